This design comes from an exercise in tuning for small area on the open sky130 flow, not from production work.
The RTL was checked by simulation tests, not by an equivalence proof against the original design.
Runs are listed by start time; runs that overlapped did not see each other's results, and the first one shown may already differ from the original design.
Some runs may be left out. An edit can pass the tests and still lose a function that they never use.
The flow treats the clock pin as an ideal source, which a real chip does not have.
Power and IR drop assume default switching activity.

## flow/design.v

```verilog
module lcd_controller (	
	idata,irs,istart,odone,iclk,irst_n,
	lcd_data,lcd_rw,lcd_en,lcd_rs	);
input	[7:0]	idata;
input	irs,istart;
input	iclk,irst_n;
output reg odone;
output [7:0] lcd_data;
output reg lcd_en;
output lcd_rw;
output lcd_rs;
reg [4:0]	cont;
reg	[1:0]	state;
reg	prestart,mstart;
assign	lcd_data	=	idata; 
assign	lcd_rw		=	1'b0;
assign	lcd_rs		=	irs;
always@(posedge iclk or negedge irst_n)
begin
	if(!irst_n)
	begin
		odone<=0;	lcd_en<=0;
		prestart<=0;	mstart<=0;
		cont<=0;	state<=0;
	end
	else
	begin
		prestart<=	istart;
		if({prestart,istart}==2'b01)
		begin
			mstart	<=	1'b1;
			odone	<=	1'b0;
		end
		if(mstart)
		begin
			case(state)
			0:	state	<=	1;	 
			1:	begin
					lcd_en	<=	1'b1;
					state		<=	2;
				end
			2:	begin					
					if(cont<25)
					cont	<=	cont+1;
					else
					state		<=	3;
				end
			3:	begin
					lcd_en	<=	1'b0;
					mstart	<=	1'b0;
					odone	<=	1'b1;
					cont	<=	0;
					state		<=	0;
				end
			endcase
		end
	end
end
endmodule
module HW21(btn,CLK,rst_n,sw,
	lcd_on,lcd_data,lcd_rs,lcd_rw,lcd_en);
input  CLK;
input  rst_n;
input [3:0] btn;
input [3:0]sw;
output [7:0] lcd_data;
output lcd_on,lcd_rs,lcd_rw,lcd_en;
reg	[5+2:0]	lut_index;
reg	[8:0]	lut_data;
reg	[5:0]	mlcd_st;
reg	[17:0]	mdly;
reg			mlcd_start;
reg	[7:0]	mlcd_data;
reg			mlcd_rs;
wire		mlcd_done;
wire		rst;
reg [7:0]	string_data[15:0][1:0];
reg [1:0]	string_state;
reg [9:0] tim;
reg [3:0] a,b;
reg [30:0] q;
reg flag;
wire tick;
integer i;
assign rst = rst_n & btn[0] & btn[1] & btn[2] & btn[3];
localparam	
	lcd_intial	=	0,
	lcd_line1	=	5,
	lcd_ch_line	=	lcd_line1+16,
	lcd_line2	=	lcd_line1+16+1,
	lut_size	=	lcd_line1+32+1;
assign lcd_on=1'b1;
always@(posedge CLK or negedge rst)
begin
	if(!rst)
	begin
		lut_index	<=	0;
		mlcd_st		<=	0;
		mdly		<=	0;
		mlcd_start	<=	0;
		mlcd_data	<=	0;
		mlcd_rs		<=	0;
	end
	else
	begin
		if(lut_index<lut_size)
		begin
			case(mlcd_st)
			0:	begin
					mlcd_data	<=	lut_data[7:0];
					mlcd_rs		<=	lut_data[8];
					mlcd_start	<=	1;
					mlcd_st		<=	1;
				end
			1:	begin
					if(mlcd_done)
					begin
						mlcd_start	<=	0;
						mlcd_st		<=	2;					
					end
				end
			2:	begin
					if(mdly<18'h00ffe)
					mdly	<=	mdly+1;
					else
					begin
						mdly	<=	0;
						mlcd_st	<=	3;
					end
				end
			3:	begin
					lut_index	<=	lut_index+1;
					mlcd_st	<=	0;
				end
			endcase
		end
	end
end
always @*
begin
	case(lut_index)
	lcd_intial+0:	lut_data	=	9'h038;
	lcd_intial+1:	lut_data	=	9'h00c;
	lcd_intial+2:	lut_data	=	9'h001;
	lcd_intial+3:	lut_data	=	9'h006;
	lcd_intial+4:	lut_data	=	9'h080;
	lcd_line1+0:	lut_data	=	{1'b1,string_data[0] [0]};	 
	lcd_line1+1:	lut_data	=	{1'b1,string_data[1] [0]};
	lcd_line1+2:	lut_data	=	{1'b1,string_data[2] [0]};
	lcd_line1+3:	lut_data	=	{1'b1,string_data[3] [0]};
	lcd_line1+4:	lut_data	=	{1'b1,string_data[4] [0]};
	lcd_line1+5:	lut_data	=	{1'b1,string_data[5] [0]};
	lcd_line1+6:	lut_data	=	{1'b1,string_data[6] [0]};
	lcd_line1+7:	lut_data	=	{1'b1,string_data[7] [0]};
	lcd_line1+8:	lut_data	=	{1'b1,string_data[8] [0]};
	lcd_line1+9:	lut_data	=	{1'b1,string_data[9] [0]};
	lcd_line1+10:	lut_data	=	{1'b1,string_data[10][0]};
	lcd_line1+11:	lut_data	=	{1'b1,string_data[11][0]};
	lcd_line1+12:	lut_data	=	{1'b1,string_data[12][0]};
	lcd_line1+13:	lut_data	=	{1'b1,string_data[13][0]};
	lcd_line1+14:	lut_data	=	{1'b1,string_data[14][0]};
	lcd_line1+15:	lut_data	=	{1'b1,string_data[15][0]};
	lcd_ch_line:	lut_data	=	9'h0c0;
	lcd_line2+0:	lut_data	=	{1'b1,string_data[0] [1]};	 
	lcd_line2+1:	lut_data	=	{1'b1,string_data[1] [1]};	
	lcd_line2+2:	lut_data	=	{1'b1,string_data[2] [1]};
	lcd_line2+3:	lut_data	=	{1'b1,string_data[3] [1]};
	lcd_line2+4:	lut_data	=	{1'b1,string_data[4] [1]};
	lcd_line2+5:	lut_data	=	{1'b1,string_data[5] [1]};
	lcd_line2+6:	lut_data	=	{1'b1,string_data[6] [1]};
	lcd_line2+7:	lut_data	=	{1'b1,string_data[7] [1]};
	lcd_line2+8:	lut_data	=	{1'b1,string_data[8] [1]};
	lcd_line2+9:	lut_data	=	{1'b1,string_data[9] [1]};
	lcd_line2+10:	lut_data	=	{1'b1,string_data[10][1]};
	lcd_line2+11:	lut_data	=	{1'b1,string_data[11][1]};
	lcd_line2+12:	lut_data	=	{1'b1,string_data[12][1]};
	lcd_line2+13:	lut_data	=	{1'b1,string_data[13][1]};
	lcd_line2+14:	lut_data	=	{1'b1,string_data[14][1]};
	lcd_line2+15:	lut_data	=	{1'b1,string_data[15][1]};
	default:		lut_data	=	9'h120;
	endcase
end
always @(posedge CLK)
begin
	a <= tim % 10;
	b <= tim	/ 10 % 10;
	string_data[0][0]	<=	"C";
	string_data[1][0]	<=	"L";
	string_data[2][0]	<=	"K";
	string_data[3][0]	<=	" ";
	string_data[4][0]	<=	"S";
	string_data[5][0]	<=	"E";
	string_data[6][0]	<=	"T";
	string_data[7][0]	<=	":";
	string_data[8][0]	<=	"0"+b;
	string_data[9][0]	<=	"0"+a;
	string_data[10][0]	<=	" ";
	string_data[11][0]	<=	" ";
	string_data[12][0]	<=	" ";
	string_data[13][0]	<=	" ";
	string_data[14][0]	<=	" ";
	string_data[15][0]	<=	" ";
	for(i=0;i<16;i=i+1)
		string_data[i][1]	<=	8'h20;
end
always @(posedge CLK or negedge rst_n)
begin
	if(!rst_n)
		q <= 0;
	else
		q <= q + 1;
end
assign tick = (q[14:0] == 15'h3fff);
always @(posedge CLK or negedge rst_n)
begin
	if(!rst_n) begin tim <= 0; flag <= 0; end
	else if(tick) begin
	if(!btn[3])tim <= 0;
	else if(!(btn[0] || flag))begin tim <= tim + 1;flag <= 1; end
	else if(!(btn[1] || flag))begin tim <= tim - 1;flag <= 1; end
	else if(btn == 4'b1111)flag<= 0;
	end
end
lcd_controller 		u0	(	 
							.idata(mlcd_data),
							.irs(mlcd_rs),
							.istart(mlcd_start),
							.odone(mlcd_done),
							.iclk(CLK),
							.irst_n(rst),
							.lcd_data(lcd_data),
							.lcd_rw(lcd_rw),
							.lcd_en(lcd_en),
							.lcd_rs(lcd_rs)	);
endmodule
```

## flow/run.sh

```bash
#!/bin/bash
# synth_recipe.tcl (not shown) runs the flow's synth.tcl, then flattens the netlist and writes it again
# the make line also repeats each setting of config.mk as NAME=value (left out here)
make -C /OpenROAD-flow-scripts/flow DESIGN_CONFIG=/design/flow/config.mk WORK_HOME=/design/flow/orfs CLKGATE_MAP_FILE= SYNTH_SCRIPT=/design/flow/synth_recipe.tcl finish
```

## flow/config.mk

```make
export PLATFORM = sky130hd
export DESIGN_NAME = HW21
export DESIGN_NICKNAME = HW21
export VERILOG_FILES = /design/flow/design.v
export SDC_FILE = /design/flow/constraint.sdc
export NUM_CORES = 4
export LEC_CHECK = 0
export CAP_MARGIN = 20
export CORE_MARGIN = 2
export CORE_UTILIZATION = 40
export SLEW_MARGIN = 20
```

## flow/constraint.sdc

```tcl
create_clock -name core_clock -period 10.0 [get_ports {CLK}]
set_input_delay 2.0000 -clock core_clock [delete_from_list [all_inputs] [get_ports {CLK}]]
set_output_delay 2.0000 -clock core_clock [all_outputs]
set_load 0.01 [all_outputs]
```

==> impl_metrics.toml, run 1 <==
[die]
die_x_um = 130
io_pins = 22
core_area_um2 = 15300
fp-row-count = 45
dieArea_um2 = 16800
initial_core_util = 0.412
dieHeight_um = 130

[synth]
ys_seq_area_frac = 0.348
netlist_instances = 721
synth_cell_type_count = 96
post_synth_instance_area_um2 = 6300
post_synth_edffs = 0
postSynthAreaPerCell_um2 = 8.74
postSynth.topFlopCell = "dfrtp_1"
asyncSetResetFlopFracSynth = 0.824
ys_seq_elements = 91
yosysWarnings = 3

[worst_hold_path]
worstHoldStart = "a[2]$_DFF_P_"
timing.hold.worst_endpoint = "string_data[13][2]$_DFF_P_"
min_path_type = "reg2reg"
worst_hold_path.num_cells = 0

[sta]
final-hold-violation-count = 0
transition_time_at_the_pin_with_the_least_slew_margin_ps = 824
post-route-min-period_ps = 7560
timing.setup.tns_ps = 0
rsz0062_at_grt = "false"
final_min_period_over_clock_period = 0.756
finClkSkew_ps = 13.2
max_slew_margin = 0.448
setup_viol_count_final = 0
fmax_ghz = 0.132
final_slew_viol_count = 0

[setup_path]
timing.reg2reg.worst_path_depth = 27
critical_path.reg2reg.endpoint = "b[2]$_DFF_P_"
setup.worst_path.start_class = "flop"
worst-r2r-setup-slack_ps = 2440
cp_data_required_time_ps = 10240
crit_path_max_fanout = 20
type_of_the_worst_setup_path = "reg2reg"
worstSetupEndpointType = "flop"
crit-reg2reg-launch = "tim[8]$_DFFE_PN0P_"
worst_ep_arrival_time_ps = 7810

[placement]
numPortBuffers = 15
gpl.final_weighted_congestion = 0.884
hpwl_um = 9690
placed_cells = 913

[clock_tree]
clock_pin_slew_worst_setup_and_hold_paths_ps = 70
postCtsSetupRepairBufs = 0
clock_sinks = 91
tritoncts.num_buffers = 9
clock_insertion_delay_worst_skew_ps = 340
cts_repair_resize_count = 0
root_buffer = "clkbuf_16"
cts_tree = "done"
ctsLongestPathBuffers = 2
clock_tree.htree_level_count = 3
cts_hold_buffers = 0

[finish]
most-common-layout-cells = "nor2_1, dfrtp_1, nand2_1"
filler_cell_count = 1473
post-route-util = 0.450
drive_above_1_share = 0.0905
layout_commonest_cell = "nor2_1"
final_cell_count_no_fill = 929
finish.net_count = 753
register_area_um2 = 2200
num_antenna_cells = 0
multi_input_gate_area_um2 = 3810
synthToLayoutAreaGrowth_pct = 9.39

[global_route]
grt_antenna_before_repair = 0
grt.overflow.total = 0
grt_start_max_net_pins = 50
groute.usage.overall = 0.168
first_global_vias = 4969
grt_pass1_wl_um = 23500

[route]
dr.first_iter.drc_count = 404
drc = 0
final_antenna_net_count = 0
wl_um = 13300
dr.pass1.iters = 5
routedWlPerCell_um = 14.3
vias_per_std_cell = 5.60
dr_total_vias = 5200

[run]
cap_viol_max_count = 0

[run_status]
status = "finished clean"
## worst max-delay path, stage by stage (launching register included)
cell and delay [ps]:
dfrtp_1 740, nor2_1 130, inv_1 80, ha_1 260
nor2b_1 590, a211oi_1 200, a21oi_1 450, nor4_1 160
o31ai_4 290, nand4_1 480, or4_1 870, a31oi_1 240
o2bb2ai_1 160, nand3_2 140, nor3_4 310, nor2_1 70
nor2_1 90, a21oi_1 50, ha_1 260, o41a_2 530
nor2_1 180, a31oi_4 160, nand2b_4 180, a21o_1 180
ha_1 300, nand2_1 60, o21ai_0 90, a221oi_2 220
## synth_stat cells (all sizes together) (9+ instances only)
cell,instances,area [um2]
nand4,9,56.3
xor2,17,149
a21oi,42,214
and3,11,68.8
clkbuf,20,75.1
dfrtp,75,1880
nor3,19,111
nand3,21,128
a31oi,12,90.1
buf,16,103
nor4,9,56.3
o21ai,45,225
nand2,69,262
inv,34,128
nand2b,10,70.1
ha,29,363
nor2,77,289
xnor2,28,245
dfxtp,16,320
## state kept, by name (all words and copies together), names as in the netlist
name         count
mlcd_rs          1
mlcd_start       1
lut_index        8
u0.cont          5
mdly            18
u0.state         2
u0.lcd_en        1
b                4
u0.odone         1
mlcd_st          2
tim             10
a                4
flag             1
mlcd_data        8
u0.mstart        1
u0.prestart      1
q               15
string_data      8
## final cells by class
type,count,share of cell area
inverters,34,0.0185
well taps,211,0.0383
clock buffers,10,0.0347
clock inverters,6,0.0136
flip-flops and latches,91,0.319
repair buffers,17,0.0239
multi-input cells,560,0.552
## logic make-up (layout without fill, tap and decap cells)
family	after synthesis	after routing	share of synthesized area
simple gates	259	259	0.206
compound gates	208	208	0.242
flops	91	91	0.348
buf+inv	70	67	0.0484
xor+xnor	45	45	0.0625
fa+ha+maj	33	33	0.0657
mux	13	13	0.0260
other cells	2	2	0.00119
## metrics by stage
stage	setup WS (ps)	instance area [um2]	hold slack, ps
6_report	2440	6900	326
3_5_place_dp	2530	6560	312
5_1_grt	1730	6900	331
4_1_cts	2430	6900	326
3_3_place_gp	2590	6560	313
2_1_floorplan	4070	6300	310
## worst max path at each step
stage,from,end,slack (ps),cells past startpoint
2_1_floorplan,tim[8]$_DFFE_PN0P_,b[2]$_DFF_P_,4070,31
3_3_place_gp,tim[8]$_DFFE_PN0P_,b[2]$_DFF_P_,2590,27
3_5_place_dp,tim[8]$_DFFE_PN0P_,b[2]$_DFF_P_,2530,27
4_1_cts,tim[8]$_DFFE_PN0P_,b[2]$_DFF_P_,2430,27
5_1_grt,tim[8]$_DFFE_PN0P_,b[2]$_DFF_P_,1730,30
6_report,tim[8]$_DFFE_PN0P_,b[2]$_DFF_P_,2440,27
## routing by layer
metal  global-route usage  vias up  wire (um)
met5                    0        -          0
met4               0.0601        0        252
met3               0.0277       20        423
met2                0.278      105       6270
met1                0.224     2469       6320
li1                     -     2606          -
Power of run 1 is not shown: the default activity estimate is doubtful for this run.
==> run 2: changes to the inputs <==
==> flow/design.v (replaced) <==
module lcd_controller(iclk, irst_n, tens, units, lcd_data, lcd_rs, lcd_en);
input iclk, irst_n;
input [3:0] tens, units;
output [7:0] lcd_data;
output lcd_rs, lcd_en;
reg [12:0] c;
reg [5:0] k;
reg [8:0] rom;
wire first = (k == 6'd25);
wire done  = (k == 6'd63);
wire wrap  = c[12] & c[0] & (~first | (&c[4:1]));
always @(posedge iclk or negedge irst_n)
	if (!irst_n) begin
		c <= 13'd4097;
		k <= 6'd24;
	end else begin
		c <= wrap ? 13'd0 : c + 13'd1;
		if (wrap & ~done) k <= k + 6'd1;
	end
always @*
	case (k)
	6'd24: rom = 9'h000;
	6'd25: rom = 9'h038;
	6'd26: rom = 9'h00c;
	6'd27: rom = 9'h001;
	6'd28: rom = 9'h006;
	6'd29: rom = 9'h080;
	6'd30: rom = 9'h143;
	6'd31: rom = 9'h14c;
	6'd32: rom = 9'h14b;
	6'd33: rom = 9'h120;
	6'd34: rom = 9'h153;
	6'd35: rom = 9'h145;
	6'd36: rom = 9'h154;
	6'd37: rom = 9'h13a;
	6'd38: rom = {5'h13, tens};
	6'd39: rom = {5'h13, units};
	6'd40: rom = 9'h120;
	6'd41: rom = 9'h120;
	6'd42: rom = 9'h120;
	6'd43: rom = 9'h120;
	6'd44: rom = 9'h120;
	6'd45: rom = 9'h120;
	6'd46: rom = 9'h0c0;
	6'd47: rom = 9'h120;
	6'd48: rom = 9'h120;
	6'd49: rom = 9'h120;
	6'd50: rom = 9'h120;
	6'd51: rom = 9'h120;
	6'd52: rom = 9'h120;
	6'd53: rom = 9'h120;
	6'd54: rom = 9'h120;
	6'd55: rom = 9'h120;
	6'd56: rom = 9'h120;
	6'd57: rom = 9'h120;
	6'd58: rom = 9'h120;
	6'd59: rom = 9'h120;
	6'd60: rom = 9'h120;
	6'd61: rom = 9'h120;
	6'd62: rom = 9'h120;
	6'd63: rom = 9'h120;
	default: rom = 9'h120;
	endcase
assign lcd_en = ~done & ~|c[12:5] & (c[4:0] >= 5'd3) & (c[4:0] <= 5'd29);
assign lcd_data = rom[7:0];
assign lcd_rs = rom[8];
endmodule
module HW21(btn,CLK,rst_n,sw,
	lcd_on,lcd_data,lcd_rs,lcd_rw,lcd_en);
input  CLK;
input  rst_n;
input [3:0] btn;
input [3:0]sw;
output [7:0] lcd_data;
output lcd_on,lcd_rs,lcd_rw,lcd_en;
wire rst = rst_n & btn[0] & btn[1] & btn[2] & btn[3];
assign lcd_on = 1'b1;
assign lcd_rw = 1'b0;
reg [14:0] q;
wire qz = ~|q[13:0];
wire tick = qz & ~q[14];
always @(posedge CLK or negedge rst_n)
	if (!rst_n) q <= 15'h0102;
	else        q <= {q[13:0], q[14] ^ q[13] ^ qz};
reg [3:0] u, t, h;
reg flag;
wire top  = h[3] & h[1] & t[1] & u[1] & u[0];    
wire zero = ~|{u, t, h};                         
wire u9 = u[3] & u[0];
wire t9 = t[3] & t[0];
wire u0 = ~|u;
wire t0 = ~|t;
always @(posedge CLK or negedge rst_n)
begin
	if (!rst_n) begin
		u <= 0; t <= 0; h <= 0; flag <= 0;
	end else if (tick) begin
		if (!btn[3]) begin
			u <= 0; t <= 0; h <= 0;
		end else if (!(btn[0] || flag)) begin
			flag <= 1;
			if (top) begin
				u <= 0; t <= 0; h <= 0;
			end else if (!u9) u <= u + 1;
			else begin
				u <= 0;
				if (!t9) t <= t + 1;
				else begin t <= 0; h <= h + 1; end
			end
		end else if (!(btn[1] || flag)) begin
			flag <= 1;
			if (zero) begin
				u <= 3; t <= 2; h <= 10;
			end else if (!u0) u <= u - 1;
			else begin
				u <= 9;
				if (!t0) t <= t - 1;
				else begin t <= 9; h <= h - 1; end
			end
		end else if (btn == 4'b1111) flag <= 0;
	end
end
lcd_controller u0_lcd (
	.iclk(CLK), .irst_n(rst), .tens(t), .units(u),
	.lcd_data(lcd_data), .lcd_rs(lcd_rs), .lcd_en(lcd_en));
endmodule
==> impl_metrics.toml, run 2 <==
[run_status]
status = "finished clean"

[global_route]
grtUsageMet1 = 0.239
grt_pass1_wl_um = 10400
grt_start_max_net_pins = 30
first_global_vias = 2186
grt-busiest-layer = "met2"
groute.usage.overall = 0.164
grt_antenna_before_repair = 0
global_route.usage.met2 = 0.246
gr-usage-met3 = 0.0314
grt.overflow.total = 0

[synth]
postSynth.topFlopCell = "dfrtp_1"
post-synth-top-count-cell = "dfrtp_1"
post_synth_instance_area_um2 = 2910
synth_cell_type_count = 65
netlist_instances = 321
postSynthAreaPerCell_um2 = 9.07
ys_seq_elements = 47
synth_top_cell_area_share = 0.352
post_synth_edffs = 0
asyncSetResetFlopFracSynth = 1.00
synthTopCellsByCount = "dfrtp_1, nor2_1, nand2_1"
yosysWarnings = 2
synth_area_leaders = "dfrtp_1, ha_1, dfstp_2"
ys_seq_area_frac = 0.406
synth_largest_area_cell = "dfrtp_1"

[power]
leakage_power_nw = 1.29
ir_worst_vdd_mv = 0.0770
powerDensity_nw_per_um2 = 116

[placement]
gpl.final_weighted_congestion = 0.808
detailed_place.area_um2 = 3110
hpwl_um = 4160
dp_worst_setup_slack_ps = 5440
numPortBuffers = 15

[route]
vias_per_std_cell = 5.52
dr_total_vias = 2353
final_antenna_net_count = 0
drc = 0
dr.pass1.iters = 4
wl_um = 5890
dr.first_iter.drc_count = 157
routedWlPerCell_um = 13.8

[clock_tree]
ctsLongestPathBuffers = 2
root_buffer = "clkbuf_8"
clock_insertion_delay_worst_skew_ps = 300
cts_hold_buffers = 0
cts_repair_resize_count = 0
tritoncts.num_buffers = 5
cts_tree = "done"
postCtsSetupRepairBufs = 0
clock_sinks = 47
clock_pin_slew_worst_setup_and_hold_paths_ps = 90
clock_tree.htree_level_count = 2

[finish]
register_area_um2 = 1180
layout_commonest_cell = "dfrtp_1"
finish.net_count = 350
synthToLayoutAreaGrowth_pct = 10.0
registers.top_by_ff_count = "q"
multi_input_gate_area_um2 = 1580
drive_above_1_share = 0.0917
filler_cell_count = 720
number_of_flip_flops_in_the_largest_register = 15
largestRegisters = "q x15, u0_lcd.c x13, u0_lcd.k x6"
fin_area_um2 = 3200
num_antenna_cells = 0
most-common-layout-cells = "dfrtp_1, nor2_1, nand2_1"

[setup_path]
cp_data_required_time_ps = 8000
type_of_the_worst_setup_path = "reg2out"
worst_ep_arrival_time_ps = 2900
setup.worst_path.start_class = "flop"
crit_path_max_fanout = 13
worstSetupEndpointType = "primary output"

[die]
io_pins = 22
dieArea_um2 = 7980
core_area_um2 = 7140
fp-row-count = 31
initial_core_util = 0.408
die_x_um = 89.3
dieHeight_um = 89.3

[worst_hold_path]
min_path_type = "reg2reg"

[sta]
timing.setup.tns_ps = 0
post-route-min-period_ps = 4900
final_slew_viol_count = 0
max_slew_margin = 0.441
rsz0062_at_grt = "false"
finClkSkew_ps = 9.30
final.setup.worst_slack_ps = 5100
setup_viol_count_final = 0
transition_time_at_the_pin_with_the_least_slew_margin_ps = 835
final_min_period_over_clock_period = 0.490
fin_worst_hold_slack_ps = 383
final-hold-violation-count = 0
fmax_ghz = 0.204

[run]
cap_viol_max_count = 0
## run 2: area by class of cell
cell class,count,area share
clock buffer,6,0.0258
clock inverter,2,0.00508
inverter,14,0.0164
multi-input combinational,241,0.493
sequential,47,0.369
tap,99,0.0387
timing repair buffer,17,0.0515
## run 2: final timing paths
kind,slack (ps),startpoint,depth (start not counted),end
min in group asynchronous,2070,rst_n,2,q[11]$_DFF_PN0_
max in group asynchronous,7060,rst_n,5,u0_lcd.c[12]$_DFF_PN1_
worst min register to register,380,q[12]$_DFF_PN0_,0,q[13]$_DFF_PN0_
worst min-delay path,380,q[12]$_DFF_PN0_,0,q[13]$_DFF_PN0_
worst max-delay path,5100,u0_lcd.k[0]$_DFFE_PN0P_,8,lcd_data[5]
worst max register to register,7540,u0_lcd.k[2]$_DFFE_PN0P_,5,u0_lcd.k[5]$_DFFE_PN0P_
## run 2: worst max-delay path, stage by stage (launching register included)
cell and delay, ps:
dfrtp_1 460, inv_1 120, ha_1 360, or3_1 410
a21oi_1 150, a21oi_1 50, or3_1 320, o21ai_0 170
clkdlybuf4s50_1 550
## run 2: metal layers
layer	share of wire	vias up
met5	0	-
met4	0.013	0
met3	0.035	6
met2	0.45	34
met1	0.50	1150
li1	-	1163
## run 2: stage by stage
stage	total power [mW]	util	instances
after floorplan	0.240	-	321
after global placement	0.253	0.435	418
after detailed placement	0.253	0.435	418
after CTS	0.378	0.449	426
after global routing	0.393	0.449	426
final	0.372	0.449	426
## run 2: report_power, final
part	total [mW]	internal (mW)	switching [mW]
registers	0.204	0.194	0.00950
logic	0.0459	0.0200	0.0259
clock network	0.123	0.0565	0.0661
## run 2: cell families after synthesis
| logic type | Yosys count | synth area share |
|---|---|---|
| buffers and inverters | 33 | 0.0511 |
| AND/OR/NAND/NOR | 123 | 0.231 |
| other | 2 | 0.00258 |
| XOR/XNOR | 16 | 0.0481 |
| flip-flops | 47 | 0.406 |
| adder cells (fa/ha/maj) | 14 | 0.0601 |
| multiplexers | 2 | 0.00730 |
| AO/OA/AOI/OAI | 84 | 0.193 |
==> run 3: changes to the inputs <==
==> flow/flow/run.sh (new file) <==
#!/bin/bash
# Own layout flow: the standard synthesis, then its combinational logic mapped
# again by ABC for area (registers untouched: same instances, names and cells),
# then the standard ORFS flow from floorplan on, with buf_1 port buffers and a
# clock tree without dummy loads.  Each tool's output goes to a log_*.txt here.
set -euo pipefail
W=$(pwd)
F=$W/flow
PLAT=${FLOW_PLATFORM:-sky130hd}
LIB=$FLOW_HOME/platforms/$PLAT/lib/sky130_fd_sc_hd__tt_025C_1v80.lib
R=$W/orfs/results/$PLAT/HW21/base
YOSYS=${YOSYS_EXE:-$(command -v yosys || echo $FLOW_HOME/../tools/install/yosys/bin/yosys)}

# 1. standard synthesis
bash standard.sh synth > $W/log_1_synth.txt 2>&1
cp $R/1_2_yosys.v $W/std_1_2_yosys.v

# 2. area remapping of the combinational cells
DU=""
for c in $(grep -o 'sky130_fd_sc_hd__\(lpflow_[a-z0-9_]*\|probec\?_p_8\)' $LIB | sort -u); do DU="$DU -dont_use $c"; done
cat > $W/resyn.ys <<YS
read_liberty -ignore_miss_func $LIB
read_verilog $W/std_1_2_yosys.v
hierarchy -top $FLOW_TOP
setattr -mod -set blackbox 1 sky130_fd_sc_hd__df*
flatten
delete t:\$scopeinfo
opt_clean
stat -liberty $LIB
abc -liberty $LIB $DU -script $F/area.abc
opt_clean -purge
read_liberty -lib -overwrite -ignore_miss_func $LIB
hilomap -singleton -hicell sky130_fd_sc_hd__conb_1 HI -locell sky130_fd_sc_hd__conb_1 LO
splitnets
opt_clean -purge
insbuf -buf sky130_fd_sc_hd__buf_1 A X
check -assert
stat -liberty $LIB
select $FLOW_TOP
write_verilog -selected -noattr -noexpr -nohex -nodec $W/resyn.v
YS
$YOSYS -s $W/resyn.ys > $W/log_2_resyn.txt 2>&1
cp $W/resyn.v $R/1_2_yosys.v
bash standard.sh do-1_synth > $W/log_3_synth_odb.txt 2>&1

# 3. the rest of the standard flow
export BUFFER_PORTS_ARGS="-buffer_cell sky130_fd_sc_hd__buf_1"
export CTS_ARGS="-sink_clustering_enable -repair_clock_nets -dont_use_dummy_load"
bash standard.sh finish > $W/log_4_finish.txt 2>&1
==> flow/flow/area.abc (new file) <==
strash
&get -n
&st
&dch -f
&nf -R 1000
&put
strash
&get -n
&st
&dch -f
&nf -R 1000
&put
==> flow/standard.sh (new file) <==
#!/bin/bash
# synth_recipe.tcl (not shown) runs the flow's synth.tcl, then flattens the netlist and writes it again
# the make line also repeats each setting of config.mk as NAME=value (left out here)
make -C /OpenROAD-flow-scripts/flow DESIGN_CONFIG=/design/flow/config.mk WORK_HOME=/design/flow/orfs CLKGATE_MAP_FILE= SYNTH_SCRIPT=/design/flow/synth_recipe.tcl "${@:-finish}"
removed: flow/run.sh
==> impl_metrics.toml, run 3 <==
[run_status]
status = "finished clean"

[setup_path]
crit-reg2reg-launch = "q[3]$_DFF_PN0_"
critical_path.reg2reg.endpoint = "h[3]$_DFFE_PN0P_"
endpoint = "lcd_data[6]"
crit_path_max_fanout = 6
setup.worst_path.start_class = "flop"
cp_data_required_time_ps = 8000
worstSetupEndpointType = "primary output"
type_of_the_worst_setup_path = "reg2out"
worst_ep_arrival_time_ps = 2070
worstSetupStartpoint = "u0_lcd.k[4]$_DFFE_PN1P_"
worst-r2r-setup-slack_ps = 7180
timing.reg2reg.worst_path_depth = 8

[finish]
layout_commonest_cell = "dfrtp_1"
final_cell_count_no_fill = 358
filler_cell_count = 561
fin_area_um2 = 2590
registers.top_by_ff_count = "q"
most-common-layout-cells = "dfrtp_1, nand2_1, nor2_1"
num_antenna_cells = 0
register_area_um2 = 1180
drive_above_1_share = 0.0455
multi_input_gate_area_um2 = 1170
largestRegisters = "q x15, u0_lcd.c x13, u0_lcd.k x6"
synthToLayoutAreaGrowth_pct = 9.74
finish.net_count = 298
number_of_flip_flops_in_the_largest_register = 15

[sta]
fmax_ghz = 0.246
rsz0062_at_grt = "false"
post-route-min-period_ps = 4070
fin_worst_hold_slack_ps = 379
final_slew_viol_count = 0
transition_time_at_the_pin_with_the_least_slew_margin_ps = 650
timing.setup.tns_ps = 0
max_slew_margin = 0.563
finClkSkew_ps = 17.4
setup_viol_count_final = 0
final-hold-violation-count = 0
final_min_period_over_clock_period = 0.407

[clock_tree]
ctsLongestPathBuffers = 2
tritoncts.num_buffers = 5
cts_repair_resize_count = 0
clock_insertion_delay_worst_skew_ps = 290
clock_pin_slew_worst_setup_and_hold_paths_ps = 80
clock_tree.htree_level_count = 2
clock_sinks = 47
root_buffer = "clkbuf_8"
cts_tree = "done"
postCtsSetupRepairBufs = 0
cts_hold_buffers = 0

[placement]
gpl.final_weighted_congestion = 0.811
detailed_place.area_um2 = 2520
numPortBuffers = 15
placed_cells = 353
hpwl_um = 3680

[route]
dr.pass1.iters = 4
dr_total_vias = 2048
final_antenna_net_count = 0
routedWlPerCell_um = 14.3
wl_um = 5120
drc = 0
dr.first_iter.drc_count = 98
vias_per_std_cell = 5.72

[run]
cap_viol_max_count = 0

[synth]
yosysWarnings = 2
post_synth_instance_area_um2 = 2360
postSynthAreaPerCell_um2 = 8.95
netlist_instances = 264

[global_route]
grt.overflow.total = 0
grt_pass1_wl_um = 9030
grt_antenna_before_repair = 0
gr-usage-met3 = 0.0344
grt-busiest-layer = "met2"
global_route.usage.met2 = 0.291
grtUsageMet1 = 0.237
groute.usage.overall = 0.177
grt_start_max_net_pins = 30
first_global_vias = 1963

[worst_hold_path]
min_path_type = "reg2reg"

[power]
powerDensity_nw_per_um2 = 126
ir_worst_vdd_mv = 0.0846
leakage_power_nw = 1.07
power_frac_seq = 0.612
power.clock.fraction = 0.313
switching_share = 0.244
comb_power_share = 0.075
switching_power_mw = 0.0798
power.internal_mw = 0.247

[die]
initial_core_util = 0.421
die_x_um = 80.9
dieHeight_um = 80.9
fp-row-count = 27
core_area_um2 = 5610
io_pins = 22
dieArea_um2 = 6540
-- run 3: cell count changes in the layout (fill, tap and decap cells not counted), sizes merged, moves of 4 or more --
cell and change:
xnor2 -7, inv -14, nand3 -5, nand4 -7
buf +15, a21oi +9, nor3 +6, ha -14
a31oi +5, clkdlybuf4s50 -15, o21ai -5, or3 -4
nand2 +10, and2 +4
-- run 3: layout make-up --
class,instances,share of cell area
Sequential cell,47,0.456
Tap cell,72,0.0347
Inverter,3,0.00434
Multi-Input combinational cell,214,0.451
Clock buffer,5,0.0265
Timing Repair Buffer,17,0.0275
-- run 3: how the worst min path moves through the flow --
stage                          startpoint         endpoint  slack (ps)  depth (start not counted)
after floorplan            q[3]$_DFF_PN0_   q[4]$_DFF_PN0_         350                          0
after global placement     q[0]$_DFF_PN0_   q[1]$_DFF_PN1_         360                          0
after detailed placement  q[11]$_DFF_PN0_  q[12]$_DFF_PN0_         360                          0
after CTS                 q[10]$_DFF_PN0_  q[11]$_DFF_PN0_         380                          0
after global routing       q[0]$_DFF_PN0_   q[1]$_DFF_PN1_         390                          0
final                      q[0]$_DFF_PN0_   q[1]$_DFF_PN1_         380                          0
-- run 3: worst max-delay path: stages, from the launching register on --
cell and delay [ps]:
dfstp_2 580, nand2_1 90, nor2_1 210, and2_0 220
nand2_1 120, nand2_1 80, o21ai_0 130, o311ai_0 140
buf_1 190
-- run 3: layer usage --
metal / up-vias / part of all wire
li1: 1036 / -
met1: 970 / 0.51
met2: 35 / 0.44
met3: 7 / 0.034
met4: 0 / 0.010
met5: - / 0
-- run 3: per-stage QoR --
step / total power [mW] / setup slack, ps / utilization
after global routing: 0.345 / 5690 / 0.463
after floorplan: 0.219 / 6520 / -
after detailed placement: 0.228 / 5720 / 0.450
after CTS: 0.332 / 5910 / 0.463
after global placement: 0.228 / 5740 / 0.450
final: 0.327 / 5930 / 0.463
-- run 3: power by group through the flow --
stage / clock network [mW] / registers [mW] / logic (mW)
3_3_place_gp: 0 / 0.204 / 0.0241
3_5_place_dp: 0 / 0.204 / 0.0245
2_1_floorplan: 0 / 0.202 / 0.0170
6_report: 0.103 / 0.200 / 0.0244
5_1_grt: 0.116 / 0.201 / 0.0283
4_1_cts: 0.108 / 0.200 / 0.0246
==> run 4: changes to the inputs <==
--- a/flow/design.v
+++ b/flow/design.v
@@ -85,40 +85,40 @@
 reg [3:0] u, t, h;
 reg flag;
+wire E  = tick & btn[3];
+wire S  = E & ~flag & ~(btn[0] & btn[1]);    
+wire dn = btn[0];                             
 wire top  = h[3] & h[1] & t[1] & u[1] & u[0];    
-wire zero = ~|{u, t, h};                         
-wire u9 = u[3] & u[0];
-wire t9 = t[3] & t[0];
-wire u0 = ~|u;
-wire t0 = ~|t;
+wire uz = ~(u[3] | u[2] | u[1] | u[0]);
+wire tz = ~(t[3] | t[2] | t[1] | t[0]);
+wire hz = ~(h[3] | h[2] | h[1] | h[0]);
+wire zero = uz & tz & hz;                        
+function [3:0] tog(input [3:0] v, input d);
+  tog = d ? {~v[0] & ~v[1] & ~v[2],
+             ~v[0] & ~v[1] & (v[2] | v[3]),
+             ~v[0] & (v[3] | v[2] | v[1]),
+             1'b1}
+          : {v[0] & (v[3] | v[2] & v[1]),
+             v[1] & v[0],
+             v[0] & ~v[3],
+             1'b1};
+endfunction
+wire cu = dn ? uz : (u[3] & u[0]);      
+wire ct = cu & (dn ? tz : (t[3] & t[0]));
+wire [3:0] hT = {h[2:0] ^ {3{dn}}, 1'b1};
+wire [3:0] htog = {&hT[3:0], &hT[2:0], &hT[1:0], 1'b1};
+wire clr  = tick & ~btn[3] | S & ~dn & top;    
+wire setw = S & dn & zero;                     
+wire [3:0] un = u ^ ({4{S}} & tog(u, dn));
+wire [3:0] tn = t ^ ({4{S & cu}} & tog(t, dn));
+wire [3:0] hn = h ^ ({4{S & ct}} & htog);
 always @(posedge CLK or negedge rst_n)
-begin
 	if (!rst_n) begin
 		u <= 0; t <= 0; h <= 0; flag <= 0;
-	end else if (tick) begin
-		if (!btn[3]) begin
-			u <= 0; t <= 0; h <= 0;
-		end else if (!(btn[0] || flag)) begin
-			flag <= 1;
-			if (top) begin
-				u <= 0; t <= 0; h <= 0;
-			end else if (!u9) u <= u + 1;
-			else begin
-				u <= 0;
-				if (!t9) t <= t + 1;
-				else begin t <= 0; h <= h + 1; end
-			end
-		end else if (!(btn[1] || flag)) begin
-			flag <= 1;
-			if (zero) begin
-				u <= 3; t <= 2; h <= 10;
-			end else if (!u0) u <= u - 1;
-			else begin
-				u <= 9;
-				if (!t0) t <= t - 1;
-				else begin t <= 9; h <= h - 1; end
-			end
-		end else if (btn == 4'b1111) flag <= 0;
+	end else begin
+		u <= clr ? 4'd0 : setw ? 4'd3  : un;
+		t <= clr ? 4'd0 : setw ? 4'd2  : tn;
+		h <= clr ? 4'd0 : setw ? 4'd10 : hn;
+		if (E) flag <= ~(btn[0] & btn[1] & (btn[2] | ~flag));
 	end
-end
 lcd_controller u0_lcd (
 	.iclk(CLK), .irst_n(rst), .tens(t), .units(u),
--- a/flow/flow/run.sh
+++ b/flow/flow/run.sh
@@ -46,4 +46,4 @@
 # 3. the rest of the standard flow
 export BUFFER_PORTS_ARGS="-buffer_cell sky130_fd_sc_hd__buf_1"
-export CTS_ARGS="-sink_clustering_enable -repair_clock_nets -dont_use_dummy_load"
+export CTS_ARGS="-sink_clustering_enable -sink_clustering_size 50 -sink_clustering_max_diameter 1000 -repair_clock_nets -dont_use_dummy_load"
 bash standard.sh finish > $W/log_4_finish.txt 2>&1
==> impl_metrics.toml, run 4 <==
[run_status]
status = "finished clean"

[finish]
finish.net_count = 287
multi_input_gate_area_um2 = 1080
registers.top_by_ff_count = "q"
synthToLayoutAreaGrowth_pct = 10.1
post-route-util = 0.456
number_of_flip_flops_in_the_largest_register = 15
most-common-layout-cells = "dfrtp_1, nand2_1, nor2_1"
drive_above_1_share = 0.0473
num_antenna_cells = 0
register_area_um2 = 1180
layout_commonest_cell = "dfrtp_1"
largestRegisters = "q x15, u0_lcd.c x13, u0_lcd.k x6"
filler_cell_count = 556

[sta]
post-route-min-period_ps = 4240
setup_viol_count_final = 0
max_slew_margin = 0.395
fmax_ghz = 0.236
rsz0062_at_grt = "false"
final_slew_viol_count = 0
finClkSkew_ps = 23.9
final-hold-violation-count = 0
final.setup.worst_slack_ps = 5760
timing.setup.tns_ps = 0
transition_time_at_the_pin_with_the_least_slew_margin_ps = 901
final_min_period_over_clock_period = 0.424

[global_route]
grt_start_max_net_pins = 30
grtUsageMet1 = 0.221
gr-usage-met3 = 0.0317
grt_pass1_wl_um = 7980
groute.usage.overall = 0.160
grt_antenna_before_repair = 0
grt.overflow.total = 0
global_route.usage.met2 = 0.249
grt-busiest-layer = "met2"
first_global_vias = 1769

[route]
routedWlPerCell_um = 12.8
dr.first_iter.drc_count = 112
dr.pass1.iters = 4
drc = 0
wl_um = 4440
vias_per_std_cell = 5.35
dr_total_vias = 1856
final_antenna_net_count = 0

[setup_path]
type_of_the_worst_setup_path = "reg2out"
setup.worst_path.start_class = "flop"
worst_ep_arrival_time_ps = 2240
worstSetupStartpoint = "u0_lcd.k[4]$_DFFE_PN1P_"
crit_path_max_fanout = 6
worstSetupEndpointType = "primary output"
cp_data_required_time_ps = 8000
crit-reg2reg-launch = "q[0]$_DFF_PN0_"

[clock_tree]
cts_repair_resize_count = 0
clock_sinks = 47
postCtsSetupRepairBufs = 0
clock_insertion_delay_worst_skew_ps = 300
tritoncts.num_buffers = 5
clock_pin_slew_worst_setup_and_hold_paths_ps = 90
ctsLongestPathBuffers = 2
clock_tree.htree_level_count = 2
root_buffer = "clkbuf_8"
cts_tree = "done"
cts_hold_buffers = 0

[die]
core_area_um2 = 5510
die_x_um = 79.6
io_pins = 22
dieArea_um2 = 6330
dieHeight_um = 79.6
initial_core_util = 0.415
fp-row-count = 27

[run]
cap_viol_max_count = 0

[power]
leakage_power_nw = 1.05
powerDensity_nw_per_um2 = 122
ir_worst_vdd_mv = 0.0589
report.power.total_mw = 0.307

[placement]
numPortBuffers = 15
hpwl_um = 3180
gpl.final_weighted_congestion = 0.876
dp_worst_setup_slack_ps = 5460

[synth]
yosysWarnings = 2
post_synth_instance_area_um2 = 2280
postSynthAreaPerCell_um2 = 9.03
netlist_instances = 253

[worst_hold_path]
worstHoldStart = "q[3]$_DFF_PN0_"
min_path_type = "reg2reg"
run 4: layout make-up:
class,count,area share
clock buffers,5,0.0274
inverters,4,0.00597
multi-input cells,202,0.432
flip-flops and latches,47,0.471
well taps,72,0.0358
repair buffers,17,0.0284
run 4: final timing paths:
| kind | cells past startpoint | slack (ps) | endpoint |
|---|---|---|---|
| setup reg to reg | 9 | 6500 | h[1]$_DFF_PN0_ |
| max in group asynchronous | 5 | 7430 | u0_lcd.c[0]$_DFF_PN1_ |
| hold reg to reg | 0 | 390 | q[4]$_DFF_PN0_ |
| min in group asynchronous | 2 | 1680 | q[11]$_DFF_PN0_ |
| hold / removal | 0 | 390 | q[4]$_DFF_PN0_ |
| setup / recovery | 8 | 5760 | lcd_data[5] |
run 4: critical path, stage by stage (launching register included):
cell and delay (ps):
dfstp_2 580, nand2_1 70, or2_0 270, or4_1 550, nand3b_1 100, nor4_1 60
o21ai_0 90, nand2_1 90, buf_1 130
run 4: stage by stage:
stage	std cells	hold WS (ps)	cell area, um2
after floorplan	253	347	2280
after global placement	342	360	2440
after detailed placement	342	365	2440
after CTS	347	387	2510
after global routing	347	393	2510
final	347	386	2510
run 4: layer usage:
metal | wire (um) | up-vias
li1 | - | 938
met1 | 2230 | 889
met2 | 2060 | 27
met3 | 123 | 2
met4 | 34 | 0
met5 | 0 | -
run 4: power by group:
part           switching [mW]  total (mW)  internal, mW
logic                 0.00844      0.0123       0.00383
clock network          0.0570       0.102        0.0452
registers             0.00158       0.193         0.191
==> run 5: changes to the inputs <==
--- a/flow/design.v
+++ b/flow/design.v
@@ -3,18 +3,23 @@
 input [3:0] tens, units;
 output [7:0] lcd_data;
-output lcd_rs, lcd_en;
-reg [12:0] c;
+output lcd_rs;
+output reg lcd_en;
+reg [12:0] s;
 reg [5:0] k;
 reg [8:0] rom;
 wire first = (k == 6'd25);
 wire done  = (k == 6'd63);
-wire wrap  = c[12] & c[0] & (~first | (&c[4:1]));
+wire last  = (s[11:0] == 12'h5ca);
+wire flip  = last & s[12] | first & (s == 13'h0ca7);
+wire fb    = s[4] ^ s[5] ^ s[6] ^ s[12] ^ flip;
 always @(posedge iclk or negedge irst_n)
 	if (!irst_n) begin
-		c <= 13'd4097;
+		s <= 13'h05ca;
 		k <= 6'd24;
+		lcd_en <= 1'b0;
 	end else begin
-		c <= wrap ? 13'd0 : c + 13'd1;
-		if (wrap & ~done) k <= k + 6'd1;
+		s <= {s[11:0], fb};
+		if (last & ~done) k <= k + 6'd1;
+		lcd_en <= (lcd_en | (s == 13'h0e56) & ~done) & ~(s == 13'h0efe);
 	end
 always @*
@@ -62,5 +67,4 @@
 	default: rom = 9'h120;
 	endcase
-assign lcd_en = ~done & ~|c[12:5] & (c[4:0] >= 5'd3) & (c[4:0] <= 5'd29);
 assign lcd_data = rom[7:0];
 assign lcd_rs = rom[8];
--- a/flow/flow/run.sh
+++ b/flow/flow/run.sh
@@ -2,6 +2,6 @@
 # Own layout flow: the standard synthesis, then its combinational logic mapped
 # again by ABC for area (registers untouched: same instances, names and cells),
-# then the standard ORFS flow from floorplan on, with buf_1 port buffers and a
-# clock tree without dummy loads.  Each tool's output goes to a log_*.txt here.
+# then the standard ORFS flow with buf_1 port buffers and, in place of its
+# CTS step, a single clock buffer driving every register (flow/cts.tcl).  Each tool's output goes to a log_*.txt here.
 set -euo pipefail
 W=$(pwd)
@@ -44,6 +44,12 @@
 bash standard.sh do-1_synth > $W/log_3_synth_odb.txt 2>&1
 
-# 3. the rest of the standard flow
+# 3. placement, standard
 export BUFFER_PORTS_ARGS="-buffer_cell sky130_fd_sc_hd__buf_1"
-export CTS_ARGS="-sink_clustering_enable -sink_clustering_size 50 -sink_clustering_max_diameter 1000 -repair_clock_nets -dont_use_dummy_load"
-bash standard.sh finish > $W/log_4_finish.txt 2>&1
+bash standard.sh place > $W/log_4_place.txt 2>&1
+
+# 4. clock tree: one buffer (flow/cts.tcl) in place of the standard CTS
+RESULTS=$R LIB=$LIB PLAT=$PLAT CLKBUF=${CLKBUF:-sky130_fd_sc_hd__clkbuf_8} NCLK=${NCLK:-3} \
+  openroad -no_init -exit $F/cts.tcl > $W/log_5_cts.txt 2>&1
+
+# 5. routing and the rest of the standard flow
+bash standard.sh finish > $W/log_6_finish.txt 2>&1
==> flow/flow/cts.tcl (new file) <==
# Clock tree: the registers are split into NCLK groups of neighbours
# (k-means on their positions) and one clock buffer, placed at the centre of its
# group, drives each group straight from the clock port.  Reads 3_place.odb,
# writes 4_1_cts.odb and 4_cts.sdc in place of the standard CTS step.
set R $::env(RESULTS)
read_db $R/3_place.odb
read_liberty $::env(LIB)
read_sdc $R/3_place.sdc
source $::env(FLOW_HOME)/platforms/$::env(PLAT)/setRC.tcl

set block [ord::get_db_block]
set dbu [$block getDbUnitsPerMicron]
set ngroups $::env(NCLK)
set sinks {}
foreach it [[$block findNet CLK] getITerms] {
  set inst [$it getInst]
  set bb [$inst getBBox]
  set x [expr {([$bb xMin] + [$bb xMax]) / 2.0 / $dbu}]
  set y [expr {([$bb yMin] + [$bb yMax]) / 2.0 / $dbu}]
  lappend sinks [list $x $y "[$inst getName]/[[$it getMTerm] getName]"]
}
set sinks [lsort -real -index 0 $sinks]
set n [llength $sinks]
puts "clock sinks: $n, groups: $ngroups"
# k-means on the sink positions, started from equal-count strips by x
set centres {}
for {set g 0} {$g < $ngroups} {incr g} {
  set s [lindex $sinks [expr {(2 * $g + 1) * $n / (2 * $ngroups)}]]
  lappend centres [list [lindex $s 0] [lindex $s 1]]
}
for {set iter 0} {$iter < 30} {incr iter} {
  set groups {}
  for {set g 0} {$g < $ngroups} {incr g} { lappend groups {} }
  foreach s $sinks {
    set best 0; set bd 1e18
    for {set g 0} {$g < $ngroups} {incr g} {
      set c [lindex $centres $g]
      set d [expr {abs([lindex $s 0] - [lindex $c 0]) + abs([lindex $s 1] - [lindex $c 1])}]
      if {$d < $bd} { set bd $d; set best $g }
    }
    lset groups $best [concat [lindex $groups $best] [list $s]]
  }
  set centres {}
  foreach grp $groups {
    set sx 0.0; set sy 0.0
    foreach s $grp { set sx [expr {$sx + [lindex $s 0]}]; set sy [expr {$sy + [lindex $s 1]}] }
    set m [expr {max(1, [llength $grp])}]
    lappend centres [list [expr {$sx / $m}] [expr {$sy / $m}]]
  }
}
for {set g 0} {$g < $ngroups} {incr g} {
  set grp [lindex $groups $g]
  if {[llength $grp] == 0} { continue }
  set pins {}
  foreach s $grp { lappend pins [get_pins [lindex $s 2]] }
  set loc [lindex $centres $g]
  insert_buffer -buffer_cell $::env(CLKBUF) -net CLK -load_pins $pins -location $loc \
    -buffer_name clkbuf_leaf_$g -net_name clknet_leaf_$g
  puts "group $g: [llength $grp] sinks, buffer at $loc"
}
foreach it [[$block findNet CLK] getITerms] {
  set net [[[$it getInst] findITerm X] getNet]
  $net setSigType CLOCK
  puts "clock buffer [[$it getInst] getName] drives [llength [$net getITerms]] pins"
}
detailed_placement
check_placement -verbose
set_propagated_clock [all_clocks]
estimate_parasitics -placement
report_clock_skew
report_checks -path_delay min_max
report_check_types -max_slew -max_capacitance -violators
write_db $R/4_1_cts.odb
write_sdc -no_timestamp $R/4_cts.sdc
file copy -force $R/4_1_cts.odb $R/4_cts.odb
==> impl_metrics.toml, run 5 <==
[clock_tree]
clock_insertion_delay_worst_skew_ps = 180
clock_pin_slew_worst_setup_and_hold_paths_ps = 120

[setup_path]
critical_path.slowest_cell = "nor3b_1"
worst-r2r-setup-slack_ps = 7150
critical_path_buf_inv_count = 1
timing.reg2reg.worst_path_depth = 10
type_of_the_worst_setup_path = "reg2out"
crit-reg2reg-launch = "q[0]$_DFF_PN0_"
cp_slowest_stage_delay_ps = 750
worstSetupEndpointType = "primary output"
cp_num_cells = 7
worstSetupStartpoint = "u0_lcd.k[5]$_DFFE_PN0P_"
cp_data_required_time_ps = 8000
worst_path_most_repeated_cell = "nand2_1"
cpLargestDelayFamily = "simple AND/OR/NAND/NOR gates"
critical_path.reg2reg.endpoint = "h[1]$_DFF_PN0_"
worst_ep_arrival_time_ps = 2370
setup.worst_path.start_class = "flop"
crit_path_max_fanout = 8
worstPathCellList = "nor3b_1 -> nand2_1 -> o311ai_0 -> nor2_1 -> nand2_1 -> o221ai_1 -> buf_1"
endpoint = "lcd_data[5]"

[global_route]
grt.overflow.total = 0
grt_pass1_wl_um = 8070
first_global_vias = 1694
grt_antenna_before_repair = 0
groute.usage.overall = 0.154
grt_start_max_net_pins = 30

[finish]
finish.net_count = 270
registers.top_by_ff_count = "q"
drive_above_1_share = 0.0581
most-common-layout-cells = "dfrtp_1, nand2_1, nor2_1"
multi_input_gate_area_um2 = 1040
register_area_um2 = 1210
layout_commonest_cell = "dfrtp_1"
largestRegisters = "q x15, u0_lcd.s x13, u0_lcd.k x6"
number_of_flip_flops_in_the_largest_register = 15
fin_area_um2 = 2470
num_antenna_cells = 0
filler_cell_count = 537
final_cell_count_no_fill = 330
synthToLayoutAreaGrowth_pct = 8.93

[worst_hold_path]
min_path_type = "reg2reg"

[sta]
fmax_ghz = 0.229
final_min_period_over_clock_period = 0.437
final_slew_viol_count = 0
transition_time_at_the_pin_with_the_least_slew_margin_ps = 894
timing.setup.tns_ps = 0
post-route-min-period_ps = 4370
rsz0062_at_grt = "false"
fin_worst_hold_slack_ps = 381
final-hold-violation-count = 0
max_slew_margin = 0.403
finClkSkew_ps = 56.6
setup_viol_count_final = 0

[placement]
detailed_place.area_um2 = 2430
gpl.final_weighted_congestion = 0.857
numPortBuffers = 15
hpwl_um = 3400
placed_cells = 327

[synth]
yosysWarnings = 2
postSynthAreaPerCell_um2 = 9.54
post_synth_instance_area_um2 = 2270
netlist_instances = 238

[route]
drc = 0
met2WireLength_um = 2150
routedWlPerCell_um = 14.2
wl_um = 4670
dr.pass1.iters = 4
wl_met1_um = 2310
dr_total_vias = 1819
dr.first_iter.drc_count = 88
final_antenna_net_count = 0
vias_per_std_cell = 5.51
met3_length_um = 164
route.top_layer_used = "met4"

[die]
dieArea_um2 = 6300
core_area_um2 = 5510
io_pins = 22
fp-row-count = 27
initial_core_util = 0.412
dieHeight_um = 79.3
die_x_um = 79.3

[power]
powerDensity_nw_per_um2 = 115
leakage_power_nw = 0.955
ir_worst_vdd_mv = 0.106
report.power.total_mw = 0.284

[run_status]
status = "finished clean"

[run]
cap_viol_max_count = 0
run 5: worst min-delay path by stage:
stage / start / end / cells past startpoint
finish: q[6]$_DFF_PN0_ / q[7]$_DFF_PN0_ / 0
detailed placement: q[10]$_DFF_PN0_ / q[11]$_DFF_PN0_ / 0
global placement: q[3]$_DFF_PN0_ / q[4]$_DFF_PN0_ / 0
global route: q[6]$_DFF_PN0_ / q[7]$_DFF_PN0_ / 0
floorplan: q[6]$_DFF_PN0_ / q[7]$_DFF_PN0_ / 0
run 5: area by class of cell:
cell class,count,share of cell area
Tap cell,72,0.0364
Inverter,4,0.00607
Sequential cell,48,0.491
Multi-Input combinational cell,186,0.421
Timing Repair Buffer,17,0.0288
Clock buffer,3,0.0167
run 5: routing by layer:
layer	vias to the layer above	track usage
li1	907	-
met1	880	0.231
met2	27	0.253
met3	5	0.0125
met4	0	0.0190
met5	-	0
run 5: through the flow:
| step | utilization | worst slack [ps] |
|---|---|---|
| after global placement | 0.442 | 5820 |
| after floorplan | - | 6320 |
| final | 0.449 | 5630 |
| after detailed placement | 0.442 | 5780 |
| after global routing | 0.449 | 5430 |
run 5: power breakdown:
| part | switching, mW | leakage, nW | internal [mW] |
|---|---|---|---|
| registers | 0.00244 | 0.603 | 0.195 |
| logic | 0.00809 | 0.330 | 0.00439 |
| clock network | 0.0461 | 0.0216 | 0.0278 |
==> run 6: changes to the inputs <==
--- a/flow/flow/run.sh
+++ b/flow/flow/run.sh
@@ -49,5 +49,5 @@
 
 # 4. clock tree: one buffer (flow/cts.tcl) in place of the standard CTS
-RESULTS=$R LIB=$LIB PLAT=$PLAT CLKBUF=${CLKBUF:-sky130_fd_sc_hd__clkbuf_8} NCLK=${NCLK:-3} \
+RESULTS=$R LIB=$LIB PLAT=$PLAT CLKBUF=sky130_fd_sc_hd__clkbuf_8 NCLK=4 \
   openroad -no_init -exit $F/cts.tcl > $W/log_5_cts.txt 2>&1
 
==> impl_metrics.toml, run 6 <==
[setup_path]
worstSetupStartpoint = "u0_lcd.k[5]$_DFFE_PN0P_"
type_of_the_worst_setup_path = "reg2out"
cpLargestDelayFamily = "simple AND/OR/NAND/NOR gates"
crit-reg2reg-launch = "q[0]$_DFF_PN0_"
critical_path_buf_inv_count = 1
cp_data_required_time_ps = 8000
worst_ep_arrival_time_ps = 2290
worstPathCellList = "nor3b_1 -> nand2_1 -> o311ai_0 -> nor2_1 -> nand2_1 -> o221ai_1 -> buf_1"
crit_path_max_fanout = 8
worst_path_most_repeated_cell = "nand2_1"
worstSetupEndpointType = "primary output"
cp_slowest_stage_delay_ps = 740
setup.worst_path.start_class = "flop"
critical_path.slowest_cell = "nor3b_1"

[power]
report.power.total_mw = 0.293
powerDensity_nw_per_um2 = 118
leakage_power_nw = 0.962
ir_worst_vdd_mv = 0.101

[route]
routedWlPerCell_um = 14.2
dr.pass1.iters = 4
final_antenna_net_count = 0
wl_um = 4680
dr_total_vias = 1850
vias_per_std_cell = 5.59
dr.first_iter.drc_count = 97
drc = 0

[finish]
registers.top_by_ff_count = "q"
post-route-util = 0.452
finish.net_count = 271
synthToLayoutAreaGrowth_pct = 9.53
number_of_flip_flops_in_the_largest_register = 15
final_cell_count_no_fill = 331
layout_commonest_cell = "dfrtp_1"
drive_above_1_share = 0.0618
largestRegisters = "q x15, u0_lcd.s x13, u0_lcd.k x6"
most-common-layout-cells = "dfrtp_1, nand2_1, nor2_1"
num_antenna_cells = 0
fin_area_um2 = 2490

[global_route]
grt_antenna_before_repair = 0
groute.usage.overall = 0.155
first_global_vias = 1719
grt_start_max_net_pins = 30
grt_pass1_wl_um = 8110
grt.overflow.total = 0

[die]
core_area_um2 = 5510
fp-row-count = 27
initial_core_util = 0.412
die_x_um = 79.3
io_pins = 22
dieArea_um2 = 6300
dieHeight_um = 79.3

[sta]
final_slew_viol_count = 0
timing.setup.tns_ps = 0
setup_viol_count_final = 0
finClkSkew_ps = 32.4
post-route-min-period_ps = 4290
final_min_period_over_clock_period = 0.429
transition_time_at_the_pin_with_the_least_slew_margin_ps = 878
max_slew_margin = 0.414
final-hold-violation-count = 0
rsz0062_at_grt = "false"
fmax_ghz = 0.233

[placement]
gpl.final_weighted_congestion = 0.857
hpwl_um = 3400
placed_cells = 327
numPortBuffers = 15
detailed_place.area_um2 = 2430

[clock_tree]
clock_insertion_delay_worst_skew_ps = 150
clock_pin_slew_worst_setup_and_hold_paths_ps = 90

[run]
cap_viol_max_count = 0

[worst_hold_path]
worstHoldStart = "q[6]$_DFF_PN0_"
min_path_type = "reg2reg"

[synth]
postSynthAreaPerCell_um2 = 9.54
yosysWarnings = 2
netlist_instances = 238
post_synth_instance_area_um2 = 2270

[run_status]
status = "finished clean"
run 6: path summary, 6_finish.rpt:
| path | end | cells past startpoint | slack [ps] |
|---|---|---|---|
| max | lcd_data[5] | 7 | 5710 |
| min | q[7]$_DFF_PN0_ | 0 | 380 |
| max reg2reg | h[1]$_DFF_PN0_ | 10 | 7150 |
| min reg2reg | q[7]$_DFF_PN0_ | 0 | 380 |
| max in group asynchronous | u0_lcd.s[10]$_DFF_PN1_ | 4 | 7180 |
| min in group asynchronous | h[1]$_DFF_PN0_ | 2 | 1830 |
run 6: metrics by stage:
stage / setup slack [ps] / hold slack [ps]
floorplan: 6320 / 346
global placement: 5820 / 350
detailed placement: 5780 / 363
global route: 5490 / 395
finish: 5710 / 379
run 6: where the power goes:
group / internal [mW] / total (mW) / switching [mW] / leakage, nW
combinational: 0.00439 / 0.0125 / 0.00809 / 0.330
sequential: 0.195 / 0.198 / 0.00243 / 0.603
clock: 0.0366 / 0.0825 / 0.0459 / 0.0288
total: 0.236 / 0.293 / 0.0564 / 0.962
run 6: cell type report:
class                   instances  area [um2]
clock buffers                   4        55.1
fillers                       536        3020
inverters                       4        15.0
multi-input cells             186        1040
flip-flops and latches         48        1210
well taps                      72        90.1
repair buffers                 17        71.3
run 6: metal layers:
metal,GRT usage,wire length (um)
met3,0.0136,219
met4,0.0241,70
met1,0.226,2210
met2,0.258,2180
met5,0,0
==> run 7: changes to the inputs <==
--- a/flow/flow/run.sh
+++ b/flow/flow/run.sh
@@ -49,5 +49,5 @@
 
 # 4. clock tree: one buffer (flow/cts.tcl) in place of the standard CTS
-RESULTS=$R LIB=$LIB PLAT=$PLAT CLKBUF=sky130_fd_sc_hd__clkbuf_8 NCLK=4 \
+RESULTS=$R LIB=$LIB PLAT=$PLAT CLKBUF=sky130_fd_sc_hd__clkbuf_16 NCLK=2 \
   openroad -no_init -exit $F/cts.tcl > $W/log_5_cts.txt 2>&1
 
==> impl_metrics.toml, run 7 <==
[run_status]
status = "finished clean"

[sta]
final.setup.worst_slack_ps = 5670
transition_time_at_the_pin_with_the_least_slew_margin_ps = 886
timing.setup.tns_ps = 0
setup_viol_count_final = 0
final_slew_viol_count = 0
final_min_period_over_clock_period = 0.433
fmax_ghz = 0.231
post-route-min-period_ps = 4330
rsz0062_at_grt = "false"
final-hold-violation-count = 0
max_slew_margin = 0.408
finClkSkew_ps = 18.4

[setup_path]
timing.reg2reg.worst_path_depth = 10
setup.worst_path.start_class = "flop"
worstSetupEndpointType = "primary output"
crit-reg2reg-launch = "q[0]$_DFF_PN0_"
worst_ep_arrival_time_ps = 2330
crit_path_max_fanout = 8
critical_path.reg2reg.endpoint = "h[1]$_DFF_PN0_"
cp_data_required_time_ps = 8000
worst-r2r-setup-slack_ps = 7150
type_of_the_worst_setup_path = "reg2out"

[worst_hold_path]
worst_hold_path.num_cells = 0
timing.hold.worst_endpoint = "q[7]$_DFF_PN0_"
min_path_type = "reg2reg"
worstHoldStart = "q[6]$_DFF_PN0_"

[die]
dieArea_um2 = 6300
die_x_um = 79.3
initial_core_util = 0.412
io_pins = 22
fp-row-count = 27
core_area_um2 = 5510
dieHeight_um = 79.3

[synth]
postSynthAreaPerCell_um2 = 9.54
netlist_instances = 238
yosysWarnings = 2
post_synth_instance_area_um2 = 2270

[route]
routedWlPerCell_um = 14.3
vias_per_std_cell = 5.44
drc = 0
wl_um = 4700
dr.pass1.iters = 4
final_antenna_net_count = 0
dr.first_iter.drc_count = 142
dr_total_vias = 1790

[placement]
numPortBuffers = 15
hpwl_um = 3400
gpl.final_weighted_congestion = 0.857
dp_worst_setup_slack_ps = 5780

[clock_tree]
clock_pin_slew_worst_setup_and_hold_paths_ps = 100
clock_insertion_delay_worst_skew_ps = 160

[global_route]
grt_start_max_net_pins = 30
first_global_vias = 1697
grt_antenna_before_repair = 0
grt.overflow.total = 0
groute.usage.overall = 0.154
grt_pass1_wl_um = 8050

[finish]
drive_above_1_share = 0.0545
number_of_flip_flops_in_the_largest_register = 15
filler_cell_count = 537
num_antenna_cells = 0
most-common-layout-cells = "dfrtp_1, nand2_1, nor2_1"
layout_commonest_cell = "dfrtp_1"
largestRegisters = "q x15, u0_lcd.s x13, u0_lcd.k x6"
multi_input_gate_area_um2 = 1040
finish.net_count = 269
register_area_um2 = 1210
synthToLayoutAreaGrowth_pct = 9.31
registers.top_by_ff_count = "q"
post-route-util = 0.451

[power]
ir_worst_vdd_mv = 0.135
report.power.total_mw = 0.293
powerDensity_nw_per_um2 = 118
leakage_power_nw = 0.958

[run]
cap_viol_max_count = 0
[run 7: area by class of cell]
class,instances,share of cell area
Tap cell,72,0.0363
Sequential cell,48,0.489
Timing Repair Buffer,17,0.0287
Clock buffer,2,0.0202
Multi-Input combinational cell,186,0.420
Inverter,4,0.00605
[run 7: worst max-delay path by stage]
stage | depth (start not counted) | endpoint | from | slack [ps]
2_1_floorplan | 6 | lcd_data[5] | u0_lcd.k[4]$_DFFE_PN1P_ | 6320
3_3_place_gp | 9 | h[1]$_DFF_PN0_ | btn[0] | 5820
6_report | 7 | lcd_data[5] | u0_lcd.k[5]$_DFFE_PN0P_ | 5670
3_5_place_dp | 9 | h[1]$_DFF_PN0_ | btn[0] | 5780
5_1_grt | 7 | lcd_data[5] | u0_lcd.k[5]$_DFFE_PN0P_ | 5480
[run 7: critical path, stage by stage (launching register included)]
cell,delay (ps)
dfrtp_1,400
nor3b_1,750
nand2_1,190
o311ai_0,440
nor2_1,70
nand2_1,70
o221ai_1,100
buf_1,160
[run 7: through the flow]
step | cells | cell area (um2) | hold WS, ps
floorplan | 238 | 2270 | 346
detailed placement | 327 | 2430 | 363
global placement | 327 | 2430 | 350
global route | 329 | 2480 | 396
finish | 329 | 2480 | 380
[run 7: layer usage]
layer | GRT usage | vias to the layer above | share of wire
met5 | 0 | - | 0
met4 | 0.0121 | 0 | 0.0072
met3 | 0.0102 | 2 | 0.032
met2 | 0.264 | 24 | 0.47
met1 | 0.226 | 862 | 0.49
li1 | - | 902 | -
[run 7: where the power goes]
group | internal (mW) | switching, mW | leakage, nW | total (mW)
Clock | 0.0367 | 0.0466 | 0.0246 | 0.0833
Combinational | 0.00439 | 0.00805 | 0.330 | 0.0124
Sequential | 0.195 | 0.00242 | 0.603 | 0.198
Total | 0.236 | 0.0571 | 0.958 | 0.293
==> run 8: changes to the inputs <==
--- a/flow/flow/run.sh
+++ b/flow/flow/run.sh
@@ -41,4 +41,5 @@
 YS
 $YOSYS -s $W/resyn.ys > $W/log_2_resyn.txt 2>&1
+python3 $F/mergetie.py $W/resyn.v > $W/log_2b_mergetie.txt 2>&1
 cp $W/resyn.v $R/1_2_yosys.v
 bash standard.sh do-1_synth > $W/log_3_synth_odb.txt 2>&1
@@ -49,5 +50,5 @@
 
 # 4. clock tree: one buffer (flow/cts.tcl) in place of the standard CTS
-RESULTS=$R LIB=$LIB PLAT=$PLAT CLKBUF=sky130_fd_sc_hd__clkbuf_16 NCLK=2 \
+RESULTS=$R LIB=$LIB PLAT=$PLAT CLKBUF=${CLKBUF:-sky130_fd_sc_hd__clkbuf_8} NCLK=${NCLK:-3} \
   openroad -no_init -exit $F/cts.tcl > $W/log_5_cts.txt 2>&1
 
--- a/flow/flow/cts.tcl
+++ b/flow/flow/cts.tcl
@@ -1,4 +1,4 @@
 # Clock tree: the registers are split into NCLK groups of neighbours
-# (k-means on their positions) and one clock buffer, placed at the centre of its
+# (k-means on their positions, at most ceil(n / NCLK) in a group) and one clock buffer, placed at the centre of its
 # group, drives each group straight from the clock port.  Reads 3_place.odb,
 # writes 4_1_cts.odb and 4_cts.sdc in place of the standard CTS step.
@@ -29,15 +29,30 @@
   lappend centres [list [lindex $s 0] [lindex $s 1]]
 }
+set cap [expr {($n + $ngroups - 1) / $ngroups}]
 for {set iter 0} {$iter < 30} {incr iter} {
+  # balanced assignment: closest (sink, centre) pairs first, at most cap per group
+  set pairs {}
+  for {set i 0} {$i < $n} {incr i} {
+    set s [lindex $sinks $i]
+    for {set g 0} {$g < $ngroups} {incr g} {
+      set c [lindex $centres $g]
+      lappend pairs [list [expr {abs([lindex $s 0] - [lindex $c 0]) + abs([lindex $s 1] - [lindex $c 1])}] $i $g]
+    }
+  }
+  set pairs [lsort -real -index 0 $pairs]
+  array unset owner
+  set count {}
+  for {set g 0} {$g < $ngroups} {incr g} { lappend count 0 }
+  foreach p $pairs {
+    lassign $p d i g
+    if {[info exists owner($i)] || [lindex $count $g] >= $cap} { continue }
+    set owner($i) $g
+    lset count $g [expr {[lindex $count $g] + 1}]
+  }
   set groups {}
   for {set g 0} {$g < $ngroups} {incr g} { lappend groups {} }
-  foreach s $sinks {
-    set best 0; set bd 1e18
-    for {set g 0} {$g < $ngroups} {incr g} {
-      set c [lindex $centres $g]
-      set d [expr {abs([lindex $s 0] - [lindex $c 0]) + abs([lindex $s 1] - [lindex $c 1])}]
-      if {$d < $bd} { set bd $d; set best $g }
-    }
-    lset groups $best [concat [lindex $groups $best] [list $s]]
+  for {set i 0} {$i < $n} {incr i} {
+    set g $owner($i)
+    lset groups $g [concat [lindex $groups $g] [list [lindex $sinks $i]]]
   }
   set centres {}
==> flow/flow/mergetie.py (new file) <==
# Drive both constant outputs from one tie cell: the HI and LO pins of a
# single sky130_fd_sc_hd__conb_1 instead of one cell for each.
import re, sys
p = sys.argv[1]
s = open(p).read()
cells = re.findall(r'(  sky130_fd_sc_hd__conb_1 (\S+) \((.*?)\);\n)', s, re.S)
hi = [c for c in cells if '.HI(' in c[2] and '.LO(' not in c[2]]
lo = [c for c in cells if '.LO(' in c[2] and '.HI(' not in c[2]]
if len(hi) == 1 and len(lo) == 1:
    lonet = re.search(r'\.LO\(([^)]*)\)', lo[0][2]).group(1)
    hinet = re.search(r'\.HI\(([^)]*)\)', hi[0][2]).group(1)
    merged = '  sky130_fd_sc_hd__conb_1 %s (\n    .HI(%s),\n    .LO(%s)\n  );\n' % (hi[0][1], hinet, lonet)
    s = s.replace(hi[0][0], merged).replace(lo[0][0], '')
    print('merged tie cells %s and %s' % (hi[0][1], lo[0][1]))
open(p, 'w').write(s)
==> impl_metrics.toml, run 8 <==
[worst_hold_path]
worstHoldStart = "q[3]$_DFF_PN0_"
worst_hold_path.num_cells = 0
timing.hold.worst_endpoint = "q[4]$_DFF_PN0_"
min_path_type = "reg2reg"

[global_route]
grt_antenna_before_repair = 0
gr-usage-met3 = 0.0114
grt_pass1_wl_um = 7690
grtUsageMet1 = 0.216
grt-busiest-layer = "met2"
groute.usage.overall = 0.147
global_route.usage.met2 = 0.244
grt_start_max_net_pins = 30
grt.overflow.total = 0
first_global_vias = 1676

[setup_path]
worst-r2r-setup-slack_ps = 7170
worstPathCellList = "nor3b_1 -> nand2_1 -> o311ai_0 -> nor2_1 -> nand2_1 -> o221ai_1 -> buf_1"
critical_path.reg2reg.endpoint = "h[1]$_DFF_PN0_"
type_of_the_worst_setup_path = "reg2out"
critical_path.slowest_cell = "nor3b_1"
worstSetupEndpointType = "primary output"
worst_ep_arrival_time_ps = 2250
timing.reg2reg.worst_path_depth = 10
crit-reg2reg-launch = "q[0]$_DFF_PN0_"
cp_num_cells = 7
cp_data_required_time_ps = 8000
critical_path_buf_inv_count = 1
cpLargestDelayFamily = "simple AND/OR/NAND/NOR gates"
setup.worst_path.start_class = "flop"
cp_slowest_stage_delay_ps = 680
crit_path_max_fanout = 8
worst_path_most_repeated_cell = "nand2_1"

[finish]
final_cell_count_no_fill = 330
largestRegisters = "q x15, u0_lcd.s x13, u0_lcd.k x6"
registers.top_by_ff_count = "q"
fin_area_um2 = 2470
finish.net_count = 270
post-route-util = 0.449
number_of_flip_flops_in_the_largest_register = 15
synthToLayoutAreaGrowth_pct = 9.11
filler_cell_count = 527
num_antenna_cells = 0
most-common-layout-cells = "dfrtp_1, nand2_1, nor2_1"
drive_above_1_share = 0.0581
layout_commonest_cell = "dfrtp_1"

[route]
vias_per_std_cell = 5.45
wl_um = 4520
final_antenna_net_count = 0
drc = 0
dr_total_vias = 1798
dr.first_iter.drc_count = 101
dr.pass1.iters = 4
routedWlPerCell_um = 13.7

[sta]
final.setup.worst_slack_ps = 5750
max_slew_margin = 0.468
setup_viol_count_final = 0
transition_time_at_the_pin_with_the_least_slew_margin_ps = 796
final-hold-violation-count = 0
fmax_ghz = 0.235
post-route-min-period_ps = 4250
final_min_period_over_clock_period = 0.425
rsz0062_at_grt = "false"
timing.setup.tns_ps = 0
fin_worst_hold_slack_ps = 381
final_slew_viol_count = 0
finClkSkew_ps = 14.8

[power]
powerDensity_nw_per_um2 = 115
report.power.total_mw = 0.285
ir_worst_vdd_mv = 0.0852
leakage_power_nw = 0.955

[placement]
placed_cells = 327
gpl.final_weighted_congestion = 0.831
hpwl_um = 3280
detailed_place.area_um2 = 2430
dp_worst_setup_slack_ps = 5780
numPortBuffers = 15

[die]
dieHeight_um = 79.3
initial_core_util = 0.412
die_x_um = 79.3
dieArea_um2 = 6290
fp-row-count = 27
io_pins = 22
core_area_um2 = 5510

[run]
cap_viol_max_count = 0

[run_status]
status = "finished clean"

[clock_tree]
clock_pin_slew_worst_setup_and_hold_paths_ps = 100
clock_insertion_delay_worst_skew_ps = 160

[synth]
yosysWarnings = 2
postSynthAreaPerCell_um2 = 9.57
post_synth_instance_area_um2 = 2270
netlist_instances = 237
-- run 8: how the worst max path moves through the flow --
stage / start / end / slack (ps)
5_1_grt: u0_lcd.k[5]$_DFFE_PN0P_ / lcd_data[5] / 5420
2_1_floorplan: u0_lcd.k[4]$_DFFE_PN1P_ / lcd_data[5] / 6320
3_3_place_gp: btn[0] / h[1]$_DFF_PN0_ / 5800
3_5_place_dp: btn[0] / h[1]$_DFF_PN0_ / 5780
6_report: u0_lcd.k[5]$_DFFE_PN0P_ / lcd_data[5] / 5750
-- run 8: metal layers --
| metal | routed length (um) | vias to the layer above |
|---|---|---|
| li1 | - | 903 |
| met1 | 2240 | 863 |
| met2 | 2060 | 27 |
| met3 | 146 | 5 |
| met4 | 75 | 0 |
| met5 | 0 | - |
-- run 8: power breakdown --
group          switching (mW)  total, mW  leakage [nW]  internal (mW)
logic                 0.00807     0.0125         0.330        0.00440
registers             0.00241      0.198         0.603          0.195
clock network          0.0469     0.0747        0.0216         0.0278
total                  0.0573      0.285         0.955          0.227
-- run 8: worst register-to-register path: cells and delay by family, from the launching register on --
kind	cells	cell delay (ps)
DFF	1	390
and+or+nand+nor	9	2210
xor gates and xnor gates	1	130
-- run 8: cell type report --
class	count	area, um2	area share
clock buffers	3	41.3	0.0167
repair buffers	17	71.3	0.0288
well taps	72	90.1	0.0364
inverters	4	15.0	0.00607
flip-flops and latches	48	1210	0.491
multi-input cells	186	1040	0.421
==> run 9: changes to the inputs <==
--- a/flow/flow/run.sh
+++ b/flow/flow/run.sh
@@ -41,5 +41,4 @@
 YS
 $YOSYS -s $W/resyn.ys > $W/log_2_resyn.txt 2>&1
-python3 $F/mergetie.py $W/resyn.v > $W/log_2b_mergetie.txt 2>&1
 cp $W/resyn.v $R/1_2_yosys.v
 bash standard.sh do-1_synth > $W/log_3_synth_odb.txt 2>&1
removed: flow/flow/mergetie.py
==> impl_metrics.toml, run 9 <==
[run_status]
status = "finished clean"

[sta]
max_slew_margin = 0.413
rsz0062_at_grt = "false"
timing.setup.tns_ps = 0
final-hold-violation-count = 0
fin_worst_hold_slack_ps = 378
finClkSkew_ps = 22.1
transition_time_at_the_pin_with_the_least_slew_margin_ps = 879
final_min_period_over_clock_period = 0.434
fmax_ghz = 0.230
post-route-min-period_ps = 4340
setup_viol_count_final = 0
final_slew_viol_count = 0

[global_route]
grt_start_max_net_pins = 30
grt_pass1_wl_um = 8140
first_global_vias = 1709
grt.overflow.total = 0
groute.usage.overall = 0.157
grt_antenna_before_repair = 0

[power]
switching_power_mw = 0.0596
leakage_power_nw = 0.955
powerDensity_nw_per_um2 = 116
switching_share = 0.207
power.clock.fraction = 0.268
power_frac_seq = 0.689
comb_power_share = 0.043
power.internal_mw = 0.228
ir_worst_vdd_mv = 0.0974

[setup_path]
worst-r2r-setup-slack_ps = 7180
worstSetupEndpointType = "primary output"
worstPathCellList = "nor3b_1 -> nand2_1 -> o311ai_0 -> nor2_1 -> nand2_1 -> o221ai_1 -> buf_1"
cp_slowest_stage_delay_ps = 740
critical_path.reg2reg.endpoint = "h[1]$_DFF_PN0_"
cp_data_required_time_ps = 8000
crit_path_max_fanout = 8
worst_ep_arrival_time_ps = 2340
cpLargestDelayFamily = "simple AND/OR/NAND/NOR gates"
setup.worst_path.start_class = "flop"
timing.reg2reg.worst_path_depth = 10
type_of_the_worst_setup_path = "reg2out"
crit-reg2reg-launch = "q[0]$_DFF_PN0_"
critical_path_buf_inv_count = 1
worst_path_most_repeated_cell = "nand2_1"
critical_path.slowest_cell = "nor3b_1"

[run]
cap_viol_max_count = 0

[finish]
number_of_flip_flops_in_the_largest_register = 15
synthToLayoutAreaGrowth_pct = 8.93
post-route-util = 0.449
drive_above_1_share = 0.0581
largestRegisters = "q x15, u0_lcd.s x13, u0_lcd.k x6"
num_antenna_cells = 0
registers.top_by_ff_count = "q"
finish.net_count = 270
layout_commonest_cell = "dfrtp_1"
most-common-layout-cells = "dfrtp_1, nand2_1, nor2_1"

[placement]
numPortBuffers = 15
gpl.final_weighted_congestion = 0.857
hpwl_um = 3400

[route]
dr_total_vias = 1844
drc = 0
wl_um = 4750
final_antenna_net_count = 0
dr.pass1.iters = 4
vias_per_std_cell = 5.59
dr.first_iter.drc_count = 106
routedWlPerCell_um = 14.4

[worst_hold_path]
worst_hold_path.num_cells = 0
timing.hold.worst_endpoint = "q[7]$_DFF_PN0_"
min_path_type = "reg2reg"
worstHoldStart = "q[6]$_DFF_PN0_"

[synth]
post_synth_instance_area_um2 = 2270
postSynthAreaPerCell_um2 = 9.54
yosysWarnings = 2
netlist_instances = 238

[die]
dieHeight_um = 79.3
dieArea_um2 = 6300
io_pins = 22
fp-row-count = 27
die_x_um = 79.3
initial_core_util = 0.412
core_area_um2 = 5510

[clock_tree]
clock_insertion_delay_worst_skew_ps = 170
clock_pin_slew_worst_setup_and_hold_paths_ps = 110
run 9: how the worst max path moves through the flow:
stage | slack (ps) | end | from | cells past startpoint
floorplan | 6320 | lcd_data[5] | u0_lcd.k[4]$_DFFE_PN1P_ | 6
global placement | 5820 | h[1]$_DFF_PN0_ | btn[0] | 9
detailed placement | 5780 | h[1]$_DFF_PN0_ | btn[0] | 9
global route | 5440 | lcd_data[5] | u0_lcd.k[5]$_DFFE_PN0P_ | 7
finish | 5660 | lcd_data[5] | u0_lcd.k[5]$_DFFE_PN0P_ | 7
run 9: layout make-up:
| class | count | area (um2) |
|---|---|---|
| Fill cell | 538 | 3030 |
| Sequential cell | 48 | 1210 |
| Tap cell | 72 | 90.1 |
| Multi-Input combinational cell | 186 | 1040 |
| Inverter | 4 | 15.0 |
| Clock buffer | 3 | 41.3 |
| Timing Repair Buffer | 17 | 71.3 |
run 9: routing by layer:
metal | routed length, um | track usage
met5 | 0 | 0
met4 | 69 | 0.0224
met3 | 227 | 0.0148
met2 | 2170 | 0.256
met1 | 2290 | 0.233
run 9: power groups by stage:
stage	clock network (mW)	registers (mW)	logic, mW
global route	0.0878	0.198	0.0144
detailed placement	0	0.201	0.0126
floorplan	0	0.201	0.00711
finish	0.0769	0.198	0.0125
global placement	0	0.201	0.0124
run 9: stage by stage:
stage          setup WS, ps  cells  total power, mW  cell area [um2]
2_1_floorplan          6320    238            0.208             2270
5_1_grt                5440    330            0.300             2470
3_3_place_gp           5820    327            0.214             2430
3_5_place_dp           5780    327            0.214             2430
6_report               5660    330            0.287             2470
==> run 10: changes to the inputs <==
==> flow/flow/run.sh (replaced) <==
#!/bin/bash
# Own layout flow: the standard synthesis; its combinational logic mapped again
# by ABC for area, the best of a few scripts (registers untouched: the same
# instances, names and cells); then the standard ORFS flow with buf_1 port
# buffers and, in place of its CTS step, a few clock buffers each driving a
# group of neighbouring registers (flow/cts.tcl).  Each tool's output goes to
# a log_*.txt file here.
set -euo pipefail
W=$(pwd)
F=$W/flow
PLAT=${FLOW_PLATFORM:-sky130hd}
LIB=$FLOW_HOME/platforms/$PLAT/lib/sky130_fd_sc_hd__tt_025C_1v80.lib
R=$W/orfs/results/$PLAT/HW21/base
YOSYS=${YOSYS_EXE:-$(command -v yosys || echo $FLOW_HOME/../tools/install/yosys/bin/yosys)}

# 1. standard synthesis
bash standard.sh synth > $W/log_1_synth.txt 2>&1
cp $R/1_2_yosys.v $W/std_1_2_yosys.v

# 2. area remapping of the combinational cells
DU=""
for c in $(grep -o 'sky130_fd_sc_hd__\(lpflow_[a-z0-9_]*\|probec\?_p_8\)' $LIB | sort -u); do DU="$DU -dont_use $c"; done
# Several ABC scripts run side by side (flow/a*.abc); the smallest result is kept.
best=""; best_area=""
for sc in $F/a*.abc; do
  n=$(basename $sc .abc)
  cat > $W/resyn_$n.ys <<YS
read_liberty -ignore_miss_func $LIB
read_verilog $W/std_1_2_yosys.v
hierarchy -top $FLOW_TOP
setattr -mod -set blackbox 1 sky130_fd_sc_hd__df*
flatten
delete t:\$scopeinfo
opt_clean
stat -liberty $LIB
abc -liberty $LIB $DU -script $sc
opt_clean -purge
read_liberty -lib -overwrite -ignore_miss_func $LIB
hilomap -singleton -hicell sky130_fd_sc_hd__conb_1 HI -locell sky130_fd_sc_hd__conb_1 LO
splitnets
opt_clean -purge
insbuf -buf sky130_fd_sc_hd__buf_1 A X
check -assert
tee -o $W/resyn_$n.area stat -liberty $LIB
select $FLOW_TOP
write_verilog -selected -noattr -noexpr -nohex -nodec $W/resyn_$n.v
YS
  ( $YOSYS -s $W/resyn_$n.ys > $W/log_2_resyn_$n.txt 2>&1 || true ) &
done
wait
for sc in $F/a*.abc; do
  n=$(basename $sc .abc)
  [[ -s $W/resyn_$n.v ]] || continue
  a=$(grep "Chip area" $W/resyn_$n.area | awk '{print $NF}')
  echo "$n $a" >> $W/log_2_resyn_areas.txt
  if [[ -z "$best" ]] || python3 -c "import sys; sys.exit(0 if $a < $best_area else 1)"; then best=$n; best_area=$a; fi
done
echo "kept $best ($best_area)" >> $W/log_2_resyn_areas.txt
cp $W/resyn_$best.v $W/resyn.v
cp $W/resyn.v $R/1_2_yosys.v
bash standard.sh do-1_synth > $W/log_3_synth_odb.txt 2>&1

# 3. placement, standard
export BUFFER_PORTS_ARGS="-buffer_cell sky130_fd_sc_hd__buf_1"
bash standard.sh place > $W/log_4_place.txt 2>&1

# 4. clock tree (flow/cts.tcl) in place of the standard CTS step
RESULTS=$R LIB=$LIB PLAT=$PLAT CLKBUF=${CLKBUF:-sky130_fd_sc_hd__clkbuf_8} NCLK=${NCLK:-3} \
  openroad -no_init -exit $F/cts.tcl > $W/log_5_cts.txt 2>&1

# 5. routing and the rest of the standard flow
bash standard.sh finish > $W/log_6_finish.txt 2>&1
==> flow/flow/a1.abc (new file) <==
strash
&get -n
&deepsyn -T 90 -S 1
&put
strash
&get -n
&st
&dch -f
&nf -R 1000
&put
==> flow/flow/a2.abc (new file) <==
strash
&get -n
&deepsyn -T 90 -S 2
&put
strash
&get -n
&st
&nf -R 1000
&put
==> flow/flow/a3.abc (new file) <==
strash
&get -n
&deepsyn -T 90 -S 3
&put
strash
&get -n
&st
&dch -f
&nf -R 1000
&put
strash
&get -n
&st
&dch -f
&nf -R 1000
&put
==> flow/flow/a4.abc (new file) <==
strash
dc2
&get -n
&st
&dch -f
&nf -R 1000
&put
strash
&get -n
&st
&dch -f
&nf -R 1000
&put
removed: flow/flow/area.abc
==> impl_metrics.toml, run 10 <==
[synth]
netlist_instances = 211
postSynthAreaPerCell_um2 = 9.97
yosysWarnings = 2
post_synth_instance_area_um2 = 2100

[global_route]
grt_pass1_wl_um = 6980
grt_start_max_net_pins = 30
first_global_vias = 1490
grt.overflow.total = 0
groute.usage.overall = 0.138
grt_antenna_before_repair = 0

[route]
final_antenna_net_count = 0
wl_um = 3900
routedWlPerCell_um = 12.9
drc = 0
vias_per_std_cell = 5.26
dr.pass1.iters = 4
dr.first_iter.drc_count = 83
dr_total_vias = 1582

[finish]
fin_area_um2 = 2300
most-common-layout-cells = "dfrtp_1, nand2_1, nor2_1"
num_antenna_cells = 0
layout_commonest_cell = "dfrtp_1"
drive_above_1_share = 0.0649
number_of_flip_flops_in_the_largest_register = 15
largestRegisters = "q x15, u0_lcd.s x13, u0_lcd.k x6"
synthToLayoutAreaGrowth_pct = 9.51
finish.net_count = 243
registers.top_by_ff_count = "q"
post-route-util = 0.451

[setup_path]
worstSetupEndpointType = "flop"
timing.reg2reg.worst_path_depth = 13
setup.worst_path.start_class = "input port"
worst_ep_arrival_time_ps = 4690
cp_data_required_time_ps = 10110
crit_path_max_fanout = 6
type_of_the_worst_setup_path = "in2reg"

[sta]
rsz0062_at_grt = "false"
final-hold-violation-count = 0
final_min_period_over_clock_period = 0.458
transition_time_at_the_pin_with_the_least_slew_margin_ps = 665
setup_viol_count_final = 0
timing.setup.tns_ps = 0
final_slew_viol_count = 0
fmax_ghz = 0.218
finClkSkew_ps = 20.3
max_slew_margin = 0.552
post-route-min-period_ps = 4580
final.setup.worst_slack_ps = 5420

[die]
die_x_um = 76.5
io_pins = 22
dieArea_um2 = 5860
fp-row-count = 26
dieHeight_um = 76.5
initial_core_util = 0.412
core_area_um2 = 5110

[power]
powerDensity_nw_per_um2 = 121
leakage_power_nw = 0.965
ir_worst_vdd_mv = 0.0667

[placement]
gpl.final_weighted_congestion = 0.827
dp_worst_setup_slack_ps = 5190
detailed_place.area_um2 = 2260
numPortBuffers = 15
hpwl_um = 2860

[run]
cap_viol_max_count = 0

[run_status]
status = "finished clean"

[clock_tree]
clock_insertion_delay_worst_skew_ps = 160
clock_pin_slew_worst_setup_and_hold_paths_ps = 110

[worst_hold_path]
min_path_type = "reg2reg"
worst_hold_path.num_cells = 0
run 10: changes by cell type in the layout (fill, tap and decap cells not counted), moves of 2 or more:
cell / before / now
o41ai_1: 0 / 2
o22ai_1: 5 / 2
o21ai_0: 17 / 11
nor4_1: 6 / 3
xnor2_1: 10 / 4
and3_1: 0 / 2
a311oi_1: 3 / 0
nor2b_1: 7 / 5
a21oi_1: 20 / 11
nand3_1: 6 / 8
o21bai_1: 2 / 0
or3_1: 0 / 3
a31oi_1: 0 / 7
nor2_1: 27 / 23
run 10: where the power goes:
part	switching, mW	internal (mW)
logic	0.00607	0.00271
clock network	0.0458	0.0278
registers	0.00188	0.195
total	0.0538	0.226
run 10: area by class of cell:
cell class,count,area [um2]
tap,70,87.6
sequential,48,1210
timing repair buffer,17,71.3
multi-input combinational,160,880
inverter,3,11.3
fill,502,2800
clock buffer,3,41.3
run 10: path summary, 6_finish.rpt:
kind                            startpoint                     to  slack [ps]
max reg2reg                 q[0]$_DFF_PN0_         h[2]$_DFF_PN0_        6380
max in group asynchronous            rst_n  u0_lcd.s[7]$_DFF_PN1_        7360
min reg2reg                q[12]$_DFF_PN0_        q[13]$_DFF_PN0_         380
min                        q[12]$_DFF_PN0_        q[13]$_DFF_PN0_         380
max                                 btn[3]         h[2]$_DFF_PN0_        5420
min in group asynchronous            rst_n         h[2]$_DFF_PN0_        1810
run 10: stage by stage:
step	cells	hold WS, ps	total power [mW]
final	301	382	0.280
after detailed placement	298	362	0.210
after floorplan	211	354	0.205
after global placement	298	358	0.210
after global routing	301	389	0.293
run 10: per-layer routing:
| metal | up-vias | share of wire | GRT usage |
|---|---|---|---|
| li1 | 802 | - | - |
| met5 | - | 0 | 0 |
| met1 | 748 | 0.50 | 0.206 |
| met2 | 29 | 0.44 | 0.230 |
| met3 | 3 | 0.042 | 0.00829 |
| met4 | 0 | 0.013 | 0.0145 |
run 10: critical path: stages:
cell	delay [ps]
buf_1	120
nand2_1	90
a21oi_1	180
nand2b_1	160
or4_1	470
nor3_1	470
nand2_1	130
o21ai_0	560
o21ai_0	230
xor2_1	190
nor2_1	80
==> run 11: changes to the inputs <==
--- a/flow/design.v
+++ b/flow/design.v
@@ -111,18 +111,18 @@
 wire [3:0] hT = {h[2:0] ^ {3{dn}}, 1'b1};
 wire [3:0] htog = {&hT[3:0], &hT[2:0], &hT[1:0], 1'b1};
-wire clr  = tick & ~btn[3] | S & ~dn & top;    
-wire setw = S & dn & zero;                     
-wire [3:0] un = u ^ ({4{S}} & tog(u, dn));
-wire [3:0] tn = t ^ ({4{S & cu}} & tog(t, dn));
-wire [3:0] hn = h ^ ({4{S & ct}} & htog);
+wire C  = tick & ~btn[3];               
+wire sp = S & (dn ? zero : top);         
+wire [3:0] Tu = sp ? 4'b0011 : {4{S}} & tog(u, dn);
+wire [3:0] Tt = sp ? 4'b0010 : {4{S & cu}} & tog(t, dn);
+wire [3:0] Th = sp ? 4'b1010 : {4{S & ct}} & htog;
+wire keep = rst_n & ~C;
+always @(posedge CLK) begin
+	u <= {4{keep}} & (u ^ Tu);
+	t <= {4{keep}} & (t ^ Tt);
+	h <= {4{keep}} & (h ^ Th);
+end
 always @(posedge CLK or negedge rst_n)
-	if (!rst_n) begin
-		u <= 0; t <= 0; h <= 0; flag <= 0;
-	end else begin
-		u <= clr ? 4'd0 : setw ? 4'd3  : un;
-		t <= clr ? 4'd0 : setw ? 4'd2  : tn;
-		h <= clr ? 4'd0 : setw ? 4'd10 : hn;
-		if (E) flag <= ~(btn[0] & btn[1] & (btn[2] | ~flag));
-	end
+	if (!rst_n) flag <= 0;
+	else if (E) flag <= ~(btn[0] & btn[1] & (btn[2] | ~flag));
 lcd_controller u0_lcd (
 	.iclk(CLK), .irst_n(rst), .tens(t), .units(u),
==> impl_metrics.toml, run 11 <==
[global_route]
grt_pass1_wl_um = 6470
grt_start_max_net_pins = 21
grt_antenna_before_repair = 0
first_global_vias = 1341
groute.usage.overall = 0.140
grt.overflow.total = 0

[setup_path]
crit_path_max_fanout = 5
worst_ep_arrival_time_ps = 4410
worstPathCellList = "buf_1 -> a21oi_1 -> nor2b_1 -> and2_0 -> o21ai_0 -> or3_1 -> clkinv_1 -> nand2_1 -> o31ai_1 -> nand2_1 -> nand2_1 -> a21oi_1 -> o21a_1"
worst_path_most_repeated_cell = "nand2_1"
critical_path.slowest_cell = "or3_1"
cp_data_required_time_ps = 10070
type_of_the_worst_setup_path = "in2reg"
setup.worst_path.start_class = "input port"
worstSetupEndpointType = "flop"
timing.reg2reg.worst_path_depth = 15
cp_slowest_stage_delay_ps = 420

[die]
core_area_um2 = 5040
io_pins = 22
fp-row-count = 26
die_x_um = 75.9
dieArea_um2 = 5760
initial_core_util = 0.410
dieHeight_um = 75.9

[power]
leakage_power_nw = 0.872
power_frac_seq = 0.703
powerDensity_nw_per_um2 = 121
comb_power_share = 0.026
switching_power_mw = 0.0518
power.clock.fraction = 0.271
ir_worst_vdd_mv = 0.0898
report.power.total_mw = 0.276
power.internal_mw = 0.224
switching_share = 0.188

[worst_hold_path]
min_path_type = "reg2reg"
worst_hold_path.num_cells = 0

[route]
routedWlPerCell_um = 12.4
dr_total_vias = 1577
wl_um = 3760
dr.pass1.iters = 4
vias_per_std_cell = 5.20
drc = 0
dr.first_iter.drc_count = 102
final_antenna_net_count = 0

[placement]
gpl.final_weighted_congestion = 0.792
placed_cells = 300
dp_worst_setup_slack_ps = 5450
numPortBuffers = 15
detailed_place.area_um2 = 2230
hpwl_um = 2750

[finish]
final_cell_count_no_fill = 303
finish.net_count = 245
largestRegisters = "q x15, u0_lcd.s x13, u0_lcd.k x6"
registers.top_by_ff_count = "q"
fin_area_um2 = 2270
number_of_flip_flops_in_the_largest_register = 15
drive_above_1_share = 0.0687
num_antenna_cells = 0
synthToLayoutAreaGrowth_pct = 10.1
post-route-util = 0.451
most-common-layout-cells = "nand2_1, dfrtp_1, a21oi_1"

[sta]
fmax_ghz = 0.230
rsz0062_at_grt = "false"
transition_time_at_the_pin_with_the_least_slew_margin_ps = 538
final_slew_viol_count = 0
max_slew_margin = 0.638
timing.setup.tns_ps = 0
setup_viol_count_final = 0
final_min_period_over_clock_period = 0.435
post-route-min-period_ps = 4350
final-hold-violation-count = 0
finClkSkew_ps = 13.2
fin_worst_hold_slack_ps = 381
final.setup.worst_slack_ps = 5650

[synth]
post_synth_instance_area_um2 = 2070
yosysWarnings = 2
netlist_instances = 212
postSynthAreaPerCell_um2 = 9.74

[clock_tree]
clock_insertion_delay_worst_skew_ps = 160
clock_pin_slew_worst_setup_and_hold_paths_ps = 100

[run]
cap_viol_max_count = 0

[run_status]
status = "finished clean"
run 11: cell types whose count changed in the layout (fill, tap and decap cells not counted), moves of 5 or more:
cell,change
dfrtp_1,-12
dfxtp_1,+12
a21oi_1,+9
o21a_1,+8
nor2_1,-6
a31oi_1,-5
nand2_1,-5
nor4_1,+5
run 11: metal layers:
metal | global-route usage | vias up | part of all wire
met3 | 0.0119 | 5 | 0.028
met1 | 0.226 | 745 | 0.52
met4 | 0.0136 | 0 | 0.014
li1 | - | 808 | -
met2 | 0.210 | 19 | 0.44
met5 | 0 | - | 0
run 11: worst max-delay path: cells and delay by family:
kind                   cells  cell delay (ps)
AO/OA/AOI/OAI              5              980
buffers and inverters      2              220
AND/OR/NAND/NOR            6             1230
run 11: path summary, 6_finish.rpt:
check,from,to,slack [ps]
max,btn[0],h[3]$_DFF_P_,5650
min,q[12]$_DFF_PN0_,q[13]$_DFF_PN0_,380
max reg2reg,q[13]$_DFF_PN0_,h[3]$_DFF_P_,6550
min reg2reg,q[12]$_DFF_PN0_,q[13]$_DFF_PN0_,380
max in group asynchronous,rst_n,u0_lcd.s[1]$_DFF_PN1_,7480
min in group asynchronous,rst_n,q[13]$_DFF_PN0_,1760
run 11: cell type report:
class                           instances  area [um2]
Timing Repair Buffer                   18        78.8
Sequential cell                        48        1150
Fill cell                             486        2770
Clock buffer                            3        41.3
Multi-Input combinational cell        159         893
Tap cell                               70        87.6
Inverter                                5        18.8
run 11: power groups by stage:
stage	Combinational, mW	Sequential [mW]	Clock, mW
2_1_floorplan	0.00348	0.198	0
3_3_place_gp	0.00712	0.198	0
3_5_place_dp	0.00724	0.198	0
5_1_grt	0.00848	0.194	0.0862
6_report	0.00708	0.194	0.0748
==> run 12: changes to the inputs <==
==> flow/flow/a4.abc (replaced) <==
strash
&get -n
&deepsyn -T 90 -S 4
&put
strash
&get -n
&st
&dch -f
&nf -R 1000
&put
--- a/flow/config.mk
+++ b/flow/config.mk
@@ -6,6 +6,6 @@
 export NUM_CORES = 4
 export LEC_CHECK = 0
-export CAP_MARGIN = 20
+export CAP_MARGIN = 0
 export CORE_MARGIN = 2
 export CORE_UTILIZATION = 40
-export SLEW_MARGIN = 20
+export SLEW_MARGIN = 0
==> impl_metrics.toml, run 12 <==
[run_status]
status = "finished clean"

[placement]
gpl.final_weighted_congestion = 0.792
hpwl_um = 2750
numPortBuffers = 15
dp_worst_setup_slack_ps = 5450
placed_cells = 300

[worst_hold_path]
min_path_type = "reg2reg"
timing.hold.worst_endpoint = "q[13]$_DFF_PN0_"
worstHoldStart = "q[12]$_DFF_PN0_"
worst_hold_path.num_cells = 0

[sta]
rsz0062_at_grt = "false"
fmax_ghz = 0.230
max_slew_margin = 0.638
final-hold-violation-count = 0
transition_time_at_the_pin_with_the_least_slew_margin_ps = 538
post-route-min-period_ps = 4350
finClkSkew_ps = 13.2
final_min_period_over_clock_period = 0.435
timing.setup.tns_ps = 0
setup_viol_count_final = 0
final.setup.worst_slack_ps = 5650
final_slew_viol_count = 0

[finish]
num_antenna_cells = 0
post-route-util = 0.451
registers.top_by_ff_count = "q"
drive_above_1_share = 0.0687
synthToLayoutAreaGrowth_pct = 10.1
number_of_flip_flops_in_the_largest_register = 15
largestRegisters = "q x15, u0_lcd.s x13, u0_lcd.k x6"
finish.net_count = 245
final_cell_count_no_fill = 303
most-common-layout-cells = "nand2_1, dfrtp_1, a21oi_1"

[setup_path]
critical_path.slowest_cell = "or3_1"
crit-reg2reg-launch = "q[13]$_DFF_PN0_"
critical_path_buf_inv_count = 2
type_of_the_worst_setup_path = "in2reg"
setup.worst_path.start_class = "input port"
critical_path.reg2reg.endpoint = "h[3]$_DFF_P_"
cpLargestDelayFamily = "simple AND/OR/NAND/NOR gates"
worstSetupStartpoint = "btn[0]"
worst_ep_arrival_time_ps = 4410
worstSetupEndpointType = "flop"
worst_path_most_repeated_cell = "nand2_1"
worst-r2r-setup-slack_ps = 6550
worstPathCellList = "buf_1 -> a21oi_1 -> nor2b_1 -> and2_0 -> o21ai_0 -> or3_1 -> clkinv_1 -> nand2_1 -> o31ai_1 -> nand2_1 -> nand2_1 -> a21oi_1 -> o21a_1"
cp_slowest_stage_delay_ps = 420
crit_path_max_fanout = 5
timing.reg2reg.worst_path_depth = 15
cp_data_required_time_ps = 10070

[die]
core_area_um2 = 5040
die_x_um = 75.9
initial_core_util = 0.410
dieArea_um2 = 5760
dieHeight_um = 75.9
fp-row-count = 26
io_pins = 22

[synth]
postSynthAreaPerCell_um2 = 9.74
post_synth_instance_area_um2 = 2070
netlist_instances = 212
yosysWarnings = 2

[route]
dr.first_iter.drc_count = 102
final_antenna_net_count = 0
dr_total_vias = 1577
drc = 0
routedWlPerCell_um = 12.4
vias_per_std_cell = 5.20
wl_um = 3760
dr.pass1.iters = 4

[power]
leakage_power_nw = 0.872
powerDensity_nw_per_um2 = 121
ir_worst_vdd_mv = 0.0898
report.power.total_mw = 0.276

[global_route]
grt_start_max_net_pins = 21
grt_antenna_before_repair = 0
grt.overflow.total = 0
grt_pass1_wl_um = 6470
groute.usage.overall = 0.140
first_global_vias = 1341

[clock_tree]
clock_insertion_delay_worst_skew_ps = 160
clock_pin_slew_worst_setup_and_hold_paths_ps = 100

[run]
cap_viol_max_count = 0
run 12: cell type report:
cell class	instances	area [um2]
fill	486	2770
sequential	48	1150
multi-input combinational	159	893
tap	70	87.6
timing repair buffer	18	78.8
clock buffer	3	41.3
inverter	5	18.8
run 12: worst max path at each step:
stage	end	cells after the start
after detailed placement	h[3]$_DFF_P_	13
after floorplan	h[3]$_DFF_P_	12
final	h[3]$_DFF_P_	13
after global placement	h[3]$_DFF_P_	13
after global routing	h[3]$_DFF_P_	13
run 12: power by group:
part           total [mW]  leakage (nW)  internal, mW  switching (mW)
combinational     0.00708         0.312       0.00233         0.00475
clock              0.0748        0.0216        0.0278          0.0469
sequential          0.194         0.539         0.194        0.000141
run 12: per-stage QoR:
step,hold slack [ps],area [um2]
6_report,381,2270
3_5_place_dp,364,2230
5_1_grt,390,2270
2_1_floorplan,354,2070
3_3_place_gp,358,2230
run 12: per-layer routing:
layer | vias to the layer above | wire length [um] | track usage
met5 | - | 0 | 0
met4 | 0 | 51 | 0.0136
met3 | 5 | 106 | 0.0119
met2 | 19 | 1650 | 0.210
met1 | 745 | 1950 | 0.226
li1 | 808 | - | -
==> run 13: changes to the inputs <==
--- a/flow/config.mk
+++ b/flow/config.mk
@@ -6,6 +6,6 @@
 export NUM_CORES = 4
 export LEC_CHECK = 0
-export CAP_MARGIN = 0
+export CAP_MARGIN = 20
 export CORE_MARGIN = 2
-export CORE_UTILIZATION = 40
-export SLEW_MARGIN = 0
+export CORE_UTILIZATION = 65
+export SLEW_MARGIN = 20
==> impl_metrics.toml, run 13 <==
[power]
power.internal_mw = 0.224
ir_worst_vdd_mv = 0.114
powerDensity_nw_per_um2 = 122
leakage_power_nw = 0.872
power_frac_seq = 0.710
switching_share = 0.180
comb_power_share = 0.026
switching_power_mw = 0.0491
power.clock.fraction = 0.263

[sta]
post-route-min-period_ps = 4430
final_min_period_over_clock_period = 0.443
rsz0062_at_grt = "false"
fmax_ghz = 0.226
transition_time_at_the_pin_with_the_least_slew_margin_ps = 512
final_slew_viol_count = 0
timing.setup.tns_ps = 0
finClkSkew_ps = 5.79
max_slew_margin = 0.655
setup_viol_count_final = 0
final-hold-violation-count = 0

[finish]
synthToLayoutAreaGrowth_pct = 8.48
most-common-layout-cells = "nand2_1, dfrtp_1, a21oi_1"
filler_cell_count = 226
number_of_flip_flops_in_the_largest_register = 15
post-route-util = 0.740
finish.net_count = 245
register_area_um2 = 1150
drive_above_1_share = 0.0687
registers.top_by_ff_count = "q"
num_antenna_cells = 0
largestRegisters = "q x15, u0_lcd.s x13, u0_lcd.k x6"
multi_input_gate_area_um2 = 893

[route]
dr.pass1.iters = 4
dr.first_iter.drc_count = 78
vias_per_std_cell = 5.87
final_antenna_net_count = 0
routedWlPerCell_um = 13.7
wl_um = 3810
drc = 0
dr_total_vias = 1627

[die]
io_pins = 22
fp-row-count = 20
die_x_um = 60.4
dieArea_um2 = 3650
initial_core_util = 0.682
core_area_um2 = 3030
dieHeight_um = 60.4

[synth]
post_synth_instance_area_um2 = 2070
postSynthAreaPerCell_um2 = 9.74
netlist_instances = 212
yosysWarnings = 2

[setup_path]
crit_path_max_fanout = 5
cp_data_required_time_ps = 10050
timing.reg2reg.worst_path_depth = 15
type_of_the_worst_setup_path = "in2reg"
setup.worst_path.start_class = "input port"
worstSetupEndpointType = "flop"
worst_ep_arrival_time_ps = 4490

[placement]
numPortBuffers = 15
hpwl_um = 2870
gpl.final_weighted_congestion = 0.859

[worst_hold_path]
min_path_type = "reg2reg"
worst_hold_path.num_cells = 0

[run]
cap_viol_max_count = 0

[global_route]
grt.overflow.total = 0
grt_antenna_before_repair = 0
groute.usage.overall = 0.223
grt_pass1_wl_um = 6430
grt_start_max_net_pins = 21
first_global_vias = 1474

[clock_tree]
clock_insertion_delay_worst_skew_ps = 150
clock_pin_slew_worst_setup_and_hold_paths_ps = 90

[run_status]
status = "finished clean"
[run 13: power groups by stage]
stage               Clock [mW]  Sequential [mW]  Combinational (mW)
floorplan                    0            0.198             0.00348
global placement             0            0.198             0.00685
detailed placement           0            0.198             0.00726
global route            0.0792            0.194             0.00828
finish                  0.0718            0.194             0.00721
[run 13: worst paths after layout]
check,start,end,slack [ps]
worst min-delay path,q[10]$_DFF_PN0_,q[11]$_DFF_PN0_,390
worst max register to register,q[7]$_DFF_PN0_,h[3]$_DFF_P_,6440
worst max-delay path,btn[0],h[3]$_DFF_P_,5570
min in group asynchronous,rst_n,flag$_DFFE_PN0N_,1770
max in group asynchronous,rst_n,u0_lcd.s[8]$_DFF_PN1_,7450
worst min register to register,q[10]$_DFF_PN0_,q[11]$_DFF_PN0_,390
[run 13: cell type report]
class | count | area share
Inverter | 5 | 0.00838
Clock buffer | 3 | 0.0184
Timing Repair Buffer | 18 | 0.0352
Tap cell | 44 | 0.0246
Multi-Input combinational cell | 159 | 0.399
Sequential cell | 48 | 0.515
[run 13: critical path, stage by stage]
cell and delay, ps:
buf_1 150, a21oi_1 210, nor2b_1 330, and2_0 210, o21ai_0 200, or3_1 420, clkinv_1 90, nand2_1 100
o31ai_1 410, nand2_1 90, nand2_1 100, a21oi_1 70, o21a_1 100
[run 13: layer usage]
layer / part of all wire / routed length [um] / track usage / up-vias
met1: 0.44 / 1680 / 0.310 / 776
met2: 0.50 / 1910 / 0.394 / 41
met5: 0 / 0 / 0 / -
li1: - / - / - / 803
met3: 0.046 / 176 / 0.0149 / 7
met4: 0.012 / 45 / 0.0349 / 0
[run 13: through the flow]
| stage | worst slack (ps) | hold WS [ps] | std cells | instance area, um2 | total power, mW |
|---|---|---|---|---|---|
| floorplan | 5970 | 354 | 212 | 2070 | 0.201 |
| global placement | 5630 | 361 | 274 | 2200 | 0.204 |
| detailed placement | 5450 | 360 | 274 | 2200 | 0.205 |
| global route | 5360 | 399 | 277 | 2240 | 0.281 |
| finish | 5570 | 385 | 277 | 2240 | 0.273 |
==> run 14: changes to the inputs <==
--- a/flow/config.mk
+++ b/flow/config.mk
@@ -9,3 +9,4 @@
 export CORE_MARGIN = 2
 export CORE_UTILIZATION = 65
+export GPL_TIMING_DRIVEN = 0
 export SLEW_MARGIN = 20
==> impl_metrics.toml, run 14 <==
[sta]
setup_viol_count_final = 0
timing.setup.tns_ps = 0
final_min_period_over_clock_period = 0.433
rsz0062_at_grt = "false"
fmax_ghz = 0.231
post-route-min-period_ps = 4330
fin_worst_hold_slack_ps = 382
finClkSkew_ps = 6.81
final_slew_viol_count = 0
max_slew_margin = 0.402
final-hold-violation-count = 0
transition_time_at_the_pin_with_the_least_slew_margin_ps = 896

[route]
dr_total_vias = 1600
wl_met1_um = 1680
drc = 0
dr.pass1.iters = 4
dr.first_iter.drc_count = 94
wl_um = 3870
met2WireLength_um = 1980
final_antenna_net_count = 0
vias_per_std_cell = 5.82
met3_length_um = 170
route.top_layer_used = "met4"
routedWlPerCell_um = 14.1

[finish]
register_area_um2 = 1150
multi_input_gate_area_um2 = 896
num_antenna_cells = 0
synthToLayoutAreaGrowth_pct = 8.06
most-common-layout-cells = "nand2_1, dfrtp_1, a21oi_1"
largestRegisters = "q x15, u0_lcd.s x13, u0_lcd.k x6"
drive_above_1_share = 0.0649
final_cell_count_no_fill = 275
filler_cell_count = 230
number_of_flip_flops_in_the_largest_register = 15
finish.net_count = 243
registers.top_by_ff_count = "q"

[worst_hold_path]
min_path_type = "reg2reg"
worst_hold_path.num_cells = 0

[global_route]
grt_antenna_before_repair = 0
groute.usage.overall = 0.229
grt_start_max_net_pins = 19
grt_pass1_wl_um = 6390
grt.overflow.total = 0
first_global_vias = 1388

[die]
core_area_um2 = 3030
die_x_um = 60.4
fp-row-count = 20
dieHeight_um = 60.4
io_pins = 22
dieArea_um2 = 3650
initial_core_util = 0.682

[synth]
post_synth_instance_area_um2 = 2070
postSynthAreaPerCell_um2 = 9.74
netlist_instances = 212
yosysWarnings = 2

[placement]
numPortBuffers = 15
placed_cells = 272
gpl.final_weighted_congestion = 0.857
hpwl_um = 2930

[setup_path]
cp_data_required_time_ps = 10050
timing.reg2reg.worst_path_depth = 15
setup.worst_path.start_class = "input port"
worst_path_most_repeated_cell = "nand2_1"
type_of_the_worst_setup_path = "in2reg"
critical_path.slowest_cell = "or3_1"
cp_slowest_stage_delay_ps = 420
worstSetupEndpointType = "flop"
worstPathCellList = "buf_1 -> a21oi_1 -> nor2b_1 -> and2_0 -> o21ai_0 -> or3_1 -> clkinv_1 -> nand2_1 -> o31ai_1 -> nand2_1 -> nand2_1 -> a21oi_1 -> o21a_1"
worst_ep_arrival_time_ps = 4390
crit_path_max_fanout = 5

[clock_tree]
clock_pin_slew_worst_setup_and_hold_paths_ps = 90
clock_insertion_delay_worst_skew_ps = 150

[run_status]
status = "finished clean"

[power]
powerDensity_nw_per_um2 = 123
ir_worst_vdd_mv = 0.0906
leakage_power_nw = 0.863

[run]
cap_viol_max_count = 0
## run 14: metal layers
layer,GRT usage,up-vias
met3,0.0192,2
met5,0,-
li1,-,799
met1,0.323,763
met2,0.408,36
met4,0.0127,0
## run 14: per-stage QoR
stage	total power, mW	setup WS (ps)	area, um2	utilization
floorplan	0.201	5970	2070	-
finish	0.274	5670	2230	0.737
global placement	0.204	5580	2180	0.719
global route	0.283	5410	2230	0.737
detailed placement	0.204	5480	2190	0.724
## run 14: cell type report
type,count,share of cell area
Sequential cell,48,0.517
Multi-Input combinational cell,159,0.401
Timing Repair Buffer,16,0.0303
Tap cell,44,0.0247
Clock buffer,3,0.0185
Inverter,5,0.00841
## run 14: report_power, final
group          switching (mW)  internal [mW]
sequential           0.000183          0.194
clock                  0.0452         0.0278
combinational         0.00490        0.00188
## run 14: worst max-delay path: cells and delay by family
| kind | cells | cell delay (ps) |
|---|---|---|
| AO/OA/AOI/OAI | 5 | 930 |
| buffers and inverters | 2 | 220 |
| AND/OR/NAND/NOR | 6 | 1210 |
## run 14: worst paths after layout
kind	slack (ps)	startpoint	end
max	5670	btn[0]	h[3]$_DFF_P_
min	380	q[4]$_DFF_PN0_	q[5]$_DFF_PN0_
max reg2reg	6550	q[7]$_DFF_PN0_	h[3]$_DFF_P_
min reg2reg	380	q[4]$_DFF_PN0_	q[5]$_DFF_PN0_
max in group asynchronous	6940	rst_n	u0_lcd.s[8]$_DFF_PN1_
min in group asynchronous	1870	btn[2]	u0_lcd.s[0]$_DFF_PN0_
==> run 15: changes to the inputs <==
--- a/flow/flow/run.sh
+++ b/flow/flow/run.sh
@@ -47,4 +47,5 @@
 YS
   ( $YOSYS -s $W/resyn_$n.ys > $W/log_2_resyn_$n.txt 2>&1 || true ) &
+  while (( $(jobs -rp | wc -l) >= 3 )); do sleep 1; done
 done
 wait
==> flow/flow/a1.abc (replaced) <==
strash
&get -n
&deepsyn -T 120 -S 1
&put
strash
&get -n
&st
&dch -f
&nf -R 1000
&put
==> flow/flow/a2.abc (replaced) <==
strash
&get -n
&deepsyn -T 120 -S 2
&put
strash
&get -n
&st
&nf -R 1000
&put
==> flow/flow/a3.abc (replaced) <==
strash
&get -n
&deepsyn -T 120 -S 3
&put
strash
&get -n
&st
&dch -f
&nf -R 1000
&put
==> flow/flow/a4.abc (replaced) <==
strash
&get -n
&deepsyn -T 120 -S 4
&put
strash
&get -n
&st
&nf -R 1000
&put
==> flow/flow/a5.abc (new file) <==
strash
&get -n
&deepsyn -T 120 -S 5
&put
strash
&get -n
&st
&dch -f
&nf -R 1000
&put
==> flow/flow/a6.abc (new file) <==
strash
&get -n
&deepsyn -T 120 -S 6
&put
strash
&get -n
&st
&nf -R 1000
&put
==> impl_metrics.toml, run 15 <==
[global_route]
grt_start_max_net_pins = 19
grt.overflow.total = 0
grt_antenna_before_repair = 0
first_global_vias = 1388
grt_pass1_wl_um = 6390
groute.usage.overall = 0.229

[route]
drc = 0
dr.first_iter.drc_count = 94
wl_um = 3870
dr.pass1.iters = 4
routedWlPerCell_um = 14.1
vias_per_std_cell = 5.82
dr_total_vias = 1600
final_antenna_net_count = 0

[finish]
most-common-layout-cells = "nand2_1, dfrtp_1, a21oi_1"
num_antenna_cells = 0
number_of_flip_flops_in_the_largest_register = 15
finish.net_count = 243
filler_cell_count = 230
registers.top_by_ff_count = "q"
post-route-util = 0.737
largestRegisters = "q x15, u0_lcd.s x13, u0_lcd.k x6"
synthToLayoutAreaGrowth_pct = 8.06
drive_above_1_share = 0.0649

[sta]
setup_viol_count_final = 0
final_min_period_over_clock_period = 0.433
max_slew_margin = 0.402
transition_time_at_the_pin_with_the_least_slew_margin_ps = 896
timing.setup.tns_ps = 0
finClkSkew_ps = 6.81
fmax_ghz = 0.231
final-hold-violation-count = 0
post-route-min-period_ps = 4330
rsz0062_at_grt = "false"
final_slew_viol_count = 0

[power]
report.power.total_mw = 0.274
ir_worst_vdd_mv = 0.0906
powerDensity_nw_per_um2 = 123
leakage_power_nw = 0.863

[clock_tree]
clock_insertion_delay_worst_skew_ps = 150
clock_pin_slew_worst_setup_and_hold_paths_ps = 90

[setup_path]
crit-reg2reg-launch = "q[7]$_DFF_PN0_"
worst-r2r-setup-slack_ps = 6550
crit_path_max_fanout = 5
setup.worst_path.start_class = "input port"
cpLargestDelayFamily = "simple AND/OR/NAND/NOR gates"
worstSetupEndpointType = "flop"
worst_path_most_repeated_cell = "nand2_1"
cp_data_required_time_ps = 10050
critical_path.reg2reg.endpoint = "h[3]$_DFF_P_"
type_of_the_worst_setup_path = "in2reg"
timing.reg2reg.worst_path_depth = 15
cp_slowest_stage_delay_ps = 420
critical_path.slowest_cell = "or3_1"
worstPathCellList = "buf_1 -> a21oi_1 -> nor2b_1 -> and2_0 -> o21ai_0 -> or3_1 -> clkinv_1 -> nand2_1 -> o31ai_1 -> nand2_1 -> nand2_1 -> a21oi_1 -> o21a_1"
critical_path_buf_inv_count = 2
worst_ep_arrival_time_ps = 4390

[synth]
post_synth_instance_area_um2 = 2070
netlist_instances = 212
postSynthAreaPerCell_um2 = 9.74
yosysWarnings = 2

[worst_hold_path]
min_path_type = "reg2reg"
worst_hold_path.num_cells = 0
worstHoldStart = "q[4]$_DFF_PN0_"
timing.hold.worst_endpoint = "q[5]$_DFF_PN0_"

[placement]
hpwl_um = 2930
gpl.final_weighted_congestion = 0.857
numPortBuffers = 15

[die]
fp-row-count = 20
die_x_um = 60.4
dieHeight_um = 60.4
core_area_um2 = 3030
io_pins = 22
dieArea_um2 = 3650
initial_core_util = 0.682

[run]
cap_viol_max_count = 0

[run_status]
status = "finished clean"
## run 15: report_power, final
group / total (mW) / leakage [nW] / internal, mW / switching (mW)
Clock: 0.0729 / 0.0216 / 0.0278 / 0.0452
Combinational: 0.00679 / 0.303 / 0.00188 / 0.00490
Sequential: 0.194 / 0.539 / 0.194 / 0.000183
Total: 0.274 / 0.863 / 0.223 / 0.0503
## run 15: how the worst max path moves through the flow
stage / startpoint / end / slack (ps) / depth (start not counted)
3_5_place_dp: btn[0] / h[3]$_DFF_P_ / 5480 / 13
3_3_place_gp: btn[0] / h[3]$_DFF_P_ / 5580 / 13
6_report: btn[0] / h[3]$_DFF_P_ / 5670 / 13
2_1_floorplan: btn[1] / h[3]$_DFF_P_ / 5970 / 12
5_1_grt: btn[0] / h[3]$_DFF_P_ / 5410 / 13
## run 15: area by class of cell
cell class	count	area, um2	area share
flip-flops and latches	48	1150	0.517
well taps	44	55.1	0.0247
multi-input cells	159	896	0.401
inverters	5	18.8	0.00841
repair buffers	16	67.6	0.0303
clock buffers	3	41.3	0.0185
## run 15: per-layer routing
metal / global-route usage / vias to the layer above / routed length [um]
met5: 0 / - / 0
met4: 0.0127 / 0 / 28
met3: 0.0192 / 2 / 170
met2: 0.408 / 36 / 1980
met1: 0.323 / 763 / 1680
li1: - / 799 / -
## run 15: metrics by stage
step / setup WS, ps / hold WS (ps) / instance area (um2) / std cells
2_1_floorplan: 5970 / 354 / 2070 / 212
3_3_place_gp: 5580 / 362 / 2180 / 271
3_5_place_dp: 5480 / 359 / 2190 / 272
5_1_grt: 5410 / 396 / 2230 / 275
6_report: 5670 / 382 / 2230 / 275
==> run 16: changes to the inputs <==
--- a/flow/flow/run.sh
+++ b/flow/flow/run.sh
@@ -67,5 +67,5 @@
 
 # 4. clock tree (flow/cts.tcl) in place of the standard CTS step
-RESULTS=$R LIB=$LIB PLAT=$PLAT CLKBUF=${CLKBUF:-sky130_fd_sc_hd__clkbuf_8} NCLK=${NCLK:-3} \
+RESULTS=$R LIB=$LIB PLAT=$PLAT CLKBUF=sky130_fd_sc_hd__clkbuf_4 NCLK=4 \
   openroad -no_init -exit $F/cts.tcl > $W/log_5_cts.txt 2>&1
 
==> impl_metrics.toml, run 16 <==
[run_status]
status = "finished clean"

[synth]
postSynthAreaPerCell_um2 = 9.74
netlist_instances = 212
yosysWarnings = 2
post_synth_instance_area_um2 = 2070

[sta]
fmax_ghz = 0.232
rsz0062_at_grt = "false"
max_slew_margin = 0.388
finClkSkew_ps = 13.5
final-hold-violation-count = 0
final.setup.worst_slack_ps = 5690
setup_viol_count_final = 0
final_min_period_over_clock_period = 0.431
post-route-min-period_ps = 4310
final_slew_viol_count = 0
transition_time_at_the_pin_with_the_least_slew_margin_ps = 918
timing.setup.tns_ps = 0

[route]
drc = 0
final_antenna_net_count = 0
dr.first_iter.drc_count = 104
wl_um = 3880
vias_per_std_cell = 5.79
dr_total_vias = 1597
routedWlPerCell_um = 14.1
dr.pass1.iters = 5

[setup_path]
crit_path_max_fanout = 5
worst_path_most_repeated_cell = "nand2_1"
critical_path.slowest_cell = "or3_1"
worstPathCellList = "buf_1 -> a21oi_1 -> nor2b_1 -> and2_0 -> o21ai_0 -> or3_1 -> clkinv_1 -> nand2_1 -> o31ai_1 -> nand2_1 -> nand2_1 -> a21oi_1 -> o21a_1"
setup.worst_path.start_class = "input port"
worstSetupEndpointType = "flop"
type_of_the_worst_setup_path = "in2reg"
worst_ep_arrival_time_ps = 4380
cp_slowest_stage_delay_ps = 420
cp_data_required_time_ps = 10070

[finish]
filler_cell_count = 230
num_antenna_cells = 0
number_of_flip_flops_in_the_largest_register = 15
finish.net_count = 244
synthToLayoutAreaGrowth_pct = 7.51
drive_above_1_share = 0.0690
most-common-layout-cells = "nand2_1, dfrtp_1, a21oi_1"
registers.top_by_ff_count = "q"
largestRegisters = "q x15, u0_lcd.s x13, u0_lcd.k x6"

[die]
dieArea_um2 = 3650
dieHeight_um = 60.4
initial_core_util = 0.682
core_area_um2 = 3030
die_x_um = 60.4
io_pins = 22
fp-row-count = 20

[global_route]
grt_pass1_wl_um = 6470
first_global_vias = 1424
grt_start_max_net_pins = 19
groute.usage.overall = 0.231
grt.overflow.total = 0
grt_antenna_before_repair = 0

[power]
ir_worst_vdd_mv = 0.0783
powerDensity_nw_per_um2 = 120
leakage_power_nw = 0.860

[placement]
dp_worst_setup_slack_ps = 5480
hpwl_um = 2930
gpl.final_weighted_congestion = 0.857
numPortBuffers = 15

[worst_hold_path]
min_path_type = "reg2reg"

[clock_tree]
clock_pin_slew_worst_setup_and_hold_paths_ps = 110
clock_insertion_delay_worst_skew_ps = 180

[run]
cap_viol_max_count = 0
## run 16: layout make-up
type	instances	area, um2	share of cell area
flip-flops and latches	48	1150	0.519
multi-input cells	159	896	0.403
repair buffers	16	67.6	0.0304
well taps	44	55.1	0.0248
clock buffers	4	30.0	0.0135
inverters	5	18.8	0.00845
## run 16: worst paths after layout
| check | cells past startpoint | from | end | slack [ps] |
|---|---|---|---|---|
| max reg2reg | 15 | q[7]$_DFF_PN0_ | h[3]$_DFF_P_ | 6530 |
| max in group asynchronous | 4 | rst_n | u0_lcd.s[1]$_DFF_PN1_ | 6950 |
| min reg2reg | 0 | q[10]$_DFF_PN0_ | q[11]$_DFF_PN0_ | 390 |
| min | 0 | q[10]$_DFF_PN0_ | q[11]$_DFF_PN0_ | 390 |
| max | 13 | btn[0] | h[3]$_DFF_P_ | 5690 |
| min in group asynchronous | 3 | btn[2] | u0_lcd.s[0]$_DFF_PN0_ | 1840 |
## run 16: routing by layer
metal | track usage | up-vias | routed length, um
li1 | - | 800 | -
met1 | 0.326 | 745 | 1750
met2 | 0.413 | 50 | 1950
met3 | 0.0171 | 2 | 161
met4 | 0.0159 | 0 | 17
met5 | 0 | - | 0
## run 16: power breakdown
| part | total [mW] | internal, mW | switching (mW) |
|---|---|---|---|
| registers | 0.194 | 0.194 | 0.000179 |
| logic | 0.00682 | 0.00188 | 0.00493 |
| clock network | 0.0653 | 0.0193 | 0.0461 |
## run 16: metrics by stage
stage / hold slack [ps] / util / cells / power (mW) / instance area (um2)
3_5_place_dp: 359 / 0.724 / 272 / 0.204 / 2190
5_1_grt: 399 / 0.733 / 276 / 0.276 / 2220
3_3_place_gp: 362 / 0.719 / 271 / 0.204 / 2180
2_1_floorplan: 354 / - / 212 / 0.201 / 2070
6_report: 387 / 0.733 / 276 / 0.266 / 2220
## run 16: critical path, delay by kind of cell
| kind | cells | cell delay (ps) |
|---|---|---|
| AND/OR/NAND/NOR | 6 | 1210 |
| AO/OA/AOI/OAI | 5 | 930 |
| buffers and inverters | 2 | 220 |
==> run 17: changes to the inputs <==
--- a/flow/flow/run.sh
+++ b/flow/flow/run.sh
@@ -47,5 +47,5 @@
 YS
   ( $YOSYS -s $W/resyn_$n.ys > $W/log_2_resyn_$n.txt 2>&1 || true ) &
-  while (( $(jobs -rp | wc -l) >= 3 )); do sleep 1; done
+  while (( $(jobs -rp | wc -l) >= 4 )); do sleep 1; done
 done
 wait
@@ -67,5 +67,5 @@
 
 # 4. clock tree (flow/cts.tcl) in place of the standard CTS step
-RESULTS=$R LIB=$LIB PLAT=$PLAT CLKBUF=sky130_fd_sc_hd__clkbuf_4 NCLK=4 \
+RESULTS=$R LIB=$LIB PLAT=$PLAT CLKBUF=${CLKBUF:-sky130_fd_sc_hd__clkbuf_8} NCLK=${NCLK:-3} \
   openroad -no_init -exit $F/cts.tcl > $W/log_5_cts.txt 2>&1
 
==> flow/flow/a7.abc (new file) <==
strash
&get -n
&deepsyn -T 90 -S 2
&put
strash
&get -n
&st
&nf -R 1000
&put
strash
&get -n
&deepsyn -T 90 -S 5
&put
strash
&get -n
&st
&nf -R 1000
&put
==> flow/flow/a8.abc (new file) <==
strash
&get -n
&deepsyn -T 120 -S 2
&put
strash
&get -n
&st
&nf -R 1000 -a
&put
==> impl_metrics.toml, run 17 <==
[run_status]
status = "finished clean"

[die]
io_pins = 22
dieHeight_um = 60.4
die_x_um = 60.4
core_area_um2 = 3030
dieArea_um2 = 3650
initial_core_util = 0.682
fp-row-count = 20

[power]
leakage_power_nw = 0.863
powerDensity_nw_per_um2 = 123
ir_worst_vdd_mv = 0.0906

[finish]
number_of_flip_flops_in_the_largest_register = 15
largestRegisters = "q x15, u0_lcd.s x13, u0_lcd.k x6"
synthToLayoutAreaGrowth_pct = 8.06
num_antenna_cells = 0
most-common-layout-cells = "nand2_1, dfrtp_1, a21oi_1"
drive_above_1_share = 0.0649
final_cell_count_no_fill = 275
registers.top_by_ff_count = "q"
filler_cell_count = 230
finish.net_count = 243

[global_route]
grt_start_max_net_pins = 19
grt.overflow.total = 0
first_global_vias = 1388
groute.usage.overall = 0.229
grt_antenna_before_repair = 0
grt_pass1_wl_um = 6390

[placement]
placed_cells = 272
hpwl_um = 2930
gpl.final_weighted_congestion = 0.857
numPortBuffers = 15

[sta]
fin_worst_hold_slack_ps = 382
transition_time_at_the_pin_with_the_least_slew_margin_ps = 896
fmax_ghz = 0.231
max_slew_margin = 0.402
rsz0062_at_grt = "false"
final-hold-violation-count = 0
final_min_period_over_clock_period = 0.433
post-route-min-period_ps = 4330
final_slew_viol_count = 0
setup_viol_count_final = 0
timing.setup.tns_ps = 0
finClkSkew_ps = 6.81

[synth]
postSynthAreaPerCell_um2 = 9.74
netlist_instances = 212
post_synth_instance_area_um2 = 2070
yosysWarnings = 2

[setup_path]
worstPathCellList = "buf_1 -> a21oi_1 -> nor2b_1 -> and2_0 -> o21ai_0 -> or3_1 -> clkinv_1 -> nand2_1 -> o31ai_1 -> nand2_1 -> nand2_1 -> a21oi_1 -> o21a_1"
critical_path.slowest_cell = "or3_1"
critical_path_buf_inv_count = 2
worst_ep_arrival_time_ps = 4390
crit-reg2reg-launch = "q[7]$_DFF_PN0_"
cp_data_required_time_ps = 10050
cp_slowest_stage_delay_ps = 420
worst_path_most_repeated_cell = "nand2_1"
timing.reg2reg.worst_path_depth = 15
setup.worst_path.start_class = "input port"
type_of_the_worst_setup_path = "in2reg"
crit_path_max_fanout = 5
cpLargestDelayFamily = "simple AND/OR/NAND/NOR gates"
critical_path.reg2reg.endpoint = "h[3]$_DFF_P_"
worst-r2r-setup-slack_ps = 6550
worstSetupEndpointType = "flop"

[clock_tree]
clock_insertion_delay_worst_skew_ps = 150
clock_pin_slew_worst_setup_and_hold_paths_ps = 90

[route]
dr_total_vias = 1600
vias_per_std_cell = 5.82
routedWlPerCell_um = 14.1
final_antenna_net_count = 0
drc = 0
wl_um = 3870
dr.pass1.iters = 4
dr.first_iter.drc_count = 94

[worst_hold_path]
worst_hold_path.num_cells = 0
worstHoldStart = "q[4]$_DFF_PN0_"
timing.hold.worst_endpoint = "q[5]$_DFF_PN0_"
min_path_type = "reg2reg"

[run]
cap_viol_max_count = 0
[run 17: per-layer routing]
layer  global-route usage  share of wire  up-vias
met4               0.0127         0.0072        0
met1                0.323           0.44      763
met2                0.408           0.51       36
met3               0.0192          0.044        2
li1                     -              -      799
met5                    0              0        -
[run 17: stage by stage]
step / util / power [mW] / worst slack (ps) / instance area, um2
floorplan: - / 0.201 / 5970 / 2070
global placement: 0.719 / 0.204 / 5580 / 2180
detailed placement: 0.724 / 0.204 / 5480 / 2190
global route: 0.737 / 0.283 / 5410 / 2230
finish: 0.737 / 0.274 / 5670 / 2230
[run 17: area by class of cell]
class / count / area (um2) / share of cell area
repair buffers: 16 / 67.6 / 0.0303
well taps: 44 / 55.1 / 0.0247
flip-flops and latches: 48 / 1150 / 0.517
inverters: 5 / 18.8 / 0.00841
clock buffers: 3 / 41.3 / 0.0185
multi-input cells: 159 / 896 / 0.401
[run 17: where the power goes]
group	total, mW	switching (mW)	internal [mW]
registers	0.194	0.000183	0.194
logic	0.00679	0.00490	0.00188
clock network	0.0729	0.0452	0.0278
total	0.274	0.0503	0.223
[run 17: worst reg2reg max path, stage by stage, from the launching register on]
cell and delay [ps]:
dfrtp_1 400, nor4_1 320, nand4_1 140, or2_0 260
a21oi_1 170, nor2b_1 310, and2_0 210, o21ai_0 190
or3_1 420, clkinv_1 80, nand2_1 100, o31ai_1 350
nand2_1 80, nand2_1 90, a21oi_1 70, o21a_1 140
[run 17: how the worst max path moves through the flow]
| stage | start | end | cells past startpoint |
|---|---|---|---|
| finish | btn[0] | h[3]$_DFF_P_ | 13 |
| global placement | btn[0] | h[3]$_DFF_P_ | 13 |
| global route | btn[0] | h[3]$_DFF_P_ | 13 |
| floorplan | btn[1] | h[3]$_DFF_P_ | 12 |
| detailed placement | btn[0] | h[3]$_DFF_P_ | 13 |
==> run 18: changes to the inputs <==
--- a/flow/design.v
+++ b/flow/design.v
@@ -111,18 +111,18 @@
 wire [3:0] hT = {h[2:0] ^ {3{dn}}, 1'b1};
 wire [3:0] htog = {&hT[3:0], &hT[2:0], &hT[1:0], 1'b1};
-wire C  = tick & ~btn[3];               
-wire sp = S & (dn ? zero : top);         
-wire [3:0] Tu = sp ? 4'b0011 : {4{S}} & tog(u, dn);
-wire [3:0] Tt = sp ? 4'b0010 : {4{S & cu}} & tog(t, dn);
-wire [3:0] Th = sp ? 4'b1010 : {4{S & ct}} & htog;
-wire keep = rst_n & ~C;
-always @(posedge CLK) begin
-	u <= {4{keep}} & (u ^ Tu);
-	t <= {4{keep}} & (t ^ Tt);
-	h <= {4{keep}} & (h ^ Th);
-end
+wire clr  = tick & ~btn[3] | S & ~dn & top;    
+wire setw = S & dn & zero;                     
+wire [3:0] un = u ^ ({4{S}} & tog(u, dn));
+wire [3:0] tn = t ^ ({4{S & cu}} & tog(t, dn));
+wire [3:0] hn = h ^ ({4{S & ct}} & htog);
 always @(posedge CLK or negedge rst_n)
-	if (!rst_n) flag <= 0;
-	else if (E) flag <= ~(btn[0] & btn[1] & (btn[2] | ~flag));
+	if (!rst_n) begin
+		u <= 0; t <= 0; h <= 0; flag <= 0;
+	end else begin
+		u <= clr ? 4'd0 : setw ? 4'd3  : un;
+		t <= clr ? 4'd0 : setw ? 4'd2  : tn;
+		h <= clr ? 4'd0 : setw ? 4'd10 : hn;
+		if (E) flag <= ~(btn[0] & btn[1] & (btn[2] | ~flag));
+	end
 lcd_controller u0_lcd (
 	.iclk(CLK), .irst_n(rst), .tens(t), .units(u),
==> impl_metrics.toml, run 18 <==
[run_status]
status = "finished clean"

[finish]
number_of_flip_flops_in_the_largest_register = 15
finish.net_count = 242
multi_input_gate_area_um2 = 882
filler_cell_count = 237
drive_above_1_share = 0.0696
post-route-util = 0.738
fin_area_um2 = 2270
num_antenna_cells = 0
most-common-layout-cells = "dfrtp_1, nand2_1, nor2_1"
largestRegisters = "q x15, u0_lcd.s x13, u0_lcd.k x6"
synthToLayoutAreaGrowth_pct = 7.97
register_area_um2 = 1210
registers.top_by_ff_count = "q"
layout_commonest_cell = "dfrtp_1"

[global_route]
grt_antenna_before_repair = 0
first_global_vias = 1525
grt_pass1_wl_um = 6960
groute.usage.overall = 0.244
grt_start_max_net_pins = 30
grt.overflow.total = 0

[die]
fp-row-count = 20
initial_core_util = 0.684
core_area_um2 = 3080
die_x_um = 60.9
dieHeight_um = 60.9
dieArea_um2 = 3710
io_pins = 22

[sta]
rsz0062_at_grt = "false"
final_min_period_over_clock_period = 0.463
transition_time_at_the_pin_with_the_least_slew_margin_ps = 622
timing.setup.tns_ps = 0
setup_viol_count_final = 0
final_slew_viol_count = 0
finClkSkew_ps = 19.4
max_slew_margin = 0.581
final-hold-violation-count = 0
final.setup.worst_slack_ps = 5370
post-route-min-period_ps = 4630
fmax_ghz = 0.216

[placement]
dp_worst_setup_slack_ps = 5180
gpl.final_weighted_congestion = 0.881
numPortBuffers = 15
hpwl_um = 3020
detailed_place.area_um2 = 2230

[route]
dr.pass1.iters = 4
final_antenna_net_count = 0
vias_per_std_cell = 6.02
dr.first_iter.drc_count = 253
routedWlPerCell_um = 14.4
dr_total_vias = 1650
wl_um = 3960
drc = 0

[synth]
netlist_instances = 211
post_synth_instance_area_um2 = 2100
yosysWarnings = 2
postSynthAreaPerCell_um2 = 9.97

[setup_path]
cp_data_required_time_ps = 10060
critical_path.reg2reg.endpoint = "h[2]$_DFF_PN0_"
worst_ep_arrival_time_ps = 4690
type_of_the_worst_setup_path = "in2reg"
setup.worst_path.start_class = "input port"
crit_path_max_fanout = 6
timing.reg2reg.worst_path_depth = 13
crit-reg2reg-launch = "q[0]$_DFF_PN0_"
worst-r2r-setup-slack_ps = 6250
worstSetupEndpointType = "flop"

[power]
powerDensity_nw_per_um2 = 122
leakage_power_nw = 0.964
ir_worst_vdd_mv = 0.167
report.power.total_mw = 0.278

[worst_hold_path]
min_path_type = "reg2reg"
worstHoldStart = "q[12]$_DFF_PN0_"
timing.hold.worst_endpoint = "q[13]$_DFF_PN0_"
worst_hold_path.num_cells = 0

[run]
cap_viol_max_count = 0

[clock_tree]
clock_insertion_delay_worst_skew_ps = 160
clock_pin_slew_worst_setup_and_hold_paths_ps = 100
==> run 18: metrics by stage <==
stage,cells,hold WS (ps)
floorplan,211,354
global placement,270,359
detailed placement,271,367
global route,274,385
finish,274,367
==> run 18: layout make-up <==
type	instances	share of cell area
clock buffers	3	0.0182
inverters	3	0.00496
multi-input cells	160	0.388
flip-flops and latches	48	0.534
well taps	44	0.0242
repair buffers	16	0.0303
==> run 18: layer usage <==
metal / global-route usage / share of wire
met5: 0 / 0
met4: 0.0373 / 0.013
met3: 0.0107 / 0.033
met2: 0.418 / 0.50
met1: 0.359 / 0.46
==> run 18: power by group <==
| group | internal (mW) | total (mW) | switching (mW) |
|---|---|---|---|
| clock network | 0.0277 | 0.0722 | 0.0444 |
| logic | 0.00256 | 0.00845 | 0.00589 |
| registers | 0.195 | 0.197 | 0.00204 |
==> run 18: worst max-delay path by stage <==
stage                     startpoint        endpoint  slack, ps  depth (start not counted)
after floorplan               btn[3]  h[2]$_DFF_PN0_       5830                         10
final                         btn[3]  h[2]$_DFF_PN0_       5370                         11
after detailed placement      btn[3]  h[2]$_DFF_PN0_       5180                         11
after global routing          btn[3]  h[2]$_DFF_PN0_       4940                         11
after global placement        btn[3]  h[2]$_DFF_PN0_       5400                         11
==> run 18: critical path, cell delays in order <==
cell and delay, ps:
buf_1 110, nand2_1 80, a21oi_1 180, nand2b_1 170, or4_1 480, nor3_1 460
nand2_1 150, o21ai_0 540, o21ai_0 250, xor2_1 220, nor2_1 60
==> run 19: changes to the inputs <==
--- a/flow/flow/run.sh
+++ b/flow/flow/run.sh
@@ -59,4 +59,5 @@
 echo "kept $best ($best_area)" >> $W/log_2_resyn_areas.txt
 cp $W/resyn_$best.v $W/resyn.v
+python3 $F/splitrst.py $W/resyn.v > $W/log_2c_splitrst.txt 2>&1
 cp $W/resyn.v $R/1_2_yosys.v
 bash standard.sh do-1_synth > $W/log_3_synth_odb.txt 2>&1
==> flow/flow/splitrst.py (new file) <==
# Gate cloning on the reset net: the gate that drives the most asynchronous
# set/reset pins of registers is duplicated, and the copy drives half of them,
# so that no buffer is needed on that net.
import re, sys
p = sys.argv[1]
s = open(p).read()
inst_re = re.compile(r'  (sky130_fd_sc_hd__\w+) (\\\S+ |\S+) \((.*?)\);\n', re.S)
pin_re = re.compile(r'\.(\w+)\(([^()]*)\)')
insts = [(m.group(0), m.group(1), m.group(2), m.group(3)) for m in inst_re.finditer(s)]
loads = {}
for text, cell, name, body in insts:
    for pin, net in pin_re.findall(body):
        if pin in ('RESET_B', 'SET_B'):
            loads.setdefault(net.strip(), []).append((text, pin))
drivers = {}
for text, cell, name, body in insts:
    for pin, net in pin_re.findall(body):
        if pin in ('X', 'Y') and 'df' not in cell:
            drivers[net.strip()] = (text, cell, name, body)
best = max((n for n in loads if n in drivers), key=lambda n: len(loads[n]), default=None)
if best is None or len(loads[best]) < 12:
    print('nothing to split'); sys.exit(0)
text, cell, name, body = drivers[best]
newnet = 'rst_clone_net'
outpin = 'Y' if re.search(r'\.Y\(', body) else 'X'
newbody = re.sub(r'\.%s\([^()]*\)' % outpin, '.%s(%s)' % (outpin, newnet), body)
clone = '  %s rst_clone (%s);\n' % (cell, newbody)
s = s.replace(text, text + clone)
moved = loads[best][len(loads[best]) // 2:]
for ltext, pin in moved:
    nt = re.sub(r'\.%s\([^()]*\)' % pin, '.%s(%s)' % (pin, newnet), ltext)
    s = s.replace(ltext, nt)
s = s.replace('\n  wire ', '\n  wire %s;\n  wire ' % newnet, 1)
open(p, 'w').write(s)
print('cloned %s (%s) driving %s: %d of %d set/reset pins moved' % (name.strip(), cell, best, len(moved), len(loads[best])))
==> impl_metrics.toml, run 19 <==
[run_status]
status = "finished clean"

[sta]
final_min_period_over_clock_period = 0.455
rsz0062_at_grt = "false"
setup_viol_count_final = 0
finClkSkew_ps = 24.3
max_slew_margin = 0.480
timing.setup.tns_ps = 0
fmax_ghz = 0.220
final-hold-violation-count = 0
final.setup.worst_slack_ps = 5450
transition_time_at_the_pin_with_the_least_slew_margin_ps = 777
final_slew_viol_count = 0
post-route-min-period_ps = 4550

[finish]
drive_above_1_share = 0.0609
registers.top_by_ff_count = "q"
number_of_flip_flops_in_the_largest_register = 15
largestRegisters = "q x15, u0_lcd.s x13, u0_lcd.k x6"
most-common-layout-cells = "dfrtp_1, nand2_1, nor2_1"
finish.net_count = 242
filler_cell_count = 244
final_cell_count_no_fill = 274
num_antenna_cells = 0
synthToLayoutAreaGrowth_pct = 7.30
layout_commonest_cell = "dfrtp_1"

[die]
initial_core_util = 0.685
dieArea_um2 = 3710
io_pins = 22
die_x_um = 61.0
dieHeight_um = 61.0
core_area_um2 = 3080
fp-row-count = 20

[global_route]
first_global_vias = 1544
gr-usage-met3 = 0.0213
grt_antenna_before_repair = 0
grt.overflow.total = 0
grt_start_max_net_pins = 30
grt_pass1_wl_um = 6860
groute.usage.overall = 0.240
grt-busiest-layer = "met2"
global_route.usage.met2 = 0.413
grtUsageMet1 = 0.348

[synth]
yosysWarnings = 2
post_synth_instance_area_um2 = 2110
netlist_instances = 212
postSynthAreaPerCell_um2 = 9.94

[placement]
numPortBuffers = 15
dp_worst_setup_slack_ps = 5220
hpwl_um = 3070
placed_cells = 271
gpl.final_weighted_congestion = 0.869

[setup_path]
setup.worst_path.start_class = "input port"
cp_data_required_time_ps = 10110
cpLargestDelayFamily = "simple AND/OR/NAND/NOR gates"
critical_path.slowest_cell = "o21ai_0"
type_of_the_worst_setup_path = "in2reg"
worstPathCellList = "buf_1 -> nand2_1 -> a21oi_1 -> nand2b_1 -> or4_1 -> nor3_1 -> nand2_1 -> o21ai_0 -> o21ai_0 -> xor2_1 -> nor2_1"
critical_path_buf_inv_count = 1
worst_ep_arrival_time_ps = 4660
crit_path_max_fanout = 6
worstSetupEndpointType = "flop"
cp_slowest_stage_delay_ps = 540

[route]
dr_total_vias = 1685
dr.first_iter.drc_count = 241
wl_um = 4110
dr.pass1.iters = 4
routedWlPerCell_um = 15.0
vias_per_std_cell = 6.15
drc = 0
final_antenna_net_count = 0

[power]
power.internal_mw = 0.226
powerDensity_nw_per_um2 = 124
ir_worst_vdd_mv = 0.127
report.power.total_mw = 0.280
comb_power_share = 0.030
power_frac_seq = 0.706
switching_share = 0.193
power.clock.fraction = 0.263
leakage_power_nw = 0.959
switching_power_mw = 0.0539

[clock_tree]
clock_pin_slew_worst_setup_and_hold_paths_ps = 110
clock_insertion_delay_worst_skew_ps = 160

[run]
cap_viol_max_count = 0

[worst_hold_path]
min_path_type = "reg2reg"
-- run 19: final timing paths --
kind / start / end / slack, ps / cells after the start
max reg2reg: q[5]$_DFF_PN0_ / h[2]$_DFF_PN0_ / 6340 / 13
max in group asynchronous: rst_n / u0_lcd.k[2]$_DFFE_PN0P_ / 6920 / 3
min reg2reg: q[12]$_DFF_PN0_ / q[13]$_DFF_PN0_ / 380 / 0
max: btn[3] / h[2]$_DFF_PN0_ / 5450 / 11
min: q[12]$_DFF_PN0_ / q[13]$_DFF_PN0_ / 380 / 0
min in group asynchronous: rst_n / h[0]$_DFF_PN0_ / 1830 / 1
-- run 19: layer usage --
metal	up-vias	wire, um
li1	796	-
met1	832	1780
met2	51	2070
met3	6	216
met4	0	41
met5	-	0
-- run 19: power groups by stage --
| stage | clock network [mW] | logic (mW) | registers, mW |
|---|---|---|---|
| 5_1_grt | 0.0808 | 0.00993 | 0.198 |
| 3_5_place_dp | 0 | 0.00864 | 0.201 |
| 6_report | 0.0736 | 0.00852 | 0.197 |
| 2_1_floorplan | 0 | 0.00443 | 0.200 |
| 3_3_place_gp | 0 | 0.00817 | 0.201 |
-- run 19: final cells by class --
class / instances / area [um2] / share of cell area
tap: 44 / 55.1 / 0.0243
clock buffer: 3 / 41.3 / 0.0183
multi-input combinational: 161 / 883 / 0.390
timing repair buffer: 15 / 57.6 / 0.0254
sequential: 48 / 1210 / 0.537
inverter: 3 / 11.3 / 0.00498
-- run 19: per-stage QoR --
stage          cell area, um2   util  hold WS (ps)
3_3_place_gp             2220  0.721           360
2_1_floorplan            2110      -           354
3_5_place_dp             2220  0.722           362
6_report                 2260  0.735           380
5_1_grt                  2260  0.735           401
-- run 19: worst reg2reg max path, delay by kind of cell (launching register included) --
kind	cells	cell delay, ps
compound gates	3	930
simple gates	9	2100
xor+xnor	1	180
flops	1	400

[static timing again, ports no longer ideal]
In the flow no input, the clock included, has a driving cell. The finished layouts below were timed again as built, in two steps.
Step 1 sets driving cells, clkbuf_16 on the clock port and buf_2 on the other inputs (assumed; they add their load-dependent delay and slew).
Step 2 also shifts input and output timing later by t, the mid clock arrival at the registers, as if the neighbouring blocks saw the same clock.
a / b / c = ideal / step 1 / step 2; a / b = the first two.
run	t (ns)	setup slack, ns	worst data-port slew with drivers (ns)
run 1	0.374	2.435 / 2.435 / 2.435	0.04
run 2	0.329	5.097 / 5.069 / 5.398	0.03
run 3	0.312	5.932 / 5.904 / 5.686	0.03
run 4	0.316	5.765 / 5.738 / 5.472	0.03
run 5	0.192	5.626 / 5.581 / 5.773	0.03
run 6	0.191	5.706 / 5.651 / 5.772	0.03
run 7	0.200	5.672 / 5.625 / 5.802	0.03
run 8	0.203	5.748 / 5.698 / 5.763	0.03
run 9	0.209	5.657 / 5.605 / 5.805	0.03
run 10	0.200	5.418 / 5.431 / 5.231	0.04
run 11	0.201	5.654 / 5.684 / 5.483	0.03
run 12	0.201	5.654 / 5.684 / 5.483	0.03
run 13	0.190	5.569 / 5.591 / 5.401	0.03
run 14	0.196	5.666 / 5.693 / 5.497	0.03
run 15	0.196	5.666 / 5.693 / 5.497	0.03
run 16	0.212	5.690 / 5.710 / 5.498	0.03
run 17	0.196	5.666 / 5.693 / 5.497	0.03
run 18	0.190	5.366 / 5.381 / 5.192	0.03
run 19	0.195	5.446 / 5.468 / 5.273	0.03
After both steps setup and hold are still met in every run listed. For run 4, which loses most, drivers alone change the setup slack by -0.027 ns; drivers and shift together by -0.293 ns.
